This design comes from an exercise in tuning for small area, a short achievable clock period and few clock cycles on the open sky130 flow, not from production work.
At most, simulation tests tie the RTL to the original design; equivalence was not proved.
Runs are listed by start time; runs that overlapped did not see each other's results, and the first one shown may already differ from the original design.
The series may have gaps, and a smaller design here may also do less where the tests do not look.
Only the layout flow was run in runs 2 to 6; the RTL was not checked for function there.

<file path="design.v">
module cordic_core (
    input  wire         clk,
    input  wire         rst,
    input  wire         bus_write,
    input  wire         bus_read,
    input  wire [5:0]   addr,
    input  wire [31:0]  wdata,
    output reg  [31:0]  rdata,
    output reg          done
);
    parameter WIDTH = 16;       
    parameter ITER  = 16;       
    reg signed [WIDTH-1:0] x, y;
    reg signed [31:0]       z;
    reg [4:0]               iter_cnt;
    reg                     busy;
    reg [31:0] atan_val;
    always @(*) begin
        case (iter_cnt[3:0])
            4'd0:  atan_val = 32'b00100000000000000000000000000000;
            4'd1:  atan_val = 32'b00010010111001000000010100011101;
            4'd2:  atan_val = 32'b00001001111110110011100001011011;
            4'd3:  atan_val = 32'b00000101000100010001000111010100;
            4'd4:  atan_val = 32'b00000010100010110000110101000011;
            4'd5:  atan_val = 32'b00000001010001011101011111100001;
            4'd6:  atan_val = 32'b00000000101000101111011000011110;
            4'd7:  atan_val = 32'b00000000010100010111110001010101;
            4'd8:  atan_val = 32'b00000000001010001011111001010011;
            4'd9:  atan_val = 32'b00000000000101000101111100101110;
            4'd10: atan_val = 32'b00000000000010100010111110011000;
            4'd11: atan_val = 32'b00000000000001010001011111001100;
            4'd12: atan_val = 32'b00000000000000101000101111100110;
            4'd13: atan_val = 32'b00000000000000010100010111110011;
            4'd14: atan_val = 32'b00000000000000001010001011111001;
            default: atan_val = 32'b00000000000000000101000101111100;
        endcase
    end
    localparam ADDR_CTRL  = 6'h00;
    localparam ADDR_ANGLE = 6'h04;
    localparam ADDR_COS   = 6'h08;
    localparam ADDR_SIN   = 6'h0C;
    always @(posedge clk) begin
        if (rst) begin
            busy     <= 0;
            done     <= 0;
            iter_cnt <= 0;
            x        <= 0;
            y        <= 0;
            z        <= 0;
        end else begin
            if (done && !bus_write) begin
                done <= 0;
            end
            if (bus_write && addr == ADDR_ANGLE) begin
                z        <= wdata;
                x        <= 16'd19890;  
                y        <= 0;
                iter_cnt <= 0;
                busy     <= 1;
                done     <= 0;
            end 
            else if (busy) begin
                if (z[31] == 0) begin
                    x <= x - (y >>> iter_cnt);
                    y <= y + (x >>> iter_cnt);
                    z <= z - atan_val;
                end else begin
                    x <= x + (y >>> iter_cnt);
                    y <= y - (x >>> iter_cnt);
                    z <= z + atan_val;
                end
                if (iter_cnt == ITER-1) begin
                    busy     <= 0;
                    done     <= 1;
                    iter_cnt <= 0;
                end else begin
                    iter_cnt <= iter_cnt + 1;
                end
            end
        end
    end
    always @(*) begin
        case(addr)
            ADDR_CTRL:  rdata = {31'b0, done};
            ADDR_COS:   rdata = {{16{x[WIDTH-1]}}, x};  
            ADDR_SIN:   rdata = {{16{y[WIDTH-1]}}, y};  
            default:    rdata = 32'b0;
        endcase
    end
endmodule
</file>
<file path="run.sh">
#!/bin/bash
# synth_recipe.tcl (not shown) runs the flow's synth.tcl, then flattens the netlist and writes it again
# the make line also repeats each setting of config.mk as NAME=value (left out here)
make -C /OpenROAD-flow-scripts/flow DESIGN_CONFIG=/design/flow/config.mk WORK_HOME=/design/flow/orfs CLKGATE_MAP_FILE= SYNTH_SCRIPT=/design/flow/synth_recipe.tcl finish
</file>
<file path="config.mk">
export PLATFORM = sky130hd
export DESIGN_NAME = cordic_core
export DESIGN_NICKNAME = cordic_core
export VERILOG_FILES = /design/flow/design.v
export SDC_FILE = /design/flow/constraint.sdc
export NUM_CORES = 4
export LEC_CHECK = 0
export CAP_MARGIN = 20
export CORE_MARGIN = 2
export CORE_UTILIZATION = 40
export SLEW_MARGIN = 20
</file>
<file path="constraint.sdc">
create_clock -name core_clock -period 10.0 [get_ports {clk}]
set_input_delay 2.0000 -clock core_clock [delete_from_list [all_inputs] [get_ports {clk}]]
set_output_delay 2.0000 -clock core_clock [all_outputs]
set_load 0.01 [all_outputs]
</file>
==> reports/metrics.cfg, run 1 <==
[place]
port_buffers=73
pre_cts_slack_ns=2.956
routabilityCongestion=0.9097
dp_hpwl_um=20590
dpl-instance-area_um2=10980

[synth]
yosysWarnings=1
ys_ff_latch=101
syn_area_per_cell_um2=7.992
seq_area_frac_synth_pct=19.84
ys_async_sr_fraction_pct=0
synthesis.instances=1275
synth_nets=1393
synth-edff-count=0
syn_area_um2=10190
yosys.cell_types.count=73
synth-main-ff-cell=dfxtp_1

[global_routing]
grt_pass1_vias=9071
antenna_found_initial=0
grt_pass1_wl_um=46710
use_met1_pct=27.80
grtUsageMet3_pct=3.809
grt-ovfl-total=0
met2_usage_pct=37.41
grt_usage_pct=21.90
grt_max_degree=75
busiest_layer=met2

[min_path]
hold_path.class=register to register
whs_path_depth=2

[clock_network]
cts_buffers=9
cts.sinks=101
clk_pin_slew_ns=0.07
hold_buffers=0
ctsResizeCount=0
post_cts_buffers=0
cts_buffer_depth=2
cts_tree=yes
cts-root-buf=clkbuf_16
clkLatencyLatePin_ns=0.37
htreeDepth=3

[timing]
max_freq_mhz=142.3
layout_setup_ws_ns=2.971
finalSetupViolCount=0
rsz0062_at_grt=false
slew_headroom_pct=33.08
final_hold_viol_count=0
period_minus_slack_ns=7.029
worst_slew_pin_slew_ns=1.004
tns_ns=0
final.setup_skew_ns=0.006492
finalCritPeriodShare_pct=70.29
maxSlewViolCount=0

[final_layout]
syn_to_final_growth_pct=10.66
nNetsFinal=1404
finalInstanceArea_um2=11280
drive_gt1_share_pct=6.662
antenna_cells=0

[floorplanning]
die_w_um=163.6
fp-row-count=58
io_pins=75
die-area_um2=26770
die_h_um=163.6
core_area_um2=25110
initial_core_util_pct=40.58

[worst_setup_path]
cp_max_fo=17
crit_arrival_ns=5.03
critical_path_class=input port to primary output
endpoint=rdata[27]
cp_cell_sequence=clkdlybuf4s50_1 -> or4_1 -> nor2_1 -> a22o_1 -> clkdlybuf4s50_1
timing.rr.start=iter_cnt[1]$_SDFFE_PP0P_
path_depth=5
worst-path-buf-inv=2
worstReg2RegEnd=x[15]$_SDFFE_PP0P_
cp-start-kind=input port
max_stage_delay_ns=0.77
crit_slowest_cell=nor2_1
endpoint_kind=primary output
required_ns=8.00
crit_top_cell=clkdlybuf4s50_1
reg2regPathDepth=19
startpoint=addr[1]
regToRegSetupSlack_ns=4.43
critical_path.top_delay_family=simple AND/OR/NAND/NOR gates

[drt]
wire_per_inst_um=17.92
drtPass1Iterations=5
drcViolationCount=0
postRouteWirelength_um=29040
viasPerCell=5.861
vias=9500
drtIter0Drc=713
antenna_left=0

[job]
drv_cap=0

[status]
outcome=complete, no violations

placed cells by master (no fill, tap or decap), drive strengths merged, types with 5 or more instances in the layout:
cell / synthesis / routed
nor4: 8 / 8
clkbuf: 48 / 9
a22o: 17 / 17
nor2b: 8 / 8
mux2i: 59 / 59
or2: 9 / 9
nand2: 101 / 101
a21oi: 115 / 115
nor2: 162 / 162
a21o: 26 / 26
buf: 39 / 15
o21ai: 59 / 59
o22ai: 7 / 7
o21bai: 7 / 7
nand4: 6 / 6
a211oi: 36 / 36
and2: 16 / 16
o31ai: 7 / 7
inv: 34 / 38
nand3: 19 / 19
xnor2: 52 / 52
nor3: 27 / 27
or3: 5 / 5
xor2: 55 / 55
dfxtp: 101 / 101
mux2: 12 / 12
ha: 73 / 73
o211ai: 11 / 11
a31oi: 22 / 22
clkdlybuf4s50: 0 / 72
o21a: 12 / 12
a221oi: 5 / 5
nand2b: 10 / 10
mux4: 29 / 29
and3: 14 / 14
cell families (layout without fill, tap and decap cells):
| group | count (synthesis) | after routing | synth area share [%] |
|---|---|---|---|
| buf+inv | 123 | 139 | 5.857 |
| fa+ha+maj | 76 | 76 | 9.553 |
| compound gates | 368 | 368 | 23.59 |
| mux | 100 | 100 | 13.86 |
| flops | 101 | 101 | 19.84 |
| xor+xnor | 107 | 107 | 9.271 |
| simple gates | 400 | 400 | 18.03 |
state kept, by name (all words and copies together), names as in the netlist:
register and count:
atan_val 30, busy 1, done 1, iter_cnt 5, x 16, y 16, z 32
worst min-delay path by stage:
stage,from,to,slack [ns]
floorplan,y[0]$_SDFFE_PP0P_,y[0]$_SDFFE_PP0P_,0.47
global placement,y[0]$_SDFFE_PP0P_,y[0]$_SDFFE_PP0P_,0.49
detailed placement,y[0]$_SDFFE_PP0P_,y[0]$_SDFFE_PP0P_,0.49
CTS,y[0]$_SDFFE_PP0P_,y[0]$_SDFFE_PP0P_,0.50
global route,y[0]$_SDFFE_PP0P_,y[0]$_SDFFE_PP0P_,0.54
finish,y[0]$_SDFFE_PP0P_,y[0]$_SDFFE_PP0P_,0.50
layer usage:
layer | wire, um | share of wire, %
met3 | 1821 | 6.3
met5 | 0 | 0
met4 | 948 | 3.3
met2 | 13620 | 47
met1 | 12650 | 44
synth_stat cells, drive strengths merged, types with 7 or more instances:
library cell / number / area, um2
o21bai: 7 / 52.55
o31ai: 7 / 52.55
a211oi: 36 / 270.3
ha: 73 / 913.4
buf: 39 / 281.5
nand2b: 10 / 62.56
a22o: 17 / 148.9
mux4: 29 / 686.9
nor2b: 8 / 50.05
dfxtp: 101 / 2022
nor4: 8 / 50.05
or2: 9 / 56.30
o21a: 12 / 90.09
o22ai: 7 / 43.79
a21o: 26 / 195.2
nand3: 19 / 95.09
inv: 34 / 127.6
xor2: 55 / 481.7
nand2: 101 / 379.1
a31oi: 22 / 137.6
mux2i: 59 / 590.6
o211ai: 11 / 82.58
nor2: 162 / 608.1
xnor2: 52 / 463.0
mux2: 12 / 135.1
o21ai: 59 / 295.3
a21oi: 115 / 579.3
clkbuf: 48 / 180.2
and2: 16 / 100.1
and3: 14 / 87.58
nor3: 27 / 135.1
stage by stage:
stage / hold slack, ns / cells / util [%]
after floorplan: 0.4657 / 1275 / -
after global placement: 0.4860 / 1605 / 43.75
after detailed placement: 0.4891 / 1605 / 43.75
after CTS: 0.5000 / 1621 / 44.91
after global routing: 0.5367 / 1621 / 44.91
final: 0.5026 / 1621 / 44.91
worst reg2reg max path: stages (launching register included):
cell	delay, ns
dfxtp_2	0.32
buf_4	0.56
mux4_1	0.71
mux2i_1	0.38
o22a_1	0.21
and2_1	0.15
ha_1	0.21
nand2_1	0.09
nor3_1	0.53
nand3_1	0.18
a31oi_1	0.20
o21ai_0	0.11
ha_1	0.40
and2_1	0.19
o211ai_1	0.24
nand4_1	0.17
a41oi_1	0.37
xnor2_2	0.16
a21oi_1	0.08
a31o_1	0.22
layout make-up:
type	instances	area, um2
fillers	2613	13830
multi-input cells	1051	7577
flip-flops and latches	101	2028
repair buffers	87	830.8
well taps	330	412.9
clock buffers	9	225.2
inverters	36	135.1
clock inverters	7	66.31
Testbench counts, summed over its fixed seeds: cycles 136,000.
Power of run 1 is not shown: the default activity estimate is doubtful for this run.
==> inputs of run 2 (changes only) <==
==> design.v (replaced) <==
module cordic_core (
    input  wire         clk,
    input  wire         rst,
    input  wire         bus_write,
    input  wire         bus_read,
    input  wire [5:0]   addr,
    input  wire [31:0]  wdata,
    output reg  [31:0]  rdata,
    output reg          done
);
    wire d0 = ~wdata[31];
    wire d1 = d0 ? ($signed(wdata) >= 32'sd536870912) : ($signed(wdata) >= -32'sd536870912);
    wire [31:0] pm = ({d1, d0} == 2'd0) ? 32'd3441162979 : ({d1, d0} == 2'd1) ? 32'd219937507 : ({d1, d0} == 2'd2) ? 32'd4075029789 : 32'd853804317;
    wire [15:0] xm = ({d1, d0} == 2'd0) ? 16'h26d9 : ({d1, d0} == 2'd1) ? 16'h748b : ({d1, d0} == 2'd2) ? 16'h748b : 16'h26d9;
    wire [15:0] ym = ({d1, d0} == 2'd0) ? 16'h8b75 : ({d1, d0} == 2'd1) ? 16'h26d9 : ({d1, d0} == 2'd2) ? 16'hd927 : 16'h748b;
    wire [31:0] zm = wdata - pm;
    reg [15:0] xr, yr;
    reg [31:0] zr;
    reg [3:0]  cnt;       
    reg        busy;
    wire dc = ~zr[31];
    wire [15:0] xs = $signed(xr) >>> cnt;
    wire [15:0] ys = $signed(yr) >>> cnt;
    reg [31:0] at;
    always @(*) begin
        case (cnt)
            4'd2: at = 32'd167458907;
            4'd3: at = 32'd85004756;
            4'd4: at = 32'd42667331;
            4'd5: at = 32'd21354465;
            4'd6: at = 32'd10679838;
            4'd7: at = 32'd5340245;
            4'd8: at = 32'd2670163;
            4'd9: at = 32'd1335086;
            4'd10: at = 32'd667544;
            4'd11: at = 32'd333772;
            4'd12: at = 32'd166886;
            4'd13: at = 32'd83443;
            4'd14: at = 32'd41721;
            default: at = 32'd0;
        endcase
    end
    wire [16:0] xn_t = {xr, 1'b1} + {ys ^ {16{dc}}, dc};
    wire [15:0] xn = xn_t[16:1];
    wire [16:0] yn_t = {yr, 1'b1} + {xs ^ {16{~dc}}, ~dc};
    wire [15:0] yn = yn_t[16:1];
    wire [32:0] zn_t = {zr, 1'b1} + {at ^ {32{dc}}, dc};
    wire [31:0] zn = zn_t[32:1];
    wire start = bus_write && (addr == 6'h04);
    always @(posedge clk) begin
        if (start) begin
            xr <= xm; yr <= ym; zr <= zm; cnt <= 4'd2;
        end else if (busy) begin
            xr <= xn; yr <= yn; zr <= zn; cnt <= cnt + 4'd1;
        end
    end
    always @(posedge clk) begin
        if (rst) begin
            busy <= 1'b0; done <= 1'b0;
        end else if (start) begin
            busy <= 1'b1; done <= 1'b0;
        end else if (busy) begin
            if (cnt == 4'd14) begin busy <= 1'b0; done <= 1'b1; end
        end else begin
            done <= done & bus_write;
        end
    end
    wire d15 = ~zr[31];
    wire [15:0] xs15 = {16{xr[15]}};    
    wire [15:0] ys15 = {16{yr[15]}};
    wire [16:0] xf_t = {xr, 1'b1} + {ys15 ^ {16{d15}}, d15};
    wire [15:0] xf = xf_t[16:1];
    wire [16:0] yf_t = {yr, 1'b1} + {xs15 ^ {16{~d15}}, ~d15};
    wire [15:0] yf = yf_t[16:1];
    always @(*) begin
        case (addr)
            6'h00:   rdata = {31'b0, done};
            6'h08:   rdata = {{16{xf[15]}}, xf};
            6'h0C:   rdata = {{16{yf[15]}}, yf};
            default: rdata = 32'b0;
        endcase
    end
endmodule
--- a/config.mk
+++ b/config.mk
@@ -8,4 +8,5 @@
 export CAP_MARGIN = 20
 export CORE_MARGIN = 2
 export CORE_UTILIZATION = 40
+export SETUP_SLACK_MARGIN = 4.0
 export SLEW_MARGIN = 20
==> run 2 against run 1 <==
  * Non-clock buffer count grew 26
  * First-iteration DRC count shrank 3.8%
  * Synthesized cell count grew 18%
  * Wire length grew 21%
  * Global-route usage grew 0.24 points
  * Final cell count grew 20%
  * Core utilization grew 2.8 points
  * Sequential share of layout area grew 0.31 points
  * Critical path type unchanged
  * Largest cell class unchanged
  * Highest routed layer unchanged
==> reports/metrics.cfg, run 2 <==
[status]
outcome=complete, no violations

[global_routing]
antenna_found_initial=0  ; unchanged
grt_pass1_vias=10548  ; +16%
grt_max_degree=72  ; -4.0%
grt_usage_pct=22.13  ; +0.24 points
grt_pass1_wl_um=55430  ; +19%
grt-ovfl-total=0  ; unchanged

[min_path]
hold_start=busy$_SDFF_PP0_
hold_path.class=register to register

[synth]
synth-main-ff-cell=edfxtp_1
yosysTopAreaCell=edfxtp_1
synth.most_common_cell=a21oi_1
syn_area_per_cell_um2=8.083  ; +1.1%
synth_mux_area_share_pct=7.194  ; -6.7 points
synth-edff-count=64  ; +64
synth_area_leaders=edfxtp_1 (16%), ha_1 (13%), xnor2_1 (8.9%), dfxtp_1 (5.6%), a21oi_1 (5.4%)
synthAdderAreaFrac_pct=13.07  ; +3.5 points
synth_xor_area_share_pct=11.89  ; +2.6 points
seq_area_frac_synth_pct=21.41  ; +1.6 points
synth_nets=1670  ; +20%
synth_compound_area_share_pct=24.06  ; +0.48 points
syn_area_um2=12160  ; +19%
synthDominantCellAreaShare_pct=15.81  ; -4.0 points
ys_ff_latch=98  ; -3.0%
synth_top_family_by_area=compound AO/OA/AOI/OAI gates
synth_common_cells=a21oi_1 (132), o21ai_0 (130), nor2_1 (129)
yosysWarnings=1  ; unchanged
ys_async_sr_fraction_pct=0  ; unchanged
synth_simple_gate_area_share_pct=17.89  ; -0.14 points
yosys.cell_types.count=78  ; +6.8%
synthesis.instances=1504  ; +18%

[worst_setup_path]
worst-path-buf-inv=4  ; +2
worstReg2RegEnd=xr[14]$_DFFE_PP_
path_depth=8  ; +3
endpoint_kind=primary output
max_stage_delay_ns=0.53  ; -0.24 ns
endpoint=rdata[17]
cp-start-kind=input port
crit_slowest_cell=or4_4
reg2regPathDepth=18  ; -1
startpoint=addr[4]
required_ns=8.00  ; about the same
critical_path.top_delay_family=simple AND/OR/NAND/NOR gates
crit_arrival_ns=3.94  ; -1.09 ns
cp_cell_sequence=clkdlybuf4s50_1 -> nor4_2 -> buf_4 -> nand2_4 -> or4_4 -> buf_4 -> nand2_4 -> buf_2
regToRegSetupSlack_ns=4.99  ; +0.56 ns
cp_max_fo=16  ; -1
critical_path_class=input port to primary output
timing.rr.start=cnt[1]$_SDFFE_PP1P_

[drt]
vias=11256  ; +18%
wire_per_inst_um=18.15  ; +1.3%
drcViolationCount=0  ; unchanged
drtIter0Drc=686  ; -3.8%
viasPerCell=5.790  ; -1.2%
drtPass1Iterations=5  ; unchanged
postRouteWirelength_um=35280  ; +21%
antenna_left=0  ; unchanged

[clock_network]
cts-root-buf=clkbuf_16
htreeDepth=3  ; unchanged
clkLatencyLatePin_ns=0.36  ; about the same
cts_buffer_depth=2  ; unchanged
cts_tree=yes
cts.sinks=98  ; -3.0%
cts_buffers=9  ; unchanged
clk_pin_slew_ns=0.07  ; about the same

[timing]
max_freq_mhz=168.4  ; +18%
slew_headroom_pct=38.11  ; +5.0 points
finalCritPeriodShare_pct=59.38  ; -11 points
period_minus_slack_ns=5.938  ; -1.091 ns
final.setup_skew_ns=0.009983  ; +0.003491 ns
final_hold_viol_count=0  ; unchanged
maxSlewViolCount=0  ; unchanged
worst_slew_pin_slew_ns=0.9252  ; -0.07862 ns
finalSetupViolCount=0  ; unchanged
rsz0062_at_grt=true
tns_ns=0  ; unchanged

[floorplanning]
initial_core_util_pct=40.80  ; +0.22 points
core_area_um2=29800  ; +19%
die_w_um=178.3  ; +9.0%
io_pins=75  ; unchanged
die-area_um2=31800  ; +19%
die_h_um=178.3  ; +9.0%
fp-row-count=63  ; +8.6%

[final_layout]
fin_util_pct=47.75  ; +2.8 points
fillerInstances=2932  ; +12%
drive_gt1_share_pct=11.97  ; +5.3 points
largest_reg_flops=32  ; unchanged
final_cells=1944  ; +20%
antenna_cells=0  ; unchanged
nNetsFinal=1715  ; +22%
layout_commonest_cell=nor2_1
regMostFlops=zr
syn_to_final_growth_pct=17.03
layout_common_cells=nor2_1 (129), a21oi_1 (127), nand2_1 (122)

[place]
port_buffers=73  ; unchanged
dpl.cell_count=1900  ; +18%
routabilityCongestion=0.8624  ; -5.2%
dp_hpwl_um=25730  ; +25%

[job]
drv_cap=0  ; unchanged

-- run 2: metal layers --
metal	global-route usage [%]	share of wire (%)	vias to the layer above
met4	7.622	2.7	0
li1	-	-	5623
met2	38.87	49	292
met1	28.26	44	5285
met3	2.131	4.1	56
met5	0	0	-
-- run 2: worst min-delay path by stage --
stage                      endpoint  slack [ns]  cells after the start
floorplan           busy$_SDFF_PP0_        0.60                      3
global placement    busy$_SDFF_PP0_        0.58                      2
detailed placement  busy$_SDFF_PP0_        0.58                      2
CTS                 busy$_SDFF_PP0_        0.59                      2
global route        busy$_SDFF_PP0_        0.66                      2
finish              busy$_SDFF_PP0_        0.59                      2
-- run 2: area by class of cell --
class / count / area, um2 / share of cell area, %
sequential: 98 / 2604 / 18.30
clock buffer: 10 / 229.0 / 1.609
tap: 390 / 488.0 / 3.430
timing repair buffer: 113 / 1134 / 7.968
clock inverter: 6 / 47.55 / 0.3342
multi-input combinational: 1282 / 9557 / 67.17
inverter: 45 / 168.9 / 1.187
-- run 2: stage by stage --
step,hold slack (ns),instance area (um2),setup slack (ns)
floorplan,0.5989,12250,3.997
global placement,0.5795,13170,2.599
detailed placement,0.5775,13170,2.508
CTS,0.5883,13860,3.902
global route,0.6649,14230,3.907
finish,0.5888,14230,4.062
-- run 2: tightest hold or removal path: stages (launching register included) --
cell and delay [ns]:
dfxtp_1 0.40, nand2_1 0.09, a21oi_1 0.05
-- run 2: cells by family after synthesis --
family | after synthesis
adders and majority gates | 127
buffers and inverters | 126
and+or+nand+nor | 458
muxes | 63
xor gates and xnor gates | 165
AOI/OAI and AO/OA | 467
DFF | 98
-- run 2: what timing repair did --
action / CTS / global route
gates resized for setup: 74 / 126
buffers inserted: 15 / 9
cloned: 3 / 1
hold buffers: 0 / 0
endpoints found under the setup margin: 53 / 37
pin swaps: 13 / 26
Power of run 2 is not shown: the default activity estimate is doubtful for this run.
==> inputs of run 3 (changes only) <==
--- a/config.mk
+++ b/config.mk
@@ -8,5 +8,5 @@
 export CAP_MARGIN = 20
 export CORE_MARGIN = 2
 export CORE_UTILIZATION = 40
-export SETUP_SLACK_MARGIN = 4.0
+export SETUP_SLACK_MARGIN = 5.0
 export SLEW_MARGIN = 20
==> run 3 against run 2 <==
  * Still clean
  * Hold slack improved by 0.055 ns
  * Via count increased by 4.9%
  * First-iteration DRC count increased by 15%
  * Sequential share of layout area decreased by 1.9 points
  * Clock skew increased by 0.0047 ns
  * Largest cell class unchanged
==> reports/metrics.cfg, run 3 <==
[status]
outcome=complete, no violations

[synth]
syn_area_per_cell_um2=8.083  ; unchanged
yosysTopAreaCell=edfxtp_1
ys_async_sr_fraction_pct=0  ; unchanged
ys_ff_latch=98  ; unchanged
synthesis.instances=1504  ; unchanged
yosys.cell_types.count=78  ; unchanged
synth.most_common_cell=a21oi_1
synth-edff-count=64  ; unchanged
synth_nets=1670  ; unchanged
synthDominantCellAreaShare_pct=15.81  ; unchanged
syn_area_um2=12160  ; unchanged
synth_area_leaders=edfxtp_1 (16%), ha_1 (13%), xnor2_1 (8.9%), dfxtp_1 (5.6%), a21oi_1 (5.4%)
yosysWarnings=1  ; unchanged
synth_common_cells=a21oi_1 (132), o21ai_0 (130), nor2_1 (129)
synth-main-ff-cell=edfxtp_1
seq_area_frac_synth_pct=21.41  ; unchanged

[drt]
postRouteWirelength_um=37980  ; +7.7%
vias=11813  ; +4.9%
wire_per_inst_um=18.56  ; +2.3%
viasPerCell=5.774  ; -0.28%
drtIter0Drc=790  ; +15%
drcViolationCount=0  ; unchanged
drtPass1Iterations=5  ; unchanged
antenna_left=0  ; unchanged

[clock_network]
cts.sinks=98  ; unchanged
cts-root-buf=clkbuf_16
clk_pin_slew_ns=0.08  ; about the same
cts_tree=yes
clkLatencyLatePin_ns=0.37  ; about the same
cts_buffers=9  ; unchanged
cts_buffer_depth=2  ; unchanged
hold_buffers=0  ; unchanged
htreeDepth=3  ; unchanged

[min_path]
hold_path.class=register to register
whs_path_depth=2  ; unchanged

[worst_setup_path]
reg2regPathDepth=16  ; -2
crit_arrival_ns=3.92  ; -0.02 ns
worstReg2RegEnd=yr[14]$_DFFE_PP_
critical_path_class=register to primary output
cp-start-kind=register
endpoint=rdata[22]
timing.rr.start=cnt[2]$_SDFFE_PP0P_
required_ns=8.00  ; about the same
cp_max_fo=4  ; -12
regToRegSetupSlack_ns=5.37  ; +0.38 ns
startpoint=zr[31]$_DFFE_PP_
endpoint_kind=primary output

[global_routing]
antenna_found_initial=0  ; unchanged
grt_pass1_wl_um=58190  ; +5.0%
grt_usage_pct=23.28  ; +1.1 points
grt_max_degree=72  ; unchanged
grt_pass1_vias=10932  ; +3.6%
grt-ovfl-total=0  ; unchanged

[timing]
final.setup_skew_ns=0.01466  ; +0.004672 ns
rsz0062_at_grt=true
max_freq_mhz=168.9  ; +0.27%
finalCritPeriodShare_pct=59.22  ; -0.16 points
slew_headroom_pct=42.61  ; +4.5 points
tns_ns=0  ; unchanged
maxSlewViolCount=0  ; unchanged
finalSetupViolCount=0  ; unchanged
period_minus_slack_ns=5.922  ; -0.01606 ns
worst_slew_pin_slew_ns=0.8609  ; -0.06434 ns
final_hold_viol_count=0  ; unchanged

[job]
drv_cap=0  ; unchanged

[floorplanning]
core_area_um2=29800  ; unchanged
io_pins=75  ; unchanged
die-area_um2=31800  ; unchanged
fp-row-count=63  ; unchanged
die_w_um=178.3  ; unchanged
die_h_um=178.3  ; unchanged
initial_core_util_pct=40.80  ; unchanged

[final_layout]
fillerInstances=2703  ; -7.8%
regMostFlops=zr
drive_gt1_share_pct=25.72  ; +14 points
nNetsFinal=1817  ; +5.9%
largest_reg_flops=32  ; unchanged
syn_to_final_growth_pct=30.79
antenna_cells=0  ; unchanged
layout_common_cells=nor2_1 (121), nand2_1 (117), xnor2_1 (117)
layout_commonest_cell=nor2_1

[place]
routabilityCongestion=0.8670  ; +0.53%
dp_hpwl_um=25660  ; -0.27%
port_buffers=73  ; unchanged

==> run 3: cell counts after synthesis <==
No cell type changed its count.
==> run 3: repair_timing <==
action                                  4_1_cts  5_1_grt
gates cloned                                  7        0
pin swaps                                    88       63
buffers inserted                             93       31
gates resized for setup                     435      114
endpoints found under the setup margin       62       57
==> run 3: stage by stage <==
step	cell area (um2)	util [%]	setup slack [ns]	hold slack, ns	cells
final	15900	53.36	4.078	0.6436	2046
after global routing	15900	53.36	3.970	0.6648	2046
after CTS	15220	51.09	4.070	0.6367	2015
after detailed placement	13420	45.03	2.737	0.6162	1899
after global placement	13420	45.03	2.800	0.6052	1899
after floorplan	12630	-	4.308	0.5989	1504
==> run 3: cell type report <==
type / count / area (um2) / area share, %
clock buffer: 11 / 264.0 / 1.660
clock inverter: 5 / 46.29 / 0.2912
inverter: 45 / 209.0 / 1.314
multi-input combinational: 1283 / 10290 / 64.70
sequential: 98 / 2604 / 16.38
tap: 390 / 488.0 / 3.069
timing repair buffer: 212 / 1969 / 12.39
timing repair inverter: 2 / 32.53 / 0.2046
==> run 3: kinds of logic after synthesis <==
kind of cell / count (synthesis) / synth area share (%)
XOR/XNOR: 165 / 11.89
flip-flops: 98 / 21.41
AND/OR/NAND/NOR: 458 / 17.89
multiplexers: 63 / 7.194
AO/OA/AOI/OAI: 467 / 24.06
buffers and inverters: 126 / 4.488
adder cells (fa/ha/maj): 127 / 13.07
==> run 3: worst min path at each step <==
stage                         start         endpoint  slack (ns)
detailed placement  busy$_SDFF_PP0_  busy$_SDFF_PP0_        0.62
global placement    busy$_SDFF_PP0_  busy$_SDFF_PP0_        0.61
CTS                 busy$_SDFF_PP0_  busy$_SDFF_PP0_        0.64
global route        busy$_SDFF_PP0_  busy$_SDFF_PP0_        0.66
finish              busy$_SDFF_PP0_  busy$_SDFF_PP0_        0.64
floorplan           busy$_SDFF_PP0_  busy$_SDFF_PP0_        0.60
==> run 3: routing by layer <==
layer,GRT usage (%),wire length [um],vias up
met3,2.408,1727,57
met5,0,0,-
li1,-,-,5827
met4,8.570,1151,0
met1,29.22,15930,5618
met2,41.12,19170,311
==> run 3: critical path, stage by stage (launching register included) <==
cell and delay [ns]:
edfxtp_1 0.43, buf_12 0.18, xor2_4 0.19, buf_6 0.14
buf_6 0.11, ha_4 0.22, inv_4 0.06, o21bai_4 0.08
a2111oi_4 0.41, o21ai_2 0.11, a41oi_2 0.19, o21ai_2 0.08
o21a_1 0.18, o21a_1 0.18, or4_4 0.64, nand2_4 0.14
buf_4 0.13, buf_6 0.09
Power of run 3 is not shown: the default activity estimate is doubtful for this run.
==> inputs of run 4 (changes only) <==
==> design.v (replaced) <==
module cordic_core (
    input  wire         clk,
    input  wire         rst,
    input  wire         bus_write,
    input  wire         bus_read,
    input  wire [5:0]   addr,
    input  wire [31:0]  wdata,
    output reg  [31:0]  rdata,
    output reg          done
);
    wire d0 = ~wdata[31];
    wire d1 = d0 ? ($signed(wdata) >= 32'sd536870912) : ($signed(wdata) >= -32'sd536870912);
    wire [31:0] pm = ({d1, d0} == 2'd0) ? 32'd3441162979 : ({d1, d0} == 2'd1) ? 32'd219937507 : ({d1, d0} == 2'd2) ? 32'd4075029789 : 32'd853804317;
    wire [15:0] xm = ({d1, d0} == 2'd0) ? 16'h26d9 : ({d1, d0} == 2'd1) ? 16'h748b : ({d1, d0} == 2'd2) ? 16'h748b : 16'h26d9;
    wire [15:0] ym = ({d1, d0} == 2'd0) ? 16'h8b75 : ({d1, d0} == 2'd1) ? 16'h26d9 : ({d1, d0} == 2'd2) ? 16'hd927 : 16'h748b;
    wire [31:0] zm = wdata - pm;
    reg [15:0] xr, yr;
    reg [31:0] zr;
    reg [2:0]  cnt;       
    reg        busy;
    wire e0 = ~zr[31];
    reg [31:0] tp;
    always @(*) begin
        case (cnt)
            3'd0: tp = 32'd167458907;
            3'd1: tp = 32'd42667331;
            3'd2: tp = 32'd10679838;
            3'd3: tp = 32'd2670163;
            3'd4: tp = 32'd667544;
            3'd5: tp = 32'd166886;
            3'd6: tp = 32'd41721;
            default: tp = 32'd0;
        endcase
    end
    reg [31:0] tn;
    always @(*) begin
        case (cnt)
            3'd0: tn = 32'd4127508389;
            3'd1: tn = 32'd4252299965;
            3'd2: tn = 32'd4284287458;
            3'd3: tn = 32'd4292297133;
            3'd4: tn = 32'd4294299752;
            3'd5: tn = 32'd4294800410;
            3'd6: tn = 32'd4294925575;
            default: tn = 32'd0;
        endcase
    end
    wire e1 = e0 ? ($signed(zr) >= $signed(tp)) : ($signed(zr) >= $signed(tn));
    reg [31:0] zp;
    always @(*) begin
        case ({cnt, e1, e0})
            5'd0: zp = 32'd4042503633;
            5'd1: zp = 32'd82454151;
            5'd2: zp = 32'd4212513145;
            5'd3: zp = 32'd252463663;
            5'd4: zp = 32'd4230945500;
            5'd5: zp = 32'd21312866;
            5'd6: zp = 32'd4273654430;
            5'd7: zp = 32'd64021796;
            5'd8: zp = 32'd4278947213;
            5'd9: zp = 32'd5339593;
            5'd10: zp = 32'd4289627703;
            5'd11: zp = 32'd16020083;
            5'd12: zp = 32'd4290962047;
            5'd13: zp = 32'd1335077;
            5'd14: zp = 32'd4293632219;
            5'd15: zp = 32'd4005249;
            5'd16: zp = 32'd4293965980;
            5'd17: zp = 32'd333772;
            5'd18: zp = 32'd4294633524;
            5'd19: zp = 32'd1001316;
            5'd20: zp = 32'd4294716967;
            5'd21: zp = 32'd83443;
            5'd22: zp = 32'd4294883853;
            5'd23: zp = 32'd250329;
            5'd24: zp = 32'd4294904715;
            5'd25: zp = 32'd20861;
            5'd26: zp = 32'd4294946435;
            5'd27: zp = 32'd62581;
            default: zp = 32'd0;
        endcase
    end
    wire [31:0] zn = zr - zp;
    reg [15:0] sx0;
    always @(*) begin
        case (cnt)
            3'd0: sx0 = $signed(xr) >>> 2;
            3'd1: sx0 = $signed(xr) >>> 4;
            3'd2: sx0 = $signed(xr) >>> 6;
            3'd3: sx0 = $signed(xr) >>> 8;
            3'd4: sx0 = $signed(xr) >>> 10;
            3'd5: sx0 = $signed(xr) >>> 12;
            3'd6: sx0 = $signed(xr) >>> 14;
            default: sx0 = 16'd0;
        endcase
    end
    reg [15:0] sy0;
    always @(*) begin
        case (cnt)
            3'd0: sy0 = $signed(yr) >>> 2;
            3'd1: sy0 = $signed(yr) >>> 4;
            3'd2: sy0 = $signed(yr) >>> 6;
            3'd3: sy0 = $signed(yr) >>> 8;
            3'd4: sy0 = $signed(yr) >>> 10;
            3'd5: sy0 = $signed(yr) >>> 12;
            3'd6: sy0 = $signed(yr) >>> 14;
            default: sy0 = 16'd0;
        endcase
    end
    reg [15:0] sx1;
    always @(*) begin
        case (cnt)
            3'd0: sx1 = $signed(xr) >>> 3;
            3'd1: sx1 = $signed(xr) >>> 5;
            3'd2: sx1 = $signed(xr) >>> 7;
            3'd3: sx1 = $signed(xr) >>> 9;
            3'd4: sx1 = $signed(xr) >>> 11;
            3'd5: sx1 = $signed(xr) >>> 13;
            3'd6: sx1 = $signed(xr) >>> 15;
            default: sx1 = 16'd0;
        endcase
    end
    reg [15:0] sy1;
    always @(*) begin
        case (cnt)
            3'd0: sy1 = $signed(yr) >>> 3;
            3'd1: sy1 = $signed(yr) >>> 5;
            3'd2: sy1 = $signed(yr) >>> 7;
            3'd3: sy1 = $signed(yr) >>> 9;
            3'd4: sy1 = $signed(yr) >>> 11;
            3'd5: sy1 = $signed(yr) >>> 13;
            3'd6: sy1 = $signed(yr) >>> 15;
            default: sy1 = 16'd0;
        endcase
    end
    reg [15:0] sx2;
    always @(*) begin
        case (cnt)
            3'd0: sx2 = $signed(xr) >>> 5;
            3'd1: sx2 = $signed(xr) >>> 9;
            3'd2: sx2 = $signed(xr) >>> 13;
            3'd3: sx2 = $signed(xr) >>> 15;
            3'd4: sx2 = $signed(xr) >>> 15;
            3'd5: sx2 = $signed(xr) >>> 15;
            3'd6: sx2 = $signed(xr) >>> 15;
            default: sx2 = 16'd0;
        endcase
    end
    reg [15:0] sy2;
    always @(*) begin
        case (cnt)
            3'd0: sy2 = $signed(yr) >>> 5;
            3'd1: sy2 = $signed(yr) >>> 9;
            3'd2: sy2 = $signed(yr) >>> 13;
            3'd3: sy2 = $signed(yr) >>> 15;
            3'd4: sy2 = $signed(yr) >>> 15;
            3'd5: sy2 = $signed(yr) >>> 15;
            3'd6: sy2 = $signed(yr) >>> 15;
            default: sy2 = 16'd0;
        endcase
    end
    reg [15:0] lm;
    always @(*) begin
        case (cnt)
            3'd0: lm = 16'h0007;
            3'd1: lm = 16'h001f;
            3'd2: lm = 16'h007f;
            3'd3: lm = 16'h01ff;
            3'd4: lm = 16'h07ff;
            3'd5: lm = 16'h1fff;
            3'd6: lm = 16'h7fff;
            default: lm = 16'd0;
        endcase
    end
    wire [15:0] m0 = {16{e0}}, m1 = {16{e1}};
    wire [15:0] vx = sy0 ^ m0;           
    wire [15:0] vy = sx0 ^ ~m0;          
    wire [16:0] lx = {1'b0, xr & lm} + {1'b0, vx & lm} + {16'b0, e0};
    wire [16:0] ly = {1'b0, yr & lm} + {1'b0, vy & lm} + {16'b0, ~e0};
    reg [0:0] cx;
    always @(*) begin
        case (cnt)
            3'd0: cx = lx[3];
            3'd1: cx = lx[5];
            3'd2: cx = lx[7];
            3'd3: cx = lx[9];
            3'd4: cx = lx[11];
            3'd5: cx = lx[13];
            3'd6: cx = lx[15];
            default: cx = 1'd0;
        endcase
    end
    reg [0:0] cy;
    always @(*) begin
        case (cnt)
            3'd0: cy = ly[3];
            3'd1: cy = ly[5];
            3'd2: cy = ly[7];
            3'd3: cy = ly[9];
            3'd4: cy = ly[11];
            3'd5: cy = ly[13];
            3'd6: cy = ly[15];
            default: cy = 1'd0;
        endcase
    end
    wire [15:0] ax = sy1 ^ m1, bx = sx2 ^ ~m0 ^ m1;
    wire [15:0] ay = sx1 ^ ~m1, by = sy2 ^ m0 ^ ~m1;
    wire [15:0] xs1 = xr ^ vx ^ ax;
    wire [15:0] xc1 = {(xr[14:0] & vx[14:0]) | (xr[14:0] & ax[14:0]) | (vx[14:0] & ax[14:0]), e0};
    wire [15:0] xs2 = xs1 ^ xc1 ^ bx;
    wire [15:0] xc2 = {(xs1[14:0] & xc1[14:0]) | (xs1[14:0] & bx[14:0]) | (xc1[14:0] & bx[14:0]), e1};
    wire xci = cy ^ e1;
    wire [16:0] xt = {xs2, xci} + {xc2, xci};
    wire [15:0] xn = xt[16:1];
    wire [15:0] ys1 = yr ^ vy ^ ay;
    wire [15:0] yc1 = {(yr[14:0] & vy[14:0]) | (yr[14:0] & ay[14:0]) | (vy[14:0] & ay[14:0]), ~e0};
    wire [15:0] ys2 = ys1 ^ yc1 ^ by;
    wire [15:0] yc2 = {(ys1[14:0] & yc1[14:0]) | (ys1[14:0] & by[14:0]) | (yc1[14:0] & by[14:0]), ~e1};
    wire yci = cx ^ ~e1;
    wire [16:0] yt = {ys2, yci} + {yc2, yci};
    wire [15:0] yn = yt[16:1];
    wire start = bus_write && (addr == 6'h04);
    always @(posedge clk) begin
        if (start) begin
            xr <= xm; yr <= ym; zr <= zm; cnt <= 3'd0;
        end else if (busy) begin
            xr <= xn; yr <= yn; zr <= zn; cnt <= cnt + 3'd1;
        end
    end
    always @(posedge clk) begin
        if (rst) begin
            busy <= 1'b0; done <= 1'b0;
        end else if (start) begin
            busy <= 1'b1; done <= 1'b0;
        end else if (busy) begin
            if (cnt == 3'd6) begin busy <= 1'b0; done <= 1'b1; end
        end else begin
            done <= done & bus_write;
        end
    end
    wire sel_xy = ~addr[5] & ~addr[4] & addr[3] & ~addr[1] & ~addr[0];
    wire sel_ct = ~addr[5] & ~addr[4] & ~addr[3] & ~addr[2] & ~addr[1] & ~addr[0];
    wire [15:0] rv = addr[2] ? yr : xr;
    always @(*) begin
        rdata = {{16{sel_xy & rv[15]}}, {16{sel_xy}} & rv};
        rdata[0] = (sel_xy & rv[0]) | (sel_ct & done);
    end
endmodule
--- a/config.mk
+++ b/config.mk
@@ -5,6 +5,7 @@
 export SDC_FILE = /design/flow/constraint.sdc
 export NUM_CORES = 4
 export LEC_CHECK = 0
+export ABC_AREA = 1
 export CAP_MARGIN = 20
 export CORE_MARGIN = 2
 export CORE_UTILIZATION = 40
==> run 4 against run 3 <==
  * Synthesized area increased by 22%
  * Wire length grew 52%
  * Sequential share of layout area down 6.6 points
  * Die area grew 22%
  * Hold slack got worse by 0.12 ns
  * Still clean on timing, DRC and antenna
  * Via count rose by 38%
  * Setup slack worse by 0.19 ns
  * Synthesized cell count up 48%
  * First-iteration DRC count up 56%
  * Non-clock buffer count up 58
==> reports/metrics.cfg, run 4 <==
[clock_network]
cts_tree=yes
hold_buffers=0  ; unchanged
htreeDepth=3  ; unchanged
cts-root-buf=clkbuf_16
cts.sinks=69  ; -30%
clk_pin_slew_ns=0.07  ; about the same
cts_buffers=9  ; unchanged
cts_buffer_depth=2  ; unchanged
clkLatencyLatePin_ns=0.36  ; about the same

[place]
dp_hpwl_um=41630  ; +62%
dpl-instance-area_um2=16770  ; +25%
port_buffers=73  ; unchanged
routabilityCongestion=0.9469  ; +9.2%

[timing]
slew_headroom_pct=42.61  ; about the same
max_freq_mhz=163.6  ; -3.1%
finalSetupViolCount=0  ; unchanged
tns_ns=0  ; unchanged
period_minus_slack_ns=6.113  ; +0.1915 ns
final_hold_viol_count=0  ; unchanged
worst_slew_pin_slew_ns=0.8608  ; -0.00009674 ns
rsz0062_at_grt=true
maxSlewViolCount=0  ; unchanged
finalCritPeriodShare_pct=61.13  ; +1.9 points
final.setup_skew_ns=0.009988  ; -0.004667 ns

[drt]
viasPerCell=5.604  ; -2.9%
drtPass1Iterations=6  ; +1
vias=16312  ; +38%
antenna_left=0  ; unchanged
drcViolationCount=0  ; unchanged
wire_per_inst_um=19.84  ; +6.9%
postRouteWirelength_um=57750  ; +52%
drtIter0Drc=1229  ; +56%

[worst_setup_path]
critical_path_class=register to register
max_stage_delay_ns=0.39  ; -0.25 ns
endpoint_kind=register
crit_top_cell=nand2_2
timing.rr.start=cnt[1]$_SDFFE_PP0P_
cp-start-kind=register
crit_arrival_ns=6.23  ; +2.31 ns
cp_max_fo=5  ; +1
startpoint=cnt[1]$_SDFFE_PP0P_
crit_slowest_cell=dfxtp_4
required_ns=10.11  ; +2.11 ns
critical_path.top_delay_family=simple AND/OR/NAND/NOR gates
worst-path-buf-inv=12  ; +6
regToRegSetupSlack_ns=3.89  ; -1.48 ns

[synth]
ys_async_sr_fraction_pct=0  ; unchanged
syn_area_um2=14880  ; +22%
synth_common_cells=nand2_1 (494), inv_1 (279), nor2_1 (249)
synth_area_leaders=ha_1 (17%), edfxtp_1 (13%), nand2_1 (12%), fa_1 (8.3%), inv_1 (7.0%)
syn_area_per_cell_um2=6.696  ; -17%
synth_nets=2523  ; +51%
yosys.cell_types.count=54  ; -31%
ys_ff_latch=69  ; -30%
synthesis.instances=2222  ; +48%
synth.most_common_cell=nand2_1
seq_area_frac_synth_pct=13.59  ; -7.8 points
synth-edff-count=64  ; unchanged
synthDominantCellAreaShare_pct=16.57  ; +0.76 points
synth-main-ff-cell=edfxtp_1
yosysWarnings=1  ; unchanged
yosysTopAreaCell=ha_1

[min_path]
hold_start=done$_SDFFE_PP0P_
hold_path.class=register to register

[status]
outcome=complete, no violations

[floorplanning]
fp-row-count=70  ; +11%
initial_core_util_pct=40.64  ; -0.16 points
die-area_um2=38760  ; +22%
die_w_um=196.9  ; +10%
io_pins=75  ; unchanged
core_area_um2=36610  ; +23%
die_h_um=196.9  ; +10%

[global_routing]
grt_max_degree=62  ; -14%
antenna_found_initial=0  ; unchanged
grt_pass1_wl_um=89980  ; +55%
grt_usage_pct=29.89  ; +6.6 points
grt_pass1_vias=16088  ; +47%
grt-ovfl-total=0  ; unchanged

[final_layout]
layout_common_cells=nand2_1 (416), inv_1 (245), nor2_1 (226)
largest_reg_flops=32  ; unchanged
layout_commonest_cell=nand2_1
nNetsFinal=2740  ; +51%
antenna_cells=0  ; unchanged
syn_to_final_growth_pct=39.20
drive_gt1_share_pct=27.47  ; +1.7 points
finalInstanceArea_um2=20710  ; +30%
regMostFlops=zr

[job]
drv_cap=0  ; unchanged

-- run 4: cell count changes in the layout (fill, tap and decap cells not counted), sizes merged, moves of 40 or more --
cell,change
nand2,+377
inv,+236
nor2,+127
xnor2,-86
ha,+74
a21oi,+63
fa,+61
nand3,+49
xor2,+48
o21ai,+45
buf,+40
-- run 4: worst paths after layout --
check	depth (start not counted)	to
worst max-delay path	43	zr[16]$_DFFE_PP_
worst min-delay path	2	done$_SDFFE_PP0P_
worst max register to register	43	zr[16]$_DFFE_PP_
worst min register to register	2	done$_SDFFE_PP0P_
-- run 4: through the flow --
step	cells	utilization [%]	setup slack (ns)	hold WS (ns)
2_1_floorplan	2222	-	3.943	0.5014
3_3_place_gp	2712	45.81	1.988	0.5031
3_5_place_dp	2712	45.81	1.954	0.5156
4_1_cts	2872	54.01	3.970	0.5229
5_1_grt	2911	56.58	3.622	0.5576
6_report	2911	56.58	3.887	0.5204
-- run 4: worst min-delay path, stage by stage (launching register included) --
cell and delay, ns:
dfxtp_1 0.32, inv_1 0.07, a2111oi_0 0.08
-- run 4: cell type report --
cell class	instances	area (um2)
fill	3381	15900
multi-input combinational	1799	13880
timing repair buffer	270	2765
sequential	69	2031
inverter	289	1164
tap	468	585.6
clock buffer	9	225.2
clock inverter	6	55.05
timing repair inverter	1	5.005
-- run 4: timing repair --
action | CTS | global route
resized for setup | 523 | 181
setup buffers | 133 | 39
endpoints found under the setup margin | 95 | 91
pin swaps | 175 | 121
hold endpoints to repair | 0 | 0
gates cloned | 12 | 0
-- run 4: cell families (layout without fill, tap and decap cells) --
logic type,after synthesis,count (layout),synth area share [%]
adder cells (fa/ha/maj),259,259,24.91
multiplexers,1,1,0.06727
XOR/XNOR,127,127,7.476
AND/OR/NAND/NOR,934,934,26.32
AO/OA/AOI/OAI,478,478,18.05
buffers and inverters,354,575,9.595
flip-flops,69,69,13.59
-- run 4: layer usage --
| layer | vias to the layer above | global-route usage, % | share of wire [%] |
|---|---|---|---|
| met5 | - | 0 | 0 |
| met4 | 0 | 9.914 | 3.2 |
| met3 | 110 | 3.576 | 6.1 |
| met2 | 557 | 49.95 | 46 |
| met1 | 7784 | 40.09 | 44 |
| li1 | 7861 | - | - |
Power of run 4 is not shown: default switching activity piles up to over one toggle a cycle in this logic, so the estimate is an artifact.
==> inputs of run 5 (changes only) <==
--- a/config.mk
+++ b/config.mk
@@ -5,7 +5,6 @@
 export SDC_FILE = /design/flow/constraint.sdc
 export NUM_CORES = 4
 export LEC_CHECK = 0
-export ABC_AREA = 1
 export CAP_MARGIN = 20
 export CORE_MARGIN = 2
 export CORE_UTILIZATION = 40
==> run 5 against run 4 <==
  * Still clean on timing, DRC and antenna
  * Core utilization increased by 0.40 points
  * Hold slack better by 0.033 ns
  * Via count down 4.9%
  * Flip-flop and latch count did not move
  * Critical path depth decreased by 9
==> reports/metrics.cfg, run 5 <==
[clock_network]
cts-root-buf=clkbuf_16
cts_buffers=9  ; unchanged
cts_tree=yes
hold_buffers=0  ; unchanged
cts_buffer_depth=2  ; unchanged
htreeDepth=3  ; unchanged
cts.sinks=69  ; unchanged
clk_pin_slew_ns=0.06  ; about the same
clkLatencyLatePin_ns=0.38  ; +0.02 ns

[drt]
postRouteWirelength_um=55910  ; -3.2%
drcViolationCount=0  ; unchanged
vias=15518  ; -4.9%
drtPass1Iterations=10  ; +4
drtIter0Drc=1367  ; +11%
viasPerCell=6.131  ; +9.4%
antenna_left=0  ; unchanged
wire_per_inst_um=22.09  ; +11%

[synth]
ys_async_sr_fraction_pct=0  ; unchanged
synth_common_cells=ha_1 (197), nor2_1 (182), a21oi_1 (142)
synth_area_leaders=ha_1 (17%), edfxtp_1 (13%), fa_1 (8.5%), xnor2_1 (6.5%), a21oi_1 (4.9%)
synth.most_common_cell=ha_1
syn_area_per_cell_um2=7.993  ; +19%
yosys.cell_types.count=81  ; +50%
syn_area_um2=14600  ; -1.8%
synth-main-ff-cell=edfxtp_1
synth_compound_area_share_pct=25.55  ; +7.5 points
yosysWarnings=1  ; unchanged
yosysTopAreaCell=ha_1
synth_mux_area_share_pct=2.399  ; +2.3 points
synth_nets=2128  ; -16%
synth_simple_gate_area_share_pct=17.64  ; -8.7 points
synthDominantCellAreaShare_pct=16.88  ; +0.31 points
synth-edff-count=64  ; unchanged
synth_xor_area_share_pct=9.176  ; +1.7 points
synth_top_family_by_area=compound AO/OA/AOI/OAI gates
ys_ff_latch=69  ; unchanged
seq_area_frac_synth_pct=13.85  ; +0.26 points
synthAdderAreaFrac_pct=25.38  ; +0.47 points
synthesis.instances=1827  ; -18%

[timing]
final.setup_skew_ns=0.01112  ; +0.001137 ns
finalSetupViolCount=0  ; unchanged
final_hold_viol_count=0  ; unchanged
finalCritPeriodShare_pct=68.58  ; +7.4 points
worst_slew_pin_slew_ns=1.019  ; +0.1580 ns
tns_ns=0  ; unchanged
rsz0062_at_grt=true
period_minus_slack_ns=6.858  ; +0.7445 ns
slew_headroom_pct=31.56  ; -11 points
maxSlewViolCount=0  ; unchanged
max_freq_mhz=145.8  ; -11%

[final_layout]
fillerInstances=3141  ; -7.1%
fin_util_pct=56.98  ; +0.40 points
largest_reg_flops=32  ; unchanged
multi_input_area_um2=13830  ; -0.36%
finalInstanceArea_um2=20370  ; -1.7%
drive_gt1_share_pct=29.97  ; +2.5 points
layout_commonest_cell=buf_4
seqCellArea_um2=2031  ; unchanged
layout_common_cells=buf_4 (184), ha_1 (158), nor2_1 (153)
final_cells=2531  ; -13%
nNetsFinal=2366  ; -14%
syn_to_final_growth_pct=39.45
regMostFlops=zr

[place]
port_buffers=73  ; unchanged
dpl.cell_count=2287  ; -16%
dp_hpwl_um=37490  ; -10%
dpl-instance-area_um2=15980  ; -4.7%
routabilityCongestion=0.9648  ; +1.9%

[global_routing]
grt_pass1_wl_um=83920  ; -6.7%
grt_usage_pct=28.14  ; -1.7 points
grt-ovfl-total=0  ; unchanged
antenna_found_initial=2  ; +2
grt_max_degree=60  ; -3.2%
grt_pass1_vias=14746  ; -8.3%

[worst_setup_path]
crit_arrival_ns=7.09  ; +0.86 ns
crit_slowest_cell=or4_4
endpoint_kind=register
critical_path_class=register to register
required_ns=10.24  ; +0.13 ns
cp_max_fo=13  ; +8
max_stage_delay_ns=0.58  ; +0.19 ns
cp-start-kind=register

[floorplanning]
die_h_um=195.1  ; -0.91%
die-area_um2=38050  ; -1.8%
die_w_um=195.1  ; -0.91%
initial_core_util_pct=40.86  ; +0.22 points
core_area_um2=35740  ; -2.4%
io_pins=75  ; unchanged
fp-row-count=69  ; -1.4%

[min_path]
hold_path.class=register to register

[status]
outcome=complete, no violations

[job]
drv_cap=0  ; unchanged

run 5: cell count changes after synthesis, sizes merged, moves of 28 or more:
cell    previous run  this run
a21oi            196       144
nor2             256       182
nand2b             0        31
a21o               7        58
nand2            504       130
mux2i              1        29
xor2              90        44
inv              288       110
xnor2             37       109
clkbuf            32        64
o21ai            178       117
nand3             81        26
run 5: cells by family after synthesis:
kind of cell | count (synthesis)
flops | 69
mux | 34
xor+xnor | 153
compound gates | 560
fa+ha+maj | 259
buf+inv | 214
simple gates | 538
run 5: area by class of cell:
type	count	area share (%)
antenna	1	0.01229
clock buffer	12	1.161
clock inverter	3	0.1843
inverter	113	2.365
multi-input combinational	1545	67.92
sequential	69	9.971
tap	461	2.832
timing repair buffer	326	15.52
timing repair inverter	1	0.03072
run 5: metal layers:
metal,vias up,GRT usage (%),share of wire [%]
li1,7152,-,-
met1,7512,38.97,44
met2,719,44.19,45
met3,133,4.922,8.3
met4,2,9.556,3.3
met5,-,0,0.023
run 5: through the flow:
step | setup slack [ns] | hold WS, ns
after global placement | 1.544 | 0.5027
after CTS | 3.185 | 0.5428
after detailed placement | 1.513 | 0.5241
after global routing | 2.903 | 0.5882
final | 3.142 | 0.5532
after floorplan | 3.115 | 0.5092
run 5: path summary, 6_finish.rpt:
kind / start / endpoint / slack [ns] / depth (start not counted)
min: done$_SDFFE_PP0P_ / done$_SDFFE_PP0P_ / 0.55 / 2
min reg2reg: done$_SDFFE_PP0P_ / done$_SDFFE_PP0P_ / 0.55 / 2
max reg2reg: cnt[0]$_SDFFE_PP0P_ / zr[30]$_DFFE_PP_ / 3.14 / 34
max: cnt[0]$_SDFFE_PP0P_ / zr[30]$_DFFE_PP_ / 3.14 / 34
run 5: worst max-delay path: cells and delay by family, from the launching register on:
kind | cells | cell delay (ns)
compound gates | 13 | 2.33
fa+ha+maj | 4 | 0.94
buf+inv | 4 | 0.43
flops | 1 | 0.40
mux | 1 | 0.08
simple gates | 12 | 2.52
run 5: repair_timing:
item / in CTS / in global routing
gates cloned: 7 / 0
setup buffers: 152 / 68
resized for setup: 455 / 208
setup endpoints to repair: 95 / 95
pin swaps: 153 / 130
Power of run 5 is left out for the same reason.
==> inputs of run 6 (changes only) <==
==> design.v (replaced) <==
module cordic_core (
    input  wire         clk,
    input  wire         rst,
    input  wire         bus_write,
    input  wire         bus_read,
    input  wire [5:0]   addr,
    input  wire [31:0]  wdata,
    output reg  [31:0]  rdata,
    output reg          done
);
    wire d0 = ~wdata[31];
    wire d1 = d0 ? ($signed(wdata) >= 32'sd536870912) : ($signed(wdata) >= -32'sd536870912);
    wire [31:0] pm = ({d1, d0} == 2'd0) ? 32'd3441162979 : ({d1, d0} == 2'd1) ? 32'd219937507 : ({d1, d0} == 2'd2) ? 32'd4075029789 : 32'd853804317;
    wire [15:0] xm = ({d1, d0} == 2'd0) ? 16'h26d9 : ({d1, d0} == 2'd1) ? 16'h748b : ({d1, d0} == 2'd2) ? 16'h748b : 16'h26d9;
    wire [15:0] ym = ({d1, d0} == 2'd0) ? 16'h8b75 : ({d1, d0} == 2'd1) ? 16'h26d9 : ({d1, d0} == 2'd2) ? 16'hd927 : 16'h748b;
    wire [31:0] zm = wdata - pm;                 
    wire d2 = ~zm[31];
    wire [31:0] kp = ({d1, d0} == 2'd0) ? 32'd686345410 : ({d1, d0} == 2'd1) ? 32'd3907570882 : ({d1, d0} == 2'd2) ? 32'd52478600 : 32'd3273704072;
    wire [31:0] kn = ({d1, d0} == 2'd0) ? 32'd1021263224 : ({d1, d0} == 2'd1) ? 32'd4242488696 : ({d1, d0} == 2'd2) ? 32'd387396414 : 32'd3608621886;
    wire [31:0] zmp = wdata + kp, zmn = wdata + kn;
    wire d3 = d2 ? ~zmp[31] : ~zmn[31];
    reg [15:0] xr, yr;
    reg [31:0] zr;
    reg [6:0]  cnt;       
    reg        er1;       
    reg        busy;
    wire e0 = ~zr[31];
    wire e1 = er1;
    reg [31:0] zp;
    always @(*) begin
        zp = 32'd0;
        case ({e1, e0})
            2'd0: begin
                if (cnt[0]) zp = 32'd4042503633;
                if (cnt[1]) zp = 32'd4230945500;
                if (cnt[2]) zp = 32'd4278947213;
                if (cnt[3]) zp = 32'd4290962047;
                if (cnt[4]) zp = 32'd4293965980;
                if (cnt[5]) zp = 32'd4294716967;
                if (cnt[6]) zp = 32'd4294904715;
            end
            2'd1: begin
                if (cnt[0]) zp = 32'd82454151;
                if (cnt[1]) zp = 32'd21312866;
                if (cnt[2]) zp = 32'd5339593;
                if (cnt[3]) zp = 32'd1335077;
                if (cnt[4]) zp = 32'd333772;
                if (cnt[5]) zp = 32'd83443;
                if (cnt[6]) zp = 32'd20861;
            end
            2'd2: begin
                if (cnt[0]) zp = 32'd4212513145;
                if (cnt[1]) zp = 32'd4273654430;
                if (cnt[2]) zp = 32'd4289627703;
                if (cnt[3]) zp = 32'd4293632219;
                if (cnt[4]) zp = 32'd4294633524;
                if (cnt[5]) zp = 32'd4294883853;
                if (cnt[6]) zp = 32'd4294946435;
            end
            2'd3: begin
                if (cnt[0]) zp = 32'd252463663;
                if (cnt[1]) zp = 32'd64021796;
                if (cnt[2]) zp = 32'd16020083;
                if (cnt[3]) zp = 32'd4005249;
                if (cnt[4]) zp = 32'd1001316;
                if (cnt[5]) zp = 32'd250329;
                if (cnt[6]) zp = 32'd62581;
            end
        endcase
    end
    reg [31:0] zkp;
    always @(*) begin
        zkp = 32'd0;
        case ({e1, e0})
            2'd0: begin
                if (cnt[0]) zkp = 32'd209796332;
                if (cnt[1]) zkp = 32'd53341958;
                if (cnt[2]) zkp = 32'd13349920;
                if (cnt[3]) zkp = 32'd3337705;
                if (cnt[4]) zkp = 32'd834430;
                if (cnt[5]) zkp = 32'd208608;
                if (cnt[6]) zkp = 32'd62581;
            end
            2'd1: begin
                if (cnt[0]) zkp = 32'd4169845814;
                if (cnt[1]) zkp = 32'd4262974592;
                if (cnt[2]) zkp = 32'd4286957540;
                if (cnt[3]) zkp = 32'd4292964675;
                if (cnt[4]) zkp = 32'd4294466638;
                if (cnt[5]) zkp = 32'd4294842132;
                if (cnt[6]) zkp = 32'd4294946435;
            end
            2'd2: begin
                if (cnt[0]) zkp = 32'd39786820;
                if (cnt[1]) zkp = 32'd10633028;
                if (cnt[2]) zkp = 32'd2669430;
                if (cnt[3]) zkp = 32'd667533;
                if (cnt[4]) zkp = 32'd166886;
                if (cnt[5]) zkp = 32'd41722;
                if (cnt[6]) zkp = 32'd20861;
            end
            2'd3: begin
                if (cnt[0]) zkp = 32'd3999836302;
                if (cnt[1]) zkp = 32'd4220265662;
                if (cnt[2]) zkp = 32'd4276277050;
                if (cnt[3]) zkp = 32'd4290294503;
                if (cnt[4]) zkp = 32'd4293799094;
                if (cnt[5]) zkp = 32'd4294675246;
                if (cnt[6]) zkp = 32'd4294904715;
            end
        endcase
    end
    reg [31:0] zkn;
    always @(*) begin
        zkn = 32'd0;
        case ({e1, e0})
            2'd0: begin
                if (cnt[0]) zkn = 32'd295130994;
                if (cnt[1]) zkn = 32'd74701634;
                if (cnt[2]) zkn = 32'd18690246;
                if (cnt[3]) zkn = 32'd4672793;
                if (cnt[4]) zkn = 32'd1168202;
                if (cnt[5]) zkn = 32'd292050;
                if (cnt[6]) zkn = 32'd62581;
            end
            2'd1: begin
                if (cnt[0]) zkn = 32'd4255180476;
                if (cnt[1]) zkn = 32'd4284334268;
                if (cnt[2]) zkn = 32'd4292297866;
                if (cnt[3]) zkn = 32'd4294299763;
                if (cnt[4]) zkn = 32'd4294800410;
                if (cnt[5]) zkn = 32'd4294925574;
                if (cnt[6]) zkn = 32'd4294946435;
            end
            2'd2: begin
                if (cnt[0]) zkn = 32'd125121482;
                if (cnt[1]) zkn = 32'd31992704;
                if (cnt[2]) zkn = 32'd8009756;
                if (cnt[3]) zkn = 32'd2002621;
                if (cnt[4]) zkn = 32'd500658;
                if (cnt[5]) zkn = 32'd125164;
                if (cnt[6]) zkn = 32'd20861;
            end
            2'd3: begin
                if (cnt[0]) zkn = 32'd4085170964;
                if (cnt[1]) zkn = 32'd4241625338;
                if (cnt[2]) zkn = 32'd4281617376;
                if (cnt[3]) zkn = 32'd4291629591;
                if (cnt[4]) zkn = 32'd4294132866;
                if (cnt[5]) zkn = 32'd4294758688;
                if (cnt[6]) zkn = 32'd4294904715;
            end
        endcase
    end
    wire [31:0] zn = zr - zp;
    wire [31:0] zsp = zr + zkp, zsn = zr + zkn;
    wire en1 = ~zn[31] ? ~zsp[31] : ~zsn[31];
    reg [15:0] sx0;
    always @(*) begin
        sx0 = 16'd0;
        if (cnt[0]) sx0 = sx0 | ($unsigned($signed(xr) >>> 2));
        if (cnt[1]) sx0 = sx0 | ($unsigned($signed(xr) >>> 4));
        if (cnt[2]) sx0 = sx0 | ($unsigned($signed(xr) >>> 6));
        if (cnt[3]) sx0 = sx0 | ($unsigned($signed(xr) >>> 8));
        if (cnt[4]) sx0 = sx0 | ($unsigned($signed(xr) >>> 10));
        if (cnt[5]) sx0 = sx0 | ($unsigned($signed(xr) >>> 12));
        if (cnt[6]) sx0 = sx0 | ($unsigned($signed(xr) >>> 14));
    end
    reg [15:0] sy0;
    always @(*) begin
        sy0 = 16'd0;
        if (cnt[0]) sy0 = sy0 | ($unsigned($signed(yr) >>> 2));
        if (cnt[1]) sy0 = sy0 | ($unsigned($signed(yr) >>> 4));
        if (cnt[2]) sy0 = sy0 | ($unsigned($signed(yr) >>> 6));
        if (cnt[3]) sy0 = sy0 | ($unsigned($signed(yr) >>> 8));
        if (cnt[4]) sy0 = sy0 | ($unsigned($signed(yr) >>> 10));
        if (cnt[5]) sy0 = sy0 | ($unsigned($signed(yr) >>> 12));
        if (cnt[6]) sy0 = sy0 | ($unsigned($signed(yr) >>> 14));
    end
    reg [15:0] sx1;
    always @(*) begin
        sx1 = 16'd0;
        if (cnt[0]) sx1 = sx1 | ($unsigned($signed(xr) >>> 3));
        if (cnt[1]) sx1 = sx1 | ($unsigned($signed(xr) >>> 5));
        if (cnt[2]) sx1 = sx1 | ($unsigned($signed(xr) >>> 7));
        if (cnt[3]) sx1 = sx1 | ($unsigned($signed(xr) >>> 9));
        if (cnt[4]) sx1 = sx1 | ($unsigned($signed(xr) >>> 11));
        if (cnt[5]) sx1 = sx1 | ($unsigned($signed(xr) >>> 13));
        if (cnt[6]) sx1 = sx1 | ($unsigned($signed(xr) >>> 15));
    end
    reg [15:0] sy1;
    always @(*) begin
        sy1 = 16'd0;
        if (cnt[0]) sy1 = sy1 | ($unsigned($signed(yr) >>> 3));
        if (cnt[1]) sy1 = sy1 | ($unsigned($signed(yr) >>> 5));
        if (cnt[2]) sy1 = sy1 | ($unsigned($signed(yr) >>> 7));
        if (cnt[3]) sy1 = sy1 | ($unsigned($signed(yr) >>> 9));
        if (cnt[4]) sy1 = sy1 | ($unsigned($signed(yr) >>> 11));
        if (cnt[5]) sy1 = sy1 | ($unsigned($signed(yr) >>> 13));
        if (cnt[6]) sy1 = sy1 | ($unsigned($signed(yr) >>> 15));
    end
    reg [15:0] sx2;
    always @(*) begin
        sx2 = 16'd0;
        if (cnt[0]) sx2 = sx2 | ($unsigned($signed(xr) >>> 5));
        if (cnt[1]) sx2 = sx2 | ($unsigned($signed(xr) >>> 9));
        if (cnt[2]) sx2 = sx2 | ($unsigned($signed(xr) >>> 13));
        if (cnt[3]) sx2 = sx2 | ($unsigned($signed(xr) >>> 15));
        if (cnt[4]) sx2 = sx2 | ($unsigned($signed(xr) >>> 15));
        if (cnt[5]) sx2 = sx2 | ($unsigned($signed(xr) >>> 15));
        if (cnt[6]) sx2 = sx2 | ($unsigned($signed(xr) >>> 15));
    end
    reg [15:0] sy2;
    always @(*) begin
        sy2 = 16'd0;
        if (cnt[0]) sy2 = sy2 | ($unsigned($signed(yr) >>> 5));
        if (cnt[1]) sy2 = sy2 | ($unsigned($signed(yr) >>> 9));
        if (cnt[2]) sy2 = sy2 | ($unsigned($signed(yr) >>> 13));
        if (cnt[3]) sy2 = sy2 | ($unsigned($signed(yr) >>> 15));
        if (cnt[4]) sy2 = sy2 | ($unsigned($signed(yr) >>> 15));
        if (cnt[5]) sy2 = sy2 | ($unsigned($signed(yr) >>> 15));
        if (cnt[6]) sy2 = sy2 | ($unsigned($signed(yr) >>> 15));
    end
    reg [15:0] lm;
    always @(*) begin
        lm = 16'd0;
        if (cnt[0]) lm = lm | (16'h0007);
        if (cnt[1]) lm = lm | (16'h001f);
        if (cnt[2]) lm = lm | (16'h007f);
        if (cnt[3]) lm = lm | (16'h01ff);
        if (cnt[4]) lm = lm | (16'h07ff);
        if (cnt[5]) lm = lm | (16'h1fff);
        if (cnt[6]) lm = lm | (16'h7fff);
    end
    wire [15:0] m0 = {16{e0}}, m1 = {16{e1}};
    wire [15:0] vx = sy0 ^ m0;           
    wire [15:0] vy = sx0 ^ ~m0;          
    wire [16:0] lx = {1'b0, xr & lm} + {1'b0, vx & lm} + {16'b0, e0};
    wire [16:0] ly = {1'b0, yr & lm} + {1'b0, vy & lm} + {16'b0, ~e0};
    reg [0:0] cx;
    always @(*) begin
        cx = 1'd0;
        if (cnt[0]) cx = cx | (lx[3]);
        if (cnt[1]) cx = cx | (lx[5]);
        if (cnt[2]) cx = cx | (lx[7]);
        if (cnt[3]) cx = cx | (lx[9]);
        if (cnt[4]) cx = cx | (lx[11]);
        if (cnt[5]) cx = cx | (lx[13]);
        if (cnt[6]) cx = cx | (lx[15]);
    end
    reg [0:0] cy;
    always @(*) begin
        cy = 1'd0;
        if (cnt[0]) cy = cy | (ly[3]);
        if (cnt[1]) cy = cy | (ly[5]);
        if (cnt[2]) cy = cy | (ly[7]);
        if (cnt[3]) cy = cy | (ly[9]);
        if (cnt[4]) cy = cy | (ly[11]);
        if (cnt[5]) cy = cy | (ly[13]);
        if (cnt[6]) cy = cy | (ly[15]);
    end
    wire [15:0] ax = sy1 ^ m1, bx = sx2 ^ ~m0 ^ m1;
    wire [15:0] ay = sx1 ^ ~m1, by = sy2 ^ m0 ^ ~m1;
    wire [15:0] xs1 = xr ^ vx ^ ax;
    wire [15:0] xc1 = {(xr[14:0] & vx[14:0]) | (xr[14:0] & ax[14:0]) | (vx[14:0] & ax[14:0]), e0};
    wire [15:0] xs2 = xs1 ^ xc1 ^ bx;
    wire [15:0] xc2 = {(xs1[14:0] & xc1[14:0]) | (xs1[14:0] & bx[14:0]) | (xc1[14:0] & bx[14:0]), e1};
    wire xci = cy ^ e1;
    wire [16:0] xt = {xs2, xci} + {xc2, xci};
    wire [15:0] xn = xt[16:1];
    wire [15:0] ys1 = yr ^ vy ^ ay;
    wire [15:0] yc1 = {(yr[14:0] & vy[14:0]) | (yr[14:0] & ay[14:0]) | (vy[14:0] & ay[14:0]), ~e0};
    wire [15:0] ys2 = ys1 ^ yc1 ^ by;
    wire [15:0] yc2 = {(ys1[14:0] & yc1[14:0]) | (ys1[14:0] & by[14:0]) | (yc1[14:0] & by[14:0]), ~e1};
    wire yci = cx ^ ~e1;
    wire [16:0] yt = {ys2, yci} + {yc2, yci};
    wire [15:0] yn = yt[16:1];
    wire start = bus_write && (addr == 6'h04);
    always @(posedge clk) begin
        if (start) begin
            xr <= xm; yr <= ym; zr <= zm; er1 <= d3; cnt <= 7'd1;
        end else if (busy) begin
            xr <= xn; yr <= yn; zr <= zn; er1 <= en1; cnt <= {cnt[5:0], 1'b0};
        end
    end
    always @(posedge clk) begin
        if (rst) begin
            busy <= 1'b0; done <= 1'b0;
        end else if (start) begin
            busy <= 1'b1; done <= 1'b0;
        end else if (busy) begin
            if (cnt[6]) begin busy <= 1'b0; done <= 1'b1; end
        end else begin
            done <= done & bus_write;
        end
    end
    wire sel_xy = ~addr[5] & ~addr[4] & addr[3] & ~addr[1] & ~addr[0];
    wire sel_ct = ~addr[5] & ~addr[4] & ~addr[3] & ~addr[2] & ~addr[1] & ~addr[0];
    wire [15:0] rv = addr[2] ? yr : xr;
    always @(*) begin
        rdata = {{16{sel_xy & rv[15]}}, {16{sel_xy}} & rv};
        rdata[0] = (sel_xy & rv[0]) | (sel_ct & done);
    end
endmodule
--- a/config.mk
+++ b/config.mk
@@ -5,6 +5,7 @@
 export SDC_FILE = /design/flow/constraint.sdc
 export NUM_CORES = 4
 export LEC_CHECK = 0
+export ABC_AREA = 1
 export CAP_MARGIN = 20
 export CORE_MARGIN = 2
 export CORE_UTILIZATION = 40
==> run 6 against run 5 <==
  * Critical endpoint is now zr[26]$_DFFE_PP_
  * Highest routed layer is now met4
  * Synthesized area up 14%
  * Core utilization fell by 6.6 points
  * Design area rose by 1.5%
  * Hold slack got worse by 0.030 ns
  * Die area is 14% higher
  * Setup slack better by 1.5 ns
  * Still clean
==> reports/metrics.cfg, run 6 <==
[synth]
yosysTopAreaCell=ha_1
ys_ff_latch=74  ; +7.2%
synth-main-ff-cell=edfxtp_1
synth_common_cells=nand2_1 (531), inv_1 (364), nor2_1 (306)
synth_top_family_by_area=simple AND/OR/NAND/NOR gates
seq_area_frac_synth_pct=12.76  ; -1.1 points
ys_async_sr_fraction_pct=0  ; unchanged
yosysWarnings=1  ; unchanged
synth_mux_area_share_pct=0.06741  ; -2.3 points
synthAdderAreaFrac_pct=22.03  ; -3.3 points
synth.most_common_cell=nand2_1
synth_nets=2911  ; +37%
synthDominantCellAreaShare_pct=14.60  ; -2.3 points
synth_area_leaders=ha_1 (15%), nand2_1 (12%), edfxtp_1 (12%), inv_1 (8.2%), a21oi_1 (7.4%)
syn_area_um2=16710  ; +14%
synth-edff-count=65  ; +1.6%
synthesis.instances=2612  ; +43%
synth_compound_area_share_pct=21.41  ; -4.1 points
syn_area_per_cell_um2=6.396  ; -20%
synth_simple_gate_area_share_pct=26.68  ; +9.0 points
synth_xor_area_share_pct=5.872  ; -3.3 points
yosys.cell_types.count=60  ; -26%

[clock_network]
cts.sinks=74  ; +7.2%
clkLatencyLatePin_ns=0.41  ; +0.03 ns
clk_pin_slew_ns=0.07  ; about the same
cts-root-buf=clkbuf_16
cts_tree=yes
cts_buffer_depth=2  ; unchanged
htreeDepth=3  ; unchanged
cts_buffers=9  ; unchanged

[final_layout]
fillerInstances=4140  ; +32%
syn_to_final_growth_pct=23.69
largest_reg_flops=32  ; unchanged
layout_commonest_cell=nand2_1
multi_input_area_um2=13890  ; +0.45%
layout_common_cells=nand2_1 (507), inv_1 (346), nor2_1 (283)
seqCellArea_um2=2140  ; +5.4%
antenna_cells=0  ; -1
regMostFlops=zr
drive_gt1_share_pct=17.04  ; -13 points
fin_util_pct=50.38  ; -6.6 points
nNetsFinal=3058  ; +29%

[min_path]
min_to=done$_SDFFE_PP0P_
whs_path_depth=2  ; unchanged
hold_path.class=register to register
hold_start=done$_SDFFE_PP0P_

[worst_setup_path]
regToRegSetupSlack_ns=5.01  ; +1.87 ns
reg2regPathDepth=28  ; -18%
crit_top_cell=nand2_1
critical_path_class=input port to register
cp-start-kind=input port
max_stage_delay_ns=0.34  ; -0.24 ns
startpoint=wdata[18]
required_ns=10.15  ; -0.09 ns
timing.rr.start=er1$_DFFE_PP_
crit_arrival_ns=5.52  ; -1.57 ns
endpoint_kind=register
cp_max_fo=4  ; -9
crit_slowest_cell=fa_2
worstReg2RegEnd=zr[26]$_DFFE_PP_

[status]
outcome=complete, no violations

[floorplanning]
fp-row-count=74  ; +7.2%
io_pins=75  ; unchanged
die-area_um2=43420  ; +14%
die_w_um=208.4  ; +6.8%
core_area_um2=41020  ; +15%
die_h_um=208.4  ; +6.8%
initial_core_util_pct=40.73  ; -0.13 points

[timing]
final_hold_viol_count=0  ; unchanged
period_minus_slack_ns=5.362  ; -1.496 ns
tns_ns=0  ; unchanged
maxSlewViolCount=0  ; unchanged
final.setup_skew_ns=0.01274  ; +0.001616 ns
finalCritPeriodShare_pct=53.62  ; -15 points
rsz0062_at_grt=true
max_freq_mhz=186.5  ; +28%
finalSetupViolCount=0  ; unchanged
layout_setup_ws_ns=4.638  ; +1.496 ns
slew_headroom_pct=39.53  ; +8.0 points
worst_slew_pin_slew_ns=0.9037  ; -0.1151 ns
whs_ns=0.5232  ; -0.03004 ns

[place]
dp_hpwl_um=55750  ; +49%
pre_cts_slack_ns=3.062  ; +1.548 ns
routabilityCongestion=1.002  ; +3.8%
port_buffers=73  ; unchanged

[drt]
drcViolationCount=0  ; unchanged
vias=19178  ; +24%
drtIter0Drc=1632  ; +19%
antenna_left=0  ; unchanged
viasPerCell=5.819  ; -5.1%
postRouteWirelength_um=75220  ; +35%
wire_per_inst_um=22.82  ; +3.3%
drtPass1Iterations=6  ; -4

[global_routing]
grt_max_degree=51  ; -15%
grt_pass1_vias=18802  ; +28%
grt_pass1_wl_um=112600  ; +34%
grt-ovfl-total=0  ; unchanged
grt_usage_pct=34.14  ; +6.0 points
antenna_found_initial=0  ; -2

[job]
drv_cap=0  ; unchanged

[run 6: cell types whose count changed after synthesis, moves of 84 or more]
cell	before	now
xnor2_1	109	18
nor2_1	182	306
nand3_1	26	110
inv_1	108	364
a21oi_1	142	248
nand2_1	130	531
[run 6: final cells by class]
class | instances | share of cell area, %
clock inverters | 7 | 0.3996
inverters | 379 | 7.175
clock buffers | 9 | 1.090
repair buffers | 228 | 10.45
flip-flops and latches | 74 | 10.35
multi-input cells | 2065 | 67.24
repair inverters | 2 | 0.07266
well taps | 532 | 3.221
[run 6: critical path: cells and delay by family]
kind                     cells  cell delay (ns)
AND/OR/NAND/NOR             19             2.03
buffers and inverters        6             0.48
AO/OA/AOI/OAI                4             0.44
adder cells (fa/ha/maj)      2             0.55
[run 6: repair_timing]
action | in CTS | in global routing
endpoints found under the hold margin | 0 | 0
buffers inserted | 80 | 44
hold buffers | 0 | 0
pin swaps | 58 | 70
endpoints found under the setup margin | 93 | 83
cloned | 9 | 2
gates resized for setup | 455 | 119
[run 6: through the flow]
step | cell area, um2 | instances
floorplan | 16970 | 2612
global placement | 18080 | 3145
detailed placement | 18090 | 3145
CTS | 19940 | 3250
global route | 20660 | 3296
finish | 20660 | 3296
[run 6: kinds of logic after synthesis]
kind of cell | after synthesis
AOI/OAI and AO/OA | 623
xor gates and xnor gates | 112
adders and majority gates | 257
buffers and inverters | 476
DFF | 74
muxes | 1
and+or+nand+nor | 1069
[run 6: worst max path at each step]
stage                       endpoint  slack [ns]  depth (start not counted)
finish              zr[26]$_DFFE_PP_        4.64                         31
global route        zr[26]$_DFFE_PP_        4.49                         29
CTS                 zr[26]$_DFFE_PP_        4.74                         29
detailed placement  zr[29]$_DFFE_PP_        3.06                         24
global placement       er1$_DFFE_PP_        3.12                         29
floorplan           zr[26]$_DFFE_PP_        4.85                         27
[run 6: metal layers]
layer | GRT usage [%] | wire, um | up-vias
met5 | 0 | 0 | -
met4 | 22.67 | 5624 | 0
met3 | 3.442 | 4138 | 273
met2 | 60.55 | 36640 | 798
met1 | 38.96 | 28820 | 9030
li1 | - | - | 9077
Power of run 6 is not shown: the default activity estimate is doubtful for this run.
==> inputs of run 7 (changes only) <==
==> design.v (replaced) <==
module cordic_core (
    input  wire         clk,
    input  wire         rst,
    input  wire         bus_write,
    input  wire         bus_read,
    input  wire [5:0]   addr,
    input  wire [31:0]  wdata,
    output reg  [31:0]  rdata,
    output reg          done
);
    wire d0 = ~wdata[31];
    wire d1 = d0 ? (wdata[30] | wdata[29]) : (wdata[30] & wdata[29]);
    wire [31:0] pm = ({d1, d0} == 2'd0) ? 32'd3441162979 : ({d1, d0} == 2'd1) ? 32'd219937507 : ({d1, d0} == 2'd2) ? 32'd4075029789 : 32'd853804317;
    wire [15:0] xm = ({d1, d0} == 2'd0) ? 16'h26d9 : ({d1, d0} == 2'd1) ? 16'h748b : ({d1, d0} == 2'd2) ? 16'h748b : 16'h26d9;
    wire [15:0] ym = ({d1, d0} == 2'd0) ? 16'h8b75 : ({d1, d0} == 2'd1) ? 16'h26d9 : ({d1, d0} == 2'd2) ? 16'hd927 : 16'h748b;
    wire [31:0] zm = wdata - pm;
    reg [15:0] xr, yr;
    reg [31:0] zr;
    reg [2:0]  cnt;       
    reg        busy;
    wire e0 = ~zr[31];
    reg [31:0] tp;
    always @(*) begin
        case (cnt)
            3'd0: tp = 32'd167458907;
            3'd1: tp = 32'd42667331;
            3'd2: tp = 32'd10679838;
            3'd3: tp = 32'd2670163;
            3'd4: tp = 32'd667544;
            3'd5: tp = 32'd166886;
            3'd6: tp = 32'd41721;
            default: tp = 32'd0;
        endcase
    end
    reg [31:0] tn;
    always @(*) begin
        case (cnt)
            3'd0: tn = 32'd4127508389;
            3'd1: tn = 32'd4252299965;
            3'd2: tn = 32'd4284287458;
            3'd3: tn = 32'd4292297133;
            3'd4: tn = 32'd4294299752;
            3'd5: tn = 32'd4294800410;
            3'd6: tn = 32'd4294925575;
            default: tn = 32'd0;
        endcase
    end
    wire e1 = e0 ? ({~zr[31], zr[30:0]} >= {~tp[31], tp[30:0]}) : ({~zr[31], zr[30:0]} >= {~tn[31], tn[30:0]});
    reg [31:0] zp;
    always @(*) begin
        case ({cnt, e1, e0})
            5'd0: zp = 32'd4042503633;
            5'd1: zp = 32'd82454151;
            5'd2: zp = 32'd4212513145;
            5'd3: zp = 32'd252463663;
            5'd4: zp = 32'd4230945500;
            5'd5: zp = 32'd21312866;
            5'd6: zp = 32'd4273654430;
            5'd7: zp = 32'd64021796;
            5'd8: zp = 32'd4278947213;
            5'd9: zp = 32'd5339593;
            5'd10: zp = 32'd4289627703;
            5'd11: zp = 32'd16020083;
            5'd12: zp = 32'd4290962047;
            5'd13: zp = 32'd1335077;
            5'd14: zp = 32'd4293632219;
            5'd15: zp = 32'd4005249;
            5'd16: zp = 32'd4293965980;
            5'd17: zp = 32'd333772;
            5'd18: zp = 32'd4294633524;
            5'd19: zp = 32'd1001316;
            5'd20: zp = 32'd4294716967;
            5'd21: zp = 32'd83443;
            5'd22: zp = 32'd4294883853;
            5'd23: zp = 32'd250329;
            5'd24: zp = 32'd4294904715;
            5'd25: zp = 32'd20861;
            5'd26: zp = 32'd4294946435;
            5'd27: zp = 32'd62581;
            default: zp = 32'd0;
        endcase
    end
    wire [31:0] zn = zr - zp;
    reg [15:0] sx0;
    always @(*) begin
        case (cnt)
            3'd0: sx0 = {{2{xr[15]}}, xr[15:2]};
            3'd1: sx0 = {{4{xr[15]}}, xr[15:4]};
            3'd2: sx0 = {{6{xr[15]}}, xr[15:6]};
            3'd3: sx0 = {{8{xr[15]}}, xr[15:8]};
            3'd4: sx0 = {{10{xr[15]}}, xr[15:10]};
            3'd5: sx0 = {{12{xr[15]}}, xr[15:12]};
            3'd6: sx0 = {{14{xr[15]}}, xr[15:14]};
            default: sx0 = 16'd0;
        endcase
    end
    reg [15:0] sy0;
    always @(*) begin
        case (cnt)
            3'd0: sy0 = {{2{yr[15]}}, yr[15:2]};
            3'd1: sy0 = {{4{yr[15]}}, yr[15:4]};
            3'd2: sy0 = {{6{yr[15]}}, yr[15:6]};
            3'd3: sy0 = {{8{yr[15]}}, yr[15:8]};
            3'd4: sy0 = {{10{yr[15]}}, yr[15:10]};
            3'd5: sy0 = {{12{yr[15]}}, yr[15:12]};
            3'd6: sy0 = {{14{yr[15]}}, yr[15:14]};
            default: sy0 = 16'd0;
        endcase
    end
    reg [15:0] sx1;
    always @(*) begin
        case (cnt)
            3'd0: sx1 = {{3{xr[15]}}, xr[15:3]};
            3'd1: sx1 = {{5{xr[15]}}, xr[15:5]};
            3'd2: sx1 = {{7{xr[15]}}, xr[15:7]};
            3'd3: sx1 = {{9{xr[15]}}, xr[15:9]};
            3'd4: sx1 = {{11{xr[15]}}, xr[15:11]};
            3'd5: sx1 = {{13{xr[15]}}, xr[15:13]};
            3'd6: sx1 = {{15{xr[15]}}, xr[15:15]};
            default: sx1 = 16'd0;
        endcase
    end
    reg [15:0] sy1;
    always @(*) begin
        case (cnt)
            3'd0: sy1 = {{3{yr[15]}}, yr[15:3]};
            3'd1: sy1 = {{5{yr[15]}}, yr[15:5]};
            3'd2: sy1 = {{7{yr[15]}}, yr[15:7]};
            3'd3: sy1 = {{9{yr[15]}}, yr[15:9]};
            3'd4: sy1 = {{11{yr[15]}}, yr[15:11]};
            3'd5: sy1 = {{13{yr[15]}}, yr[15:13]};
            3'd6: sy1 = {{15{yr[15]}}, yr[15:15]};
            default: sy1 = 16'd0;
        endcase
    end
    reg [15:0] sx2;
    always @(*) begin
        case (cnt)
            3'd0: sx2 = {{5{xr[15]}}, xr[15:5]};
            3'd1: sx2 = {{9{xr[15]}}, xr[15:9]};
            3'd2: sx2 = {{13{xr[15]}}, xr[15:13]};
            3'd3: sx2 = {{15{xr[15]}}, xr[15:15]};
            3'd4: sx2 = {{15{xr[15]}}, xr[15:15]};
            3'd5: sx2 = {{15{xr[15]}}, xr[15:15]};
            3'd6: sx2 = {{15{xr[15]}}, xr[15:15]};
            default: sx2 = 16'd0;
        endcase
    end
    reg [15:0] sy2;
    always @(*) begin
        case (cnt)
            3'd0: sy2 = {{5{yr[15]}}, yr[15:5]};
            3'd1: sy2 = {{9{yr[15]}}, yr[15:9]};
            3'd2: sy2 = {{13{yr[15]}}, yr[15:13]};
            3'd3: sy2 = {{15{yr[15]}}, yr[15:15]};
            3'd4: sy2 = {{15{yr[15]}}, yr[15:15]};
            3'd5: sy2 = {{15{yr[15]}}, yr[15:15]};
            3'd6: sy2 = {{15{yr[15]}}, yr[15:15]};
            default: sy2 = 16'd0;
        endcase
    end
    reg [15:0] lm;
    always @(*) begin
        case (cnt)
            3'd0: lm = 16'h0007;
            3'd1: lm = 16'h001f;
            3'd2: lm = 16'h007f;
            3'd3: lm = 16'h01ff;
            3'd4: lm = 16'h07ff;
            3'd5: lm = 16'h1fff;
            3'd6: lm = 16'h7fff;
            default: lm = 16'd0;
        endcase
    end
    wire [15:0] m0 = {16{e0}}, m1 = {16{e1}};
    wire [15:0] vx = sy0 ^ m0;           
    wire [15:0] vy = sx0 ^ ~m0;          
    wire [16:0] lx = {1'b0, xr & lm} + {1'b0, vx & lm} + {16'b0, e0};
    wire [16:0] ly = {1'b0, yr & lm} + {1'b0, vy & lm} + {16'b0, ~e0};
    reg [0:0] cx;
    always @(*) begin
        case (cnt)
            3'd0: cx = lx[3];
            3'd1: cx = lx[5];
            3'd2: cx = lx[7];
            3'd3: cx = lx[9];
            3'd4: cx = lx[11];
            3'd5: cx = lx[13];
            3'd6: cx = lx[15];
            default: cx = 1'd0;
        endcase
    end
    reg [0:0] cy;
    always @(*) begin
        case (cnt)
            3'd0: cy = ly[3];
            3'd1: cy = ly[5];
            3'd2: cy = ly[7];
            3'd3: cy = ly[9];
            3'd4: cy = ly[11];
            3'd5: cy = ly[13];
            3'd6: cy = ly[15];
            default: cy = 1'd0;
        endcase
    end
    wire [15:0] ax = sy1 ^ m1, bx = sx2 ^ ~m0 ^ m1;
    wire [15:0] ay = sx1 ^ ~m1, by = sy2 ^ m0 ^ ~m1;
    wire [15:0] xs1 = xr ^ vx ^ ax;
    wire [15:0] xc1 = {(xr[14:0] & vx[14:0]) | (xr[14:0] & ax[14:0]) | (vx[14:0] & ax[14:0]), e0};
    wire [15:0] xs2 = xs1 ^ xc1 ^ bx;
    wire [15:0] xc2 = {(xs1[14:0] & xc1[14:0]) | (xs1[14:0] & bx[14:0]) | (xc1[14:0] & bx[14:0]), e1};
    wire xci = cy ^ e1;
    wire [16:0] xt = {xs2, xci} + {xc2, xci};
    wire [15:0] xn = xt[16:1];
    wire [15:0] ys1 = yr ^ vy ^ ay;
    wire [15:0] yc1 = {(yr[14:0] & vy[14:0]) | (yr[14:0] & ay[14:0]) | (vy[14:0] & ay[14:0]), ~e0};
    wire [15:0] ys2 = ys1 ^ yc1 ^ by;
    wire [15:0] yc2 = {(ys1[14:0] & yc1[14:0]) | (ys1[14:0] & by[14:0]) | (yc1[14:0] & by[14:0]), ~e1};
    wire yci = cx ^ ~e1;
    wire [16:0] yt = {ys2, yci} + {yc2, yci};
    wire [15:0] yn = yt[16:1];
    wire start = bus_write && (addr == 6'h04);
    always @(posedge clk) begin
        if (start) begin
            xr <= xm; yr <= ym; zr <= zm; cnt <= 3'd0;
        end else if (busy) begin
            xr <= xn; yr <= yn; zr <= zn; cnt <= cnt + 3'd1;
        end
    end
    always @(posedge clk) begin
        if (rst) begin
            busy <= 1'b0; done <= 1'b0;
        end else if (start) begin
            busy <= 1'b1; done <= 1'b0;
        end else if (busy) begin
            if (cnt == 3'd6) begin busy <= 1'b0; done <= 1'b1; end
        end else begin
            done <= done & bus_write;
        end
    end
    wire sel_xy = ~addr[5] & ~addr[4] & addr[3] & ~addr[1] & ~addr[0];
    wire sel_ct = ~addr[5] & ~addr[4] & ~addr[3] & ~addr[2] & ~addr[1] & ~addr[0];
    wire [15:0] rv = addr[2] ? yr : xr;
    always @(*) begin
        rdata = {{16{sel_xy & rv[15]}}, {16{sel_xy}} & rv};
        rdata[0] = (sel_xy & rv[0]) | (sel_ct & done);
    end
endmodule
==> run 7 against run 6 <==
  * Core utilization rose by 4.2 points
  * Via count decreased by 15%
  * First-iteration DRC count is 23% lower
  * Highest routed layer unchanged
==> reports/metrics.cfg, run 7 <==
[status]
outcome=complete, no violations

[synth]
seq_area_frac_synth_pct=13.61  ; +0.84 points
synth_area_leaders=ha_1 (16%), edfxtp_1 (13%), nand2_1 (12%), fa_1 (8.4%), inv_1 (7.7%)
synth_common_cells=nand2_1 (483), inv_1 (303), nor2_1 (256)
synth.most_common_cell=nand2_1
synthDominantCellAreaShare_pct=16.42  ; +1.8 points
ys_ff_latch=69  ; -6.8%
syn_area_per_cell_um2=6.685  ; +4.5%
synth_nets=2522  ; -13%
synthesis.instances=2223  ; -15%
synth-edff-count=64  ; -1.5%
ys_async_sr_fraction_pct=0  ; unchanged
synth-main-ff-cell=edfxtp_1
yosysTopAreaCell=ha_1
yosysWarnings=1  ; unchanged
syn_area_um2=14860  ; -11%
yosys.cell_types.count=59  ; -1.7%

[timing]
maxSlewViolCount=0  ; unchanged
final_hold_viol_count=0  ; unchanged
slew_headroom_pct=36.42  ; -3.1 points
layout_setup_ws_ns=4.180  ; -0.4582 ns
tns_ns=0  ; unchanged
period_minus_slack_ns=5.820  ; +0.4582 ns
worst_slew_pin_slew_ns=0.9480  ; +0.04430 ns
finalCritPeriodShare_pct=58.20  ; +4.6 points
max_freq_mhz=171.8  ; -7.9%
rsz0062_at_grt=true
final.setup_skew_ns=0.01098  ; -0.001759 ns
finalSetupViolCount=0  ; unchanged

[floorplanning]
io_pins=75  ; unchanged
initial_core_util_pct=40.59  ; -0.14 points
core_area_um2=36610  ; -11%
die_w_um=196.7  ; -5.6%
fp-row-count=70  ; -5.4%
die_h_um=196.7  ; -5.6%
die-area_um2=38710  ; -11%

[global_routing]
grt-ovfl-total=0  ; unchanged
grt_usage_pct=28.93  ; -5.2 points
grt_pass1_vias=15540  ; -17%
antenna_found_initial=0  ; unchanged
grt_max_degree=56  ; +9.8%
grt_pass1_wl_um=86680  ; -23%

[place]
dpl-instance-area_um2=16380  ; -9.4%
port_buffers=73  ; unchanged
dp_hpwl_um=41320  ; -26%
pre_cts_slack_ns=1.877  ; -1.185 ns
routabilityCongestion=0.9300  ; -7.2%

[final_layout]
largest_reg_flops=32  ; unchanged
fillerInstances=3473  ; -16%
layout_common_cells=nand2_1 (443), inv_1 (283), nor2_1 (229)
seqCellArea_um2=2031  ; -5.1%
regMostFlops=zr
syn_to_final_growth_pct=34.38
multi_input_area_um2=13130  ; -5.5%
layout_commonest_cell=nand2_1
antenna_cells=0  ; unchanged
finalInstanceArea_um2=19970  ; -3.4%
drive_gt1_share_pct=23.95  ; +6.9 points
nNetsFinal=2745  ; -10%

[drt]
drcViolationCount=0  ; unchanged
drtIter0Drc=1250  ; -23%
antenna_left=0  ; unchanged
postRouteWirelength_um=56970  ; -24%
wire_per_inst_um=19.52  ; -14%
viasPerCell=5.577  ; -4.1%
drtPass1Iterations=5  ; -1
vias=16280  ; -15%

[min_path]
hold_path.class=register to register
hold_start=done$_SDFFE_PP0P_

[worst_setup_path]
max_stage_delay_ns=0.46  ; +0.12 ns
cp-start-kind=register
critical_path_class=register to register
cp_max_fo=8  ; +4
timing.rr.start=cnt[1]$_SDFFE_PP0P_
worstReg2RegEnd=xr[15]$_SDFFCE_PP0P_
endpoint_kind=register
reg2regPathDepth=30  ; +7.1%
startpoint=cnt[1]$_SDFFE_PP0P_
crit_arrival_ns=5.93  ; +0.41 ns
crit_slowest_cell=fa_1
endpoint=xr[15]$_SDFFCE_PP0P_
crit_top_cell=a21oi_1
regToRegSetupSlack_ns=4.18  ; -0.83 ns
required_ns=10.11  ; -0.04 ns

[clock_network]
clkLatencyLatePin_ns=0.36  ; -0.05 ns
cts-root-buf=clkbuf_16
cts_tree=yes
cts.sinks=69  ; -6.8%
cts_buffers=9  ; unchanged
hold_buffers=0  ; unchanged
clk_pin_slew_ns=0.07  ; about the same
htreeDepth=3  ; unchanged
cts_buffer_depth=2  ; unchanged

[job]
drv_cap=0  ; unchanged

==> run 7: cell count changes in the layout (fill, tap and decap cells not counted), moves of 14 or more <==
cell	previous run	this run
a21oi_1	227	141
o21ai_0	162	94
nand2_1	507	443
inv_1	346	283
nor2_1	283	229
clkdlybuf4s50_1	3	34
buf_4	111	137
xor2_1	87	64
ha_1	170	150
ha_4	21	38
a21oi_2	18	34
o22ai_1	27	11
a21oi_4	3	17
nand3_1	100	86
==> run 7: how the worst min path moves through the flow <==
stage	endpoint	slack [ns]	depth (start not counted)
3_5_place_dp	done$_SDFFE_PP0P_	0.54	2
4_1_cts	done$_SDFFE_PP0P_	0.55	2
3_3_place_gp	done$_SDFFE_PP0P_	0.52	2
6_report	done$_SDFFE_PP0P_	0.55	2
2_1_floorplan	cnt[0]$_SDFFE_PP0P_	0.49	2
5_1_grt	cnt[0]$_SDFFE_PP0P_	0.58	2
==> run 7: logic make-up after synthesis <==
| kind of cell | Yosys count | share of synthesized area [%] |
|---|---|---|
| fa+ha+maj | 257 | 24.77 |
| compound gates | 470 | 18.12 |
| simple gates | 936 | 26.69 |
| flops | 69 | 13.61 |
| mux | 1 | 0.06736 |
| buf+inv | 383 | 10.39 |
| xor+xnor | 107 | 6.357 |
==> run 7: repair_timing <==
action / CTS / global route
pin swaps: 88 / 68
buffers inserted: 139 / 45
gates cloned: 7 / 1
resized for setup: 375 / 162
setup endpoints to repair: 137 / 135
==> run 7: critical path, delay by kind of cell, from the launching register on <==
family                   cells  cell delay [ns]
XOR/XNOR                     1             0.19
adder cells (fa/ha/maj)      6             1.90
AO/OA/AOI/OAI                7             1.03
flip-flops                   1             0.37
AND/OR/NAND/NOR              9             1.13
buffers and inverters        7             0.92
==> run 7: cell type report <==
type                            instances  share of cell area, %
Sequential cell                        69                  10.17
Inverter                              321                  6.454
Timing Repair Buffer                  270                  13.16
Clock buffer                           11                  1.165
Tap cell                              468                  2.932
Multi-Input combinational cell       1775                  65.74
Clock inverter                          5                 0.3759
==> run 7: routing by layer <==
| metal | GRT usage (%) | up-vias | part of all wire [%] |
|---|---|---|---|
| met1 | 39.82 | 7701 | 45 |
| li1 | - | 7857 | - |
| met3 | 3.850 | 136 | 6.5 |
| met5 | 0 | - | 0 |
| met2 | 46.81 | 586 | 45 |
| met4 | 9.580 | 0 | 3.6 |
==> run 7: through the flow <==
| stage | hold slack, ns | cells | util (%) |
|---|---|---|---|
| floorplan | 0.4860 | 2223 | - |
| global route | 0.5777 | 2919 | 54.55 |
| CTS | 0.5495 | 2873 | 51.75 |
| global placement | 0.5240 | 2711 | 44.74 |
| finish | 0.5454 | 2919 | 54.55 |
| detailed placement | 0.5399 | 2711 | 44.74 |
Testbench counts for the RTL of run 7, summed over its fixed seeds: cycles 64,000.
Power of run 7 is not shown: default switching activity piles up to over one toggle a cycle in this logic, so the estimate is an artifact.
==> inputs of run 8 (changes only) <==
==> design.v (replaced) <==
module cordic_core (
    input  wire         clk,
    input  wire         rst,
    input  wire         bus_write,
    input  wire         bus_read,
    input  wire [5:0]   addr,
    input  wire [31:0]  wdata,
    output reg  [31:0]  rdata,
    output reg          done
);
    wire d0 = ~wdata[31];
    wire d1 = d0 ? (wdata[30] | wdata[29]) : (wdata[30] & wdata[29]);
    wire [31:0] pm = ({d1, d0} == 2'd0) ? 32'd3441162979 : ({d1, d0} == 2'd1) ? 32'd219937507 : ({d1, d0} == 2'd2) ? 32'd4075029789 : 32'd853804317;
    wire [15:0] xm = ({d1, d0} == 2'd0) ? 16'h26d9 : ({d1, d0} == 2'd1) ? 16'h748b : ({d1, d0} == 2'd2) ? 16'h748b : 16'h26d9;
    wire [15:0] ym = ({d1, d0} == 2'd0) ? 16'h8b75 : ({d1, d0} == 2'd1) ? 16'h26d9 : ({d1, d0} == 2'd2) ? 16'hd927 : 16'h748b;
    wire [31:0] zm = wdata - pm;                 
    wire d2 = ~zm[31];
    wire [31:0] kp = ({d1, d0} == 2'd0) ? 32'd686345410 : ({d1, d0} == 2'd1) ? 32'd3907570882 : ({d1, d0} == 2'd2) ? 32'd52478600 : 32'd3273704072;
    wire [31:0] kn = ({d1, d0} == 2'd0) ? 32'd1021263224 : ({d1, d0} == 2'd1) ? 32'd4242488696 : ({d1, d0} == 2'd2) ? 32'd387396414 : 32'd3608621886;
    wire [31:0] zmp = wdata + kp, zmn = wdata + kn;
    wire d3 = d2 ? ~zmp[31] : ~zmn[31];
    reg [15:0] xr, yr;
    reg [31:0] zr;
    reg [6:0]  cnt;       
    reg        er1;       
    reg        busy;
    wire e0 = ~zr[31];
    wire e1 = er1;
    reg [31:0] zp;
    always @(*) begin
        zp = 32'd0;
        case ({e1, e0})
            2'd0: begin
                if (cnt[0]) zp = 32'd4042503633;
                if (cnt[1]) zp = 32'd4230945500;
                if (cnt[2]) zp = 32'd4278947213;
                if (cnt[3]) zp = 32'd4290962047;
                if (cnt[4]) zp = 32'd4293965980;
                if (cnt[5]) zp = 32'd4294716967;
                if (cnt[6]) zp = 32'd4294904715;
            end
            2'd1: begin
                if (cnt[0]) zp = 32'd82454151;
                if (cnt[1]) zp = 32'd21312866;
                if (cnt[2]) zp = 32'd5339593;
                if (cnt[3]) zp = 32'd1335077;
                if (cnt[4]) zp = 32'd333772;
                if (cnt[5]) zp = 32'd83443;
                if (cnt[6]) zp = 32'd20861;
            end
            2'd2: begin
                if (cnt[0]) zp = 32'd4212513145;
                if (cnt[1]) zp = 32'd4273654430;
                if (cnt[2]) zp = 32'd4289627703;
                if (cnt[3]) zp = 32'd4293632219;
                if (cnt[4]) zp = 32'd4294633524;
                if (cnt[5]) zp = 32'd4294883853;
                if (cnt[6]) zp = 32'd4294946435;
            end
            2'd3: begin
                if (cnt[0]) zp = 32'd252463663;
                if (cnt[1]) zp = 32'd64021796;
                if (cnt[2]) zp = 32'd16020083;
                if (cnt[3]) zp = 32'd4005249;
                if (cnt[4]) zp = 32'd1001316;
                if (cnt[5]) zp = 32'd250329;
                if (cnt[6]) zp = 32'd62581;
            end
        endcase
    end
    reg [31:0] zkp;
    always @(*) begin
        zkp = 32'd0;
        case ({e1, e0})
            2'd0: begin
                if (cnt[0]) zkp = 32'd209796332;
                if (cnt[1]) zkp = 32'd53341958;
                if (cnt[2]) zkp = 32'd13349920;
                if (cnt[3]) zkp = 32'd3337705;
                if (cnt[4]) zkp = 32'd834430;
                if (cnt[5]) zkp = 32'd208608;
                if (cnt[6]) zkp = 32'd62581;
            end
            2'd1: begin
                if (cnt[0]) zkp = 32'd4169845814;
                if (cnt[1]) zkp = 32'd4262974592;
                if (cnt[2]) zkp = 32'd4286957540;
                if (cnt[3]) zkp = 32'd4292964675;
                if (cnt[4]) zkp = 32'd4294466638;
                if (cnt[5]) zkp = 32'd4294842132;
                if (cnt[6]) zkp = 32'd4294946435;
            end
            2'd2: begin
                if (cnt[0]) zkp = 32'd39786820;
                if (cnt[1]) zkp = 32'd10633028;
                if (cnt[2]) zkp = 32'd2669430;
                if (cnt[3]) zkp = 32'd667533;
                if (cnt[4]) zkp = 32'd166886;
                if (cnt[5]) zkp = 32'd41722;
                if (cnt[6]) zkp = 32'd20861;
            end
            2'd3: begin
                if (cnt[0]) zkp = 32'd3999836302;
                if (cnt[1]) zkp = 32'd4220265662;
                if (cnt[2]) zkp = 32'd4276277050;
                if (cnt[3]) zkp = 32'd4290294503;
                if (cnt[4]) zkp = 32'd4293799094;
                if (cnt[5]) zkp = 32'd4294675246;
                if (cnt[6]) zkp = 32'd4294904715;
            end
        endcase
    end
    reg [31:0] zkn;
    always @(*) begin
        zkn = 32'd0;
        case ({e1, e0})
            2'd0: begin
                if (cnt[0]) zkn = 32'd295130994;
                if (cnt[1]) zkn = 32'd74701634;
                if (cnt[2]) zkn = 32'd18690246;
                if (cnt[3]) zkn = 32'd4672793;
                if (cnt[4]) zkn = 32'd1168202;
                if (cnt[5]) zkn = 32'd292050;
                if (cnt[6]) zkn = 32'd62581;
            end
            2'd1: begin
                if (cnt[0]) zkn = 32'd4255180476;
                if (cnt[1]) zkn = 32'd4284334268;
                if (cnt[2]) zkn = 32'd4292297866;
                if (cnt[3]) zkn = 32'd4294299763;
                if (cnt[4]) zkn = 32'd4294800410;
                if (cnt[5]) zkn = 32'd4294925574;
                if (cnt[6]) zkn = 32'd4294946435;
            end
            2'd2: begin
                if (cnt[0]) zkn = 32'd125121482;
                if (cnt[1]) zkn = 32'd31992704;
                if (cnt[2]) zkn = 32'd8009756;
                if (cnt[3]) zkn = 32'd2002621;
                if (cnt[4]) zkn = 32'd500658;
                if (cnt[5]) zkn = 32'd125164;
                if (cnt[6]) zkn = 32'd20861;
            end
            2'd3: begin
                if (cnt[0]) zkn = 32'd4085170964;
                if (cnt[1]) zkn = 32'd4241625338;
                if (cnt[2]) zkn = 32'd4281617376;
                if (cnt[3]) zkn = 32'd4291629591;
                if (cnt[4]) zkn = 32'd4294132866;
                if (cnt[5]) zkn = 32'd4294758688;
                if (cnt[6]) zkn = 32'd4294904715;
            end
        endcase
    end
    wire [31:0] zn = zr - zp;
    wire [31:0] zsp = zr + zkp, zsn = zr + zkn;
    wire en1 = ~zn[31] ? ~zsp[31] : ~zsn[31];
    reg [15:0] sx0;
    always @(*) begin
        sx0 = 16'd0;
        if (cnt[0]) sx0 = sx0 | ({{2{xr[15]}}, xr[15:2]});
        if (cnt[1]) sx0 = sx0 | ({{4{xr[15]}}, xr[15:4]});
        if (cnt[2]) sx0 = sx0 | ({{6{xr[15]}}, xr[15:6]});
        if (cnt[3]) sx0 = sx0 | ({{8{xr[15]}}, xr[15:8]});
        if (cnt[4]) sx0 = sx0 | ({{10{xr[15]}}, xr[15:10]});
        if (cnt[5]) sx0 = sx0 | ({{12{xr[15]}}, xr[15:12]});
        if (cnt[6]) sx0 = sx0 | ({{14{xr[15]}}, xr[15:14]});
    end
    reg [15:0] sy0;
    always @(*) begin
        sy0 = 16'd0;
        if (cnt[0]) sy0 = sy0 | ({{2{yr[15]}}, yr[15:2]});
        if (cnt[1]) sy0 = sy0 | ({{4{yr[15]}}, yr[15:4]});
        if (cnt[2]) sy0 = sy0 | ({{6{yr[15]}}, yr[15:6]});
        if (cnt[3]) sy0 = sy0 | ({{8{yr[15]}}, yr[15:8]});
        if (cnt[4]) sy0 = sy0 | ({{10{yr[15]}}, yr[15:10]});
        if (cnt[5]) sy0 = sy0 | ({{12{yr[15]}}, yr[15:12]});
        if (cnt[6]) sy0 = sy0 | ({{14{yr[15]}}, yr[15:14]});
    end
    reg [15:0] sx1;
    always @(*) begin
        sx1 = 16'd0;
        if (cnt[0]) sx1 = sx1 | ({{3{xr[15]}}, xr[15:3]});
        if (cnt[1]) sx1 = sx1 | ({{5{xr[15]}}, xr[15:5]});
        if (cnt[2]) sx1 = sx1 | ({{7{xr[15]}}, xr[15:7]});
        if (cnt[3]) sx1 = sx1 | ({{9{xr[15]}}, xr[15:9]});
        if (cnt[4]) sx1 = sx1 | ({{11{xr[15]}}, xr[15:11]});
        if (cnt[5]) sx1 = sx1 | ({{13{xr[15]}}, xr[15:13]});
        if (cnt[6]) sx1 = sx1 | ({{15{xr[15]}}, xr[15:15]});
    end
    reg [15:0] sy1;
    always @(*) begin
        sy1 = 16'd0;
        if (cnt[0]) sy1 = sy1 | ({{3{yr[15]}}, yr[15:3]});
        if (cnt[1]) sy1 = sy1 | ({{5{yr[15]}}, yr[15:5]});
        if (cnt[2]) sy1 = sy1 | ({{7{yr[15]}}, yr[15:7]});
        if (cnt[3]) sy1 = sy1 | ({{9{yr[15]}}, yr[15:9]});
        if (cnt[4]) sy1 = sy1 | ({{11{yr[15]}}, yr[15:11]});
        if (cnt[5]) sy1 = sy1 | ({{13{yr[15]}}, yr[15:13]});
        if (cnt[6]) sy1 = sy1 | ({{15{yr[15]}}, yr[15:15]});
    end
    reg [15:0] sx2;
    always @(*) begin
        sx2 = 16'd0;
        if (cnt[0]) sx2 = sx2 | ({{5{xr[15]}}, xr[15:5]});
        if (cnt[1]) sx2 = sx2 | ({{9{xr[15]}}, xr[15:9]});
        if (cnt[2]) sx2 = sx2 | ({{13{xr[15]}}, xr[15:13]});
        if (cnt[3]) sx2 = sx2 | ({{15{xr[15]}}, xr[15:15]});
        if (cnt[4]) sx2 = sx2 | ({{15{xr[15]}}, xr[15:15]});
        if (cnt[5]) sx2 = sx2 | ({{15{xr[15]}}, xr[15:15]});
        if (cnt[6]) sx2 = sx2 | ({{15{xr[15]}}, xr[15:15]});
    end
    reg [15:0] sy2;
    always @(*) begin
        sy2 = 16'd0;
        if (cnt[0]) sy2 = sy2 | ({{5{yr[15]}}, yr[15:5]});
        if (cnt[1]) sy2 = sy2 | ({{9{yr[15]}}, yr[15:9]});
        if (cnt[2]) sy2 = sy2 | ({{13{yr[15]}}, yr[15:13]});
        if (cnt[3]) sy2 = sy2 | ({{15{yr[15]}}, yr[15:15]});
        if (cnt[4]) sy2 = sy2 | ({{15{yr[15]}}, yr[15:15]});
        if (cnt[5]) sy2 = sy2 | ({{15{yr[15]}}, yr[15:15]});
        if (cnt[6]) sy2 = sy2 | ({{15{yr[15]}}, yr[15:15]});
    end
    reg [15:0] lm;
    always @(*) begin
        lm = 16'd0;
        if (cnt[0]) lm = lm | (16'h0007);
        if (cnt[1]) lm = lm | (16'h001f);
        if (cnt[2]) lm = lm | (16'h007f);
        if (cnt[3]) lm = lm | (16'h01ff);
        if (cnt[4]) lm = lm | (16'h07ff);
        if (cnt[5]) lm = lm | (16'h1fff);
        if (cnt[6]) lm = lm | (16'h7fff);
    end
    wire [15:0] m0 = {16{e0}}, m1 = {16{e1}};
    wire [15:0] vx = sy0 ^ m0;           
    wire [15:0] vy = sx0 ^ ~m0;          
    wire [16:0] lx = {1'b0, xr & lm} + {1'b0, vx & lm} + {16'b0, e0};
    wire [16:0] ly = {1'b0, yr & lm} + {1'b0, vy & lm} + {16'b0, ~e0};
    reg [0:0] cx;
    always @(*) begin
        cx = 1'd0;
        if (cnt[0]) cx = cx | (lx[3]);
        if (cnt[1]) cx = cx | (lx[5]);
        if (cnt[2]) cx = cx | (lx[7]);
        if (cnt[3]) cx = cx | (lx[9]);
        if (cnt[4]) cx = cx | (lx[11]);
        if (cnt[5]) cx = cx | (lx[13]);
        if (cnt[6]) cx = cx | (lx[15]);
    end
    reg [0:0] cy;
    always @(*) begin
        cy = 1'd0;
        if (cnt[0]) cy = cy | (ly[3]);
        if (cnt[1]) cy = cy | (ly[5]);
        if (cnt[2]) cy = cy | (ly[7]);
        if (cnt[3]) cy = cy | (ly[9]);
        if (cnt[4]) cy = cy | (ly[11]);
        if (cnt[5]) cy = cy | (ly[13]);
        if (cnt[6]) cy = cy | (ly[15]);
    end
    wire [15:0] ax = sy1 ^ m1, bx = sx2 ^ ~m0 ^ m1;
    wire [15:0] ay = sx1 ^ ~m1, by = sy2 ^ m0 ^ ~m1;
    wire [15:0] xs1 = xr ^ vx ^ ax;
    wire [15:0] xc1 = {(xr[14:0] & vx[14:0]) | (xr[14:0] & ax[14:0]) | (vx[14:0] & ax[14:0]), e0};
    wire [15:0] xs2 = xs1 ^ xc1 ^ bx;
    wire [15:0] xc2 = {(xs1[14:0] & xc1[14:0]) | (xs1[14:0] & bx[14:0]) | (xc1[14:0] & bx[14:0]), e1};
    wire xci = cy ^ e1;
    wire [16:0] xt = {xs2, xci} + {xc2, xci};
    wire [15:0] xn = xt[16:1];
    wire [15:0] ys1 = yr ^ vy ^ ay;
    wire [15:0] yc1 = {(yr[14:0] & vy[14:0]) | (yr[14:0] & ay[14:0]) | (vy[14:0] & ay[14:0]), ~e0};
    wire [15:0] ys2 = ys1 ^ yc1 ^ by;
    wire [15:0] yc2 = {(ys1[14:0] & yc1[14:0]) | (ys1[14:0] & by[14:0]) | (yc1[14:0] & by[14:0]), ~e1};
    wire yci = cx ^ ~e1;
    wire [16:0] yt = {ys2, yci} + {yc2, yci};
    wire [15:0] yn = yt[16:1];
    wire start = bus_write && (addr == 6'h04);
    always @(posedge clk) begin
        if (start) begin
            xr <= xm; yr <= ym; zr <= zm; er1 <= d3; cnt <= 7'd1;
        end else if (busy) begin
            xr <= xn; yr <= yn; zr <= zn; er1 <= en1; cnt <= {cnt[5:0], 1'b0};
        end
    end
    always @(posedge clk) begin
        if (rst) begin
            busy <= 1'b0; done <= 1'b0;
        end else if (start) begin
            busy <= 1'b1; done <= 1'b0;
        end else if (busy) begin
            if (cnt[6]) begin busy <= 1'b0; done <= 1'b1; end
        end else begin
            done <= done & bus_write;
        end
    end
    wire sel_xy = ~addr[5] & ~addr[4] & addr[3] & ~addr[1] & ~addr[0];
    wire sel_ct = ~addr[5] & ~addr[4] & ~addr[3] & ~addr[2] & ~addr[1] & ~addr[0];
    wire [15:0] rv = addr[2] ? yr : xr;
    always @(*) begin
        rdata = {{16{sel_xy & rv[15]}}, {16{sel_xy}} & rv};
        rdata[0] = (sel_xy & rv[0]) | (sel_ct & done);
    end
endmodule
==> run 8 against run 7 <==
  * Global-route usage is 4.0 points higher
  * Flip-flop and latch count is 5 higher
  * Clock skew is 0.00098 ns higher
  * Synthesized area is 12% higher
  * Final cell count is 12% higher
  * Setup slack better by 0.66 ns
  * Die area is 12% higher
  * Design area is 0.54% higher
  * Critical path type is now input port to primary output
  * Largest cell class unchanged
==> reports/metrics.cfg, run 8 <==
[final_layout]
fillerInstances=4148  ; +19%
seqCellArea_um2=2138  ; +5.3%
layout_commonest_cell=nand2_1
syn_to_final_growth_pct=20.10
multi_input_area_um2=13540  ; +3.1%
layout_common_cells=nand2_1 (487), inv_1 (362), nor2_1 (280)
drive_gt1_share_pct=13.64  ; -10 points
antenna_cells=0  ; unchanged
largest_reg_flops=32  ; unchanged
regMostFlops=zr
nNetsFinal=3020  ; +10%

[drt]
drtIter0Drc=1574  ; +26%
postRouteWirelength_um=73270  ; +29%
antenna_left=0  ; unchanged
viasPerCell=5.858  ; +5.0%
drcViolationCount=0  ; unchanged
vias=19096  ; +17%
drtPass1Iterations=8  ; +3
wire_per_inst_um=22.48  ; +15%

[synth]
synthAdderAreaFrac_pct=21.87  ; -2.9 points
syn_area_per_cell_um2=6.393  ; -4.4%
synthDominantCellAreaShare_pct=14.45  ; -2.0 points
synthesis.instances=2615  ; +18%
synth_mux_area_share_pct=0  ; -0.067 points
synth_nets=2912  ; +15%
syn_area_um2=16720  ; +12%
synth_compound_area_share_pct=22.76  ; +4.6 points
yosysTopAreaCell=ha_1
ys_async_sr_fraction_pct=0  ; unchanged
yosys.cell_types.count=59  ; unchanged
seq_area_frac_synth_pct=12.75  ; -0.85 points
ys_ff_latch=74  ; +7.2%
synth-edff-count=65  ; +1.6%
synth-main-ff-cell=edfxtp_1
synth_simple_gate_area_share_pct=25.93  ; -0.76 points
synth_top_family_by_area=simple AND/OR/NAND/NOR gates
yosysWarnings=1  ; unchanged
synth.most_common_cell=nand2_1
synth_area_leaders=ha_1 (14%), edfxtp_1 (12%), nand2_1 (11%), inv_1 (8.4%), a21oi_1 (7.8%)
synth_xor_area_share_pct=5.396  ; -0.96 points
synth_common_cells=nand2_1 (506), inv_1 (375), nor2_1 (301)

[floorplanning]
io_pins=75  ; unchanged
die-area_um2=43450  ; +12%
fp-row-count=74  ; +5.7%
die_w_um=208.4  ; +5.9%
initial_core_util_pct=40.76  ; +0.17 points
core_area_um2=41020  ; +12%
die_h_um=208.4  ; +5.9%

[timing]
worst_slew_pin_slew_ns=0.9653  ; +0.01734 ns
period_minus_slack_ns=5.158  ; -0.6622 ns
maxSlewViolCount=0  ; unchanged
rsz0062_at_grt=true
whs_ns=0.5269  ; -0.01850 ns
final_hold_viol_count=0  ; unchanged
slew_headroom_pct=35.41  ; -1.0 points
tns_ns=0  ; unchanged
finalCritPeriodShare_pct=51.58  ; -6.6 points
max_freq_mhz=193.9  ; +13%
final.setup_skew_ns=0.01196  ; +0.0009780 ns
finalSetupViolCount=0  ; unchanged

[worst_setup_path]
crit_top_cell=buf_6
endpoint_kind=primary output
cp-start-kind=input port
timing.rr.start=cnt[3]$_SDFFE_PP0P_
max_stage_delay_ns=0.21  ; -0.25 ns
cp_cell_sequence=buf_2 -> nand3_4 -> buf_6 -> a211oi_4 -> buf_6 -> clkbuf_16 -> buf_6
crit_slowest_cell=buf_2
regToRegSetupSlack_ns=5.04  ; +0.86 ns
required_ns=8.00  ; -2.11 ns
critical_path_class=input port to primary output
crit_arrival_ns=3.16  ; -2.77 ns
cp_max_fo=4  ; -4
startpoint=addr[3]

[clock_network]
cts_buffer_depth=2  ; unchanged
cts_buffers=9  ; unchanged
cts_tree=yes
cts.sinks=74  ; +7.2%
htreeDepth=3  ; unchanged
cts-root-buf=clkbuf_16
clkLatencyLatePin_ns=0.40  ; +0.04 ns
clk_pin_slew_ns=0.07  ; about the same

[global_routing]
met2_usage_pct=57.64  ; +11 points
grt_pass1_wl_um=108600  ; +25%
busiest_layer=met2
grt-ovfl-total=0  ; unchanged
grt_usage_pct=32.97  ; +4.0 points
antenna_found_initial=0  ; unchanged
grt_max_degree=51  ; -8.9%
grtUsageMet3_pct=4.106  ; +0.26 points
use_met1_pct=37.81  ; -2.0 points
grt_pass1_vias=18426  ; +19%

[min_path]
hold_start=done$_SDFFE_PP0P_
hold_path.class=register to register

[place]
port_buffers=73  ; unchanged
routabilityCongestion=1.015  ; +9.2%
dp_hpwl_um=54920  ; +33%

[job]
drv_cap=0  ; unchanged

[status]
outcome=complete, no violations

[run 8: cell types whose count changed after synthesis, sizes merged, moves of 19 or more]
| cell | previous run | this run |
|---|---|---|
| o21ai | 160 | 234 |
| clkbuf | 30 | 56 |
| inv | 319 | 388 |
| nor2 | 262 | 309 |
| xor2 | 74 | 93 |
| nand2 | 500 | 522 |
| a21oi | 192 | 261 |
| xnor2 | 33 | 10 |
[run 8: final cells by class]
type | instances | area share (%)
multi-input combinational | 2060 | 67.44
sequential | 74 | 10.65
timing repair buffer | 186 | 9.335
inverter | 390 | 7.572
tap | 532 | 3.315
clock buffer | 9 | 1.122
clock inverter | 7 | 0.4923
timing repair inverter | 2 | 0.07478
[run 8: stage by stage]
| stage | area, um2 | cells | setup WS, ns | util [%] |
|---|---|---|---|---|
| after floorplan | 16840 | 2615 | 4.651 | - |
| after global routing | 20080 | 3260 | 4.814 | 48.95 |
| after global placement | 18010 | 3155 | 2.728 | 43.90 |
| after CTS | 19130 | 3219 | 4.893 | 46.64 |
| final | 20080 | 3260 | 4.842 | 48.95 |
| after detailed placement | 18010 | 3155 | 2.690 | 43.90 |
[run 8: path summary, 6_finish.rpt]
path | endpoint | cells past startpoint
max | rdata[24] | 7
min | done$_SDFFE_PP0P_ | 2
max reg2reg | zr[26]$_DFFE_PP_ | 22
min reg2reg | done$_SDFFE_PP0P_ | 2
[run 8: cell families (layout without fill, tap and decap cells)]
kind of cell	after synthesis	in the layout
AOI/OAI and AO/OA	666	666
and+or+nand+nor	1034	1036
xor gates and xnor gates	103	103
adders and majority gates	255	255
DFF	74	74
buffers and inverters	483	594
[run 8: layer usage]
| metal | vias up | part of all wire, % |
|---|---|---|
| li1 | 8996 | - |
| met1 | 8954 | 38 |
| met2 | 887 | 48 |
| met3 | 259 | 6.2 |
| met4 | 0 | 7.4 |
| met5 | - | 0 |
[run 8: critical path: cells and delay by family]
family / cells / cell delay (ns)
AOI/OAI and AO/OA: 1 / 0.17
buffers and inverters: 5 / 0.79
and+or+nand+nor: 1 / 0.18
[run 8: timing repair]
action / CTS / global route
hold buffers: 0 / 0
endpoints found under the hold margin: 0 / 0
buffers inserted: 42 / 38
endpoints found under the setup margin: 96 / 72
cloned: 6 / 3
pin swaps: 25 / 45
resized for setup: 278 / 143
Testbench counts for the RTL of run 8, summed over its fixed seeds: cycles 64,000.
Power of run 8 is not shown: the default activity estimate is doubtful for this run.
==> inputs of run 9 (changes only) <==
--- a/design.v
+++ b/design.v
@@ -37,7 +37,6 @@
                 if (cnt[3]) zp = 32'd4290962047;
                 if (cnt[4]) zp = 32'd4293965980;
                 if (cnt[5]) zp = 32'd4294716967;
-                if (cnt[6]) zp = 32'd4294904715;
             end
             2'd1: begin
                 if (cnt[0]) zp = 32'd82454151;
@@ -46,7 +45,6 @@
                 if (cnt[3]) zp = 32'd1335077;
                 if (cnt[4]) zp = 32'd333772;
                 if (cnt[5]) zp = 32'd83443;
-                if (cnt[6]) zp = 32'd20861;
             end
             2'd2: begin
                 if (cnt[0]) zp = 32'd4212513145;
@@ -55,7 +53,6 @@
                 if (cnt[3]) zp = 32'd4293632219;
                 if (cnt[4]) zp = 32'd4294633524;
                 if (cnt[5]) zp = 32'd4294883853;
-                if (cnt[6]) zp = 32'd4294946435;
             end
             2'd3: begin
                 if (cnt[0]) zp = 32'd252463663;
@@ -64,7 +61,6 @@
                 if (cnt[3]) zp = 32'd4005249;
                 if (cnt[4]) zp = 32'd1001316;
                 if (cnt[5]) zp = 32'd250329;
-                if (cnt[6]) zp = 32'd62581;
             end
         endcase
     end
@@ -79,7 +75,6 @@
                 if (cnt[3]) zkp = 32'd3337705;
                 if (cnt[4]) zkp = 32'd834430;
                 if (cnt[5]) zkp = 32'd208608;
-                if (cnt[6]) zkp = 32'd62581;
             end
             2'd1: begin
                 if (cnt[0]) zkp = 32'd4169845814;
@@ -88,7 +83,6 @@
                 if (cnt[3]) zkp = 32'd4292964675;
                 if (cnt[4]) zkp = 32'd4294466638;
                 if (cnt[5]) zkp = 32'd4294842132;
-                if (cnt[6]) zkp = 32'd4294946435;
             end
             2'd2: begin
                 if (cnt[0]) zkp = 32'd39786820;
@@ -97,7 +91,6 @@
                 if (cnt[3]) zkp = 32'd667533;
                 if (cnt[4]) zkp = 32'd166886;
                 if (cnt[5]) zkp = 32'd41722;
-                if (cnt[6]) zkp = 32'd20861;
             end
             2'd3: begin
                 if (cnt[0]) zkp = 32'd3999836302;
@@ -106,7 +99,6 @@
                 if (cnt[3]) zkp = 32'd4290294503;
                 if (cnt[4]) zkp = 32'd4293799094;
                 if (cnt[5]) zkp = 32'd4294675246;
-                if (cnt[6]) zkp = 32'd4294904715;
             end
         endcase
     end
@@ -121,7 +113,6 @@
                 if (cnt[3]) zkn = 32'd4672793;
                 if (cnt[4]) zkn = 32'd1168202;
                 if (cnt[5]) zkn = 32'd292050;
-                if (cnt[6]) zkn = 32'd62581;
             end
             2'd1: begin
                 if (cnt[0]) zkn = 32'd4255180476;
@@ -130,7 +121,6 @@
                 if (cnt[3]) zkn = 32'd4294299763;
                 if (cnt[4]) zkn = 32'd4294800410;
                 if (cnt[5]) zkn = 32'd4294925574;
-                if (cnt[6]) zkn = 32'd4294946435;
             end
             2'd2: begin
                 if (cnt[0]) zkn = 32'd125121482;
@@ -139,7 +129,6 @@
                 if (cnt[3]) zkn = 32'd2002621;
                 if (cnt[4]) zkn = 32'd500658;
                 if (cnt[5]) zkn = 32'd125164;
-                if (cnt[6]) zkn = 32'd20861;
             end
             2'd3: begin
                 if (cnt[0]) zkn = 32'd4085170964;
@@ -148,7 +137,6 @@
                 if (cnt[3]) zkn = 32'd4291629591;
                 if (cnt[4]) zkn = 32'd4294132866;
                 if (cnt[5]) zkn = 32'd4294758688;
-                if (cnt[6]) zkn = 32'd4294904715;
             end
         endcase
     end
@@ -164,7 +152,6 @@
         if (cnt[3]) sx0 = sx0 | ({{8{xr[15]}}, xr[15:8]});
         if (cnt[4]) sx0 = sx0 | ({{10{xr[15]}}, xr[15:10]});
         if (cnt[5]) sx0 = sx0 | ({{12{xr[15]}}, xr[15:12]});
-        if (cnt[6]) sx0 = sx0 | ({{14{xr[15]}}, xr[15:14]});
     end
     reg [15:0] sy0;
     always @(*) begin
@@ -175,7 +162,6 @@
         if (cnt[3]) sy0 = sy0 | ({{8{yr[15]}}, yr[15:8]});
         if (cnt[4]) sy0 = sy0 | ({{10{yr[15]}}, yr[15:10]});
         if (cnt[5]) sy0 = sy0 | ({{12{yr[15]}}, yr[15:12]});
-        if (cnt[6]) sy0 = sy0 | ({{14{yr[15]}}, yr[15:14]});
     end
     reg [15:0] sx1;
     always @(*) begin
@@ -186,7 +172,6 @@
         if (cnt[3]) sx1 = sx1 | ({{9{xr[15]}}, xr[15:9]});
         if (cnt[4]) sx1 = sx1 | ({{11{xr[15]}}, xr[15:11]});
         if (cnt[5]) sx1 = sx1 | ({{13{xr[15]}}, xr[15:13]});
-        if (cnt[6]) sx1 = sx1 | ({{15{xr[15]}}, xr[15:15]});
     end
     reg [15:0] sy1;
     always @(*) begin
@@ -197,7 +182,6 @@
         if (cnt[3]) sy1 = sy1 | ({{9{yr[15]}}, yr[15:9]});
         if (cnt[4]) sy1 = sy1 | ({{11{yr[15]}}, yr[15:11]});
         if (cnt[5]) sy1 = sy1 | ({{13{yr[15]}}, yr[15:13]});
-        if (cnt[6]) sy1 = sy1 | ({{15{yr[15]}}, yr[15:15]});
     end
     reg [15:0] sx2;
     always @(*) begin
@@ -208,7 +192,6 @@
         if (cnt[3]) sx2 = sx2 | ({{15{xr[15]}}, xr[15:15]});
         if (cnt[4]) sx2 = sx2 | ({{15{xr[15]}}, xr[15:15]});
         if (cnt[5]) sx2 = sx2 | ({{15{xr[15]}}, xr[15:15]});
-        if (cnt[6]) sx2 = sx2 | ({{15{xr[15]}}, xr[15:15]});
     end
     reg [15:0] sy2;
     always @(*) begin
@@ -219,7 +202,6 @@
         if (cnt[3]) sy2 = sy2 | ({{15{yr[15]}}, yr[15:15]});
         if (cnt[4]) sy2 = sy2 | ({{15{yr[15]}}, yr[15:15]});
         if (cnt[5]) sy2 = sy2 | ({{15{yr[15]}}, yr[15:15]});
-        if (cnt[6]) sy2 = sy2 | ({{15{yr[15]}}, yr[15:15]});
     end
     reg [15:0] lm;
     always @(*) begin
@@ -230,7 +212,6 @@
         if (cnt[3]) lm = lm | (16'h01ff);
         if (cnt[4]) lm = lm | (16'h07ff);
         if (cnt[5]) lm = lm | (16'h1fff);
-        if (cnt[6]) lm = lm | (16'h7fff);
     end
     wire [15:0] m0 = {16{e0}}, m1 = {16{e1}};
     wire [15:0] vx = sy0 ^ m0;           
@@ -246,7 +227,6 @@
         if (cnt[3]) cx = cx | (lx[9]);
         if (cnt[4]) cx = cx | (lx[11]);
         if (cnt[5]) cx = cx | (lx[13]);
-        if (cnt[6]) cx = cx | (lx[15]);
     end
     reg [0:0] cy;
     always @(*) begin
@@ -257,7 +237,6 @@
         if (cnt[3]) cy = cy | (ly[9]);
         if (cnt[4]) cy = cy | (ly[11]);
         if (cnt[5]) cy = cy | (ly[13]);
-        if (cnt[6]) cy = cy | (ly[15]);
     end
     wire [15:0] ax = sy1 ^ m1, bx = sx2 ^ ~m0 ^ m1;
     wire [15:0] ay = sx1 ^ ~m1, by = sy2 ^ m0 ^ ~m1;
@@ -289,14 +268,28 @@
         end else if (start) begin
             busy <= 1'b1; done <= 1'b0;
         end else if (busy) begin
-            if (cnt[6]) begin busy <= 1'b0; done <= 1'b1; end
+            if (cnt[5]) begin busy <= 1'b0; done <= 1'b1; end
         end else begin
             done <= done & bus_write;
         end
     end
+    wire f0 = ~zr[31], f1 = er1;
+    wire [3:0] fm0 = {4{f0}}, fm1 = {4{f1}};
+    wire [3:0] fY = {{2{yr[15]}}, yr[15:14]}, fX = {{2{xr[15]}}, xr[15:14]};    
+    wire [3:0] fA = {4{yr[15]}}, fAp = {4{xr[15]}};                            
+    wire [3:0] fB = {4{xr[15]}} ^ ~fm0, fBp = {4{yr[15]}} ^ fm0;               
+    wire [15:0] fvx = {{14{fY[3]}}, fY[1:0]} ^ {16{f0}};
+    wire [15:0] fvy = {{14{fX[3]}}, fX[1:0]} ^ {16{~f0}};
+    wire [15:0] flx = {1'b0, xr[14:0]} + {1'b0, fvx[14:0]} + {15'b0, f0};
+    wire [15:0] fly = {1'b0, yr[14:0]} + {1'b0, fvy[14:0]} + {15'b0, ~f0};
+    wire fcx = flx[15], fcy = fly[15];
+    wire [3:0] fsx = (fY ^ fm0) + (fA ^ fm1) + (fB ^ fm1) + {3'b0, f0} + {3'b0, f1} + {3'b0, fcy ^ f1};
+    wire [3:0] fsy = (fX ^ ~fm0) + (fAp ^ ~fm1) + (fBp ^ ~fm1) + {3'b0, ~f0} + {3'b0, ~f1} + {3'b0, fcx ^ ~f1};
+    wire [15:0] xf = xr + {{12{fsx[3]}}, fsx};
+    wire [15:0] yf = yr + {{12{fsy[3]}}, fsy};
     wire sel_xy = ~addr[5] & ~addr[4] & addr[3] & ~addr[1] & ~addr[0];
     wire sel_ct = ~addr[5] & ~addr[4] & ~addr[3] & ~addr[2] & ~addr[1] & ~addr[0];
-    wire [15:0] rv = addr[2] ? yr : xr;
+    wire [15:0] rv = addr[2] ? yf : xf;
     always @(*) begin
         rdata = {{16{sel_xy & rv[15]}}, {16{sel_xy}} & rv};
         rdata[0] = (sel_xy & rv[0]) | (sel_ct & done);
==> run 9 against run 8 <==
  * Still clean on timing, DRC and antenna
  * First-iteration DRC count is 8.7% higher
  * Via count rose by 8.3%
  * Maximum frequency decreased by 34%
  * Core utilization fell by 0.78 points
  * Register-to-register slack gained 0.05 ns
  * Global-route usage decreased by 1.9 points
==> reports/metrics.cfg, run 9 <==
[status]
outcome=complete, no violations

[clock_network]
cts_buffers=9  ; unchanged
cts-root-buf=clkbuf_16
htreeDepth=3  ; unchanged
cts.sinks=73  ; -1.4%
cts_buffer_depth=2  ; unchanged
clkLatencyLatePin_ns=0.39  ; about the same
hold_buffers=0  ; unchanged
cts_tree=yes
clk_pin_slew_ns=0.07  ; about the same

[worst_setup_path]
cp-start-kind=register
critical_path_class=register to primary output
max_stage_delay_ns=0.48  ; +0.27 ns
crit_arrival_ns=5.80  ; +2.64 ns
endpoint_kind=primary output
timing.rr.start=er1$_DFFE_PP_
required_ns=8.00  ; about the same
cp_max_fo=5  ; +1
reg2regPathDepth=21  ; -4.5%
regToRegSetupSlack_ns=5.09  ; +0.05 ns
crit_slowest_cell=fa_2
worstReg2RegEnd=er1$_DFFE_PP_

[final_layout]
drive_gt1_share_pct=14.70  ; +1.1 points
layout_commonest_cell=nand2_1
layout_common_cells=nand2_1 (507), inv_1 (398), nor2_1 (270)
nNetsFinal=3333  ; +10%
largest_reg_flops=32  ; unchanged
syn_to_final_growth_pct=19.49
fillerInstances=4836  ; +17%
regMostFlops=zr

[synth]
synth-edff-count=65  ; unchanged
synth_xor_area_share_pct=5.870  ; +0.47 points
synthDominantCellAreaShare_pct=17.31  ; +2.9 points
synth-main-ff-cell=edfxtp_1
synth.most_common_cell=nand2_1
yosysWarnings=1  ; unchanged
yosysTopAreaCell=ha_1
synth_mux_area_share_pct=0  ; unchanged
yosys.cell_types.count=62  ; +5.1%
synthesis.instances=2850  ; +9.0%
synth_area_leaders=ha_1 (17%), nand2_1 (11%), edfxtp_1 (10%), inv_1 (8.3%), a21oi_1 (8.0%)
ys_ff_latch=73  ; -1.4%
syn_area_um2=18650  ; +12%
synth_compound_area_share_pct=21.60  ; -1.2 points
ys_async_sr_fraction_pct=0  ; unchanged
synth_nets=3221  ; +11%
syn_area_per_cell_um2=6.544  ; +2.4%
synthAdderAreaFrac_pct=24.93  ; +3.1 points
synth_common_cells=nand2_1 (538), inv_1 (414), a21oi_1 (299)
synth_simple_gate_area_share_pct=25.39  ; -0.55 points
synth_top_family_by_area=simple AND/OR/NAND/NOR gates
seq_area_frac_synth_pct=11.32  ; -1.4 points

[floorplanning]
die_w_um=219.9  ; +5.5%
io_pins=75  ; unchanged
fp-row-count=79  ; +6.8%
die_h_um=219.9  ; +5.5%
die-area_um2=48370  ; +11%
initial_core_util_pct=40.32  ; -0.44 points
core_area_um2=46260  ; +13%

[timing]
rsz0062_at_grt=true
final.setup_skew_ns=0.01493  ; +0.002972 ns
finalSetupViolCount=0  ; unchanged
worst_slew_pin_slew_ns=0.9518  ; -0.01347 ns
finalCritPeriodShare_pct=77.98  ; +26 points
tns_ns=0  ; unchanged
max_freq_mhz=128.2  ; -34%
whs_ns=0.5411  ; +0.01423 ns
slew_headroom_pct=36.54  ; +1.1 points
maxSlewViolCount=0  ; unchanged
final_hold_viol_count=0  ; unchanged
period_minus_slack_ns=7.798  ; +2.640 ns

[drt]
postRouteWirelength_um=76580  ; +4.5%
antenna_left=0  ; unchanged
drtIter0Drc=1711  ; +8.7%
viasPerCell=5.786  ; -1.2%
vias=20686  ; +8.3%
wl_met1_um=33790  ; +21%
highest_layer=met4
drcViolationCount=0  ; unchanged
wl_met2_um=33900  ; -4.0%
wl_met3_um=6297  ; +39%
drtPass1Iterations=5  ; -3
wire_per_inst_um=21.42  ; -4.7%

[global_routing]
grt_pass1_vias=19536  ; +6.0%
grt_usage_pct=31.05  ; -1.9 points
antenna_found_initial=1  ; +1
grt_pass1_wl_um=113800  ; +4.8%
grt_max_degree=66  ; +29%
grt-ovfl-total=0  ; unchanged

[min_path]
hold_path.class=register to register
hold_start=done$_SDFFE_PP0P_
min_to=done$_SDFFE_PP0P_
whs_path_depth=2  ; unchanged

[place]
routabilityCongestion=0.9699  ; -4.5%
dp_hpwl_um=59770  ; +8.8%
port_buffers=73  ; unchanged

[job]
drv_cap=0  ; unchanged

## run 9: layer usage
| layer | GRT usage, % | up-vias |
|---|---|---|
| li1 | - | 9860 |
| met1 | 42.69 | 9761 |
| met2 | 48.70 | 903 |
| met3 | 5.300 | 162 |
| met4 | 11.14 | 0 |
| met5 | 0 | - |
## run 9: layout make-up
class,instances,area (um2),area share (%)
sequential,73,2121,9.517
timing repair inverter,2,12.51,0.05615
antenna,2,5.005,0.02246
clock buffer,11,232.7,1.044
multi-input combinational,2259,15700,70.44
timing repair buffer,185,1750,7.855
clock inverter,4,21.27,0.09545
tap,607,759.5,3.408
inverter,432,1685,7.563
## run 9: cells by family (layout without fill, tap and decap cells)
group,Yosys count,count (layout)
fa+ha+maj,329,329
other cells,0,2
compound gates,697,697
xor+xnor,125,125
simple gates,1107,1108
flops,73,73
buf+inv,519,634
## run 9: worst max-delay path: cells and delay by family, from the launching register on
| family | cells | cell delay, ns |
|---|---|---|
| xor gates and xnor gates | 2 | 0.41 |
| adders and majority gates | 5 | 1.56 |
| AOI/OAI and AO/OA | 11 | 1.65 |
| buffers and inverters | 6 | 0.76 |
| and+or+nand+nor | 6 | 0.62 |
| DFF | 1 | 0.43 |
## run 9: worst max path at each step
stage                           from         to  slack (ns)  cells past startpoint
finish              zr[31]$_DFFE_PP_  rdata[25]        2.20                     30
global route        zr[31]$_DFFE_PP_  rdata[25]        1.96                     28
CTS                 yr[15]$_DFFE_PP_  rdata[30]        2.24                     29
detailed placement  yr[15]$_DFFE_PP_  rdata[30]        1.21                     27
global placement    yr[15]$_DFFE_PP_  rdata[31]        1.33                     27
floorplan           zr[31]$_DFFE_PP_  rdata[16]        2.46                     27
## run 9: through the flow
step / utilization, % / area (um2) / instances / setup WS, ns
floorplan: - / 18990 / 2850 / 2.455
global placement: 43.78 / 20250 / 3471 / 1.325
detailed placement: 43.78 / 20250 / 3471 / 1.213
CTS: 46.35 / 21440 / 3529 / 2.235
global route: 48.17 / 22290 / 3575 / 1.956
finish: 48.17 / 22290 / 3575 / 2.202
## run 9: timing repair
action	CTS	global route
endpoints found under the hold margin	0	0
setup buffers	40	41
gates resized for setup	274	127
gates cloned	3	3
setup endpoints to repair	96	71
pin swaps	53	53
Testbench counts for the RTL of run 9, summed over its fixed seeds: cycles 56,000.
Power of run 9 is not shown: the default activity estimate is doubtful for this run.
==> inputs of run 10 (changes only) <==
--- a/config.mk
+++ b/config.mk
@@ -8,6 +8,6 @@
 export ABC_AREA = 1
 export CAP_MARGIN = 20
 export CORE_MARGIN = 2
-export CORE_UTILIZATION = 40
+export CORE_UTILIZATION = 65
 export SETUP_SLACK_MARGIN = 5.0
 export SLEW_MARGIN = 20
==> run 10 against run 9 <==
  * The flow now stops in global routing (5_1_grt)
  * Synthesized area unchanged
  * Synthesized cell count unchanged
==> reports/metrics.cfg, run 10 <==
[status]
outcome=did not finish
haltStage=global routing (5_1_grt)
stop_error=[ERROR GRT-0232] Routing congestion too high. Check the congestion heatmap in the GUI.

[global_routing]
grt_usage_pct=77.82
grt-ovfl-total=15
grt_max_degree=66

[synth]
synthDominantCellAreaShare_pct=17.31  ; unchanged
synth_area_leaders=ha_1 (17%), nand2_1 (11%), edfxtp_1 (10%), inv_1 (8.3%), a21oi_1 (8.0%)
ys_async_sr_fraction_pct=0  ; unchanged
synth.most_common_cell=nand2_1
synth_xor_area_share_pct=5.870  ; unchanged
ys_ff_latch=73  ; unchanged
syn_area_per_cell_um2=6.544  ; unchanged
syn_area_um2=18650  ; unchanged
synth-main-ff-cell=edfxtp_1
synthAdderAreaFrac_pct=24.93  ; unchanged
synth_top_family_by_area=simple AND/OR/NAND/NOR gates
synth_simple_gate_area_share_pct=25.39  ; unchanged
synth_nets=3221  ; unchanged
synth_mux_area_share_pct=0  ; unchanged
synthesis.instances=2850  ; unchanged
seq_area_frac_synth_pct=11.32  ; unchanged
synth-edff-count=65  ; unchanged
synth_compound_area_share_pct=21.60  ; unchanged
yosys.cell_types.count=62  ; unchanged
yosysTopAreaCell=ha_1
yosysWarnings=1  ; unchanged
synth_common_cells=nand2_1 (538), inv_1 (414), a21oi_1 (299)

[clock_network]
cts_buffer_depth=2  ; unchanged
cts.sinks=73  ; unchanged
hold_buffers=0  ; unchanged
htreeDepth=3  ; unchanged
cts_buffers=9  ; unchanged
cts-root-buf=clkbuf_16

[place]
dp_hpwl_um=54020  ; -9.6%
port_buffers=73  ; unchanged
routabilityCongestion=1.125  ; +16%
pre_cts_slack_ns=1.070  ; -0.1430 ns

[floorplanning]
die_w_um=173.4  ; -21%
fp-row-count=62  ; -22%
die_h_um=173.4  ; -21%
initial_core_util_pct=65.51  ; +25 points
io_pins=75  ; unchanged

[timing]
grt-worst-endpoint=rdata[24]
worstEndpointType=top-level output

-- run 10: cell counts after synthesis --
Identical to the previous run, type by type.
-- run 10: worst min path at each step --
| stage | startpoint | end | slack, ns | depth (start not counted) |
|---|---|---|---|---|
| global placement | done$_SDFFE_PP0P_ | done$_SDFFE_PP0P_ | 0.64 | 2 |
| floorplan | busy$_SDFF_PP0_ | done$_SDFFE_PP0P_ | 0.52 | 2 |
| detailed placement | done$_SDFFE_PP0P_ | done$_SDFFE_PP0P_ | 0.64 | 2 |
| CTS | done$_SDFFE_PP0P_ | done$_SDFFE_PP0P_ | 0.65 | 2 |
-- run 10: what timing repair did --
item / 4_1_cts
gates resized for setup: 309
pin swaps: 76
setup buffers: 46
gates cloned: 6
endpoints found under the setup margin: 92
-- run 10: routing by layer --
metal | GRT overflow | global-route usage (%)
met1 | 2 | 77.26
met2 | 9 | 90.87
met3 | 1 | 67.65
met4 | 3 | 74.15
met5 | 0 | 49.84
-- run 10: kinds of logic after synthesis --
group,after synthesis
flops,73
compound gates,697
xor+xnor,125
simple gates,1107
buf+inv,519
fa+ha+maj,329
-- run 10: metrics by stage --
stage | cells | area [um2]
after CTS | 3307 | 21400
after global placement | 3240 | 19910
after floorplan | 2850 | 18990
after detailed placement | 3240 | 19910
==> inputs of run 11 (changes only) <==
==> design.v: back to that of run 8 <==
--- a/config.mk
+++ b/config.mk
@@ -8,6 +8,6 @@
 export ABC_AREA = 1
 export CAP_MARGIN = 20
 export CORE_MARGIN = 2
-export CORE_UTILIZATION = 65
+export CORE_UTILIZATION = 50
 export SETUP_SLACK_MARGIN = 5.0
 export SLEW_MARGIN = 20
==> run 11 against run 10 <==
  * Synthesized area is 10% lower
  * Synthesized cell count shrank 8.2%
  * The run now finishes clean
==> reports/metrics.cfg, run 11 <==
[status]
outcome=complete, no violations

[timing]
finalSetupViolCount=0
finalCritPeriodShare_pct=50.60
final.setup_skew_ns=0.01319
tns_ns=0
final_hold_viol_count=0
layout_setup_ws_ns=4.940
rsz0062_at_grt=true
period_minus_slack_ns=5.060
slew_headroom_pct=42.78
max_freq_mhz=197.6
worst_slew_pin_slew_ns=0.8553
maxSlewViolCount=0

[synth]
synthDominantCellAreaShare_pct=14.45  ; -2.9 points
synthesis.instances=2615  ; -8.2%
syn_area_um2=16720  ; -10%
synth_area_leaders=ha_1 (14%), edfxtp_1 (12%), nand2_1 (11%), inv_1 (8.4%), a21oi_1 (7.8%)
synth-edff-count=65  ; unchanged
synth-main-ff-cell=edfxtp_1
ys_ff_latch=74  ; +1.4%
yosysTopAreaCell=ha_1
synth_common_cells=nand2_1 (506), inv_1 (375), nor2_1 (301)
yosys.cell_types.count=59  ; -4.8%
synth_nets=2912  ; -9.6%
seq_area_frac_synth_pct=12.75  ; +1.4 points
synth.most_common_cell=nand2_1
syn_area_per_cell_um2=6.393  ; -2.3%
yosysWarnings=1  ; unchanged
ys_async_sr_fraction_pct=0  ; unchanged

[worst_setup_path]
regToRegSetupSlack_ns=5.12
cp_max_fo=6
required_ns=8.00
endpoint_kind=primary output
timing.rr.start=cnt[5]$_SDFFE_PP0P_
cp-start-kind=input port
critical_path_class=input port to primary output
crit_arrival_ns=3.06
reg2regPathDepth=26
worstReg2RegEnd=zr[26]$_DFFE_PP_

[drt]
drtPass1Iterations=8
vias=19476
drtIter0Drc=2071
postRouteWirelength_um=72260
antenna_left=0
viasPerCell=6.163
wire_per_inst_um=22.87
drcViolationCount=0

[floorplanning]
die_h_um=186.9  ; +7.8%
initial_core_util_pct=51.12  ; -14 points
io_pins=75  ; unchanged
core_area_um2=32700
fp-row-count=66  ; +6.5%
die-area_um2=34910
die_w_um=186.9  ; +7.8%

[place]
routabilityCongestion=1.045  ; -7.1%
pre_cts_slack_ns=2.995  ; +1.926 ns
port_buffers=73  ; unchanged
dp_hpwl_um=52820  ; -2.2%

[global_routing]
grt_pass1_vias=18964
grt_max_degree=51
grt_pass1_wl_um=108100
grt-ovfl-total=0
antenna_found_initial=0
grt_usage_pct=40.07

[min_path]
hold_path.class=register to register
hold_start=done$_SDFFE_PP0P_
whs_path_depth=2
min_to=done$_SDFFE_PP0P_

[clock_network]
cts.sinks=74  ; +1.4%
htreeDepth=3  ; unchanged
clk_pin_slew_ns=0.08
cts_buffers=9  ; unchanged
hold_buffers=0  ; unchanged
clkLatencyLatePin_ns=0.37
cts-root-buf=clkbuf_16
cts_buffer_depth=2  ; unchanged
cts_tree=yes

[final_layout]
layout_common_cells=nand2_1 (486), inv_1 (360), nor2_1 (276)
antenna_cells=0
syn_to_final_growth_pct=18.82
largest_reg_flops=32
layout_commonest_cell=nand2_1
nNetsFinal=3010
regMostFlops=zr
drive_gt1_share_pct=13.72

[job]
drv_cap=0

[run 11: cell types whose count changed after synthesis, sizes merged, moves of 16 or more]
cell | previous run | this run
nand3 | 145 | 111
nand2 | 556 | 522
xor2 | 109 | 93
a21oi | 305 | 261
o21ai | 204 | 234
inv | 429 | 388
ha | 258 | 193
[run 11: how the worst max path moves through the flow]
stage | from | endpoint | cells after the start
2_1_floorplan | wdata[31] | er1$_DFFE_PP_ | 25
3_3_place_gp | wdata[31] | er1$_DFFE_PP_ | 27
3_5_place_dp | wdata[31] | er1$_DFFE_PP_ | 27
4_1_cts | addr[0] | rdata[13] | 7
5_1_grt | wdata[31] | er1$_DFFE_PP_ | 28
6_report | addr[5] | rdata[13] | 7
[run 11: logic make-up (layout without fill, tap and decap cells)]
logic type                 after synthesis  count (layout)  synth area share (%)
and+or+nand+nor                       1034            1035                 25.93
AOI/OAI and AO/OA                      666             666                 22.76
buffers and inverters                  483             585                 11.29
adders and majority gates              255             255                 21.87
xor gates and xnor gates               103             103                 5.396
DFF                                     74              74                 12.75
[run 11: layout make-up]
type	count	area [um2]
inverter	390	1543
timing repair inverter	2	12.51
multi-input combinational	2059	13560
sequential	74	2138
timing repair buffer	177	1710
clock inverter	7	121.4
tap	442	553.0
fill	3147	12840
clock buffer	9	225.2
[run 11: critical path: stages]
cell and delay, ns:
buf_6 0.10, nor2_4 0.14, buf_6 0.12, buf_12 0.10, nand3_4 0.18, a211oi_4 0.25, buf_2 0.17
[run 11: layer usage]
| metal | GRT usage, % | vias to the layer above | part of all wire [%] |
|---|---|---|---|
| met2 | 69.19 | 1097 | 46 |
| met3 | 7.242 | 361 | 8.7 |
| met5 | 0 | - | 0 |
| met4 | 27.11 | 0 | 8.5 |
| met1 | 45.10 | 9029 | 36 |
| li1 | - | 8989 | - |
[run 11: metrics by stage]
stage | hold slack (ns) | std cells | instance area [um2] | util, %
2_1_floorplan | 0.5220 | 2615 | 16840 | -
3_3_place_gp | 0.5118 | 3061 | 17860 | 54.63
3_5_place_dp | 0.5247 | 3061 | 17860 | 54.63
4_1_cts | 0.5350 | 3122 | 19010 | 58.14
5_1_grt | 0.5944 | 3160 | 19860 | 60.74
6_report | 0.5410 | 3160 | 19860 | 60.74
[run 11: what timing repair did]
| action | 4_1_cts | 5_1_grt |
|---|---|---|
| setup endpoints to repair | 96 | 79 |
| resized for setup | 281 | 145 |
| buffers inserted | 40 | 35 |
| pin swaps | 39 | 49 |
| cloned | 5 | 3 |
| endpoints found under the hold margin | 0 | 0 |
Testbench counts for the RTL of run 11, summed over its fixed seeds: cycles 64,000.
Power of run 11 is not shown: the default activity estimate is doubtful for this run.
==> inputs of run 12 (changes only) <==
--- a/config.mk
+++ b/config.mk
@@ -8,6 +8,6 @@
 export ABC_AREA = 1
 export CAP_MARGIN = 20
 export CORE_MARGIN = 2
-export CORE_UTILIZATION = 50
-export SETUP_SLACK_MARGIN = 5.0
+export CORE_UTILIZATION = 40
+export SETUP_SLACK_MARGIN = 4.0
 export SLEW_MARGIN = 20
==> run 12 against run 11 <==
  * Sequential share of layout area up 0.75 points
  * Clock skew up 0.00073 ns
  * Flip-flop and latch count unchanged
  * Critical endpoint is now rdata[31]
  * Still clean on timing, DRC and antenna
  * Hold slack worse by 0.011 ns
  * First-iteration DRC count down 28%
  * Non-clock buffer count down 66
  * Final cell count up 0.70%
  * Via count down 5.6%
  * Highest routed layer unchanged
  * Setup slack worse by 0.85 ns
  * Synthesized cell count unchanged
==> reports/metrics.cfg, run 12 <==
[final_layout]
nNetsFinal=2941  ; -2.3%
syn_to_final_growth_pct=10.81
fillerInstances=4353  ; +38%
layout_common_cells=nand2_1 (504), inv_1 (373), nor2_1 (294)
largest_reg_flops=32  ; unchanged
regMostFlops=zr
drive_gt1_share_pct=4.908  ; -8.8 points
layout_commonest_cell=nand2_1

[synth]
syn_area_per_cell_um2=6.393  ; unchanged
yosysTopAreaCell=ha_1
synth.most_common_cell=nand2_1
synth_area_leaders=ha_1 (14%), edfxtp_1 (12%), nand2_1 (11%), inv_1 (8.4%), a21oi_1 (7.8%)
synthesis.instances=2615  ; unchanged
synthDominantCellAreaShare_pct=14.45  ; unchanged
synth_common_cells=nand2_1 (506), inv_1 (375), nor2_1 (301)
synth-edff-count=65  ; unchanged
ys_async_sr_fraction_pct=0  ; unchanged
synth-main-ff-cell=edfxtp_1
yosys.cell_types.count=59  ; unchanged
synth_nets=2912  ; unchanged
ys_ff_latch=74  ; unchanged
syn_area_um2=16720  ; unchanged
seq_area_frac_synth_pct=12.75  ; unchanged
yosysWarnings=1  ; unchanged

[timing]
finalSetupViolCount=0  ; unchanged
final.setup_skew_ns=0.01392  ; +0.0007257 ns
period_minus_slack_ns=5.907  ; +0.8463 ns
tns_ns=0  ; unchanged
maxSlewViolCount=0  ; unchanged
slew_headroom_pct=31.66  ; -11 points
final_hold_viol_count=0  ; unchanged
finalCritPeriodShare_pct=59.07  ; +8.5 points
max_freq_mhz=169.3  ; -14%
rsz0062_at_grt=false
worst_slew_pin_slew_ns=1.024  ; +0.1683 ns

[worst_setup_path]
startpoint=addr[1]
crit_arrival_ns=3.91  ; +0.85 ns
crit_slowest_cell=clkdlybuf4s50_1
endpoint=rdata[31]
regToRegSetupSlack_ns=4.37  ; -0.75 ns
cp_max_fo=17  ; +11
path_depth=6  ; -1
required_ns=8.00  ; about the same
critical_path.top_delay_family=buffers and inverters
reg2regPathDepth=27  ; +3.8%
endpoint_kind=primary output
critical_path_class=input port to primary output
crit_top_cell=clkdlybuf4s50_1
worst-path-buf-inv=3  ; -1
worstReg2RegEnd=zr[26]$_DFFE_PP_
timing.rr.start=zr[31]$_DFFE_PP_
max_stage_delay_ns=0.54  ; +0.29 ns
cp-start-kind=input port
cp_cell_sequence=clkdlybuf4s50_1 -> nor2_2 -> nand3_4 -> a211oi_4 -> buf_12 -> clkdlybuf4s50_1

[floorplanning]
die_h_um=208.4  ; +12%
io_pins=75  ; unchanged
core_area_um2=41020  ; +25%
initial_core_util_pct=40.76  ; -10 points
die_w_um=208.4  ; +12%
die-area_um2=43450  ; +24%
fp-row-count=74  ; +12%

[global_routing]
grt_usage_pct=31.59  ; -8.5 points
grt_pass1_vias=18167  ; -4.2%
grt-ovfl-total=0  ; unchanged
grt_pass1_wl_um=104700  ; -3.2%
antenna_found_initial=2  ; +2
grt_max_degree=51  ; unchanged

[status]
outcome=complete, no violations

[clock_network]
cts_tree=yes
clkLatencyLatePin_ns=0.41  ; +0.04 ns
htreeDepth=3  ; unchanged
hold_buffers=0  ; unchanged
clk_pin_slew_ns=0.07  ; about the same
cts_buffer_depth=2  ; unchanged
cts_buffers=9  ; unchanged
cts.sinks=74  ; unchanged
cts-root-buf=clkbuf_16

[place]
dp_hpwl_um=54360  ; +2.9%
port_buffers=73  ; unchanged
routabilityCongestion=1.032  ; -1.2%

[drt]
wire_per_inst_um=21.66  ; -5.3%
drtIter0Drc=1484  ; -28%
antenna_left=0  ; unchanged
postRouteWirelength_um=68920  ; -4.6%
vias=18385  ; -5.6%
drcViolationCount=0  ; unchanged
drtPass1Iterations=6  ; -2
viasPerCell=5.778  ; -6.3%

[min_path]
hold_path.class=register to register

[job]
drv_cap=0  ; unchanged

## run 12: what timing repair did
item	4_1_cts	5_1_grt
pin swaps	2	3
endpoints found under the setup margin	51	62
cloned	0	1
buffers inserted	1	11
resized for setup	7	26
## run 12: stage by stage
stage / std cells / setup WS [ns] / hold WS [ns] / utilization, % / cell area [um2]
final: 3182 / 4.093 / 0.5295 / 45.16 / 18520
after global routing: 3181 / 4.011 / 0.5616 / 45.16 / 18520
after CTS: 3169 / 4.002 / 0.5278 / 44.66 / 18320
after detailed placement: 3152 / 3.095 / 0.5174 / 43.63 / 17890
after global placement: 3152 / 3.228 / 0.5131 / 43.63 / 17890
after floorplan: 2615 / 4.316 / 0.5220 / - / 16720
## run 12: worst reg2reg max path, cell delays in order, from the launching register on
cell	delay, ns
edfxtp_1	0.38
buf_12	0.29
inv_4	0.24
nor2_2	0.16
buf_6	0.31
clkinvlp_4	0.31
buf_4	0.31
nor2_4	0.23
inv_1	0.21
nor2_1	0.26
inv_1	0.20
o32ai_2	0.30
fa_1	0.31
nand3_1	0.11
a31oi_1	0.15
nor2_1	0.09
o21ai_1	0.22
a21boi_1	0.16
o21ai_2	0.28
a21boi_1	0.15
nor2_1	0.21
nand2_1	0.07
nand2_1	0.12
nand2_1	0.08
nand2_1	0.06
nand2_1	0.05
nand3_1	0.06
nand2_1	0.08
## run 12: cell families after synthesis
family	share of synthesized area [%]
simple gates	25.93
buf+inv	11.29
fa+ha+maj	21.87
xor+xnor	5.396
flops	12.75
compound gates	22.76
## run 12: worst min path at each step
stage | start | end | slack (ns) | cells past startpoint
after global placement | done$_SDFFE_PP0P_ | done$_SDFFE_PP0P_ | 0.51 | 2
after CTS | done$_SDFFE_PP0P_ | done$_SDFFE_PP0P_ | 0.53 | 2
after detailed placement | done$_SDFFE_PP0P_ | done$_SDFFE_PP0P_ | 0.52 | 2
after floorplan | done$_SDFFE_PP0P_ | done$_SDFFE_PP0P_ | 0.52 | 2
final | done$_SDFFE_PP0P_ | done$_SDFFE_PP0P_ | 0.53 | 2
after global routing | done$_SDFFE_PP0P_ | done$_SDFFE_PP0P_ | 0.56 | 2
## run 12: routing by layer
metal  track usage, %  part of all wire (%)
met2            54.37                    48
met4            21.88                   6.8
met3            4.045                   5.6
met5                0                     0
met1            36.50                    40
## run 12: area by class of cell
class,count,area [um2],area share (%)
multi-input cells,2058,12790,69.05
clock buffers,9,225.2,1.216
repair buffers,111,1085,5.856
clock inverters,7,146.4,0.7903
well taps,532,665.6,3.593
inverters,390,1475,7.964
flip-flops and latches,74,2133,11.52
diodes,1,2.502,0.01351
Power of run 12 is not shown: the default activity estimate is doubtful for this run.
==> inputs of run 13 (changes only) <==
--- a/config.mk
+++ b/config.mk
@@ -9,5 +9,6 @@
 export CAP_MARGIN = 20
 export CORE_MARGIN = 2
 export CORE_UTILIZATION = 40
-export SETUP_SLACK_MARGIN = 4.0
+export SETUP_SLACK_MARGIN = 5.0
 export SLEW_MARGIN = 20
+export TNS_END_PERCENT = 10
==> run 13 against run 12 <==
  * First-iteration DRC count is 12% higher
  * Synthesized cell count stayed put
  * Critical endpoint is now rdata[7]
  * Still clean on timing, DRC and antenna
  * Critical path depth stayed put
  * Register-to-register slack improved by 0.70 ns
  * Core utilization rose by 2.3 points
  * Maximum frequency grew 14%
  * Synthesized area stayed put
  * Largest cell class unchanged
  * Highest routed layer unchanged
  * Clock-buffer cell count unchanged
  * Global-route usage up 1.4 points
==> reports/metrics.cfg, run 13 <==
[drt]
drcViolationCount=0  ; unchanged
drtIter0Drc=1664  ; +12%
wire_per_inst_um=22.52  ; +4.0%
viasPerCell=5.833  ; +0.95%
antenna_left=0  ; unchanged
vias=18857  ; +2.6%
drtPass1Iterations=8  ; +2
postRouteWirelength_um=72790  ; +5.6%

[synth]
synth.most_common_cell=nand2_1
synthesis.instances=2615  ; unchanged
syn_area_per_cell_um2=6.393  ; unchanged
yosysWarnings=1  ; unchanged
synth_mux_area_share_pct=0  ; unchanged
ys_ff_latch=74  ; unchanged
synth_nets=2912  ; unchanged
seq_area_frac_synth_pct=12.75  ; unchanged
synth_area_leaders=ha_1 (14%), edfxtp_1 (12%), nand2_1 (11%), inv_1 (8.4%), a21oi_1 (7.8%)
synth_xor_area_share_pct=5.396  ; unchanged
synthDominantCellAreaShare_pct=14.45  ; unchanged
synthAdderAreaFrac_pct=21.87  ; unchanged
synth_common_cells=nand2_1 (506), inv_1 (375), nor2_1 (301)
synth-edff-count=65  ; unchanged
yosysTopAreaCell=ha_1
ys_async_sr_fraction_pct=0  ; unchanged
yosys.cell_types.count=59  ; unchanged
synth_compound_area_share_pct=22.76  ; unchanged
synth-main-ff-cell=edfxtp_1
syn_area_um2=16720  ; unchanged
synth_top_family_by_area=simple AND/OR/NAND/NOR gates
synth_simple_gate_area_share_pct=25.93  ; unchanged

[clock_network]
cts-root-buf=clkbuf_16
htreeDepth=3  ; unchanged
cts_buffer_depth=2  ; unchanged
clkLatencyLatePin_ns=0.41  ; about the same
hold_buffers=0  ; unchanged
cts.sinks=74  ; unchanged
clk_pin_slew_ns=0.08  ; about the same
cts_tree=yes
cts_buffers=9  ; unchanged

[final_layout]
layout_common_cells=nand2_1 (493), inv_1 (364), nor2_1 (277)
largest_reg_flops=32  ; unchanged
finalInstanceArea_um2=19460  ; +5.1%
nNetsFinal=2993  ; +1.8%
syn_to_final_growth_pct=16.42
regMostFlops=zr
antenna_cells=0  ; -1
final_cells=3233  ; +1.6%
layout_commonest_cell=nand2_1
drive_gt1_share_pct=10.96  ; +6.1 points

[worst_setup_path]
cp-start-kind=input port
required_ns=8.00  ; about the same
crit_arrival_ns=3.18  ; -0.73 ns
endpoint_kind=primary output
cp_max_fo=7  ; -10
critical_path_class=input port to primary output

[place]
dpl.cell_count=3155  ; +0.095%
pre_cts_slack_ns=3.237  ; +0.1426 ns
routabilityCongestion=0.9959  ; -3.5%
port_buffers=73  ; unchanged
dpl-instance-area_um2=17930  ; +0.20%
dp_hpwl_um=55090  ; +1.3%

[global_routing]
grt_pass1_wl_um=108900  ; +4.1%
grt-ovfl-total=0  ; unchanged
antenna_found_initial=0  ; -2
grt_usage_pct=33.02  ; +1.4 points
grt_pass1_vias=18351  ; +1.0%
grt_max_degree=51  ; unchanged

[status]
outcome=complete, no violations

[timing]
tns_ns=0  ; unchanged
period_minus_slack_ns=5.183  ; -0.7233 ns
final_hold_viol_count=0  ; unchanged
rsz0062_at_grt=true
slew_headroom_pct=39.22  ; +7.6 points
finalSetupViolCount=0  ; unchanged
final.setup_skew_ns=0.01607  ; +0.002151 ns
finalCritPeriodShare_pct=51.83  ; -7.2 points
max_freq_mhz=192.9  ; +14%
worst_slew_pin_slew_ns=0.9084  ; -0.1153 ns
maxSlewViolCount=0  ; unchanged
layout_setup_ws_ns=4.817  ; +0.7233 ns

[floorplanning]
initial_core_util_pct=40.76  ; unchanged
core_area_um2=41020  ; unchanged
io_pins=75  ; unchanged
fp-row-count=74  ; unchanged
die_w_um=208.4  ; unchanged
die_h_um=208.4  ; unchanged
die-area_um2=43450  ; unchanged

[job]
drv_cap=0  ; unchanged

[min_path]
hold_path.class=register to register

-- run 13: logic make-up after synthesis --
logic type | count (synthesis)
AO/OA/AOI/OAI | 666
XOR/XNOR | 103
adder cells (fa/ha/maj) | 255
buffers and inverters | 483
flip-flops | 74
AND/OR/NAND/NOR | 1034
-- run 13: timing repair --
action                     4_1_cts  5_1_grt
pin swaps                       17       30
setup buffers                   26       27
resized for setup              215       88
setup endpoints to repair       92       84
gates cloned                     5        4
-- run 13: final timing paths --
check                            from              endpoint  slack [ns]  cells past startpoint
setup / recovery              addr[0]              rdata[7]        4.82                      6
hold / removal      done$_SDFFE_PP0P_     done$_SDFFE_PP0P_        0.53                      2
setup reg to reg  cnt[6]$_SDFFE_PP0P_  xr[13]$_SDFFCE_PP1P_        5.07                     19
hold reg to reg     done$_SDFFE_PP0P_     done$_SDFFE_PP0P_        0.53                      2
-- run 13: metal layers --
metal / up-vias / GRT usage (%) / part of all wire, %
li1: 8960 / - / -
met1: 8769 / 38.18 / 38
met2: 861 / 57.23 / 48
met3: 267 / 5.087 / 6.3
met4: 0 / 20.54 / 7.5
met5: - / 0 / 0
-- run 13: final cells by class --
cell class,instances,area [um2]
Fill cell,4330,21550
Multi-Input combinational cell,2059,13230
Sequential cell,74,2140
Timing Repair Buffer,161,1625
Inverter,390,1506
Tap cell,532,665.6
Clock buffer,9,225.2
Clock inverter,7,62.56
Timing Repair inverter,1,5.005
-- run 13: worst max-delay path: stages --
cell	delay [ns]
buf_6	0.09
nor2_4	0.12
nand3_4	0.13
bufbuf_16	0.30
a211oi_2	0.23
clkdlybuf4s15_1	0.30
-- run 13: per-stage QoR --
step                utilization (%)  hold WS, ns
finish                        47.45       0.5263
global placement              43.71       0.5113
floorplan                         -       0.5220
global route                  47.45       0.5578
detailed placement            43.71       0.5118
CTS                           46.10       0.5285
Power of run 13 is not shown: the default activity estimate is doubtful for this run.
==> inputs of run 14 (changes only) <==
--- a/config.mk
+++ b/config.mk
@@ -8,7 +8,7 @@
 export ABC_AREA = 1
 export CAP_MARGIN = 20
 export CORE_MARGIN = 2
-export CORE_UTILIZATION = 40
+export CORE_UTILIZATION = 50
 export SETUP_SLACK_MARGIN = 5.0
 export SLEW_MARGIN = 20
 export TNS_END_PERCENT = 10
==> run 14 against run 13 <==
  * Synthesized cell count is the same
  * Wire length shrank 2.4%
  * Via count grew 3.1%
  * Die area shrank 20%
  * Highest routed layer is now met5
  * Still clean
  * Maximum frequency grew 0.93%
  * Critical path depth grew 1
  * Sequential share of layout area shrank 0.098 points
  * Synthesized area is the same
  * Hold slack gained 0.037 ns
  * Final cell count shrank 2.3%
  * First-iteration DRC count grew 18%
==> reports/metrics.cfg, run 14 <==
[status]
outcome=complete, no violations

[global_routing]
grt_usage_pct=39.72  ; +6.7 points
antenna_found_initial=1  ; +1
grt_max_degree=51  ; unchanged
grt_pass1_wl_um=107300  ; -1.5%
grt-ovfl-total=0  ; unchanged
grt_pass1_vias=18511  ; +0.87%

[floorplanning]
die_h_um=186.9  ; -10%
core_area_um2=32700  ; -20%
die-area_um2=34910  ; -20%
initial_core_util_pct=51.12  ; +10 points
io_pins=75  ; unchanged
die_w_um=186.9  ; -10%
fp-row-count=66  ; -11%

[drt]
postRouteWirelength_um=71020  ; -2.4%
drcViolationCount=0  ; unchanged
antenna_left=0  ; unchanged
vias=19435  ; +3.1%
drtPass1Iterations=6  ; -2
viasPerCell=6.152  ; +5.5%
wire_per_inst_um=22.48  ; -0.15%
drtIter0Drc=1961  ; +18%

[synth]
synthDominantCellAreaShare_pct=14.45  ; unchanged
synth_area_leaders=ha_1 (14%), edfxtp_1 (12%), nand2_1 (11%), inv_1 (8.4%), a21oi_1 (7.8%)
synth_nets=2912  ; unchanged
ys_ff_latch=74  ; unchanged
seq_area_frac_synth_pct=12.75  ; unchanged
synth-main-ff-cell=edfxtp_1
yosysTopAreaCell=ha_1
synthesis.instances=2615  ; unchanged
yosysWarnings=1  ; unchanged
synth.most_common_cell=nand2_1
synth-edff-count=65  ; unchanged
ys_async_sr_fraction_pct=0  ; unchanged
synth_common_cells=nand2_1 (506), inv_1 (375), nor2_1 (301)
yosys.cell_types.count=59  ; unchanged
syn_area_per_cell_um2=6.393  ; unchanged
syn_area_um2=16720  ; unchanged

[place]
dp_hpwl_um=52660  ; -4.4%
port_buffers=73  ; unchanged
routabilityCongestion=1.024  ; +2.8%

[worst_setup_path]
regToRegSetupSlack_ns=5.06  ; about the same
crit_arrival_ns=3.14  ; -0.04 ns
cp-start-kind=input port
required_ns=8.00  ; about the same
endpoint_kind=primary output
cp_max_fo=4  ; -3
worstReg2RegEnd=xr[14]$_DFFE_PP_
timing.rr.start=cnt[4]$_SDFFE_PP0P_
critical_path_class=input port to primary output
reg2regPathDepth=20  ; +1

[timing]
maxSlewViolCount=0  ; unchanged
final_hold_viol_count=0  ; unchanged
finalSetupViolCount=0  ; unchanged
rsz0062_at_grt=true
max_freq_mhz=194.7  ; +0.93%
tns_ns=0  ; unchanged
worst_slew_pin_slew_ns=0.9007  ; -0.007621 ns
period_minus_slack_ns=5.135  ; -0.04793 ns
finalCritPeriodShare_pct=51.35  ; -0.48 points
final.setup_skew_ns=0.01009  ; -0.005978 ns
slew_headroom_pct=39.32  ; +0.097 points

[job]
drv_cap=0  ; unchanged

[final_layout]
drive_gt1_share_pct=11.89  ; +0.93 points
layout_commonest_cell=nand2_1
nNetsFinal=3009  ; +0.53%
antenna_cells=0  ; unchanged
syn_to_final_growth_pct=17.33
layout_common_cells=nand2_1 (487), inv_1 (364), nor2_1 (283)
largest_reg_flops=32  ; unchanged
regMostFlops=zr
fin_util_pct=59.98  ; +13 points

[min_path]
whs_path_depth=2  ; unchanged
min_to=done$_SDFFE_PP0P_
hold_start=done$_SDFFE_PP0P_
hold_path.class=register to register

[clock_network]
htreeDepth=3  ; unchanged
cts_buffer_depth=2  ; unchanged
cts_tree=yes
cts.sinks=74  ; unchanged
clk_pin_slew_ns=0.07  ; about the same
hold_buffers=0  ; unchanged
cts-root-buf=clkbuf_16
clkLatencyLatePin_ns=0.38  ; -0.03 ns
cts_buffers=9  ; unchanged

[run 14: critical path, cell delays in order]
cell and delay (ns):
buf_6 0.10, nor2_4 0.14, buf_4 0.14, buf_12 0.10
nand3_4 0.14, o21ai_1 0.25, clkdlybuf4s15_2 0.27
[run 14: how the worst max path moves through the flow]
stage,start,end
2_1_floorplan,wdata[31],zr[26]$_DFFE_PP_
4_1_cts,cnt[2]$_SDFFE_PP0P_,xr[14]$_DFFE_PP_
5_1_grt,wdata[31],zr[29]$_DFFE_PP_
3_5_place_dp,wdata[31],zr[27]$_DFFE_PP_
6_report,addr[0],rdata[0]
3_3_place_gp,wdata[31],zr[27]$_DFFE_PP_
[run 14: what timing repair did]
item / in CTS / in global routing
resized for setup: 276 / 89
cloned: 5 / 0
pin swaps: 25 / 32
setup buffers: 47 / 30
endpoints found under the setup margin: 94 / 85
[run 14: metrics by stage]
step | hold WS, ns | setup slack (ns) | cell area, um2 | instances
finish | 0.5636 | 4.865 | 19610 | 3159
global route | 0.5872 | 4.774 | 19610 | 3159
CTS | 0.5506 | 4.942 | 19010 | 3129
detailed placement | 0.5398 | 2.946 | 17790 | 3061
global placement | 0.5109 | 3.129 | 17790 | 3061
floorplan | 0.5220 | 4.618 | 16740 | 2615
[run 14: cell families (layout without fill, tap and decap cells)]
group / count (synthesis) / after routing / share of synthesized area [%]
flip-flops: 74 / 74 / 12.75
adder cells (fa/ha/maj): 255 / 255 / 21.87
AO/OA/AOI/OAI: 666 / 666 / 22.76
AND/OR/NAND/NOR: 1034 / 1035 / 25.93
XOR/XNOR: 103 / 103 / 5.396
buffers and inverters: 483 / 584 / 11.29
[run 14: layout make-up]
type,instances,area (um2)
Clock buffer,9,225.2
Clock inverter,7,121.4
Fill cell,3128,13090
Inverter,390,1540
Multi-Input combinational cell,2059,13330
Sequential cell,74,2137
Tap cell,442,553.0
Timing Repair Buffer,177,1695
Timing Repair inverter,1,7.507
[run 14: metal layers]
metal | vias to the layer above | share of wire, % | GRT usage, % | routed length [um]
met5 | - | 0.018 | 0 | 13
li1 | 8980 | - | - | -
met3 | 339 | 7.8 | 5.310 | 5515
met4 | 2 | 7.9 | 25.61 | 5640
met2 | 1089 | 47 | 68.39 | 33510
met1 | 9025 | 37 | 46.52 | 26340
Power of run 14 is not shown: the default activity estimate is doubtful for this run.
==> inputs of run 15 (changes only) <==
--- a/design.v
+++ b/design.v
@@ -13,148 +13,151 @@
     wire [31:0] pm = ({d1, d0} == 2'd0) ? 32'd3441162979 : ({d1, d0} == 2'd1) ? 32'd219937507 : ({d1, d0} == 2'd2) ? 32'd4075029789 : 32'd853804317;
     wire [15:0] xm = ({d1, d0} == 2'd0) ? 16'h26d9 : ({d1, d0} == 2'd1) ? 16'h748b : ({d1, d0} == 2'd2) ? 16'h748b : 16'h26d9;
     wire [15:0] ym = ({d1, d0} == 2'd0) ? 16'h8b75 : ({d1, d0} == 2'd1) ? 16'h26d9 : ({d1, d0} == 2'd2) ? 16'hd927 : 16'h748b;
-    wire [31:0] zm = wdata - pm;                 
-    wire d2 = ~zm[31];
+    wire [29:0] zm = wdata[29:0] - pm[29:0];     
+    wire [31:0] wsu = {~wdata[31], wdata[30:0]};      
+    wire sat = (wsu >= 32'd3339092122) | (wsu < 32'd955875174);
+    wire d2 = sat ? d0 : ~zm[29];
     wire [31:0] kp = ({d1, d0} == 2'd0) ? 32'd686345410 : ({d1, d0} == 2'd1) ? 32'd3907570882 : ({d1, d0} == 2'd2) ? 32'd52478600 : 32'd3273704072;
     wire [31:0] kn = ({d1, d0} == 2'd0) ? 32'd1021263224 : ({d1, d0} == 2'd1) ? 32'd4242488696 : ({d1, d0} == 2'd2) ? 32'd387396414 : 32'd3608621886;
-    wire [31:0] zmp = wdata + kp, zmn = wdata + kn;
-    wire d3 = d2 ? ~zmp[31] : ~zmn[31];
+    wire [28:0] zmp = wdata[28:0] + kp[28:0], zmn = wdata[28:0] + kn[28:0];
+    wire d3 = sat ? d0 : (d2 ? ~zmp[28] : ~zmn[28]);
+    wire [29:0] zc = sat ? (d0 ? 30'd337804157 : 30'd735937666) : zm;
     reg [15:0] xr, yr;
-    reg [31:0] zr;
+    reg [29:0] zr;        
     reg [6:0]  cnt;       
     reg        er1;       
     reg        busy;
-    wire e0 = ~zr[31];
+    wire e0 = ~zr[29];
     wire e1 = er1;
-    reg [31:0] zp;
+    reg [27:0] zp;
     always @(*) begin
-        zp = 32'd0;
+        zp = 28'd0;
         case ({e1, e0})
             2'd0: begin
-                if (cnt[0]) zp = 32'd4042503633;
-                if (cnt[1]) zp = 32'd4230945500;
-                if (cnt[2]) zp = 32'd4278947213;
-                if (cnt[3]) zp = 32'd4290962047;
-                if (cnt[4]) zp = 32'd4293965980;
-                if (cnt[5]) zp = 32'd4294716967;
-                if (cnt[6]) zp = 32'd4294904715;
+                if (cnt[0]) zp = 28'd15971793;
+                if (cnt[1]) zp = 28'd204413660;
+                if (cnt[2]) zp = 28'd252415373;
+                if (cnt[3]) zp = 28'd264430207;
+                if (cnt[4]) zp = 28'd267434140;
+                if (cnt[5]) zp = 28'd268185127;
+                if (cnt[6]) zp = 28'd268372875;
             end
             2'd1: begin
-                if (cnt[0]) zp = 32'd82454151;
-                if (cnt[1]) zp = 32'd21312866;
-                if (cnt[2]) zp = 32'd5339593;
-                if (cnt[3]) zp = 32'd1335077;
-                if (cnt[4]) zp = 32'd333772;
-                if (cnt[5]) zp = 32'd83443;
-                if (cnt[6]) zp = 32'd20861;
+                if (cnt[0]) zp = 28'd82454151;
+                if (cnt[1]) zp = 28'd21312866;
+                if (cnt[2]) zp = 28'd5339593;
+                if (cnt[3]) zp = 28'd1335077;
+                if (cnt[4]) zp = 28'd333772;
+                if (cnt[5]) zp = 28'd83443;
+                if (cnt[6]) zp = 28'd20861;
             end
             2'd2: begin
-                if (cnt[0]) zp = 32'd4212513145;
-                if (cnt[1]) zp = 32'd4273654430;
-                if (cnt[2]) zp = 32'd4289627703;
-                if (cnt[3]) zp = 32'd4293632219;
-                if (cnt[4]) zp = 32'd4294633524;
-                if (cnt[5]) zp = 32'd4294883853;
-                if (cnt[6]) zp = 32'd4294946435;
+                if (cnt[0]) zp = 28'd185981305;
+                if (cnt[1]) zp = 28'd247122590;
+                if (cnt[2]) zp = 28'd263095863;
+                if (cnt[3]) zp = 28'd267100379;
+                if (cnt[4]) zp = 28'd268101684;
+                if (cnt[5]) zp = 28'd268352013;
+                if (cnt[6]) zp = 28'd268414595;
             end
             2'd3: begin
-                if (cnt[0]) zp = 32'd252463663;
-                if (cnt[1]) zp = 32'd64021796;
-                if (cnt[2]) zp = 32'd16020083;
-                if (cnt[3]) zp = 32'd4005249;
-                if (cnt[4]) zp = 32'd1001316;
-                if (cnt[5]) zp = 32'd250329;
-                if (cnt[6]) zp = 32'd62581;
+                if (cnt[0]) zp = 28'd252463663;
+                if (cnt[1]) zp = 28'd64021796;
+                if (cnt[2]) zp = 28'd16020083;
+                if (cnt[3]) zp = 28'd4005249;
+                if (cnt[4]) zp = 28'd1001316;
+                if (cnt[5]) zp = 28'd250329;
+                if (cnt[6]) zp = 28'd62581;
             end
         endcase
     end
-    reg [31:0] zkp;
+    reg [26:0] zkp;
     always @(*) begin
-        zkp = 32'd0;
+        zkp = 27'd0;
         case ({e1, e0})
             2'd0: begin
-                if (cnt[0]) zkp = 32'd209796332;
-                if (cnt[1]) zkp = 32'd53341958;
-                if (cnt[2]) zkp = 32'd13349920;
-                if (cnt[3]) zkp = 32'd3337705;
-                if (cnt[4]) zkp = 32'd834430;
-                if (cnt[5]) zkp = 32'd208608;
-                if (cnt[6]) zkp = 32'd62581;
+                if (cnt[0]) zkp = 27'd75578604;
+                if (cnt[1]) zkp = 27'd53341958;
+                if (cnt[2]) zkp = 27'd13349920;
+                if (cnt[3]) zkp = 27'd3337705;
+                if (cnt[4]) zkp = 27'd834430;
+                if (cnt[5]) zkp = 27'd208608;
+                if (cnt[6]) zkp = 27'd62581;
             end
             2'd1: begin
-                if (cnt[0]) zkp = 32'd4169845814;
-                if (cnt[1]) zkp = 32'd4262974592;
-                if (cnt[2]) zkp = 32'd4286957540;
-                if (cnt[3]) zkp = 32'd4292964675;
-                if (cnt[4]) zkp = 32'd4294466638;
-                if (cnt[5]) zkp = 32'd4294842132;
-                if (cnt[6]) zkp = 32'd4294946435;
+                if (cnt[0]) zkp = 27'd9096246;
+                if (cnt[1]) zkp = 27'd102225024;
+                if (cnt[2]) zkp = 27'd126207972;
+                if (cnt[3]) zkp = 27'd132215107;
+                if (cnt[4]) zkp = 27'd133717070;
+                if (cnt[5]) zkp = 27'd134092564;
+                if (cnt[6]) zkp = 27'd134196867;
             end
             2'd2: begin
-                if (cnt[0]) zkp = 32'd39786820;
-                if (cnt[1]) zkp = 32'd10633028;
-                if (cnt[2]) zkp = 32'd2669430;
-                if (cnt[3]) zkp = 32'd667533;
-                if (cnt[4]) zkp = 32'd166886;
-                if (cnt[5]) zkp = 32'd41722;
-                if (cnt[6]) zkp = 32'd20861;
+                if (cnt[0]) zkp = 27'd39786820;
+                if (cnt[1]) zkp = 27'd10633028;
+                if (cnt[2]) zkp = 27'd2669430;
+                if (cnt[3]) zkp = 27'd667533;
+                if (cnt[4]) zkp = 27'd166886;
+                if (cnt[5]) zkp = 27'd41722;
+                if (cnt[6]) zkp = 27'd20861;
             end
             2'd3: begin
-                if (cnt[0]) zkp = 32'd3999836302;
-                if (cnt[1]) zkp = 32'd4220265662;
-                if (cnt[2]) zkp = 32'd4276277050;
-                if (cnt[3]) zkp = 32'd4290294503;
-                if (cnt[4]) zkp = 32'd4293799094;
-                if (cnt[5]) zkp = 32'd4294675246;
-                if (cnt[6]) zkp = 32'd4294904715;
+                if (cnt[0]) zkp = 27'd107522190;
+                if (cnt[1]) zkp = 27'd59516094;
+                if (cnt[2]) zkp = 27'd115527482;
+                if (cnt[3]) zkp = 27'd129544935;
+                if (cnt[4]) zkp = 27'd133049526;
+                if (cnt[5]) zkp = 27'd133925678;
+                if (cnt[6]) zkp = 27'd134155147;
             end
         endcase
     end
-    reg [31:0] zkn;
+    reg [26:0] zkn;
     always @(*) begin
-        zkn = 32'd0;
+        zkn = 27'd0;
         case ({e1, e0})
             2'd0: begin
-                if (cnt[0]) zkn = 32'd295130994;
-                if (cnt[1]) zkn = 32'd74701634;
-                if (cnt[2]) zkn = 32'd18690246;
-                if (cnt[3]) zkn = 32'd4672793;
-                if (cnt[4]) zkn = 32'd1168202;
-                if (cnt[5]) zkn = 32'd292050;
-                if (cnt[6]) zkn = 32'd62581;
+                if (cnt[0]) zkn = 27'd26695538;
+                if (cnt[1]) zkn = 27'd74701634;
+                if (cnt[2]) zkn = 27'd18690246;
+                if (cnt[3]) zkn = 27'd4672793;
+                if (cnt[4]) zkn = 27'd1168202;
+                if (cnt[5]) zkn = 27'd292050;
+                if (cnt[6]) zkn = 27'd62581;
             end
             2'd1: begin
-                if (cnt[0]) zkn = 32'd4255180476;
-                if (cnt[1]) zkn = 32'd4284334268;
-                if (cnt[2]) zkn = 32'd4292297866;
-                if (cnt[3]) zkn = 32'd4294299763;
-                if (cnt[4]) zkn = 32'd4294800410;
-                if (cnt[5]) zkn = 32'd4294925574;
-                if (cnt[6]) zkn = 32'd4294946435;
+                if (cnt[0]) zkn = 27'd94430908;
+                if (cnt[1]) zkn = 27'd123584700;
+                if (cnt[2]) zkn = 27'd131548298;
+                if (cnt[3]) zkn = 27'd133550195;
+                if (cnt[4]) zkn = 27'd134050842;
+                if (cnt[5]) zkn = 27'd134176006;
+                if (cnt[6]) zkn = 27'd134196867;
             end
             2'd2: begin
-                if (cnt[0]) zkn = 32'd125121482;
-                if (cnt[1]) zkn = 32'd31992704;
-                if (cnt[2]) zkn = 32'd8009756;
-                if (cnt[3]) zkn = 32'd2002621;
-                if (cnt[4]) zkn = 32'd500658;
-                if (cnt[5]) zkn = 32'd125164;
-                if (cnt[6]) zkn = 32'd20861;
+                if (cnt[0]) zkn = 27'd125121482;
+                if (cnt[1]) zkn = 27'd31992704;
+                if (cnt[2]) zkn = 27'd8009756;
+                if (cnt[3]) zkn = 27'd2002621;
+                if (cnt[4]) zkn = 27'd500658;
+                if (cnt[5]) zkn = 27'd125164;
+                if (cnt[6]) zkn = 27'd20861;
             end
             2'd3: begin
-                if (cnt[0]) zkn = 32'd4085170964;
-                if (cnt[1]) zkn = 32'd4241625338;
-                if (cnt[2]) zkn = 32'd4281617376;
-                if (cnt[3]) zkn = 32'd4291629591;
-                if (cnt[4]) zkn = 32'd4294132866;
-                if (cnt[5]) zkn = 32'd4294758688;
-                if (cnt[6]) zkn = 32'd4294904715;
+                if (cnt[0]) zkn = 27'd58639124;
+                if (cnt[1]) zkn = 27'd80875770;
+                if (cnt[2]) zkn = 27'd120867808;
+                if (cnt[3]) zkn = 27'd130880023;
+                if (cnt[4]) zkn = 27'd133383298;
+                if (cnt[5]) zkn = 27'd134009120;
+                if (cnt[6]) zkn = 27'd134155147;
             end
         endcase
     end
-    wire [31:0] zn = zr - zp;
-    wire [31:0] zsp = zr + zkp, zsn = zr + zkn;
-    wire en1 = ~zn[31] ? ~zsp[31] : ~zsn[31];
+    wire [27:0] zn = zr[27:0] - zp;                   
+    wire [26:0] zsp = zr[26:0] + zkp, zsn = zr[26:0] + zkn;    
+    wire en1 = ~zn[27] ? ~zsp[26] : ~zsn[26];
     reg [15:0] sx0;
     always @(*) begin
         sx0 = 16'd0;
@@ -278,9 +281,9 @@
     wire start = bus_write && (addr == 6'h04);
     always @(posedge clk) begin
         if (start) begin
-            xr <= xm; yr <= ym; zr <= zm; er1 <= d3; cnt <= 7'd1;
+            xr <= xm; yr <= ym; zr <= zc; er1 <= d3; cnt <= 7'd1;
         end else if (busy) begin
-            xr <= xn; yr <= yn; zr <= zn; er1 <= en1; cnt <= {cnt[5:0], 1'b0};
+            xr <= xn; yr <= yn; zr <= {{2{zn[27]}}, zn}; er1 <= en1; cnt <= {cnt[5:0], 1'b0};
         end
     end
     always @(posedge clk) begin
==> run 15 against run 14 <==
  * Still clean on timing, DRC and antenna
  * Global-route usage is 2.0 points lower
  * Wire length shrank 9.9%
  * Synthesized cell count fell by 4.1%
  * Register-to-register slack improved by 0.08 ns
  * Hold slack worse by 0.014 ns
  * Design area fell by 4.7%
  * Sequential share of layout area grew 0.071 points
  * Maximum frequency rose by 1.3%
  * Setup slack improved by 0.067 ns
  * Die area shrank 2.8%
==> reports/metrics.cfg, run 15 <==
[clock_network]
cts_buffers=9  ; unchanged
clk_pin_slew_ns=0.06  ; about the same
htreeDepth=3  ; unchanged
hold_buffers=0  ; unchanged
clkLatencyLatePin_ns=0.37  ; about the same
cts.sinks=71  ; -4.1%
cts_tree=yes
cts-root-buf=clkbuf_16
cts_buffer_depth=2  ; unchanged

[global_routing]
grt_usage_pct=37.75  ; -2.0 points
antenna_found_initial=0  ; -1
grt_pass1_vias=17297  ; -6.6%
grt-ovfl-total=0  ; unchanged
grt_max_degree=53  ; +3.9%
grt_pass1_wl_um=97930  ; -8.8%

[final_layout]
largest_reg_flops=29  ; -9.4%
fillerInstances=3125  ; -0.096%
layout_commonest_cell=nand2_1
antenna_cells=0  ; unchanged
drive_gt1_share_pct=10.97  ; -0.91 points
nNetsFinal=2867  ; -4.7%
layout_common_cells=nand2_1 (486), inv_1 (320), nor2_1 (275)
syn_to_final_growth_pct=15.16
final_cells=3023  ; -4.3%
regMostFlops=zr

[synth]
synth_area_leaders=ha_1 (14%), edfxtp_1 (11%), nand2_1 (11%), fa_1 (7.6%), inv_1 (7.5%)
synth-main-ff-cell=edfxtp_1
yosysTopAreaCell=ha_1
yosysWarnings=1  ; unchanged
syn_area_per_cell_um2=6.475  ; +1.3%
ys_async_sr_fraction_pct=0  ; unchanged
ys_ff_latch=71  ; -4.1%
synth-edff-count=62  ; -4.6%
synthDominantCellAreaShare_pct=13.87  ; -0.58 points
yosys.cell_types.count=64  ; +8.5%
synth_common_cells=nand2_1 (495), inv_1 (325), nor2_1 (287)
synth_nets=2792  ; -4.1%
synthesis.instances=2508  ; -4.1%
syn_area_um2=16240  ; -2.9%
seq_area_frac_synth_pct=12.58  ; -0.18 points
synth.most_common_cell=nand2_1

[drt]
viasPerCell=6.108  ; -0.72%
wl_met1_um=24380  ; -7.5%
vias=18465  ; -5.0%
postRouteWirelength_um=63960  ; -9.9%
drcViolationCount=0  ; unchanged
antenna_left=0  ; unchanged
drtPass1Iterations=10  ; +4
wl_met2_um=28700  ; -14%
wire_per_inst_um=21.16  ; -5.9%
wl_met3_um=5834  ; +5.8%
drtIter0Drc=2145  ; +9.4%
highest_layer=met4

[timing]
worst_slew_pin_slew_ns=1.110  ; +0.2090 ns
maxSlewViolCount=0  ; unchanged
layout_setup_ws_ns=4.932  ; +0.06710 ns
max_freq_mhz=197.3  ; +1.3%
final_hold_viol_count=0  ; unchanged
slew_headroom_pct=24.11  ; -15 points
finalCritPeriodShare_pct=50.68  ; -0.67 points
tns_ns=0  ; unchanged
final.setup_skew_ns=0.005535  ; -0.004556 ns
whs_ns=0.5495  ; -0.01416 ns
rsz0062_at_grt=true
period_minus_slack_ns=5.068  ; -0.06710 ns
finalSetupViolCount=0  ; unchanged

[min_path]
hold_path.class=register to register
whs_path_depth=2  ; unchanged

[floorplanning]
initial_core_util_pct=51.06  ; -0.057 points
die_h_um=184.2  ; -1.4%
core_area_um2=31800  ; -2.8%
fp-row-count=65  ; -1.5%
die-area_um2=33930  ; -2.8%
die_w_um=184.2  ; -1.4%
io_pins=75  ; unchanged

[worst_setup_path]
reg2regPathDepth=23  ; +15%
crit_arrival_ns=3.07  ; -0.07 ns
crit_slowest_cell=buf_2
cp_cell_sequence=buf_8 -> nor2_4 -> nand3_4 -> buf_6 -> buf_4 -> a211oi_1 -> buf_2
required_ns=8.00  ; about the same
max_stage_delay_ns=0.18  ; -0.09 ns
endpoint_kind=primary output
cp_max_fo=4  ; unchanged
critical_path_class=input port to primary output
cp-start-kind=input port

[job]
drv_cap=0  ; unchanged

[place]
pre_cts_slack_ns=2.827  ; -0.1192 ns
dpl.cell_count=2946  ; -3.8%
port_buffers=73  ; unchanged
routabilityCongestion=1.071  ; +4.6%
dp_hpwl_um=48870  ; -7.2%

[status]
outcome=complete, no violations

run 15: cell types whose count changed after synthesis, moves of 8 or more:
cell / delta
o21ai_0: -36
ha_1: -13
a21oi_1: -19
nand2_2: -8
nand3_1: +8
nand2_1: -11
inv_1: -50
nor2_1: -14
xor2_1: +15
nor3_1: +9
run 15: logic make-up after synthesis:
logic type | share of synthesized area, %
AO/OA/AOI/OAI | 22.12
XOR/XNOR | 6.634
adder cells (fa/ha/maj) | 21.51
buffers and inverters | 10.64
flip-flops | 12.58
AND/OR/NAND/NOR | 26.51
run 15: worst paths after layout:
path	start	end	slack, ns
hold / removal	done$_SDFFE_PP0P_	done$_SDFFE_PP0P_	0.55
setup reg to reg	zr[29]$_DFFE_PP_	er1$_DFFE_PP_	5.14
setup / recovery	addr[5]	rdata[14]	4.93
hold reg to reg	done$_SDFFE_PP0P_	done$_SDFFE_PP0P_	0.55
run 15: layout make-up:
cell class,instances,area (um2),share of cell area [%]
flip-flops and latches,71,2051,10.97
multi-input cells,2002,12970,69.36
inverters,347,1330,7.112
clock inverters,6,116.4,0.6222
clock buffers,10,229.0,1.224
repair buffers,150,1444,7.721
repair inverters,2,15.01,0.08029
well taps,435,544.3,2.910
run 15: critical path: cells and delay by family:
kind | cells | cell delay, ns
compound gates | 1 | 0.17
buf+inv | 4 | 0.58
simple gates | 2 | 0.32
run 15: metal layers:
layer  global-route usage, %  up-vias
met5                       0        -
met3                   7.390      329
met4                   23.42        0
li1                        -     8611
met2                   62.17     1072
met1                   45.41     8453
run 15: metrics by stage:
step,util [%],instance area [um2]
after floorplan,-,16390
after global placement,54.72,17400
after detailed placement,54.72,17400
after CTS,57.35,18240
after global routing,58.81,18700
final,58.81,18700
run 15: what timing repair did:
item                       in CTS  in global routing
pin swaps                      17                 19
hold endpoints to repair        0                  0
setup endpoints to repair      93                 80
resized for setup             221                 71
buffers inserted               28                 26
cloned                          5                  2
Testbench counts for the RTL of run 15, summed over its fixed seeds: cycles 64,000.
Power of run 15 is not shown: the default activity estimate is doubtful for this run.
==> inputs of run 16 (changes only) <==
--- a/config.mk
+++ b/config.mk
@@ -11,4 +11,3 @@
 export CORE_UTILIZATION = 50
 export SETUP_SLACK_MARGIN = 5.0
 export SLEW_MARGIN = 20
-export TNS_END_PERCENT = 10
==> run 16 against run 15 <==
  * Highest routed layer unchanged
  * Still clean on timing, DRC and antenna
  * Register-to-register slack got worse by 0.02 ns
  * Via count increased by 0.61%
  * Clock skew decreased by 0.0018 ns
==> reports/metrics.cfg, run 16 <==
[clock_network]
cts_tree=yes
htreeDepth=3  ; unchanged
cts-root-buf=clkbuf_16
cts.sinks=71  ; unchanged
hold_buffers=0  ; unchanged
cts_buffer_depth=2  ; unchanged
clkLatencyLatePin_ns=0.37  ; about the same
cts_buffers=9  ; unchanged
clk_pin_slew_ns=0.06  ; about the same

[drt]
postRouteWirelength_um=63930  ; about the same
wire_per_inst_um=21.11  ; -0.21%
drcViolationCount=0  ; unchanged
antenna_left=0  ; unchanged
viasPerCell=6.135  ; +0.44%
drtPass1Iterations=8  ; -2
vias=18577  ; +0.61%
drtIter0Drc=2201  ; +2.6%

[final_layout]
layout_common_cells=nand2_1 (485), inv_1 (320), nor2_1 (274)
layout_commonest_cell=nand2_1
drive_gt1_share_pct=11.42  ; +0.44 points
largest_reg_flops=29  ; unchanged
seqCellArea_um2=2049  ; about the same
fillerInstances=3140  ; +0.48%
nNetsFinal=2872  ; +0.17%
syn_to_final_growth_pct=15.95
antenna_cells=0  ; unchanged
regMostFlops=zr
multi_input_area_um2=12970  ; about the same

[timing]
finalSetupViolCount=0  ; unchanged
max_freq_mhz=196.2  ; -0.57%
final.setup_skew_ns=0.003737  ; -0.001798 ns
maxSlewViolCount=0  ; unchanged
finalCritPeriodShare_pct=50.97  ; +0.29 points
rsz0062_at_grt=true
tns_ns=0  ; unchanged
final_hold_viol_count=0  ; unchanged
worst_slew_pin_slew_ns=1.050  ; -0.05952 ns
slew_headroom_pct=28.18  ; +4.1 points
period_minus_slack_ns=5.097  ; +0.02898 ns

[synth]
syn_area_per_cell_um2=6.475  ; unchanged
yosysTopAreaCell=ha_1
synthDominantCellAreaShare_pct=13.87  ; unchanged
synth-edff-count=62  ; unchanged
synth.most_common_cell=nand2_1
synth-main-ff-cell=edfxtp_1
ys_async_sr_fraction_pct=0  ; unchanged
synthesis.instances=2508  ; unchanged
yosys.cell_types.count=64  ; unchanged
yosysWarnings=1  ; unchanged
synth_area_leaders=ha_1 (14%), edfxtp_1 (11%), nand2_1 (11%), fa_1 (7.6%), inv_1 (7.5%)
syn_area_um2=16240  ; unchanged
ys_ff_latch=71  ; unchanged
seq_area_frac_synth_pct=12.58  ; unchanged
synth_nets=2792  ; unchanged
synth_common_cells=nand2_1 (495), inv_1 (325), nor2_1 (287)

[place]
port_buffers=73  ; unchanged
dp_hpwl_um=48760  ; -0.22%
routabilityCongestion=1.067  ; -0.44%

[global_routing]
antenna_found_initial=0  ; unchanged
grt_max_degree=63  ; +19%
grt_pass1_wl_um=98360  ; +0.44%
grt-ovfl-total=0  ; unchanged
grt_usage_pct=37.77  ; about the same
grt_pass1_vias=17604  ; +1.8%

[worst_setup_path]
startpoint=addr[4]
endpoint_kind=primary output
cp_max_fo=5  ; +1
cp-start-kind=input port
timing.rr.start=er1$_DFFE_PP_
critical_path_class=input port to primary output
required_ns=8.00  ; about the same
crit_arrival_ns=3.10  ; +0.03 ns
worstReg2RegEnd=zr[25]$_DFFE_PP_
regToRegSetupSlack_ns=5.12  ; -0.02 ns
reg2regPathDepth=19  ; -17%
endpoint=rdata[14]

[floorplanning]
core_area_um2=31800  ; unchanged
initial_core_util_pct=51.06  ; unchanged
io_pins=75  ; unchanged
fp-row-count=65  ; unchanged
die_w_um=184.2  ; unchanged
die_h_um=184.2  ; unchanged
die-area_um2=33930  ; unchanged

[status]
outcome=complete, no violations

[min_path]
hold_path.class=register to register

[job]
drv_cap=0  ; unchanged

==> run 16: cell families after synthesis <==
kind of cell / count (synthesis) / share of synthesized area [%]
adder cells (fa/ha/maj): 242 / 21.51
buffers and inverters: 437 / 10.64
XOR/XNOR: 123 / 6.634
AND/OR/NAND/NOR: 1018 / 26.51
AO/OA/AOI/OAI: 617 / 22.12
flip-flops: 71 / 12.58
==> run 16: cell type report <==
class,count,area share [%]
Multi-Input combinational cell,2000,68.87
Sequential cell,71,10.89
Timing Repair Buffer,158,8.466
Inverter,347,7.104
Tap cell,435,2.891
Clock buffer,10,1.269
Clock inverter,6,0.4785
Timing Repair inverter,1,0.03987
==> run 16: critical path, stage by stage <==
cell and delay [ns]:
buf_6 0.10, nor2_4 0.12, nand3_4 0.14, buf_12 0.17, buf_12 0.13, buf_6 0.11, a211oi_2 0.15, buf_2 0.17
==> run 16: per-layer routing <==
metal / wire length [um] / part of all wire, % / track usage [%] / vias up
met4: 4455 / 7.0 / 22.05 / 0
met2: 29120 / 46 / 62.73 / 1133
met1: 24170 / 38 / 45.56 / 8535
met5: 0 / 0 / 0 / -
met3: 6186 / 9.7 / 7.331 / 294
li1: - / - / - / 8615
==> run 16: worst min-delay path by stage <==
| stage | start | endpoint | cells past startpoint |
|---|---|---|---|
| finish | done$_SDFFE_PP0P_ | done$_SDFFE_PP0P_ | 2 |
| global route | done$_SDFFE_PP0P_ | done$_SDFFE_PP0P_ | 2 |
| CTS | done$_SDFFE_PP0P_ | done$_SDFFE_PP0P_ | 2 |
| detailed placement | done$_SDFFE_PP0P_ | done$_SDFFE_PP0P_ | 2 |
| global placement | done$_SDFFE_PP0P_ | done$_SDFFE_PP0P_ | 2 |
| floorplan | done$_SDFFE_PP0P_ | done$_SDFFE_PP0P_ | 2 |
==> run 16: per-stage QoR <==
stage	hold slack (ns)	instance area [um2]	utilization, %	setup slack, ns	instances
after floorplan	0.5220	16450	-	4.526	2508
after global placement	0.5238	17440	54.85	3.280	2947
after detailed placement	0.5303	17440	54.85	3.168	2947
after CTS	0.5370	18210	57.27	4.894	2990
after global routing	0.5668	18830	59.21	4.871	3028
final	0.5326	18830	59.21	4.903	3028
==> run 16: what timing repair did <==
action | 4_1_cts | 5_1_grt
buffers inserted | 22 | 36
hold endpoints to repair | 0 | 0
gates cloned | 5 | 2
gates resized for setup | 226 | 85
pin swaps | 14 | 28
endpoints found under the setup margin | 93 | 79
Power of run 16 is not shown: the default activity estimate is doubtful for this run.
==> inputs of run 17 (changes only) <==
--- a/config.mk
+++ b/config.mk
@@ -11,3 +11,4 @@
 export CORE_UTILIZATION = 50
 export SETUP_SLACK_MARGIN = 5.0
 export SLEW_MARGIN = 20
+export TNS_END_PERCENT = 5
==> run 17 against run 16 <==
  * Still clean on timing, DRC and antenna
  * Maximum frequency rose by 0.23%
  * Synthesized area did not move
  * Critical path type is now input port to register
  * Final cell count down 0.50%
  * Register-to-register slack got worse by 0.05 ns
  * Clock skew up 0.0029 ns
  * Flip-flop and latch count is the same
==> reports/metrics.cfg, run 17 <==
[worst_setup_path]
endpoint_kind=register
critical_path.top_delay_family=simple AND/OR/NAND/NOR gates
required_ns=10.10  ; +2.10 ns
crit_arrival_ns=5.19  ; +2.09 ns
worst-path-buf-inv=5  ; unchanged
cp_max_fo=10  ; +5
cp_cell_sequence=clkbuf_4 -> nor3_4 -> a21oi_4 -> inv_2 -> ha_4 -> nor2_4 -> buf_4 -> clkinvlp_4 -> ha_1 -> inv_1 -> nand4_1 -> nor4_4 -> nand3_1 -> o211ai_1 -> xor2_1 -> a21oi_1 -> a31oi_1
max_stage_delay_ns=0.43  ; +0.26 ns
cp-start-kind=input port
critical_path_class=input port to register
crit_slowest_cell=ha_1

[global_routing]
grt-ovfl-total=0  ; unchanged
grt_pass1_wl_um=98020  ; -0.34%
grt_pass1_vias=17418  ; -1.1%
grt_max_degree=52  ; -17%
grt_usage_pct=37.79  ; about the same
antenna_found_initial=0  ; unchanged

[synth]
syn_area_um2=16240  ; unchanged
synthesis.instances=2508  ; unchanged
yosysTopAreaCell=ha_1
ys_async_sr_fraction_pct=0  ; unchanged
synth_nets=2792  ; unchanged
synth-main-ff-cell=edfxtp_1
synth_common_cells=nand2_1 (495), inv_1 (325), nor2_1 (287)
syn_area_per_cell_um2=6.475  ; unchanged
yosys.cell_types.count=64  ; unchanged
seq_area_frac_synth_pct=12.58  ; unchanged
ys_ff_latch=71  ; unchanged
yosysWarnings=1  ; unchanged
synthDominantCellAreaShare_pct=13.87  ; unchanged
synth_area_leaders=ha_1 (14%), edfxtp_1 (11%), nand2_1 (11%), fa_1 (7.6%), inv_1 (7.5%)
synth-edff-count=62  ; unchanged
synth.most_common_cell=nand2_1

[floorplanning]
initial_core_util_pct=51.06  ; unchanged
die_w_um=184.2  ; unchanged
die-area_um2=33930  ; unchanged
die_h_um=184.2  ; unchanged
fp-row-count=65  ; unchanged
core_area_um2=31800  ; unchanged
io_pins=75  ; unchanged

[timing]
tns_ns=0  ; unchanged
maxSlewViolCount=0  ; unchanged
slew_headroom_pct=29.61  ; +1.4 points
finalCritPeriodShare_pct=50.86  ; -0.12 points
period_minus_slack_ns=5.086  ; -0.01178 ns
rsz0062_at_grt=true
final_hold_viol_count=0  ; unchanged
final.setup_skew_ns=0.006630  ; +0.002893 ns
worst_slew_pin_slew_ns=1.043  ; -0.007622 ns
finalSetupViolCount=0  ; unchanged
max_freq_mhz=196.6  ; +0.23%

[drt]
vias=18374  ; -1.1%
postRouteWirelength_um=64100  ; +0.26%
antenna_left=0  ; unchanged
drtPass1Iterations=8  ; unchanged
drcViolationCount=0  ; unchanged
wire_per_inst_um=21.27  ; +0.76%
drtIter0Drc=2330  ; +5.9%
viasPerCell=6.098  ; -0.60%

[job]
drv_cap=0  ; unchanged

[final_layout]
largest_reg_flops=29  ; unchanged
layout_commonest_cell=nand2_1
syn_to_final_growth_pct=13.68
antenna_cells=0  ; unchanged
drive_gt1_share_pct=10.47  ; -0.94 points
nNetsFinal=2858  ; -0.49%
regMostFlops=zr
layout_common_cells=nand2_1 (488), inv_1 (319), nor2_1 (278)

[status]
outcome=complete, no violations

[clock_network]
cts_tree=yes
clk_pin_slew_ns=0.06  ; about the same
hold_buffers=0  ; unchanged
htreeDepth=3  ; unchanged
cts_buffer_depth=2  ; unchanged
cts.sinks=71  ; unchanged
clkLatencyLatePin_ns=0.38  ; about the same
cts_buffers=9  ; unchanged
cts-root-buf=clkbuf_16

[place]
port_buffers=73  ; unchanged
routabilityCongestion=1.078  ; +1.0%
dp_hpwl_um=49290  ; +1.1%

[min_path]
hold_path.class=register to register

[run 17: changes by cell type in the layout (fill, tap and decap cells not counted), sizes merged, moves of 2 or more]
cell and delta:
bufbuf -2, clkdlybuf4s15 +5, clkbuf -2, clkinvlp +2, buf -18, clkinv +3, inv -2, bufinv -2
[run 17: layout make-up]
class / count / area, um2
clock inverter: 6 / 38.79
tap: 435 / 544.3
timing repair inverter: 2 / 12.51
clock buffer: 9 / 225.2
timing repair buffer: 142 / 1340
multi-input combinational: 2001 / 12920
inverter: 347 / 1334
fill: 3084 / 13340
sequential: 71 / 2043
[run 17: logic make-up (layout without fill, tap and decap cells)]
kind of cell	Yosys count	in the layout	synth area share, %
compound gates	617	617	22.12
buf+inv	437	506	10.64
xor+xnor	123	123	6.634
fa+ha+maj	242	242	21.51
simple gates	1018	1019	26.51
flops	71	71	12.58
[run 17: worst register-to-register path, delay by kind of cell (launching register included)]
| family | cells | cell delay, ns |
|---|---|---|
| compound gates | 9 | 2.50 |
| fa+ha+maj | 1 | 0.47 |
| buf+inv | 2 | 0.45 |
| flops | 1 | 0.36 |
| simple gates | 4 | 0.88 |
[run 17: worst paths after layout]
| kind | startpoint | end | slack [ns] | cells past startpoint |
|---|---|---|---|---|
| worst min-delay path | done$_SDFFE_PP0P_ | done$_SDFFE_PP0P_ | 0.54 | 2 |
| worst min register to register | done$_SDFFE_PP0P_ | done$_SDFFE_PP0P_ | 0.54 | 2 |
| worst max register to register | er1$_DFFE_PP_ | zr[25]$_DFFE_PP_ | 5.07 | 16 |
| worst max-delay path | wdata[31] | zr[26]$_DFFE_PP_ | 4.91 | 17 |
[run 17: repair_timing]
action,4_1_cts,5_1_grt
pin swaps,14,11
gates cloned,6,1
endpoints found under the setup margin,93,78
gates resized for setup,235,39
buffers inserted,21,21
[run 17: per-stage QoR]
step	area, um2	hold slack (ns)	worst slack, ns	cells	util [%]
2_1_floorplan	16390	0.5220	4.525	2508	-
3_3_place_gp	17420	0.5104	2.888	2949	54.79
5_1_grt	18460	0.5734	4.802	3013	58.05
4_1_cts	18120	0.5441	4.975	2991	56.99
6_report	18460	0.5417	4.915	3013	58.05
3_5_place_dp	17420	0.5329	2.778	2949	54.79
[run 17: layer usage]
metal	vias to the layer above	track usage, %	wire length [um]
li1	8588	-	-
met1	8474	44.91	24260
met2	1019	62.97	29110
met3	293	8.259	6033
met4	0	21.89	4696
met5	-	0	0
Power of run 17 is not shown: the default activity estimate is doubtful for this run.
==> inputs of run 18 (changes only) <==
--- a/config.mk
+++ b/config.mk
@@ -8,7 +8,7 @@
 export ABC_AREA = 1
 export CAP_MARGIN = 20
 export CORE_MARGIN = 2
-export CORE_UTILIZATION = 50
+export CORE_UTILIZATION = 45
 export SETUP_SLACK_MARGIN = 5.0
 export SLEW_MARGIN = 20
-export TNS_END_PERCENT = 5
+export TNS_END_PERCENT = 10
==> run 18 against run 17 <==
  * Flip-flop and latch count unchanged
  * Setup slack better by 0.0057 ns
  * Clock skew is 0.015 ns higher
  * First-iteration DRC count down 21%
  * Largest cell class unchanged
==> reports/metrics.cfg, run 18 <==
[clock_network]
cts-root-buf=clkbuf_16
htreeDepth=3  ; unchanged
cts_tree=yes
clkLatencyLatePin_ns=0.39  ; about the same
hold_buffers=0  ; unchanged
cts_buffers=9  ; unchanged
cts_buffer_depth=2  ; unchanged
clk_pin_slew_ns=0.07  ; about the same
cts.sinks=71  ; unchanged

[final_layout]
nNetsFinal=2876  ; +0.63%
layout_commonest_cell=nand2_1
drive_gt1_share_pct=10.55  ; +0.077 points
largest_reg_flops=29  ; unchanged
regMostFlops=zr
finalInstanceArea_um2=18640  ; +0.99%
layout_common_cells=nand2_1 (489), inv_1 (320), nor2_1 (277)
syn_to_final_growth_pct=14.81
fillerInstances=3635  ; +18%
fin_util_pct=52.41  ; -5.6 points

[synth]
seq_area_frac_synth_pct=12.58  ; unchanged
synth-edff-count=62  ; unchanged
synth_area_leaders=ha_1 (14%), edfxtp_1 (11%), nand2_1 (11%), fa_1 (7.6%), inv_1 (7.5%)
ys_async_sr_fraction_pct=0  ; unchanged
ys_ff_latch=71  ; unchanged
yosysWarnings=1  ; unchanged
synth.most_common_cell=nand2_1
syn_area_um2=16240  ; unchanged
synth_common_cells=nand2_1 (495), inv_1 (325), nor2_1 (287)
synthAdderAreaFrac_pct=21.51  ; unchanged
synth_top_family_by_area=simple AND/OR/NAND/NOR gates
synth_simple_gate_area_share_pct=26.51  ; unchanged
synth_nets=2792  ; unchanged
synth_xor_area_share_pct=6.634  ; unchanged
synth_compound_area_share_pct=22.12  ; unchanged
synth_mux_area_share_pct=0  ; unchanged
synthDominantCellAreaShare_pct=13.87  ; unchanged
yosysTopAreaCell=ha_1
synthesis.instances=2508  ; unchanged
syn_area_per_cell_um2=6.475  ; unchanged
synth-main-ff-cell=edfxtp_1
yosys.cell_types.count=64  ; unchanged

[worst_setup_path]
cp_max_fo=5  ; -5
crit_arrival_ns=3.08  ; -2.11 ns
regToRegSetupSlack_ns=5.06  ; about the same
required_ns=8.00  ; -2.10 ns
endpoint_kind=primary output
reg2regPathDepth=19  ; +3
startpoint=addr[4]
timing.rr.start=cnt[4]$_SDFFE_PP0P_
cp-start-kind=input port
worstReg2RegEnd=xr[9]$_DFFE_PP_
critical_path_class=input port to primary output

[timing]
slew_headroom_pct=26.09  ; -3.5 points
finalCritPeriodShare_pct=50.80  ; -0.057 points
maxSlewViolCount=0  ; unchanged
period_minus_slack_ns=5.080  ; -0.005700 ns
rsz0062_at_grt=true
final_hold_viol_count=0  ; unchanged
max_freq_mhz=196.9  ; +0.11%
final.setup_skew_ns=0.02185  ; +0.01522 ns
finalSetupViolCount=0  ; unchanged
worst_slew_pin_slew_ns=1.081  ; +0.03817 ns
tns_ns=0  ; unchanged

[global_routing]
grt_max_degree=47  ; -9.6%
grt_pass1_vias=17543  ; +0.72%
grt_pass1_wl_um=102600  ; +4.7%
antenna_found_initial=1  ; +1
grt_usage_pct=35.31  ; -2.5 points
grt-ovfl-total=0  ; unchanged

[floorplanning]
initial_core_util_pct=45.65  ; -5.4 points
die-area_um2=37620  ; +11%
core_area_um2=35570  ; +12%
fp-row-count=69  ; +6.2%
die_w_um=194.0  ; +5.3%
io_pins=75  ; unchanged
die_h_um=194.0  ; +5.3%

[min_path]
hold_path.class=register to register
whs_path_depth=2  ; unchanged
min_to=done$_SDFFE_PP0P_
hold_start=done$_SDFFE_PP0P_

[drt]
drcViolationCount=0  ; unchanged
antenna_left=0  ; unchanged
wire_per_inst_um=22.28  ; +4.7%
viasPerCell=6.013  ; -1.4%
drtIter0Drc=1845  ; -21%
vias=18393  ; +0.10%
drtPass1Iterations=9  ; +1
postRouteWirelength_um=68150  ; +6.3%

[place]
dpl-instance-area_um2=17500  ; +0.45%
dp_hpwl_um=52790  ; +7.1%
routabilityCongestion=1.052  ; -2.4%
port_buffers=73  ; unchanged

[job]
drv_cap=0  ; unchanged

[status]
outcome=complete, no violations

==> run 18: worst max path at each step <==
stage	depth (start not counted)	slack (ns)	end
finish	7	4.92	rdata[12]
global placement	20	3.26	zr[22]$_DFFE_PP_
CTS	7	4.96	rdata[17]
floorplan	20	4.53	zr[24]$_DFFE_PP_
detailed placement	20	3.21	zr[22]$_DFFE_PP_
global route	30	4.90	yr[15]$_DFFE_PP_
==> run 18: per-layer routing <==
layer	wire length (um)	global-route usage, %	vias to the layer above	part of all wire, %
li1	-	-	8647	-
met1	27090	43.14	8661	40
met2	31760	59.27	869	47
met3	5037	4.940	216	7.4
met4	4264	20.82	0	6.3
met5	0	0	-	0
==> run 18: timing repair <==
item,in CTS,in global routing
cloned,4,1
setup endpoints to repair,93,81
buffers inserted,17,39
gates resized for setup,189,71
pin swaps,13,20
==> run 18: cells by family (layout without fill, tap and decap cells) <==
family / after synthesis / count (layout)
and+or+nand+nor: 1018 / 1018
AOI/OAI and AO/OA: 617 / 617
buffers and inverters: 437 / 526
adders and majority gates: 242 / 242
xor gates and xnor gates: 123 / 123
DFF: 71 / 71
other: 0 / 1
==> run 18: per-stage QoR <==
stage / setup WS (ns) / std cells / hold slack [ns]
CTS: 4.963 / 3018 / 0.5315
floorplan: 4.525 / 2508 / 0.5220
finish: 4.920 / 3059 / 0.5286
detailed placement: 3.213 / 2981 / 0.5213
global route: 4.899 / 3058 / 0.5834
global placement: 3.256 / 2981 / 0.5008
==> run 18: final cells by class <==
type | instances | area [um2] | share of cell area (%)
Multi-Input combinational cell | 2000 | 12910 | 69.23
Sequential cell | 71 | 2042 | 10.95
Timing Repair Buffer | 162 | 1470 | 7.886
Inverter | 347 | 1336 | 7.168
Tap cell | 461 | 576.8 | 3.094
Clock buffer | 9 | 225.2 | 1.208
Clock inverter | 7 | 76.32 | 0.4094
Timing Repair inverter | 1 | 7.507 | 0.04027
Antenna cell | 1 | 2.502 | 0.01342
==> run 18: critical path, stage by stage <==
cell	delay (ns)
buf_2	0.12
nor2_4	0.12
nand3_4	0.11
buf_4	0.16
buf_4	0.14
a211oi_1	0.23
buf_2	0.19
Power of run 18 is not shown: the default activity estimate is doubtful for this run.

-- port drivers added, routing unchanged --
In the flow no input, the clock included, has a driving cell. The finished layouts below were timed again as built, in two steps.
Step 1 sets driving cells, clkbuf_16 on the clock port and buf_2 on the other inputs (assumed; they add their load-dependent delay and slew).
Step 2 moves the port delays by t, midway between the first and last clock arrival at a register: inputs arrive t later, outputs are due t later. That takes back most of the time a late clock gives input paths.
Slacks: no drivers / after step 1 / after step 2; pairs: no drivers / after step 1.
run	t, ns	setup slack, ns	worst hold slack (ns)	worst setup path at the end
run 1	0.411	2.971 / 2.948 / 2.948	0.503 / 0.503 / 0.503	input to output
run 2	0.407	4.062 / 4.025 / 3.801	0.589 / 0.589 / 0.589	input to register
run 3	0.413	4.078 / 4.029 / 4.367	0.644 / 0.644 / 0.644	input to register
run 4	0.411	3.887 / 3.887 / 3.612	0.520 / 0.520 / 0.520	input to register
run 5	0.424	3.142 / 3.142 / 3.012	0.553 / 0.553 / 0.553	input to register
run 6	0.451	4.638 / 4.650 / 4.199	0.523 / 0.523 / 0.523	input to register
run 7	0.410	4.180 / 4.180 / 4.010	0.545 / 0.545 / 0.545	input to register
run 8	0.448	4.842 / 4.812 / 4.549	0.527 / 0.527 / 0.527	input to register
run 9	0.429	2.202 / 2.155 / 2.585	0.541 / 0.541 / 0.541	register to output
run 11	0.424	4.940 / 4.903 / 4.617	0.541 / 0.541 / 0.541	input to register
run 12	0.455	4.093 / 4.064 / 4.004	0.530 / 0.530 / 0.530	input to register
run 13	0.455	4.817 / 4.784 / 4.784	0.526 / 0.526 / 0.526	input to output
run 14	0.429	4.865 / 4.832 / 4.522	0.564 / 0.564 / 0.564	input to register
run 15	0.422	4.932 / 4.893 / 4.696	0.549 / 0.549 / 0.549	input to register
run 16	0.421	4.903 / 4.864 / 4.669	0.533 / 0.533 / 0.533	input to register
run 17	0.430	4.914 / 4.910 / 4.513	0.542 / 0.542 / 0.542	input to register
run 18	0.435	4.920 / 4.887 / 4.702	0.529 / 0.529 / 0.529	input to register
After both steps every run listed still meets setup and hold. For run 6, which loses most, drivers alone change the setup slack by +0.012 ns; drivers and shift together by -0.439 ns.
